This is an optimization exercise on Yosys and OpenROAD, whose aim is small area, not a production implementation.
RTL that was checked went through simulation tests only; none was proved equivalent to the original.
Order is by start time. A run may have started before the one above it ended, and the first run may already hold edits.
Some runs may be left out. An edit can pass the tests and still lose a function that they never use.
The RTL of runs 5 to 8 was laid out without a check of its function.
The clock cells of runs 11 to 19 come from the design's own scripts or RTL, not from TritonCTS.
No driver is modelled on the clock port, so clock power and skew are understated where the tree is cut down; a real chip needs a root buffer or a tree.
Power figures rest on the tool's default switching activity, not on a simulated workload.

==> flow/design.v <==
`timescale 1ns/1ps
module baud_rate_generator #(
    parameter N = 9,     
    parameter M = 326    
)(
    input  wire        clk_50MHz,    
    input  wire        reset,        
    input  wire        phase_reset,  
    output wire        tick          
);
    reg [N-1:0] counter;
    always @(posedge clk_50MHz) begin
        if (reset || phase_reset) begin
            counter <= 0;
        end else if (counter == M-1) begin
            counter <= 0;
        end else begin
            counter <= counter + 1;
        end
    end
    assign tick = (counter == M-1);
endmodule
`timescale 1ns/1ps
module uart_receiver #(
    parameter DATA_BITS     = 8,
    parameter STOP_BIT_TICK = 16      
)(
    input  wire                 clk_50MHz,
    input  wire                 reset,         
    input  wire                 rx,            
    input  wire                 sample_tick,   
    output reg                  data_ready,    
    output wire [DATA_BITS-1:0] data_out,      
    output reg                  phase_reset    
);
  reg rx_sync0, rx_sync1, rx_prev;
  always @(posedge clk_50MHz) begin
    if (reset) begin
      rx_sync0 <= 1'b1;
      rx_sync1 <= 1'b1;
      rx_prev  <= 1'b1;
    end else begin
      rx_sync0 <= rx;
      rx_sync1 <= rx_sync0;
      rx_prev  <= rx_sync1;
    end
  end
  localparam [1:0]
    IDLE  = 2'b00,
    START = 2'b01,
    DATA  = 2'b10,
    STOP  = 2'b11;
  reg [1:0]                state, next_state;
  reg [3:0]                tick_cnt, next_tick;
  reg [3:0]                bit_cnt,  next_bit;
  reg [DATA_BITS-1:0]      data_reg, next_data;
  always @(posedge clk_50MHz) begin
    if (reset) begin
      state       <= IDLE;
      tick_cnt    <= 0;
      bit_cnt     <= 0;
      data_reg    <= {DATA_BITS{1'b0}};
      phase_reset <= 1'b0;
    end else begin
      phase_reset <= 1'b0;
      if (state == IDLE && rx_prev && !rx_sync1) begin
        state       <= START;
        tick_cnt    <= 0;
        phase_reset <= 1'b1;     
      end else begin
        state    <= next_state;
        tick_cnt <= next_tick;
      end
      bit_cnt  <= next_bit;
      data_reg <= next_data;
    end
  end
  always @* begin
    next_state = state;
    next_tick  = tick_cnt;
    next_bit   = bit_cnt;
    next_data  = data_reg;
    data_ready = 1'b0;
    case (state)
      IDLE: begin
      end
      START: begin
        if (sample_tick) begin
          if (tick_cnt == (STOP_BIT_TICK/2 - 1)) begin
            if (!rx_sync1) begin
              next_state = DATA;
              next_tick  = 0;
              next_bit   = 0;
              next_data  = {DATA_BITS{1'b0}};
            end else begin
              next_state = IDLE;  
            end
          end else begin
            next_tick = tick_cnt + 1;
          end
        end
      end
      DATA: begin
        if (sample_tick) begin
          if (tick_cnt == (STOP_BIT_TICK - 1)) begin
            next_data = { rx_sync1, data_reg[DATA_BITS-1:1] };
          end
          if (tick_cnt == STOP_BIT_TICK-1) begin
            next_tick = 0;
            if (bit_cnt == DATA_BITS-1)
              next_state = STOP;
            else
              next_bit = bit_cnt + 1;
          end else begin
            next_tick = tick_cnt + 1;
          end
        end
      end
      STOP: begin
        if (sample_tick) begin
          if (tick_cnt == STOP_BIT_TICK-1) begin
            data_ready = 1'b1;
            next_state = IDLE;
            next_tick  = 0;
          end else begin
            next_tick = tick_cnt + 1;
          end
        end
      end
    endcase
  end
  assign data_out = data_reg;
endmodule
module uart_transmitter
  #(
    parameter DATA_BITS     = 8,
    parameter STOP_BIT_TICK = 16     
  )
  (
    input  wire                   clk_50MHz,
    input  wire                   reset,        
    input  wire                   sample_tick,  
    input  wire                   tx_start,     
    input  wire [DATA_BITS-1:0]   data_in,      
    output wire                   tx,           
    output wire                   tx_busy,
    output wire                   tx_done_tick
  );
  localparam [1:0]
    S_IDLE  = 2'b00,
    S_START = 2'b01,
    S_DATA  = 2'b10,
    S_STOP  = 2'b11;
  reg [1:0]                state,       next_state;
  reg [3:0]                tick_cnt,    next_tick;
  reg [3:0]                bit_cnt,     next_bit;
  reg [DATA_BITS-1:0]      shreg,       next_shreg;
  reg                      tx_r,        next_tx;
  reg                      busy_r,      next_busy;
  reg                      done_r,      next_done;
  assign tx          = tx_r;
  assign tx_busy     = busy_r;
  assign tx_done_tick= done_r;
  always @(posedge clk_50MHz or posedge reset) begin
    if (reset) begin
      state    <= S_IDLE;
      tick_cnt <= 0;
      bit_cnt  <= 0;
      shreg    <= {DATA_BITS{1'b1}};   
      tx_r     <= 1'b1;
      busy_r   <= 1'b0;
      done_r   <= 1'b0;
    end else begin
      state    <= next_state;
      tick_cnt <= next_tick;
      bit_cnt  <= next_bit;
      shreg    <= next_shreg;
      tx_r     <= next_tx;
      busy_r   <= next_busy;
      done_r   <= next_done;
    end
  end
  always @* begin
    next_state = state;
    next_tick  = tick_cnt;
    next_bit   = bit_cnt;
    next_shreg = shreg;
    next_tx    = tx_r;
    next_busy  = busy_r;
    next_done  = 1'b0;               
    case (state)
      S_IDLE: begin
        next_tx   = 1'b1;
        next_busy = 1'b0;
        if (tx_start) begin
          next_state  = S_START;
          next_shreg  = data_in;      
          next_tick   = 0;
          next_busy   = 1'b1;
        end
      end
      S_START: begin
        next_tx   = 1'b0;             
        next_busy = 1'b1;
        if (sample_tick) begin
          if (tick_cnt == STOP_BIT_TICK-1) begin
            next_state = S_DATA;
            next_tick  = 0;
            next_bit   = 0;
          end else
            next_tick = tick_cnt + 1;
        end
      end
      S_DATA: begin
        next_tx   = shreg[0];         
        next_busy = 1'b1;
        if (sample_tick) begin
          if (tick_cnt == STOP_BIT_TICK-1) begin
            next_tick   = 0;
            next_shreg  = {1'b1, shreg[DATA_BITS-1:1]};  
            if (bit_cnt == DATA_BITS-1)
              next_state = S_STOP;
            else
              next_bit = bit_cnt + 1;
          end else
            next_tick = tick_cnt + 1;
        end
      end
      S_STOP: begin
        next_tx   = 1'b1;             
        next_busy = 1'b1;
        if (sample_tick) begin
          if (tick_cnt == STOP_BIT_TICK-1) begin
            next_state = S_IDLE;
            next_tick  = 0;
            next_done  = 1'b1;       
          end else
            next_tick = tick_cnt + 1;
        end
      end
    endcase
  end
endmodule
`timescale 1ns/1ps
module nmea_parser (
    input wire clk,
    input wire rst,
    input wire [7:0] rx_data,
    input wire rx_valid,
    output reg [7:0] lat_deg,
    output reg [12:0] lat_min,
    output reg [7:0] lon_deg,
    output reg [12:0] lon_min,
    output reg valid_fix
);
    localparam IDLE      = 5'b00000; 
    localparam DETECT_G  = 5'b00001; 
    localparam DETECT_P  = 5'b00010; 
    localparam DETECT_R  = 5'b00011; 
    localparam DETECT_M  = 5'b00100; 
    localparam DETECT_C  = 5'b00101; 
    localparam SKIP      = 5'b00110; 
    localparam SKIP1     = 5'b00111; 
    localparam SKIPA     = 5'b01000; 
    localparam READ_LAT  = 5'b01001; 
    localparam SKIP_NS   = 5'b01010; 
    localparam READ_LON  = 5'b01011; 
    localparam SKIP_EW   = 5'b01100; 
    localparam WAIT_CR   = 5'b01101; 
    localparam WAIT_LF   = 5'b01110; 
    localparam DONE      = 5'b01111; 
	 reg [4:0] next_state, state;
    reg [14:0] idx;
    reg [7:0] lat_idx;
    reg [7:0] lon_idx;
    reg [7:0] lat_str [0:15];
    reg [7:0] lon_str [0:15];
    always @(posedge clk)begin 
        if(rst == 0)begin
            state <= IDLE;
        end else begin
            state <= next_state;
        end
    end
    always @(*) begin  
        next_state = state;
        case(state)
            IDLE: next_state = (rx_data == 8'h24 && rx_valid)? DETECT_G : IDLE;
            DETECT_G:  next_state = (rx_data == 8'h47 && rx_valid) ? DETECT_P : DETECT_G;
            DETECT_P:  next_state = (rx_data == 8'h50 && rx_valid) ? DETECT_R : DETECT_P;
            DETECT_R: next_state = (rx_data == 8'h52 && rx_valid) ? DETECT_M : DETECT_R;
            DETECT_M: next_state = (rx_data == 8'h4D && rx_valid) ? DETECT_C : DETECT_M;
            DETECT_C:  next_state = (rx_data == 8'h43 && rx_valid) ? SKIP : DETECT_C;
            SKIP: next_state = (rx_data == 8'h2C && rx_valid)? SKIP1 : SKIP;
            SKIP1: next_state = (rx_data == 8'h2C && rx_valid)? SKIPA : SKIP1;
            SKIPA: next_state = (rx_data == 8'h2C && rx_valid)? READ_LAT : SKIPA;
            READ_LAT: next_state = (rx_data == 8'h2C && rx_valid)? SKIP_NS : READ_LAT;
            SKIP_NS: next_state = (rx_data == 8'h2C && rx_valid)? READ_LON : SKIP_NS;
            READ_LON: next_state = (rx_data == 8'h2C && rx_valid)? SKIP_EW : READ_LON;
            SKIP_EW: next_state = (rx_data == 8'h2C && rx_valid)? DONE : SKIP_EW;
            WAIT_CR: next_state = (rx_data == "\r" && rx_valid) ? DONE : WAIT_CR;   
            DONE: next_state = IDLE;
            default: next_state = IDLE;
        endcase
    end
    always @(posedge clk) begin
        if (!rst) begin
            idx <= 0;
            lat_idx <= 0;
            lon_idx <= 0;
            valid_fix <= 0;
            lat_deg <= 'd0;
            lat_min <= 'd0;
            lon_deg <= 'd0;
            lon_min <= 'd0;
        end else begin
            case (state)
                SKIP1: begin
                    lat_idx <= 0;
                end
                READ_LAT: begin
                    if (rx_data != "," && rx_valid) begin
                        if (lat_idx < 16)
                            lat_str[lat_idx[3:0]] <= rx_data;
                        lat_idx <= lat_idx + 1;
                    end
                end
                SKIP_NS: begin
                    lon_idx <= 0;
                end
                READ_LON: begin
                    if (rx_data != "," && rx_valid) begin
                        if (lon_idx < 16)
                            lon_str[lon_idx[3:0]] <= rx_data;
                        lon_idx <= lon_idx + 1;
                    end 
                end
                DONE: begin
                    lat_deg <= ((lat_str[0] - 8'h30) * 10 + (lat_str[1]- 8'h30));
                    lat_min <= (((lat_str[2]- 8'h30) * 10 + (lat_str[3]- 8'h30)) * 100 +
                                ((lat_str[5] - 8'h30) * 10 + (lat_str[6]- 8'h30)));
                    lon_deg <= (lon_str[0]- 8'h30) * 100 + (lon_str[1]- 8'h30) * 10 + (lon_str[2]- 8'h30);
                    lon_min <= (((lon_str[3] - 8'h30) * 10 + (lon_str[4] - 8'h30)) * 100 +
                                ((lon_str[6] - 8'h30) * 10 + (lon_str[7] - 8'h30)));
                    valid_fix <= 1;
                end
            endcase
        end
    end
endmodule
`timescale 1ns/1ps
module uart_top #(
    parameter DATA_BITS     = 8,
    parameter STOP_BIT_TICK = 16,    
    parameter BR_LIMIT      = 27,    
    parameter BR_BITS       = 5      
)(
    input  wire                  clk_50MHz,
    input  wire                  reset,     
    input  wire                  rx,        
    output wire                  tx,        
    output wire [7:0]            lat_deg,
    output wire [12:0]           lat_min,
    output wire [7:0]            lon_deg,
    output wire [12:0]           lon_min,
    output wire                  valid_fix
);
    wire                    tick;
    wire                    phase_reset;
    wire                    rx_done_tick;
    wire [DATA_BITS-1:0]    rx_data_out;
    wire                    tx_busy, tx_done_tick;
    reg  [DATA_BITS-1:0]    pending_buffer;
    reg                     pending_flag;
    reg  [DATA_BITS-1:0]    tx_buffer;
    reg                     tx_start_d;
    baud_rate_generator #(
        .N(BR_BITS),
        .M(BR_LIMIT)
    ) BAUD_GEN (
        .clk_50MHz   (clk_50MHz),
        .reset       (~reset),
        .phase_reset (phase_reset),
        .tick        (tick)
    );
    uart_receiver #(
        .DATA_BITS     (DATA_BITS),
        .STOP_BIT_TICK (STOP_BIT_TICK)
    ) UART_RX (
        .clk_50MHz    (clk_50MHz),
        .reset        (~reset),
        .rx           (rx),
        .sample_tick  (tick),
        .data_ready   (rx_done_tick),
        .data_out     (rx_data_out),
        .phase_reset  (phase_reset)
    );
    always @(posedge clk_50MHz or negedge reset) begin
        if (!reset) begin
            pending_flag  <= 1'b0;
            pending_buffer<= {DATA_BITS{1'b0}};
            tx_buffer     <= {DATA_BITS{1'b0}};
            tx_start_d    <= 1'b0;
        end else begin
            tx_start_d <= 1'b0;
            if (rx_done_tick) begin
                if (!tx_busy) begin
                    tx_buffer  <= rx_data_out;
                    tx_start_d <= 1'b1;
                end else begin
                    pending_buffer <= rx_data_out;
                    pending_flag   <= 1'b1;
                end
            end
            else if (tx_done_tick && pending_flag) begin
                tx_buffer    <= pending_buffer;
                tx_start_d   <= 1'b1;
                pending_flag <= 1'b0;
            end
        end
    end
    uart_transmitter #(
        .DATA_BITS     (DATA_BITS),
        .STOP_BIT_TICK (STOP_BIT_TICK)
    ) UART_TX (
        .clk_50MHz    (clk_50MHz),
        .reset        (~reset),
        .sample_tick  (tick),
        .tx_start     (tx_start_d),
        .data_in      (tx_buffer),
        .tx           (tx),
        .tx_busy      (tx_busy),
        .tx_done_tick (tx_done_tick)
    );
    nmea_parser PARSER (
        .clk       (clk_50MHz),
        .rst       (reset),
        .rx_data   (rx_data_out),
        .rx_valid  (rx_done_tick),
        .lat_deg   (lat_deg),
        .lat_min   (lat_min),
        .lon_deg   (lon_deg),
        .lon_min   (lon_min),
        .valid_fix (valid_fix)
    );
endmodule
==> flow/run.sh <==
#!/bin/bash
# synth_recipe.tcl (not shown) runs the flow's synth.tcl, then flattens the netlist and writes it again
# the make line also repeats each setting of config.mk as NAME=value (left out here)
make -C /OpenROAD-flow-scripts/flow DESIGN_CONFIG=/design/flow/config.mk WORK_HOME=/design/flow/orfs CLKGATE_MAP_FILE= SYNTH_SCRIPT=/design/flow/synth_recipe.tcl finish
==> flow/config.mk <==
export PLATFORM = sky130hd
export DESIGN_NAME = uart_top
export DESIGN_NICKNAME = uart_top
export VERILOG_FILES = /design/flow/design.v
export SDC_FILE = /design/flow/constraint.sdc
export NUM_CORES = 4
export LEC_CHECK = 0
export CAP_MARGIN = 20
export CORE_MARGIN = 2
export CORE_UTILIZATION = 40
export SLEW_MARGIN = 20
==> flow/constraint.sdc <==
create_clock -name core_clock -period 20.0 [get_ports {clk_50MHz}]
set_input_delay 4.0000 -clock core_clock [delete_from_list [all_inputs] [get_ports {clk_50MHz}]]
set_output_delay 4.0000 -clock core_clock [all_outputs]
set_load 0.01 [all_outputs]
==> results.py, run 1 <==
metrics = {
    "clock_network": {
        "htreeDepth": 1,
        "cts_setup_buffers": 0,
        "cts.sinks": 229,
        "clock_latency_ns": 0.56,
        "postCtsResizedCells": 0,
        "clkTransAtPathRegs_ns": 0.06,
        "clock_path_buffers": 3,
        "cts_inserted_buffers": 27,
        "cts_root_buf": "clkbuf_16",
        "postCtsHoldBufs": 0,
        "cts_tree": "done",
    },
    "logic_synthesis": {
        "synth_area_um2": 14900,
        "synth_flop_cell": "edfxtp_1",
        "ys_warn_count": 5,
        "seq_area_frac_synth_pct": 39.0,
        "synth_largest_area_cell": "edfxtp_1",
        "syn-num-nets": 1720,
        "syn-mean-instance-area_um2": 10.1,
        "synth_edf_count": 100,
        "ys_top_cells_by_area": "edfxtp_1 20%, ha_1 17%, dfxtp_1 12%",
        "synthArstFlopShare_pct": 17.0,
        "ys_types": 61,
        "yosys.area.top_type_share_pct": 20.2,
        "syn_inst": 1464,
        "ys_ff_latch": 229,
    },
    "worst_setup_path": {
        "crit_end": "PARSER.lat_min[12]$_SDFFE_PN0N_",
        "critical_path_required_ns": 20.42,
        "cp-start-kind": "register",
        "rr_worst_depth": 25,
        "reg2reg_to": "PARSER.lat_min[12]$_SDFFE_PN0N_",
        "crit_type": "reg2reg",
        "end_kind": "register",
        "timing.rr.start": "PARSER.lat_str[2][1]$_DFFE_PP_",
        "cp_max_fo": 4,
        "cp.arrival_ns": 6.69,
        "r2r_setup_slack_ns": 13.72,
        "worstSetupStartpoint": "PARSER.lat_str[2][1]$_DFFE_PP_",
    },
    "flow_run": {
        "cap_violations": 0,
    },
    "layout": {
        "regArea_um2": 5790,
        "fillCellCount": 3457,
        "mostFrequentLayoutCells": "206 x ha_1, 135 x nand2_1, 131 x inv_1, 131 x a21oi_1, 100 x edfxtp_1",
        "multi_input_area_um2": 8430,
        "largest_reg_flops": 53,
        "area_delta_synth_final_pct": 13.2,
        "n_antenna_cell": 0,
        "post_route_cells_drive_above_1_share_pct": 5.62,
        "final_common_cell": "ha_1",
        "nets": 1765,
    },
    "routing": {
        "drtIter0Drc": 673,
        "drt.antenna.violating_nets": 0,
        "route.detailed.drc": 0,
        "vias_per_cell": 5.15,
        "vias": 10300,
        "avgRoutedWirePerCell_um": 15.8,
        "drtPass1Iterations": 5,
        "drt-total-wl_um": 31600,
    },
    "global_routing": {
        "grt_pass1_wl_um": 53000,
        "grt_max_degree": 56,
        "grt_use_total_pct": 17.1,
        "antenna_found_initial": 0,
        "grt_overflow_total": 0,
        "grt_pass1_vias": 10300,
    },
    "min_path": {
        "hold_path_startpoint": "UART_RX.rx_sync0$_SDFF_PN1_",
        "hp-class": "reg2reg",
    },
    "floorplan": {
        "chipHeight_um": 197,
        "ioPinCount": 47,
        "coreArea_um2": 36600,
        "start_util_pct": 40.6,
        "fp.dieArea_um2": 38700,
        "num_rows": 70,
        "die_x_um": 197,
    },
    "sta": {
        "hold_viol": 0,
        "max_slew_margin_pct": 29.1,
        "rsz0062_at_grt": "no",
        "setup_tns_ns": 0,
        "clock_skew_ns": 0.0146,
        "worst_pin_slew_ns": 1.06,
        "max_freq_mhz": 159,
        "finalCritPeriodShare_pct": 31.4,
        "finalMaxSlewViolations": 0,
        "min_period_ns": 6.28,
        "setup_viol": 0,
    },
    "status": {
        "outcome": "complete, no violations",
    },
    "place": {
        "io_buffers": 46,
        "gp_congestion": 0.876,
        "hpwl_um": 23200,
    },
}
-- critical path, cell delays in order (launching register included) --
cell      delay (ns)
edfxtp_1        0.42
ha_1            0.31
ha_1            0.23
fa_1            0.45
ha_1            0.35
o21a_1          0.12
o31a_1          0.13
a21oi_1         0.27
ha_1            0.29
ha_1            0.27
inv_1           0.05
fa_1            0.53
inv_1           0.04
ha_1            0.33
a21oi_1         0.18
xor2_1          0.12
fa_1            0.41
xor2_1          0.16
xnor2_1         0.13
xnor2_1         0.16
xnor2_1         0.25
xnor2_2         0.14
xnor2_1         0.15
xnor3_1         0.35
xnor2_1         0.22
o31ai_2         0.07
-- cell usage after synthesis (4+ instances only) --
| cell | instances |
|---|---|
| fa_1 | 47 |
| dfxtp_1 | 90 |
| and3_1 | 7 |
| xor2_1 | 37 |
| nor2_1 | 96 |
| nor2b_1 | 5 |
| inv_1 | 131 |
| nand3_1 | 28 |
| or3_1 | 6 |
| ha_1 | 206 |
| o21bai_1 | 18 |
| mux2i_1 | 22 |
| xnor2_1 | 99 |
| a21oi_1 | 131 |
| dfstp_2 | 9 |
| and2_1 | 16 |
| nor4_1 | 9 |
| buf_1 | 4 |
| nand2b_1 | 15 |
| o21a_1 | 7 |
| nor3_1 | 19 |
| a21o_1 | 24 |
| a211oi_1 | 10 |
| clkbuf_1 | 33 |
| edfxtp_1 | 100 |
| a31oi_1 | 11 |
| nand2_1 | 135 |
| mux2_2 | 9 |
| nand4_1 | 12 |
| o21ai_0 | 47 |
| dfrtp_1 | 30 |
-- stage by stage --
| stage | utilization, % | cells | hold slack (ns) | worst slack, ns | instance area (um2) |
|---|---|---|---|---|---|
| 2_1_floorplan | - | 1464 | 0.386 | 14.11 | 14900 |
| 3_3_place_gp | 43.2 | 1948 | 0.393 | 13.49 | 15800 |
| 3_5_place_dp | 43.2 | 1948 | 0.401 | 13.45 | 15800 |
| 4_1_cts | 45.9 | 1998 | 0.416 | 13.70 | 16800 |
| 5_1_grt | 46.0 | 1998 | 0.425 | 13.40 | 16800 |
| 6_report | 46.0 | 1998 | 0.416 | 13.72 | 16800 |
-- routing by layer --
layer	up-vias	global-route usage [%]	part of all wire, %
li1	5149	-	-
met3	47	2.77	4.0
met1	4928	23.2	48
met4	0	3.82	1.9
met5	-	0	0
met2	162	28.7	47
-- cells by family (layout without fill, tap and decap cells) --
| group | count (synthesis) | in the layout | synth area share (%) |
|---|---|---|---|
| buffers and inverters | 171 | 237 | 4.33 |
| muxes | 31 | 31 | 2.16 |
| adders and majority gates | 253 | 253 | 23.7 |
| and+or+nand+nor | 368 | 368 | 11.5 |
| DFF | 229 | 229 | 39.0 |
| xor gates and xnor gates | 140 | 140 | 8.58 |
| AOI/OAI and AO/OA | 272 | 272 | 10.8 |
-- area by class of cell --
| class | count | area share [%] |
|---|---|---|
| multi-input cells | 1064 | 50.1 |
| well taps | 468 | 3.48 |
| repair buffers | 54 | 3.06 |
| clock inverters | 21 | 1.80 |
| clock buffers | 29 | 4.12 |
| inverters | 133 | 2.97 |
| flip-flops and latches | 229 | 34.4 |
-- how the worst min path moves through the flow --
stage | to | slack (ns) | depth (start not counted)
2_1_floorplan | UART_RX.rx_sync1$_SDFF_PN1_ | 0.39 | 1
3_3_place_gp | UART_RX.rx_sync1$_SDFF_PN1_ | 0.39 | 1
3_5_place_dp | UART_RX.rx_sync1$_SDFF_PN1_ | 0.40 | 1
4_1_cts | UART_RX.rx_sync1$_SDFF_PN1_ | 0.42 | 1
5_1_grt | UART_RX.rx_sync1$_SDFF_PN1_ | 0.42 | 1
6_report | UART_RX.rx_sync1$_SDFF_PN1_ | 0.42 | 1
Power of run 1 is not shown: the default activity estimate is doubtful for this run.
==> run 2: changes to the inputs <==
==> flow/design.v (replaced) <==
`timescale 1ns/1ps
module baud_rate_generator (
    input  wire clk_50MHz,
    input  wire reset_n,       
    input  wire phase_reset,
    output wire tick
);
    reg [4:0] counter;
    assign tick = counter[4] & counter[3] & counter[1];
    always @(posedge clk_50MHz) begin
        if (!reset_n || phase_reset || tick) counter <= 5'd0;
        else                                  counter <= counter + 5'd1;
    end
endmodule
`timescale 1ns/1ps
module uart_receiver (
    input  wire       clk_50MHz,
    input  wire       reset_n,
    input  wire       rx,
    input  wire       sample_tick,
    output wire       data_ready,
    output wire [7:0] data_out,
    output reg        phase_reset
);
    reg rx_sync0, rx_sync1, rx_prev;
    always @(posedge clk_50MHz) begin
        if (!reset_n) begin
            rx_sync0 <= 1'b1;
            rx_sync1 <= 1'b1;
            rx_prev  <= 1'b1;
        end else begin
            rx_sync0 <= rx;
            rx_sync1 <= rx_sync0;
            rx_prev  <= rx_sync1;
        end
    end
    reg [1:0] state;
    reg [3:0] tick_cnt;
    reg [8:0] sr;
    wire start_edge = (state == 2'd0) & rx_prev & ~rx_sync1;
    wire t7   = sample_tick & (tick_cnt == 4'd7);
    wire t15  = sample_tick & (tick_cnt == 4'd15);
    wire conf = state[0] & t7 & ~rx_sync1;
    assign data_ready = state[1] & sr[0] & t15;
    assign data_out   = sr[8:1];
    always @(posedge clk_50MHz) begin
        if (!reset_n) begin
            state       <= 2'd0;
            phase_reset <= 1'b0;
        end else begin
            phase_reset <= start_edge;
            if (start_edge)               state <= 2'd1;
            else if (state[0] & t7)       state <= rx_sync1 ? 2'd0 : 2'd2;
            else if (data_ready)          state <= 2'd0;
        end
    end
    always @(posedge clk_50MHz) begin
        if (state == 2'd0 || conf) tick_cnt <= 4'd0;
        else if (sample_tick)      tick_cnt <= tick_cnt + 4'd1;
    end
    always @(posedge clk_50MHz) begin
        if (conf)                         sr <= 9'h100;
        else if (state[1] & ~sr[0] & t15) sr <= {rx_sync1, sr[8:1]};
    end
endmodule
`timescale 1ns/1ps
module uart_transmitter (
    input  wire       clk_50MHz,
    input  wire       reset_n,
    input  wire       sample_tick,
    input  wire       tx_start,
    input  wire       load_a,
    input  wire [7:0] data_a,
    input  wire       load_b,
    input  wire [7:0] data_b,
    output reg        tx,
    output wire       tx_busy,
    output reg        tx_done_tick
);
    reg       active;
    reg [3:0] tick_cnt;
    reg [9:0] frame;
    wire bit_end = active & sample_tick & (tick_cnt == 4'd15);
    wire last    = (frame[9:1] == 9'd0);
    assign tx_busy = active | tx_done_tick;
    always @(posedge clk_50MHz or negedge reset_n) begin
        if (!reset_n) begin
            active       <= 1'b0;
            tx           <= 1'b1;
            tx_done_tick <= 1'b0;
        end else begin
            tx           <= ~active | frame[0];
            tx_done_tick <= bit_end & last;
            if (!active)             active <= tx_start;
            else if (bit_end & last) active <= 1'b0;
        end
    end
    always @(posedge clk_50MHz) begin
        if (!active)          tick_cnt <= 4'd0;
        else if (sample_tick) tick_cnt <= tick_cnt + 4'd1;
    end
    always @(posedge clk_50MHz) begin
        if (load_a)       frame <= {1'b1, data_a, 1'b0};
        else if (load_b)  frame <= {1'b1, data_b, 1'b0};
        else if (bit_end) frame <= {1'b0, frame[9:1]};
    end
endmodule
`timescale 1ns/1ps
module nmea_parser (
    input  wire        clk,
    input  wire        rst_n,
    input  wire [7:0]  rx_data,
    input  wire        rx_valid,
    output reg  [7:0]  lat_deg,
    output reg  [12:0] lat_min,
    output reg  [7:0]  lon_deg,
    output reg  [12:0] lon_min,
    output reg         valid_fix
);
    localparam [3:0] READ_LAT = 4'd9, READ_LON = 4'd11, SKIP_EW = 4'd12, DONE = 4'd13;
    reg [3:0] st;
    reg [7:0] expect_ch;
    always @* begin
        case (st)
            4'd0:    expect_ch = 8'h24;   
            4'd1:    expect_ch = 8'h47;   
            4'd2:    expect_ch = 8'h50;   
            4'd3:    expect_ch = 8'h52;   
            4'd4:    expect_ch = 8'h4D;   
            4'd5:    expect_ch = 8'h43;   
            default: expect_ch = 8'h2C;   
        endcase
    end
    wire is_comma = (rx_data == 8'h2C);
    always @(posedge clk) begin
        if (!rst_n || st >= DONE)                   st <= 4'd0;
        else if (rx_valid && rx_data == expect_ch)  st <= st + 4'd1;
    end
    wire       rd = (st == READ_LAT) | (st == READ_LON);
    reg  [7:0] idx;
    always @(posedge clk) begin
        if (!rd)                        idx <= 8'd0;
        else if (rx_valid && !is_comma) idx <= idx + 8'd1;
    end
    reg [3:0] slot_of;
    reg       used;
    always @* begin
        used = 1'b1;
        slot_of = 4'd0;
        if (st[1]) begin
            case (idx[2:0])
                3'd0: slot_of = 4'd6;
                3'd1: slot_of = 4'd7;
                3'd2: slot_of = 4'd8;
                3'd3: slot_of = 4'd9;
                3'd4: slot_of = 4'd10;
                3'd6: slot_of = 4'd11;
                3'd7: slot_of = 4'd12;
                default: used = 1'b0;
            endcase
        end else begin
            case (idx[2:0])
                3'd0: slot_of = 4'd0;
                3'd1: slot_of = 4'd1;
                3'd2: slot_of = 4'd2;
                3'd3: slot_of = 4'd3;
                3'd5: slot_of = 4'd4;
                3'd6: slot_of = 4'd5;
                default: used = 1'b0;
            endcase
        end
    end
    wire req = rd & rx_valid & ~is_comma & (idx[7:3] == 5'd0) & used;
    reg [2:0]   j;       
    reg [3:0]   sl;      
    reg [103:0] ring;
    reg         pend;
    reg [3:0]   wslot;
    always @(posedge clk) begin
        j <= j + 3'd1;
        if (j == 3'd7) sl <= (sl == 4'd12) ? 4'd0 : sl + 4'd1;
    end
    wire ins = pend & (sl == wslot) & (j == 3'd0);
    always @(posedge clk) begin
        if (req) begin
            pend  <= 1'b1;
            wslot <= slot_of;
        end else if (ins) begin
            pend  <= 1'b0;
        end
    end
    always @(posedge clk) begin
        ring <= {ring[0], ring[103:1]};
        if (ins) begin
            ring[103] <= rx_data[0];
            ring[6:0] <= rx_data[7:1];
        end
    end
    reg [3:0] k;         
    reg       act, h;    
    wire ew    = (st == SKIP_EW);
    wire [1:0] grp = (k <= 4'd1) ? 2'd0 : (k <= 4'd5) ? 2'd1 : (k <= 4'd8) ? 2'd2 : 2'd3;
    wire is8   = ~grp[0];
    wire first = (k == 4'd0) | (k == 4'd2) | (k == 4'd6) | (k == 4'd9);
    wire start = ew & ~act & (sl == k) & (j == 3'd0);
    wire run   = act | start;
    wire fin   = run & (is8 ? (j == 3'd7) : (h & j == 3'd4));
    always @(posedge clk) begin
        if (!ew) begin
            k   <= 4'd0;
            act <= 1'b0;
            h   <= 1'b0;
        end else begin
            act <= run & ~fin;
            h   <= run & ~is8 & ~fin & (h | j == 3'd7);
            if (fin) k <= k + 4'd1;
        end
    end
    reg [7:0]  t_ld, t_od;
    reg [12:0] t_lm, t_om;
    reg        d1, d2, d3, c1, c2;
    wire [3:0] p = {h, j};
    reg kx;
    always @* begin
        case (grp)
            2'd0: kx = (p == 4'd3) | (p == 4'd4);                                   
            2'd2: kx = (p == 4'd2) | (p == 4'd3) | (p == 4'd5);                     
            default: kx = (p == 4'd1) | (p == 4'd2) | (p == 4'd3) | (p == 4'd5) |
                          (p == 4'd7) | (p == 4'd8);                                
        endcase
    end
    wire p0 = (p == 4'd0);
    wire g1 = ~p0;
    wire g3 = (p >= 4'd3);
    wire xa = first ? kx : (d1 & g1);
    wire xb = ~first & d3 & g3;
    wire xc = ring[0] & ~h;
    wire s1  = xa ^ xb ^ xc;
    wire k1  = (xa & xb) | (xa & xc) | (xb & xc);
    wire y1  = c1 & g1;
    wire y2  = c2 & g1;
    wire nb  = s1 ^ y1 ^ y2;
    wire k2  = (s1 & y1) | (s1 & y2) | (y1 & y2);
    reg xo;
    always @* begin
        case (grp)
            2'd0: xo = t_ld[0];
            2'd1: xo = t_lm[0];
            2'd2: xo = t_od[0];
            default: xo = t_om[0];
        endcase
    end
    always @(posedge clk) begin
        d1 <= xo;
        d2 <= d1;
        d3 <= d2;
        c1 <= k1;
        c2 <= k2;
    end
    always @(posedge clk) begin
        if (run && grp == 2'd0) t_ld <= {nb, t_ld[7:1]};
        if (run && grp == 2'd1) t_lm <= {nb, t_lm[12:1]};
        if (run && grp == 2'd2) t_od <= {nb, t_od[7:1]};
        if (run && grp == 2'd3) t_om <= {nb, t_om[12:1]};
    end
    always @(posedge clk or negedge rst_n) begin
        if (!rst_n) begin
            lat_deg   <= 8'd0;
            lat_min   <= 13'd0;
            lon_deg   <= 8'd0;
            lon_min   <= 13'd0;
            valid_fix <= 1'b0;
        end else if (st == DONE) begin
            lat_deg   <= t_ld;
            lat_min   <= t_lm;
            lon_deg   <= t_od;
            lon_min   <= t_om;
            valid_fix <= 1'b1;
        end
    end
endmodule
`timescale 1ns/1ps
module uart_top (
    input  wire        clk_50MHz,
    input  wire        reset,     
    input  wire        rx,
    output wire        tx,
    output wire [7:0]  lat_deg,
    output wire [12:0] lat_min,
    output wire [7:0]  lon_deg,
    output wire [12:0] lon_min,
    output wire        valid_fix
);
    wire       tick, phase_reset, rx_done_tick;
    wire [7:0] rx_data_out;
    wire       tx_busy, tx_done_tick;
    reg  [7:0] pending_buffer;
    reg        pending_flag;
    reg        tx_start_d;
    baud_rate_generator BAUD_GEN (
        .clk_50MHz(clk_50MHz), .reset_n(reset), .phase_reset(phase_reset), .tick(tick));
    uart_receiver UART_RX (
        .clk_50MHz(clk_50MHz), .reset_n(reset), .rx(rx), .sample_tick(tick),
        .data_ready(rx_done_tick), .data_out(rx_data_out), .phase_reset(phase_reset));
    wire load_rx   = rx_done_tick & ~tx_busy & ~tx_start_d;
    wire load_pend = ~rx_done_tick & tx_done_tick & pending_flag;
    always @(posedge clk_50MHz or negedge reset) begin
        if (!reset) begin
            pending_flag <= 1'b0;
            tx_start_d   <= 1'b0;
        end else begin
            tx_start_d <= (rx_done_tick & ~tx_busy) | load_pend;
            if (rx_done_tick & tx_busy) pending_flag <= 1'b1;
            else if (load_pend)         pending_flag <= 1'b0;
        end
    end
    always @(posedge clk_50MHz)
        if (rx_done_tick & tx_busy) pending_buffer <= rx_data_out;
    uart_transmitter UART_TX (
        .clk_50MHz(clk_50MHz), .reset_n(reset), .sample_tick(tick), .tx_start(tx_start_d),
        .load_a(load_rx), .data_a(rx_data_out), .load_b(load_pend), .data_b(pending_buffer),
        .tx(tx), .tx_busy(tx_busy), .tx_done_tick(tx_done_tick));
    nmea_parser PARSER (
        .clk(clk_50MHz), .rst_n(reset), .rx_data(rx_data_out), .rx_valid(rx_done_tick),
        .lat_deg(lat_deg), .lat_min(lat_min), .lon_deg(lon_deg), .lon_min(lon_min),
        .valid_fix(valid_fix));
endmodule
==> run 2 against run 1 <==
Wire length shrank 49%. Sequential share of layout area grew 23 points. Sequential cell count grew 46. Global-route usage shrank 3.9 points. Critical path type is now reg2out. Largest cell class is now registers. Via count shrank 47%.
==> results.py, run 2 <==
metrics = {
    "status": {
        "outcome": "complete, no violations",
    },
    "logic_synthesis": {
        "synth-compound-area-share_pct": 5.61,
        "synth_adder_area_share_pct": 3.87,
        "synth_largest_area_cell": "dfxtp_1",
        "syn-num-nets": 745,
        "seq_area_frac_synth_pct": 67.9,
        "ys_warn_count": 5,
        "synthTopCellsByCount": "161 x dfxtp_1, 66 x edfxtp_1, 51 x mux2_2, 50 x nor2_1, 47 x dfrtp_1",
        "syn_inst": 714,
        "ys_types": 60,
        "ys_ff_latch": 275,
        "synthMuxAreaShare_pct": 7.89,
        "synth_top_family_by_area": "simple AND/OR/NAND/NOR gates",
        "yosys.area_share.simple_pct": 10.3,
        "ys_top_cells_by_area": "dfxtp_1 34%, edfxtp_1 21%, dfrtp_1 12%",
        "yosys.area.top_type_share_pct": 34.2,
        "synth_most_common_cell": "dfxtp_1",
        "syn-mean-instance-area_um2": 13.2,
        "synth_xor_area_share_pct": 2.41,
        "synthArstFlopShare_pct": 17.5,
        "synth_flop_cell": "dfxtp_1",
        "synth_edf_count": 66,
        "synth_area_um2": 9440,
    },
    "worst_setup_path": {
        "cp_max_fo": 1,
        "crit_family": "flip-flops",
        "cp.buffers_inverters": 1,
        "critical_path_required_ns": 16.00,
        "cp.arrival_ns": 1.58,
        "end_kind": "output pin",
        "slowest_stage": "dfstp_2",
        "critPathMaxStageDelay_ns": 0.52,
        "cp-start-kind": "register",
        "crit_type": "reg2out",
        "cp_cell_sequence": "clkdlybuf4s50_1",
    },
    "routing": {
        "drt.antenna.violating_nets": 0,
        "vias_per_cell": 4.88,
        "drtPass1Iterations": 5,
        "drtIter0Drc": 342,
        "drt-total-wl_um": 16100,
        "avgRoutedWirePerCell_um": 14.5,
        "route.detailed.drc": 0,
        "vias": 5418,
    },
    "clock_network": {
        "postCtsHoldBufs": 0,
        "cts.sinks": 275,
        "cts_setup_buffers": 0,
        "cts_tree": "done",
        "clkTransAtPathRegs_ns": 0.06,
        "clock_latency_ns": 0.54,
        "cts_root_buf": "clkbuf_16",
        "clock_path_buffers": 3,
        "htreeDepth": 1,
        "cts_inserted_buffers": 28,
        "postCtsResizedCells": 0,
    },
    "global_routing": {
        "grt_overflow_total": 0,
        "antenna_found_initial": 0,
        "grt_max_degree": 55,
        "grt_use_total_pct": 13.2,
        "grt_pass1_vias": 5397,
        "grt_pass1_wl_um": 26700,
    },
    "sta": {
        "finalCritPeriodShare_pct": 27.9,
        "clock_skew_ns": 0.0137,
        "finalMaxSlewViolations": 0,
        "max_slew_margin_pct": 30.5,
        "setup_viol": 0,
        "rsz0062_at_grt": "no",
        "min_period_ns": 5.58,
        "worst_pin_slew_ns": 1.04,
        "hold_viol": 0,
        "setup_tns_ns": 0,
        "max_freq_mhz": 179,
    },
    "layout": {
        "nets": 801,
        "n_antenna_cell": 0,
        "mostFrequentLayoutCells": "161 x dfxtp_1, 66 x edfxtp_1, 51 x mux2_2",
        "fillCellCount": 2040,
        "final_common_cell": "dfxtp_1",
        "largest_reg_flops": 104,
        "post_route_cells_drive_above_1_share_pct": 14.8,
        "area_delta_synth_final_pct": 19.1,
    },
    "place": {
        "hpwl_um": 10300,
        "io_buffers": 46,
        "gp_congestion": 0.759,
    },
    "floorplan": {
        "fp.dieArea_um2": 24800,
        "coreArea_um2": 23300,
        "start_util_pct": 40.4,
        "num_rows": 56,
        "chipHeight_um": 158,
        "die_x_um": 158,
        "ioPinCount": 47,
    },
    "min_path": {
        "hp-class": "reg2reg",
    },
    "flow_run": {
        "cap_violations": 0,
    },
}
==> run 2: worst paths after layout <==
kind / start / end / slack [ns] / cells past startpoint
max in group asynchronous: reset / pending_flag$_DFFE_PN0P_ / 15.92 / 2
hold reg to reg: PARSER.ring[64]$_DFF_P_ / PARSER.ring[63]$_DFF_P_ / 0.32 / 0
min in group asynchronous: reset / PARSER.lon_min[3]$_DFFE_PN0P_ / 3.58 / 2
setup / recovery: UART_TX.tx$_DFF_PN1_ / tx / 14.42 / 1
setup reg to reg: PARSER.k[0]$_SDFFE_PP0P_ / PARSER.t_lm[12]$_DFFE_PP_ / 16.50 / 8
hold / removal: PARSER.ring[64]$_DFF_P_ / PARSER.ring[63]$_DFF_P_ / 0.32 / 0
==> run 2: layout make-up <==
cell class                 count  area, um2  share of cell area, %
clock buffer                  39        835                   7.42
clock inverter                13        156                   1.39
inverter                      25       93.8                  0.835
multi-input combinational    390       2870                   25.5
sequential                   275       6410                   57.0
tap                          319        399                   3.55
timing repair buffer          50        485                   4.32
==> run 2: logic make-up (layout without fill, tap and decap cells) <==
logic type	after synthesis	after routing
flip-flops	275	275
AND/OR/NAND/NOR	186	186
XOR/XNOR	26	26
AO/OA/AOI/OAI	82	82
multiplexers	68	68
buffers and inverters	49	127
adder cells (fa/ha/maj)	28	28
==> run 2: routing by layer <==
metal	vias up	wire length, um	track usage (%)
met5	-	0	0
met4	0	354	4.63
met3	33	733	2.46
met2	124	7330	21.0
met1	2633	7640	18.1
li1	2628	-	-
==> run 2: metrics by stage <==
stage	std cells	setup slack [ns]	utilization (%)	area, um2	hold WS, ns
floorplan	714	15.38	-	9440	0.310
global placement	1059	14.56	43.9	10200	0.311
detailed placement	1059	14.48	43.9	10200	0.312
CTS	1111	14.39	48.1	11200	0.324
global route	1111	14.38	48.2	11200	0.327
finish	1111	14.42	48.2	11200	0.322
Power of run 2 is not shown: the default activity estimate is doubtful for this run.
==> run 3: changes to the inputs <==
--- a/flow/design.v
+++ b/flow/design.v
@@ -69,10 +69,7 @@
     input  wire       reset_n,
     input  wire       sample_tick,
     input  wire       tx_start,
-    input  wire       load_a,
-    input  wire [7:0] data_a,
-    input  wire       load_b,
-    input  wire [7:0] data_b,
+    input  wire [7:0] data_in,
     output reg        tx,
     output wire       tx_busy,
     output reg        tx_done_tick
@@ -100,9 +97,8 @@
         else if (sample_tick) tick_cnt <= tick_cnt + 4'd1;
     end
     always @(posedge clk_50MHz) begin
-        if (load_a)       frame <= {1'b1, data_a, 1'b0};
-        else if (load_b)  frame <= {1'b1, data_b, 1'b0};
-        else if (bit_end) frame <= {1'b0, frame[9:1]};
+        if (!active & tx_start) frame <= {1'b1, data_in, 1'b0};
+        else if (bit_end)       frame <= {1'b0, frame[9:1]};
     end
 endmodule
 `timescale 1ns/1ps
@@ -111,10 +107,10 @@
     input  wire        rst_n,
     input  wire [7:0]  rx_data,
     input  wire        rx_valid,
-    output reg  [7:0]  lat_deg,
-    output reg  [12:0] lat_min,
-    output reg  [7:0]  lon_deg,
-    output reg  [12:0] lon_min,
+    output wire [7:0]  lat_deg,
+    output wire [12:0] lat_min,
+    output wire [7:0]  lon_deg,
+    output wire [12:0] lon_min,
     output reg         valid_fix
 );
     localparam [3:0] READ_LAT = 4'd9, READ_LON = 4'd11, SKIP_EW = 4'd12, DONE = 4'd13;
@@ -136,57 +132,74 @@
         if (!rst_n || st >= DONE)                   st <= 4'd0;
         else if (rx_valid && rx_data == expect_ch)  st <= st + 4'd1;
     end
-    wire       rd = (st == READ_LAT) | (st == READ_LON);
-    reg  [7:0] idx;
-    always @(posedge clk) begin
-        if (!rd)                        idx <= 8'd0;
-        else if (rx_valid && !is_comma) idx <= idx + 8'd1;
-    end
-    reg [3:0] slot_of;
-    reg       used;
-    always @* begin
-        used = 1'b1;
-        slot_of = 4'd0;
-        if (st[1]) begin
-            case (idx[2:0])
-                3'd0: slot_of = 4'd6;
-                3'd1: slot_of = 4'd7;
-                3'd2: slot_of = 4'd8;
-                3'd3: slot_of = 4'd9;
-                3'd4: slot_of = 4'd10;
-                3'd6: slot_of = 4'd11;
-                3'd7: slot_of = 4'd12;
-                default: used = 1'b0;
-            endcase
-        end else begin
-            case (idx[2:0])
-                3'd0: slot_of = 4'd0;
-                3'd1: slot_of = 4'd1;
-                3'd2: slot_of = 4'd2;
-                3'd3: slot_of = 4'd3;
-                3'd5: slot_of = 4'd4;
-                3'd6: slot_of = 4'd5;
-                default: used = 1'b0;
-            endcase
-        end
-    end
-    wire req = rd & rx_valid & ~is_comma & (idx[7:3] == 5'd0) & used;
+    wire rd = (st == READ_LAT) | (st == READ_LON);
+    wire ew = (st == SKIP_EW);
     reg [2:0]   j;       
     reg [3:0]   sl;      
     reg [103:0] ring;
-    reg         pend;
-    reg [3:0]   wslot;
     always @(posedge clk) begin
         j <= j + 3'd1;
         if (j == 3'd7) sl <= (sl == 4'd12) ? 4'd0 : sl + 4'd1;
     end
-    wire ins = pend & (sl == wslot) & (j == 3'd0);
+    reg [7:0] cnt;
+    reg       pend, fld;
+    function [4:0] slot_of;   
+        input       f;
+        input [2:0] i;
+        begin
+            if (f) begin
+                case (i)
+                    3'd0: slot_of = {1'b1, 4'd6};
+                    3'd1: slot_of = {1'b1, 4'd7};
+                    3'd2: slot_of = {1'b1, 4'd8};
+                    3'd3: slot_of = {1'b1, 4'd9};
+                    3'd4: slot_of = {1'b1, 4'd10};
+                    3'd6: slot_of = {1'b1, 4'd11};
+                    3'd7: slot_of = {1'b1, 4'd12};
+                    default: slot_of = {1'b0, 4'd10};
+                endcase
+            end else begin
+                case (i)
+                    3'd0: slot_of = {1'b1, 4'd0};
+                    3'd1: slot_of = {1'b1, 4'd1};
+                    3'd2: slot_of = {1'b1, 4'd2};
+                    3'd3: slot_of = {1'b1, 4'd3};
+                    3'd5: slot_of = {1'b1, 4'd4};
+                    3'd6: slot_of = {1'b1, 4'd5};
+                    default: slot_of = {1'b0, 4'd3};
+                endcase
+            end
+        end
+    endfunction
+    wire [4:0] now_slot = slot_of(st[1], cnt[2:0]);
+    wire [4:0] pnd_slot = slot_of(fld, cnt[2:0]);
+    wire       chr      = rx_valid & ~is_comma;
+    wire       req      = rd & chr & (cnt[7:3] == 5'd0) & now_slot[4];
+    wire [3:0] tgt = ew ? cnt[3:0] : pnd_slot[3:0];
+    wire       hit = (sl == tgt) & (j == 3'd0);
+    wire       ins = pend & hit;
+    reg        act, h;    
+    wire [3:0] k     = cnt[3:0];
+    wire [1:0] grp   = (k <= 4'd1) ? 2'd0 : (k <= 4'd5) ? 2'd1 : (k <= 4'd8) ? 2'd2 : 2'd3;
+    wire       is8   = ~grp[0];
+    wire       first = (k == 4'd0) | (k == 4'd2) | (k == 4'd6) | (k == 4'd9);
+    wire       start = ew & ~act & hit;
+    wire       run   = act | start;
+    wire       fin   = run & (is8 ? (j == 3'd7) : (h & j == 3'd4));
+    always @(posedge clk) begin
+        if (req)      pend <= 1'b1;
+        else if (ins) pend <= 1'b0;
+        if (req)      fld  <= st[1];
+    end
     always @(posedge clk) begin
-        if (req) begin
-            pend  <= 1'b1;
-            wslot <= slot_of;
-        end else if (ins) begin
-            pend  <= 1'b0;
+        if (pend) begin
+            if (ins) cnt <= rd ? cnt + 8'd1 : 8'd0;
+        end else if (ew) begin
+            if (fin) cnt <= cnt + 8'd1;
+        end else if (!rd || (rx_valid && is_comma)) begin
+            cnt <= 8'd0;
+        end else if (chr && !req) begin
+            cnt <= cnt + 8'd1;
         end
     end
     always @(posedge clk) begin
@@ -196,30 +209,19 @@
             ring[6:0] <= rx_data[7:1];
         end
     end
-    reg [3:0] k;         
-    reg       act, h;    
-    wire ew    = (st == SKIP_EW);
-    wire [1:0] grp = (k <= 4'd1) ? 2'd0 : (k <= 4'd5) ? 2'd1 : (k <= 4'd8) ? 2'd2 : 2'd3;
-    wire is8   = ~grp[0];
-    wire first = (k == 4'd0) | (k == 4'd2) | (k == 4'd6) | (k == 4'd9);
-    wire start = ew & ~act & (sl == k) & (j == 3'd0);
-    wire run   = act | start;
-    wire fin   = run & (is8 ? (j == 3'd7) : (h & j == 3'd4));
     always @(posedge clk) begin
         if (!ew) begin
-            k   <= 4'd0;
             act <= 1'b0;
             h   <= 1'b0;
         end else begin
             act <= run & ~fin;
             h   <= run & ~is8 & ~fin & (h | j == 3'd7);
-            if (fin) k <= k + 4'd1;
         end
     end
     reg [7:0]  t_ld, t_od;
     reg [12:0] t_lm, t_om;
     reg        d1, d2, d3, c1, c2;
-    wire [3:0] p = {h, j};
+    wire [3:0] p = {h, j};    
     reg kx;
     always @* begin
         case (grp)
@@ -229,18 +231,17 @@
                           (p == 4'd7) | (p == 4'd8);                                
         endcase
     end
-    wire p0 = (p == 4'd0);
-    wire g1 = ~p0;
+    wire g1 = (p != 4'd0);
     wire g3 = (p >= 4'd3);
-    wire xa = first ? kx : (d1 & g1);
-    wire xb = ~first & d3 & g3;
+    wire xa = first ? kx : (~d1 & g1);
+    wire xb = ~first & ~d3 & g3;
     wire xc = ring[0] & ~h;
-    wire s1  = xa ^ xb ^ xc;
-    wire k1  = (xa & xb) | (xa & xc) | (xb & xc);
-    wire y1  = c1 & g1;
-    wire y2  = c2 & g1;
-    wire nb  = s1 ^ y1 ^ y2;
-    wire k2  = (s1 & y1) | (s1 & y2) | (y1 & y2);
+    wire s1 = xa ^ xb ^ xc;
+    wire k1 = (xa & xb) | (xa & xc) | (xb & xc);
+    wire y1 = c1 & g1;
+    wire y2 = c2 & g1;
+    wire nb = s1 ^ y1 ^ y2;
+    wire k2 = (s1 & y1) | (s1 & y2) | (y1 & y2);
     reg xo;
     always @* begin
         case (grp)
@@ -258,26 +259,29 @@
         c2 <= k2;
     end
     always @(posedge clk) begin
-        if (run && grp == 2'd0) t_ld <= {nb, t_ld[7:1]};
-        if (run && grp == 2'd1) t_lm <= {nb, t_lm[12:1]};
-        if (run && grp == 2'd2) t_od <= {nb, t_od[7:1]};
-        if (run && grp == 2'd3) t_om <= {nb, t_om[12:1]};
+        if (run && grp == 2'd0) t_ld <= {~nb, t_ld[7:1]};
+        if (run && grp == 2'd1) t_lm <= {~nb, t_lm[12:1]};
+        if (run && grp == 2'd2) t_od <= {~nb, t_od[7:1]};
+        if (run && grp == 2'd3) t_om <= {~nb, t_om[12:1]};
     end
-    always @(posedge clk or negedge rst_n) begin
-        if (!rst_n) begin
-            lat_deg   <= 8'd0;
-            lat_min   <= 13'd0;
-            lon_deg   <= 8'd0;
-            lon_min   <= 13'd0;
-            valid_fix <= 1'b0;
-        end else if (st == DONE) begin
-            lat_deg   <= t_ld;
-            lat_min   <= t_lm;
-            lon_deg   <= t_od;
-            lon_min   <= t_om;
-            valid_fix <= 1'b1;
+    reg [7:0]  o_ld, o_od;
+    reg [12:0] o_lm, o_om;
+    always @(posedge clk) begin
+        if (st == DONE) begin
+            o_ld <= t_ld;
+            o_lm <= t_lm;
+            o_od <= t_od;
+            o_om <= t_om;
         end
     end
+    always @(posedge clk or negedge rst_n) begin
+        if (!rst_n)           valid_fix <= 1'b0;
+        else if (st == DONE)  valid_fix <= 1'b1;
+    end
+    assign lat_deg = ~o_ld & {8{valid_fix}};
+    assign lat_min = ~o_lm & {13{valid_fix}};
+    assign lon_deg = ~o_od & {8{valid_fix}};
+    assign lon_min = ~o_om & {13{valid_fix}};
 endmodule
 `timescale 1ns/1ps
 module uart_top (
@@ -302,24 +306,21 @@
     uart_receiver UART_RX (
         .clk_50MHz(clk_50MHz), .reset_n(reset), .rx(rx), .sample_tick(tick),
         .data_ready(rx_done_tick), .data_out(rx_data_out), .phase_reset(phase_reset));
-    wire load_rx   = rx_done_tick & ~tx_busy & ~tx_start_d;
-    wire load_pend = ~rx_done_tick & tx_done_tick & pending_flag;
     always @(posedge clk_50MHz or negedge reset) begin
         if (!reset) begin
             pending_flag <= 1'b0;
             tx_start_d   <= 1'b0;
         end else begin
-            tx_start_d <= (rx_done_tick & ~tx_busy) | load_pend;
+            tx_start_d <= (rx_done_tick & ~tx_busy) | (tx_done_tick & pending_flag);
             if (rx_done_tick & tx_busy) pending_flag <= 1'b1;
-            else if (load_pend)         pending_flag <= 1'b0;
+            else if (tx_done_tick)      pending_flag <= 1'b0;
         end
     end
     always @(posedge clk_50MHz)
-        if (rx_done_tick & tx_busy) pending_buffer <= rx_data_out;
+        if (rx_done_tick) pending_buffer <= rx_data_out;
     uart_transmitter UART_TX (
         .clk_50MHz(clk_50MHz), .reset_n(reset), .sample_tick(tick), .tx_start(tx_start_d),
-        .load_a(load_rx), .data_a(rx_data_out), .load_b(load_pend), .data_b(pending_buffer),
-        .tx(tx), .tx_busy(tx_busy), .tx_done_tick(tx_done_tick));
+        .data_in(pending_buffer), .tx(tx), .tx_busy(tx_busy), .tx_done_tick(tx_done_tick));
     nmea_parser PARSER (
         .clk(clk_50MHz), .rst_n(reset), .rx_data(rx_data_out), .rx_valid(rx_done_tick),
         .lat_deg(lat_deg), .lat_min(lat_min), .lon_deg(lon_deg), .lon_min(lon_min),
==> run 3 against run 2 <==
Clock skew down 0.0067 ns. Non-clock buffer count down 2. Global-route usage down 0.82 points. Maximum frequency down 12%. Critical path depth up 1. Sequential cell count down 7. Worst setup slack worse by 0.73 ns. Synthesized cell count down 6.7%. Largest cell class unchanged. Highest routed layer unchanged.
==> results.py, run 3 <==
metrics = {
    "status": {
        "outcome": "complete, no violations",
    },
    "global_routing": {
        "grt_use_total_pct": 12.3,
        "grt_pass1_vias": 4967,
        "grt_overflow_total": 0,
        "grt_pass1_wl_um": 24600,
        "antenna_found_initial": 0,
        "grt_max_degree": 45,
    },
    "floorplan": {
        "start_util_pct": 40.5,
        "num_rows": 55,
        "die_x_um": 155,
        "ioPinCount": 47,
        "chipHeight_um": 155,
        "coreArea_um2": 22500,
        "fp.dieArea_um2": 24000,
    },
    "logic_synthesis": {
        "syn_inst": 666,
        "synth_most_common_cell": "dfxtp_1",
        "ys_ff_latch": 268,
        "synth_largest_area_cell": "edfxtp_1",
        "seq_area_frac_synth_pct": 71.6,
        "syn-num-nets": 690,
        "synth_area_um2": 9110,
        "yosys.area.top_type_share_pct": 37.2,
        "ys_top_cells_by_area": "edfxtp_1 37%, dfxtp_1 33%, nor2b_1 3.7%",
        "synthArstFlopShare_pct": 2.24,
        "synthTopCellsByCount": "149 x dfxtp_1, 113 x edfxtp_1, 54 x nor2b_1, 45 x nor2_1, 27 x nand2_1",
        "synth_edf_count": 113,
        "synth_flop_cell": "dfxtp_1",
        "syn-mean-instance-area_um2": 13.7,
        "ys_types": 63,
        "ys_warn_count": 5,
    },
    "sta": {
        "setup_tns_ns": 0,
        "clock_skew_ns": 0.00694,
        "worst_pin_slew_ns": 1.04,
        "max_slew_margin_pct": 30.4,
        "finalMaxSlewViolations": 0,
        "max_freq_mhz": 159,
        "min_period_ns": 6.31,
        "finalCritPeriodShare_pct": 31.5,
        "rsz0062_at_grt": "no",
        "hold_viol": 0,
        "setup_viol": 0,
    },
    "clock_network": {
        "clock_latency_ns": 0.52,
        "htreeDepth": 1,
        "cts.sinks": 268,
        "cts_inserted_buffers": 25,
        "cts_setup_buffers": 0,
        "cts_tree": "done",
        "clock_path_buffers": 3,
        "cts_root_buf": "clkbuf_16",
        "postCtsResizedCells": 0,
        "postCtsHoldBufs": 0,
        "clkTransAtPathRegs_ns": 0.06,
    },
    "worst_setup_path": {
        "cp.arrival_ns": 2.31,
        "timing.rr.start": "PARSER.cnt[0]$_DFFE_PP_",
        "rr_worst_depth": 8,
        "crit_type": "reg2out",
        "cp.depth": 2,
        "cp.buffers_inverters": 1,
        "end_kind": "output pin",
        "critical_path_required_ns": 16.00,
        "cp_max_fo": 44,
        "cp_cell_sequence": "nor2b_1, clkdlybuf4s50_1",
        "crit_end": "lat_deg[7]",
        "crit_family": "flip-flops",
        "reg2reg_to": "PARSER.t_lm[8]$_DFFE_PP_",
        "slowest_stage": "dfrtp_1",
        "r2r_setup_slack_ns": 16.22,
        "cp-start-kind": "register",
        "critPathMaxStageDelay_ns": 0.98,
        "worstSetupStartpoint": "PARSER.valid_fix$_DFFE_PN0P_",
    },
    "routing": {
        "vias": 5010,
        "drtPass1Iterations": 4,
        "route.detailed.drc": 0,
        "vias_per_cell": 4.89,
        "drt-total-wl_um": 14600,
        "drt.antenna.violating_nets": 0,
        "avgRoutedWirePerCell_um": 14.3,
        "drtIter0Drc": 242,
    },
    "layout": {
        "final_common_cell": "dfxtp_1",
        "n_antenna_cell": 0,
        "nets": 744,
        "fillCellCount": 1931,
        "post_route_cells_drive_above_1_share_pct": 9.07,
        "post-route-util_pct": 47.5,
        "largest_reg_flops": 104,
        "area_delta_synth_final_pct": 17.3,
        "mostFrequentLayoutCells": "149 x dfxtp_1, 113 x edfxtp_1, 54 x nor2b_1",
    },
    "place": {
        "gp_congestion": 0.774,
        "io_buffers": 46,
        "hpwl_um": 9370,
    },
    "flow_run": {
        "cap_violations": 0,
    },
    "min_path": {
        "hp-class": "reg2reg",
    },
}
-- run 3: cell count changes after synthesis, sizes merged, moves of 5 or more --
cell,previous run,this run
a21oi,22,17
a22oi,8,1
mux2,51,11
a22o,0,9
nor2,50,45
nand2,37,27
o21ai,18,12
edfxtp,66,113
nor2b,14,54
dfxtp,161,149
ha,26,19
dfrtp,47,5
xnor2,16,11
-- run 3: layout make-up --
class | count | area, um2 | area share (%)
repair buffers | 48 | 475 | 4.45
clock inverters | 10 | 82.6 | 0.772
clock buffers | 36 | 743 | 6.95
flip-flops and latches | 268 | 6530 | 61.1
inverters | 24 | 90.1 | 0.843
well taps | 285 | 357 | 3.34
multi-input cells | 353 | 2410 | 22.6
-- run 3: worst min path at each step --
stage / from / end / slack (ns) / cells past startpoint
2_1_floorplan: PARSER.d2$_DFF_P_ / PARSER.d3$_DFF_P_ / 0.31 / 0
3_3_place_gp: PARSER.ring[8]$_DFF_P_ / PARSER.ring[7]$_DFF_P_ / 0.31 / 0
3_5_place_dp: PARSER.ring[29]$_DFF_P_ / PARSER.ring[28]$_DFF_P_ / 0.31 / 0
4_1_cts: PARSER.ring[10]$_DFF_P_ / PARSER.ring[9]$_DFF_P_ / 0.32 / 0
5_1_grt: PARSER.ring[10]$_DFF_P_ / PARSER.ring[9]$_DFF_P_ / 0.33 / 0
6_report: PARSER.ring[10]$_DFF_P_ / PARSER.ring[9]$_DFF_P_ / 0.32 / 0
-- run 3: cell families after synthesis --
| kind of cell | Yosys count | share of synthesized area [%] |
|---|---|---|
| and+or+nand+nor | 209 | 12.3 |
| AOI/OAI and AO/OA | 74 | 5.79 |
| adders and majority gates | 21 | 3.05 |
| buffers and inverters | 45 | 1.99 |
| xor gates and xnor gates | 22 | 2.11 |
| muxes | 27 | 3.12 |
| DFF | 268 | 71.6 |
-- run 3: through the flow --
| stage | cell area [um2] | hold slack, ns | instances | setup slack (ns) |
|---|---|---|---|---|
| floorplan | 9110 | 0.310 | 666 | 15.11 |
| global placement | 9860 | 0.311 | 978 | 14.33 |
| detailed placement | 9860 | 0.312 | 978 | 14.18 |
| CTS | 10700 | 0.322 | 1024 | 13.62 |
| global route | 10700 | 0.327 | 1024 | 13.45 |
| finish | 10700 | 0.319 | 1024 | 13.69 |
-- run 3: per-layer routing --
layer	vias to the layer above	part of all wire [%]	track usage (%)	wire, um
li1	2467	-	-	-
met3	20	3.7	2.28	536
met5	-	0	0	0
met4	0	1.6	3.70	240
met1	2420	47	16.8	6940
met2	103	47	20.3	6900
-- run 3: worst reg2reg max path, cell delays in order (launching register included) --
cell	delay [ns]
edfxtp_1	0.61
inv_1	0.16
ha_1	0.29
or3_1	0.38
a311oi_2	0.32
a21oi_1	0.10
nand3b_1	0.24
o41a_1	0.51
nor3_2	0.79
Power of run 3 is not shown: the default activity estimate is doubtful for this run.
==> run 4: changes to the inputs <==
--- a/flow/config.mk
+++ b/flow/config.mk
@@ -5,7 +5,9 @@
 export SDC_FILE = /design/flow/constraint.sdc
 export NUM_CORES = 4
 export LEC_CHECK = 0
+export ABC_AREA = 1
 export CAP_MARGIN = 20
 export CORE_MARGIN = 2
-export CORE_UTILIZATION = 40
+export CORE_UTILIZATION = 70
+export CTS_BUF_LIST = sky130_fd_sc_hd__clkbuf_4
 export SLEW_MARGIN = 20
==> run 4 against run 3 <==
Die area decreased by 42%. Wire length grew 7.3%. First-iteration DRC count increased by 13%. Register-to-register slack improved by 0.49 ns. Synthesized area decreased by 0.77%. Sequential cell count stayed put. Maximum frequency rose by 1.5%. Cell count rose by 5.5%. Core utilization grew 36 points. Clock skew grew 0.019 ns.
==> results.py, run 4 <==
metrics = {
    "worst_setup_path": {
        "cp.buffers_inverters": 2,
        "critPathMaxStageDelay_ns": 0.53,
        "cp_cell_sequence": "inv_2, nor2_1, clkdlybuf4s50_1",
        "cp-start-kind": "register",
        "slowest_stage": "clkdlybuf4s50_1",
        "crit_type": "reg2out",
        "cp_max_fo": 43,
        "critical_path_required_ns": 16.00,
        "cp.arrival_ns": 2.21,
        "end_kind": "output pin",
        "crit_family": "buffers and inverters",
    },
    "logic_synthesis": {
        "syn-mean-instance-area_um2": 12.0,
        "seq_area_frac_synth_pct": 72.2,
        "synth_largest_area_cell": "edfxtp_1",
        "synth_edf_count": 113,
        "ys_warn_count": 5,
        "ys_top_cells_by_area": "edfxtp_1 38%, dfxtp_1 33%, nand2_1 4.4%",
        "ys_ff_latch": 268,
        "yosys.area.top_type_share_pct": 37.5,
        "syn_inst": 756,
        "synthTopCellsByCount": "149 x dfxtp_1, 113 x edfxtp_1, 106 x nand2_1, 87 x nor2_1, 80 x inv_1",
        "synth_flop_cell": "dfxtp_1",
        "synth_most_common_cell": "dfxtp_1",
        "synthArstFlopShare_pct": 2.24,
        "synth_area_um2": 9040,
        "ys_types": 47,
        "syn-num-nets": 780,
    },
    "clock_network": {
        "clock_latency_ns": 0.67,
        "cts.sinks": 268,
        "cts_inserted_buffers": 61,
        "clkTransAtPathRegs_ns": 0.07,
        "cts_root_buf": "clkbuf_4",
        "htreeDepth": 2,
        "clock_path_buffers": 3,
        "cts_setup_buffers": 0,
        "postCtsHoldBufs": 0,
        "postCtsResizedCells": 0,
        "cts_tree": "done",
    },
    "floorplan": {
        "num_rows": 41,
        "coreArea_um2": 12600,
        "start_util_pct": 71.7,
        "die_x_um": 118,
        "fp.dieArea_um2": 13800,
        "chipHeight_um": 118,
        "ioPinCount": 47,
    },
    "sta": {
        "setup_viol": 0,
        "max_slew_margin_pct": 47.3,
        "max_freq_mhz": 161,
        "worst_pin_slew_ns": 0.787,
        "min_period_ns": 6.21,
        "finalCritPeriodShare_pct": 31.1,
        "hold_viol": 0,
        "rsz0062_at_grt": "no",
        "finalMaxSlewViolations": 0,
        "clock_skew_ns": 0.0260,
        "setup_tns_ns": 0,
    },
    "global_routing": {
        "grt_pass1_vias": 5712,
        "antenna_found_initial": 0,
        "grt_overflow_total": 0,
        "grt_use_total_pct": 23.5,
        "grt_pass1_wl_um": 26300,
        "grt_max_degree": 44,
    },
    "min_path": {
        "hp-class": "reg2reg",
    },
    "layout": {
        "n_antenna_cell": 0,
        "mostFrequentLayoutCells": "149 x dfxtp_1, 113 x edfxtp_1, 106 x nand2_1",
        "area_delta_synth_final_pct": 16.6,
        "nets": 881,
        "post_route_cells_drive_above_1_share_pct": 16.2,
        "final_common_cell": "dfxtp_1",
        "largest_reg_flops": 104,
    },
    "routing": {
        "drt.antenna.violating_nets": 0,
        "drtPass1Iterations": 5,
        "vias": 5555,
        "wl_met2_um": 7930,
        "drt-met1-wl_um": 6670,
        "drt-total-wl_um": 15700,
        "met3WireLength_um": 783,
        "route.detailed.drc": 0,
        "highest_layer": "met4",
        "avgRoutedWirePerCell_um": 14.5,
        "vias_per_cell": 5.14,
        "drtIter0Drc": 273,
    },
    "place": {
        "gp_congestion": 0.820,
        "hpwl_um": 9980,
        "io_buffers": 46,
    },
    "status": {
        "outcome": "complete, no violations",
    },
    "flow_run": {
        "cap_violations": 0,
    },
}
## run 4: cell types whose count changed in the layout (fill, tap and decap cells not counted), sizes merged, moves of 9 or more
cell,previous run,this run
nor2,45,91
mux2i,16,0
clkinv,7,19
a21oi,17,30
nand3,16,30
xnor2,11,2
o21ai,12,44
mux2,11,0
nand2,27,113
and3,9,0
nor2b,54,0
nand2b,9,0
inv,26,87
clkbuf,36,93
## run 4: path summary, 6_finish.rpt
path                                               from                              to  slack [ns]  depth (start not counted)
hold reg to reg                 PARSER.ring[25]$_DFF_P_         PARSER.ring[24]$_DFF_P_        0.32                          0
max in group asynchronous                         reset            UART_TX.tx$_DFF_PN1_       16.00                          1
min in group asynchronous                         reset  UART_TX.tx_done_tick$_DFF_PN0_        3.66                          1
hold / removal                  PARSER.ring[25]$_DFF_P_         PARSER.ring[24]$_DFF_P_        0.32                          0
setup reg to reg                PARSER.cnt[1]$_DFFE_PP_        PARSER.t_od[7]$_DFFE_PP_       16.71                         13
setup / recovery           PARSER.valid_fix$_DFFE_PN0P_                      lat_min[7]       13.79                          3
## run 4: cell families (layout without fill, tap and decap cells)
group                      count (synthesis)  count (layout)  share of synthesized area [%]
and+or+nand+nor                          271             271                           13.6
DFF                                      268             268                           72.2
buffers and inverters                     97             249                           4.27
AOI/OAI and AO/OA                         88              88                           5.80
adders and majority gates                 21              21                           3.07
xor gates and xnor gates                  11              11                           1.07
## run 4: stage by stage
stage	instance area [um2]	hold slack [ns]	utilization (%)	instances	worst slack, ns
floorplan	9040	0.310	-	756	15.08
global placement	9680	0.311	76.7	965	14.07
detailed placement	9680	0.312	76.7	965	13.83
CTS	10500	0.321	83.3	1079	13.07
global route	10500	0.324	83.6	1080	13.64
finish	10500	0.317	83.6	1080	13.79
## run 4: layout make-up
class                   count  area (um2)
clock buffers              93         698
repair buffers             47         488
inverters                  88         337
fillers                   705        2070
well taps                 172         215
flip-flops and latches    268        6530
multi-input cells         391        2140
clock inverters            21         141
## run 4: per-layer routing
layer	track usage [%]	vias to the layer above
met5	0	-
met2	40.5	158
met4	10.2	0
met3	5.91	26
met1	28.3	2619
li1	-	2752
Power of run 4 is not shown: the default activity estimate is doubtful for this run.
==> run 5: changes to the inputs <==
--- a/flow/design.v
+++ b/flow/design.v
@@ -111,7 +111,7 @@
     output wire [12:0] lat_min,
     output wire [7:0]  lon_deg,
     output wire [12:0] lon_min,
-    output reg         valid_fix
+    output wire        valid_fix
 );
     localparam [3:0] READ_LAT = 4'd9, READ_LON = 4'd11, SKIP_EW = 4'd12, DONE = 4'd13;
     reg [3:0] st;
@@ -274,14 +274,16 @@
             o_om <= t_om;
         end
     end
+    reg no_fix;    
     always @(posedge clk or negedge rst_n) begin
-        if (!rst_n)           valid_fix <= 1'b0;
-        else if (st == DONE)  valid_fix <= 1'b1;
+        if (!rst_n)           no_fix <= 1'b1;
+        else if (st == DONE)  no_fix <= 1'b0;
     end
-    assign lat_deg = ~o_ld & {8{valid_fix}};
-    assign lat_min = ~o_lm & {13{valid_fix}};
-    assign lon_deg = ~o_od & {8{valid_fix}};
-    assign lon_min = ~o_om & {13{valid_fix}};
+    assign valid_fix = ~no_fix;
+    assign lat_deg = ~(o_ld | {8{no_fix}});
+    assign lat_min = ~(o_lm | {13{no_fix}});
+    assign lon_deg = ~(o_od | {8{no_fix}});
+    assign lon_min = ~(o_om | {13{no_fix}});
 endmodule
 `timescale 1ns/1ps
 module uart_top (
==> flow/flow/run.sh (new file) <==
#!/bin/bash
export BUFFER_PORTS_ARGS="-inputs -outputs -buffer_cell sky130_fd_sc_hd__buf_1"
export CTS_ARGS="-sink_clustering_enable -repair_clock_nets -dont_use_dummy_load -sink_clustering_size 18 -sink_clustering_max_diameter 150 -buf_list sky130_fd_sc_hd__clkbuf_16 -sink_buffer_max_cap_derate 1.0"
bash standard.sh > standard.log 2>&1
==> flow/standard.sh (new file) <==
#!/bin/bash
# synth_recipe.tcl (not shown) runs the flow's synth.tcl, then flattens the netlist and writes it again
# the make line also repeats each setting of config.mk as NAME=value (left out here)
make -C /OpenROAD-flow-scripts/flow DESIGN_CONFIG=/design/flow/config.mk WORK_HOME=/design/flow/orfs CLKGATE_MAP_FILE= SYNTH_SCRIPT=/design/flow/synth_recipe.tcl "${@:-finish}"
--- a/flow/config.mk
+++ b/flow/config.mk
@@ -8,6 +8,5 @@
 export ABC_AREA = 1
 export CAP_MARGIN = 20
 export CORE_MARGIN = 2
-export CORE_UTILIZATION = 70
-export CTS_BUF_LIST = sky130_fd_sc_hd__clkbuf_4
+export CORE_UTILIZATION = 80
 export SLEW_MARGIN = 20
removed: flow/run.sh
==> run 5 against run 4 <==
Cell area shrank 6.3%. Synthesized area grew 0.89%. Sequential share of layout area is 4.1 points higher. Count of clock-buffer cells in the layout decreased by 75. Maximum frequency rose by 4.6%. Cell count is 10% lower. First-iteration DRC count grew to 2.9 times the previous value. Critical path type unchanged. Global-route usage increased by 9.6 points.
==> results.py, run 5 <==
metrics = {
    "status": {
        "outcome": "complete, no violations",
    },
    "floorplan": {
        "fp.dieArea_um2": 12300,
        "chipHeight_um": 111,
        "coreArea_um2": 11300,
        "die_x_um": 111,
        "num_rows": 39,
        "ioPinCount": 47,
        "start_util_pct": 81.0,
    },
    "logic_synthesis": {
        "synth_area_um2": 9130,
        "synth_top_family_by_area": "simple AND/OR/NAND/NOR gates",
        "synth_xor_area_share_pct": 1.33,
        "synth-compound-area-share_pct": 5.47,
        "synth_flop_cell": "dfxtp_1",
        "synthMuxAreaShare_pct": 0,
        "syn-num-nets": 797,
        "synth_adder_area_share_pct": 3.18,
        "yosys.area_share.simple_pct": 13.9,
        "ys_types": 43,
        "synthTopCellsByCount": "149 x dfxtp_1, 113 x edfxtp_1, 101 x nand2_1, 98 x nor2_1, 84 x inv_1",
        "synthArstFlopShare_pct": 2.24,
        "syn-mean-instance-area_um2": 11.8,
        "ys_warn_count": 5,
        "synth_edf_count": 113,
        "synth_largest_area_cell": "edfxtp_1",
        "yosys.area.top_type_share_pct": 37.2,
        "ys_ff_latch": 268,
        "syn_inst": 772,
        "synth_most_common_cell": "dfxtp_1",
        "ys_top_cells_by_area": "edfxtp_1 37%, dfxtp_1 33%, nand2_1 4.2%",
        "seq_area_frac_synth_pct": 71.5,
    },
    "layout": {
        "n_antenna_cell": 0,
        "area_delta_synth_final_pct": 8.34,
        "largest_reg_flops": 104,
        "final_cell_area_um2": 9890,
        "post_route_cells_drive_above_1_share_pct": 8.00,
        "final_common_cell": "dfxtp_1",
        "nets": 852,
        "mostFrequentLayoutCells": "149 x dfxtp_1, 113 x edfxtp_1, 101 x nand2_1",
    },
    "clock_network": {
        "clock_latency_ns": 0.50,
        "htreeDepth": 1,
        "cts_root_buf": "clkbuf_16",
        "postCtsHoldBufs": 0,
        "cts.sinks": 268,
        "cts_inserted_buffers": 18,
        "postCtsResizedCells": 0,
        "clkTransAtPathRegs_ns": 0.08,
        "clock_path_buffers": 3,
        "cts_setup_buffers": 0,
        "cts_tree": "done",
    },
    "worst_setup_path": {
        "cp-start-kind": "register",
        "critPathMaxStageDelay_ns": 1.06,
        "crit_type": "reg2out",
        "cp_max_fo": 44,
        "rr_worst_depth": 11,
        "cp.arrival_ns": 1.94,
        "cp_cell_sequence": "nor2_1, buf_1",
        "critical_path_required_ns": 16.00,
        "end_kind": "output pin",
        "slowest_stage": "dfstp_2",
    },
    "min_path": {
        "hp-class": "reg2reg",
        "min_path_cells": 0,
    },
    "global_routing": {
        "antenna_found_initial": 0,
        "grt_pass1_vias": 5933,
        "grt_use_total_pct": 33.2,
        "grt_pass1_wl_um": 31800,
        "grt_max_degree": 45,
        "grt_overflow_total": 0,
    },
    "sta": {
        "hold_viol": 0,
        "max_slew_margin_pct": 24.9,
        "setup_viol": 0,
        "max_freq_mhz": 168,
        "setup_tns_ns": 0,
        "clock_skew_ns": 0.0398,
        "rsz0062_at_grt": "no",
        "worst_pin_slew_ns": 1.12,
        "finalMaxSlewViolations": 0,
        "finalCritPeriodShare_pct": 29.7,
        "min_period_ns": 5.94,
    },
    "routing": {
        "vias_per_cell": 6.29,
        "drtPass1Iterations": 5,
        "avgRoutedWirePerCell_um": 21.4,
        "vias": 6091,
        "route.detailed.drc": 0,
        "drt-total-wl_um": 20700,
        "drtIter0Drc": 802,
        "drt.antenna.violating_nets": 0,
    },
    "place": {
        "gp_congestion": 0.854,
        "hpwl_um": 11700,
        "io_buffers": 46,
        "post_dp_cell_area_um2": 9410,
    },
    "flow_run": {
        "cap_violations": 0,
    },
}
-- run 5: layout make-up --
| class | instances | area (um2) |
|---|---|---|
| Fill cell | 455 | 1390 |
| Clock buffer | 18 | 450 |
| Tap cell | 143 | 179 |
| Timing Repair Buffer | 47 | 200 |
| Multi-Input combinational cell | 401 | 2190 |
| Inverter | 91 | 342 |
| Sequential cell | 268 | 6530 |
-- run 5: path summary, 6_finish.rpt --
check | from | to | slack, ns
min reg2reg | PARSER.ring[38]$_DFF_P_ | PARSER.ring[37]$_DFF_P_ | 0.31
max in group asynchronous | reset | PARSER.no_fix$_DFFE_PN1P_ | 16.10
max reg2reg | PARSER.cnt[1]$_DFFE_PP_ | PARSER.t_om[12]$_DFFE_PP_ | 16.34
min in group asynchronous | reset | UART_TX.active$_DFF_PN0_ | 3.48
min | PARSER.ring[38]$_DFF_P_ | PARSER.ring[37]$_DFF_P_ | 0.31
max | PARSER.no_fix$_DFFE_PN1P_ | lat_min[2] | 14.06
-- run 5: stage by stage --
stage	worst slack [ns]	utilization (%)	instances	hold WS (ns)
floorplan	14.89	-	772	0.310
global placement	14.72	83.4	949	0.312
detailed placement	14.62	83.4	949	0.312
CTS	14.10	87.4	967	0.307
global route	14.00	87.7	968	0.321
finish	14.06	87.7	968	0.313
-- run 5: kinds of logic (layout without fill, tap and decap cells) --
logic type,count (synthesis),in the layout
adders and majority gates,22,22
DFF,268,268
AOI/OAI and AO/OA,84,84
xor gates and xnor gates,13,13
buffers and inverters,103,156
and+or+nand+nor,282,282
-- run 5: routing by layer --
layer / vias to the layer above / part of all wire, % / track usage (%)
li1: 2651 / - / -
met1: 2943 / 38 / 42.5
met2: 396 / 49 / 57.5
met3: 101 / 8.1 / 5.80
met4: 0 / 4.8 / 11.9
met5: - / 0 / 0
-- run 5: worst max-delay path, delay by kind of cell, from the launching register on --
| family | cells | cell delay [ns] |
|---|---|---|
| buffers and inverters | 1 | 0.19 |
| AND/OR/NAND/NOR | 1 | 0.20 |
| flip-flops | 1 | 1.06 |
Power of run 5 is not shown: the default activity estimate is doubtful for this run.
==> run 6: changes to the inputs <==
==> flow/flow/run.sh (replaced) <==
#!/bin/bash
export BUFFER_PORTS_ARGS="-inputs -outputs -buffer_cell sky130_fd_sc_hd__buf_1"
export CTS_ARGS="-sink_clustering_enable -repair_clock_nets -dont_use_dummy_load -sink_clustering_size 22 -sink_clustering_max_diameter 100 -buf_list sky130_fd_sc_hd__clkbuf_16 -sink_buffer_max_cap_derate 1.0"
bash standard.sh > standard.log 2>&1
==> run 6 against run 5 <==
Worst hold slack lost 0.032 ns. Synthesized cell count is the same. Count of clock-buffer cells in the layout shrank 2. Critical path depth is the same. Cell area shrank 0.51%. Critical path type unchanged. Global-route usage shrank 0.94 points.
==> results.py, run 6 <==
metrics = {
    "routing": {
        "vias_per_cell": 6.09,
        "drtPass1Iterations": 5,
        "avgRoutedWirePerCell_um": 21.4,
        "drt-total-wl_um": 20600,
        "wl_met2_um": 10600,
        "drt.antenna.violating_nets": 0,
        "vias": 5886,
        "met3WireLength_um": 1700,
        "route.detailed.drc": 0,
        "highest_layer": "met4",
        "drtIter0Drc": 958,
        "drt-met1-wl_um": 7550,
    },
    "clock_network": {
        "clock_path_buffers": 3,
        "cts_setup_buffers": 0,
        "cts_tree": "done",
        "postCtsHoldBufs": 0,
        "clock_latency_ns": 0.49,
        "cts_root_buf": "clkbuf_16",
        "htreeDepth": 1,
        "cts_inserted_buffers": 16,
        "postCtsResizedCells": 0,
        "cts.sinks": 268,
        "clkTransAtPathRegs_ns": 0.09,
    },
    "logic_synthesis": {
        "seq_area_frac_synth_pct": 71.5,
        "synthArstFlopShare_pct": 2.24,
        "synth_flop_cell": "dfxtp_1",
        "syn-mean-instance-area_um2": 11.8,
        "syn-num-nets": 797,
        "synth_largest_area_cell": "edfxtp_1",
        "synth_edf_count": 113,
        "ys_ff_latch": 268,
        "synth_most_common_cell": "dfxtp_1",
        "synth_area_um2": 9130,
        "ys_types": 43,
        "ys_top_cells_by_area": "edfxtp_1 37%, dfxtp_1 33%, nand2_1 4.2%",
        "syn_inst": 772,
        "synthTopCellsByCount": "149 x dfxtp_1, 113 x edfxtp_1, 101 x nand2_1, 98 x nor2_1, 84 x inv_1",
        "ys_warn_count": 5,
        "yosys.area.top_type_share_pct": 37.2,
    },
    "global_routing": {
        "antenna_found_initial": 0,
        "grt_pass1_vias": 5830,
        "grt_overflow_total": 0,
        "grt_use_total_pct": 32.2,
        "grt_pass1_wl_um": 31100,
        "grt_max_degree": 45,
    },
    "layout": {
        "final_common_cell": "dfxtp_1",
        "post_route_cells_drive_above_1_share_pct": 7.78,
        "mostFrequentLayoutCells": "149 x dfxtp_1, 113 x edfxtp_1, 101 x nand2_1",
        "area_delta_synth_final_pct": 7.79,
        "nets": 850,
        "n_antenna_cell": 0,
        "largest_reg_flops": 104,
    },
    "sta": {
        "worst_pin_slew_ns": 1.15,
        "finalCritPeriodShare_pct": 29.7,
        "min_period_ns": 5.95,
        "rsz0062_at_grt": "no",
        "finalMaxSlewViolations": 0,
        "hold_viol": 0,
        "max_slew_margin_pct": 22.8,
        "clock_skew_ns": 0.0514,
        "setup_viol": 0,
        "fin_ws_ns": 14.05,
        "setup_tns_ns": 0,
        "max_freq_mhz": 168,
    },
    "status": {
        "outcome": "complete, no violations",
    },
    "floorplan": {
        "ioPinCount": 47,
        "die_x_um": 111,
        "fp.dieArea_um2": 12300,
        "num_rows": 39,
        "chipHeight_um": 111,
        "start_util_pct": 81.0,
        "coreArea_um2": 11300,
    },
    "worst_setup_path": {
        "cp.buffers_inverters": 1,
        "cp_max_fo": 44,
        "crit_family": "flip-flops",
        "slowest_stage": "dfstp_2",
        "cp.arrival_ns": 1.95,
        "crit_type": "reg2out",
        "cp-start-kind": "register",
        "critical_path_required_ns": 16.00,
        "cp_cell_sequence": "nor2_1, buf_1",
        "critPathMaxStageDelay_ns": 1.07,
        "r2r_setup_slack_ns": 16.37,
        "end_kind": "output pin",
    },
    "flow_run": {
        "cap_violations": 0,
    },
    "place": {
        "hpwl_um": 11700,
        "gp_congestion": 0.854,
        "place_ws_ns": 14.62,
        "io_buffers": 46,
    },
    "min_path": {
        "hp-class": "reg2reg",
    },
}
==> run 6: cell families after synthesis <==
| family | after synthesis | share of synthesized area [%] |
|---|---|---|
| AO/OA/AOI/OAI | 84 | 5.47 |
| XOR/XNOR | 13 | 1.33 |
| adder cells (fa/ha/maj) | 22 | 3.18 |
| buffers and inverters | 103 | 4.61 |
| flip-flops | 268 | 71.5 |
| AND/OR/NAND/NOR | 282 | 13.9 |
==> run 6: path summary, 6_finish.rpt <==
check | startpoint | endpoint | depth (start not counted)
min reg2reg | PARSER.ring[70]$_DFF_P_ | PARSER.ring[69]$_DFF_P_ | 0
max reg2reg | PARSER.cnt[0]$_DFFE_PP_ | PARSER.t_od[7]$_DFFE_PP_ | 12
min | PARSER.ring[70]$_DFF_P_ | PARSER.ring[69]$_DFF_P_ | 0
max | PARSER.no_fix$_DFFE_PN1P_ | lat_min[3] | 2
max in group asynchronous | reset | UART_TX.active$_DFF_PN0_ | 1
min in group asynchronous | reset | tx_start_d$_DFF_PN0_ | 1
==> run 6: final cells by class <==
| cell class | instances | area (um2) |
|---|---|---|
| flip-flops and latches | 268 | 6530 |
| multi-input cells | 401 | 2190 |
| fillers | 454 | 1440 |
| clock buffers | 16 | 400 |
| inverters | 91 | 342 |
| repair buffers | 47 | 200 |
| well taps | 143 | 179 |
==> run 6: stage by stage <==
step                hold WS (ns)  area [um2]  instances  utilization [%]
floorplan                  0.310        9130        772                -
global placement           0.312        9410        949             83.4
detailed placement         0.312        9410        949             83.4
CTS                        0.290        9810        965             87.0
global route               0.285        9840        966             87.3
finish                     0.281        9840        966             87.3
==> run 6: per-layer routing <==
metal  up-vias  global-route usage (%)
met5         -                       0
met4         0                    11.5
met3        84                    3.94
met2       407                    56.5
met1      2756                    42.0
li1       2639                       -
Power of run 6 is not shown: the default activity estimate is doubtful for this run.
==> run 7: changes to the inputs <==
==> flow/flow/run.sh (replaced) <==
#!/bin/bash
export BUFFER_PORTS_ARGS="-inputs -outputs -buffer_cell sky130_fd_sc_hd__buf_1"
export CTS_ARGS="-sink_clustering_enable -repair_clock_nets -dont_use_dummy_load -sink_clustering_size 30 -sink_clustering_max_diameter 120 -buf_list sky130_fd_sc_hd__clkbuf_16 -sink_buffer_max_cap_derate 1.0"
bash standard.sh > standard.log 2>&1
--- a/flow/config.mk
+++ b/flow/config.mk
@@ -8,5 +8,5 @@
 export ABC_AREA = 1
 export CAP_MARGIN = 20
 export CORE_MARGIN = 2
-export CORE_UTILIZATION = 80
+export CORE_UTILIZATION = 85
 export SLEW_MARGIN = 20
==> run 7 against run 6 <==
The flow now stops in global routing. Synthesized cell count unchanged. Synthesized area did not move.
==> results.py, run 7 <==
metrics = {
    "logic_synthesis": {
        "yosys.area.top_type_share_pct": 37.2,
        "synth_edf_count": 113,
        "seq_area_frac_synth_pct": 71.5,
        "ys_types": 43,
        "ys_top_cells_by_area": "edfxtp_1 37%, dfxtp_1 33%, nand2_1 4.2%",
        "synthArstFlopShare_pct": 2.24,
        "synth_most_common_cell": "dfxtp_1",
        "syn-mean-instance-area_um2": 11.8,
        "synth_area_um2": 9130,
        "ys_ff_latch": 268,
        "synthTopCellsByCount": "149 x dfxtp_1, 113 x edfxtp_1, 101 x nand2_1, 98 x nor2_1, 84 x inv_1",
        "synth_flop_cell": "dfxtp_1",
        "ys_warn_count": 5,
        "synth_largest_area_cell": "edfxtp_1",
        "syn_inst": 772,
        "syn-num-nets": 797,
    },
    "clock_network": {
        "postCtsResizedCells": 0,
        "cts_root_buf": "clkbuf_16",
        "cts_inserted_buffers": 12,
        "postCtsHoldBufs": 0,
        "cts.sinks": 268,
        "htreeDepth": 1,
        "cts_setup_buffers": 0,
        "clock_path_buffers": 3,
    },
    "global_routing": {
        "antenna_found_initial": 1,
        "grt_max_degree": 45,
    },
    "status": {
        "lastStage": "global routing",
        "stop_error": "[ERROR DPL-0033] detailed placement checks failed during check placement.",
        "outcome": "aborted with a tool error",
    },
    "place": {
        "gp_congestion": 0.903,
        "post_dp_cell_area_um2": 9400,
        "hpwl_um": 15000,
        "dpl.cell_count": 942,
        "place_ws_ns": 14.58,
        "io_buffers": 46,
    },
    "floorplan": {
        "ioPinCount": 47,
        "num_rows": 37,
        "die_x_um": 108,
        "start_util_pct": 88.0,
        "chipHeight_um": 108,
    },
}
run 7: worst max path at each step:
stage,depth (start not counted),slack [ns],end
after floorplan,3,14.89,lat_deg[0]
after global placement,2,14.72,lat_min[2]
after detailed placement,3,14.58,PARSER.st[1]$_SDFFE_PP0P_
after CTS,2,14.00,lat_min[4]
run 7: power by group through the flow:
stage                     clock [mW]  combinational, mW  sequential, mW
after floorplan                    0            0.00172           0.579
after detailed placement           0            0.00297           0.579
after CTS                      0.268            0.00327           0.567
after global placement             0            0.00243           0.579
run 7: cell families after synthesis:
logic type	synth area share (%)
and+or+nand+nor	13.9
DFF	71.5
buffers and inverters	4.61
AOI/OAI and AO/OA	5.47
adders and majority gates	3.18
xor gates and xnor gates	1.33
==> run 8: changes to the inputs <==
==> flow/flow/run.sh (replaced) <==
#!/bin/bash
export BUFFER_PORTS_ARGS="-inputs -outputs -buffer_cell sky130_fd_sc_hd__buf_1"
export CTS_ARGS="-sink_clustering_enable -repair_clock_nets -dont_use_dummy_load -sink_clustering_size 26 -sink_clustering_max_diameter 100 -buf_list sky130_fd_sc_hd__clkbuf_16 -sink_buffer_max_cap_derate 1.0"
bash standard.sh > standard.log 2>&1
--- a/flow/config.mk
+++ b/flow/config.mk
@@ -8,5 +8,5 @@
 export ABC_AREA = 1
 export CAP_MARGIN = 20
 export CORE_MARGIN = 2
-export CORE_UTILIZATION = 85
+export CORE_UTILIZATION = 90
 export SLEW_MARGIN = 20
==> run 8 against run 7 <==
The run fails in detailed placement. Synthesized area unchanged. Synthesized cell count unchanged.
==> results.py, run 8 <==
metrics = {
    "logic_synthesis": {
        "synth_edf_count": 113,
        "synth_flop_cell": "dfxtp_1",
        "syn_inst": 772,
        "synthArstFlopShare_pct": 2.24,
        "synth_most_common_cell": "dfxtp_1",
        "synth_largest_area_cell": "edfxtp_1",
        "yosys.area.top_type_share_pct": 37.2,
        "ys_top_cells_by_area": "edfxtp_1 37%, dfxtp_1 33%, nand2_1 4.2%",
        "seq_area_frac_synth_pct": 71.5,
        "ys_types": 43,
        "synthTopCellsByCount": "149 x dfxtp_1, 113 x edfxtp_1, 101 x nand2_1, 98 x nor2_1, 84 x inv_1",
        "ys_warn_count": 5,
        "syn-mean-instance-area_um2": 11.8,
        "syn-num-nets": 797,
        "synth_area_um2": 9130,
        "ys_ff_latch": 268,
    },
    "place": {
        "gp_congestion": 0.883,
        "hpwl_um": 18100,
        "io_buffers": 46,
    },
    "floorplan": {
        "ioPinCount": 47,
        "die_x_um": 105,
        "chipHeight_um": 105,
        "start_util_pct": 92.9,
        "num_rows": 36,
    },
    "status": {
        "lastStage": "detailed placement",
        "outcome": "aborted with a tool error",
        "stop_error": "[ERROR DPL-0033] detailed placement checks failed during check placement.",
    },
}
[run 8: worst min path at each step]
stage | end | slack [ns] | cells after the start
3_3_place_gp | PARSER.ring[19]$_DFF_P_ | 0.31 | 0
2_1_floorplan | PARSER.d3$_DFF_P_ | 0.31 | 0
[run 8: cells by family after synthesis]
group	after synthesis	synth area share (%)
xor+xnor	13	1.33
flops	268	71.5
compound gates	84	5.47
buf+inv	103	4.61
simple gates	282	13.9
fa+ha+maj	22	3.18
[run 8: power by group through the flow]
stage             combinational (mW)  sequential [mW]  clock (mW)
global placement             0.00266            0.579           0
floorplan                    0.00172            0.579           0
[run 8: per-stage QoR]
step	std cells	cell area [um2]	power [mW]	setup WS (ns)
after global placement	940	9400	0.581	14.78
after floorplan	772	9130	0.580	14.89
==> run 9: changes to the inputs <==
--- a/flow/design.v
+++ b/flow/design.v
@@ -174,7 +174,7 @@
     wire [4:0] now_slot = slot_of(st[1], cnt[2:0]);
     wire [4:0] pnd_slot = slot_of(fld, cnt[2:0]);
     wire       chr      = rx_valid & ~is_comma;
-    wire       req      = rd & chr & (cnt[7:3] == 5'd0) & now_slot[4];
+    wire       req      = rst_n & rd & chr & (cnt[7:3] == 5'd0) & now_slot[4];
     wire [3:0] tgt = ew ? cnt[3:0] : pnd_slot[3:0];
     wire       hit = (sl == tgt) & (j == 3'd0);
     wire       ins = pend & hit;
==> flow/flow/run.sh (replaced) <==
#!/bin/bash
# Standard layout (bash standard.sh) with three changes, passed to ORFS as
# environment variables:
#  - ports are buffered with buf_1 instead of the default clkdlybuf4s50_1;
#  - CTS makes larger sink clusters (up to 22 sinks within 100 um) with
#    clkbuf_16 and adds no dummy loads.
# The full output of the flow is in standard.log.
export BUFFER_PORTS_ARGS="-inputs -outputs -buffer_cell sky130_fd_sc_hd__buf_1"
export CTS_ARGS="-sink_clustering_enable -repair_clock_nets -dont_use_dummy_load -sink_clustering_size 22 -sink_clustering_max_diameter 100 -buf_list sky130_fd_sc_hd__clkbuf_16 -sink_buffer_max_cap_derate 1.0"
bash standard.sh > standard.log 2>&1
--- a/flow/config.mk
+++ b/flow/config.mk
@@ -8,5 +8,5 @@
 export ABC_AREA = 1
 export CAP_MARGIN = 20
 export CORE_MARGIN = 2
-export CORE_UTILIZATION = 90
+export CORE_UTILIZATION = 80
 export SLEW_MARGIN = 20
==> run 9 against run 8 <==
The run now finishes clean. Synthesized cell count shrank 1.6%. Synthesized area shrank 0.49%.
==> results.py, run 9 <==
metrics = {
    "worst_setup_path": {
        "end_kind": "output pin",
        "crit_type": "reg2out",
        "r2r_setup_slack_ns": 16.17,
        "critical_path_required_ns": 16.00,
        "timing.rr.start": "PARSER.cnt[1]$_DFFE_PP_",
        "cp-start-kind": "register",
        "rr_worst_depth": 11,
        "worstSetupStartpoint": "PARSER.no_fix$_DFFE_PN1P_",
        "cp.arrival_ns": 1.84,
        "crit_end": "lon_min[5]",
        "reg2reg_to": "PARSER.t_lm[12]$_DFFE_PP_",
        "cp_max_fo": 44,
    },
    "layout": {
        "post-route-util_pct": 89.5,
        "fillCellCount": 423,
        "regArea_um2": 6530,
        "multi_input_area_um2": 2190,
        "post_route_cells_drive_above_1_share_pct": 7.80,
        "mostFrequentLayoutCells": "149 x dfxtp_1, 113 x edfxtp_1, 97 x nand2_1",
        "nets": 835,
        "final_common_cell": "dfxtp_1",
        "area_delta_synth_final_pct": 7.76,
        "n_antenna_cell": 0,
        "largest_reg_flops": 104,
    },
    "sta": {
        "max_freq_mhz": 171,
        "setup_tns_ns": 0,
        "clock_skew_ns": 0.0483,
        "setup_viol": 0,
        "worst_pin_slew_ns": 1.10,
        "fin_ws_ns": 14.16,
        "min_period_ns": 5.84,
        "finalMaxSlewViolations": 0,
        "hold_viol": 0,
        "finalCritPeriodShare_pct": 29.2,
        "max_slew_margin_pct": 26.2,
        "rsz0062_at_grt": "no",
    },
    "clock_network": {
        "cts_root_buf": "clkbuf_16",
        "cts.sinks": 268,
        "postCtsResizedCells": 0,
        "cts_setup_buffers": 0,
        "clock_path_buffers": 3,
        "clock_latency_ns": 0.48,
        "postCtsHoldBufs": 0,
        "htreeDepth": 1,
        "clkTransAtPathRegs_ns": 0.09,
        "cts_inserted_buffers": 16,
        "cts_tree": "done",
    },
    "logic_synthesis": {
        "ys_top_cells_by_area": "edfxtp_1 37%, dfxtp_1 33%, nand2_1 4.0%",
        "synth_edf_count": 113,
        "ys_warn_count": 5,
        "seq_area_frac_synth_pct": 71.9,
        "synth_largest_area_cell": "edfxtp_1",
        "synth_area_um2": 9080,
        "yosys.area.top_type_share_pct": 37.4,
        "syn_inst": 760,
        "ys_types": 44,
        "synth_flop_cell": "dfxtp_1",
        "ys_ff_latch": 268,
        "syn-mean-instance-area_um2": 11.9,
        "synthTopCellsByCount": "149 x dfxtp_1, 113 x edfxtp_1, 97 x nand2_1, 94 x nor2_1, 71 x inv_1",
        "synthArstFlopShare_pct": 2.24,
        "syn-num-nets": 785,
        "synth_most_common_cell": "dfxtp_1",
    },
    "global_routing": {
        "antenna_found_initial": 0,
        "grt_max_degree": 45,
        "grt_overflow_total": 0,
        "grt_pass1_vias": 5967,
        "grt_use_total_pct": 32.5,
        "grt_pass1_wl_um": 31800,
    },
    "routing": {
        "drt.antenna.violating_nets": 0,
        "vias_per_cell": 6.26,
        "avgRoutedWirePerCell_um": 20.7,
        "route.detailed.drc": 0,
        "drtPass1Iterations": 6,
        "vias": 5937,
        "drtIter0Drc": 963,
        "drt-total-wl_um": 19600,
    },
    "min_path": {
        "min_path_cells": 0,
        "hp-class": "reg2reg",
    },
    "floorplan": {
        "ioPinCount": 47,
        "num_rows": 38,
        "coreArea_um2": 10900,
        "start_util_pct": 83.0,
        "chipHeight_um": 111,
        "fp.dieArea_um2": 12200,
        "die_x_um": 111,
    },
    "status": {
        "outcome": "complete, no violations",
    },
    "place": {
        "place_ws_ns": 14.45,
        "io_buffers": 46,
        "hpwl_um": 11800,
        "gp_congestion": 0.863,
    },
    "flow_run": {
        "cap_violations": 0,
    },
}
==> run 9: routing by layer <==
| layer | up-vias | share of wire [%] | track usage [%] |
|---|---|---|---|
| li1 | 2614 | - | - |
| met1 | 2802 | 37 | 42.3 |
| met2 | 415 | 49 | 54.8 |
| met3 | 106 | 7.9 | 4.88 |
| met4 | 0 | 5.6 | 14.6 |
| met5 | - | 0 | 0 |
==> run 9: metrics by stage <==
stage	instances	instance area [um2]	hold WS, ns
global route	948	9780	0.275
finish	948	9780	0.279
detailed placement	931	9350	0.313
global placement	931	9350	0.311
floorplan	760	9080	0.310
CTS	947	9750	0.276
==> run 9: kinds of logic (layout without fill, tap and decap cells) <==
| kind of cell | after synthesis | in the layout | share of synthesized area (%) |
|---|---|---|---|
| adder cells (fa/ha/maj) | 22 | 22 | 3.20 |
| flip-flops | 268 | 268 | 71.9 |
| XOR/XNOR | 10 | 10 | 0.965 |
| buffers and inverters | 92 | 140 | 4.11 |
| AND/OR/NAND/NOR | 280 | 280 | 14.1 |
| AO/OA/AOI/OAI | 88 | 88 | 5.73 |
==> run 9: how the worst min path moves through the flow <==
stage / slack [ns] / startpoint / endpoint
5_1_grt: 0.28 / PARSER.ring[13]$_DFF_P_ / PARSER.ring[12]$_DFF_P_
3_5_place_dp: 0.31 / PARSER.ring[48]$_DFF_P_ / PARSER.ring[47]$_DFF_P_
3_3_place_gp: 0.31 / PARSER.ring[8]$_DFF_P_ / PARSER.ring[7]$_DFF_P_
6_report: 0.28 / PARSER.ring[11]$_DFF_P_ / PARSER.ring[10]$_DFF_P_
4_1_cts: 0.28 / PARSER.ring[11]$_DFF_P_ / PARSER.ring[10]$_DFF_P_
2_1_floorplan: 0.31 / PARSER.d2$_DFF_P_ / PARSER.d3$_DFF_P_
==> run 9: critical path, cell delays in order (launching register included) <==
cell and delay (ns):
dfstp_2 1.01, nor2_1 0.16, buf_1 0.18
==> run 9: layout make-up <==
type                    instances  area share [%]
clock buffers                  16            4.09
inverters                      77            2.98
multi-input cells             400            22.4
flip-flops and latches        268            66.7
well taps                     140            1.79
repair buffers                 47            2.05
Power of run 9 is not shown: the default activity estimate is doubtful for this run.
==> run 10: changes to the inputs <==
==> flow/flow/run.sh (replaced) <==
#!/bin/bash
# Standard layout (bash standard.sh) with three changes, passed to ORFS as
# environment variables:
#  - ports are buffered with buf_1 instead of the default clkdlybuf4s50_1;
#  - CTS makes larger sink clusters (up to 22 sinks within 100 um) with
#    clkbuf_16 and adds no dummy loads.
# The full output of the flow is in standard.log.
export BUFFER_PORTS_ARGS="-inputs -outputs -buffer_cell sky130_fd_sc_hd__buf_1"
export CTS_ARGS="-sink_clustering_enable -repair_clock_nets -dont_use_dummy_load -sink_clustering_size 28 -sink_clustering_max_diameter 70 -buf_list sky130_fd_sc_hd__clkbuf_16 -sink_buffer_max_cap_derate 1.0"
bash standard.sh > standard.log 2>&1
==> run 10 against run 9 <==
Still clean. Worst setup slack lost 0.031 ns. Core utilization shrank 0.69 points. Sequential share of layout area grew 0.52 points. Die area is the same. Via count grew 1.5%. Synthesized cell count is the same. Global-route usage grew 1.3 points. Cell count shrank 0.32%. Clock skew shrank 0.016 ns. Register-to-register slack gained 0.02 ns. Critical path depth is the same. Largest cell class unchanged. Highest routed layer unchanged.
==> results.py, run 10 <==
metrics = {
    "worst_setup_path": {
        "cp.buffers_inverters": 1,
        "r2r_setup_slack_ns": 16.19,
        "crit_family": "flip-flops",
        "critical_path_required_ns": 16.00,
        "reg2reg_to": "PARSER.t_lm[6]$_DFFE_PP_",
        "worstSetupStartpoint": "PARSER.no_fix$_DFFE_PN1P_",
        "crit_type": "reg2out",
        "cp_max_fo": 44,
        "end_kind": "output pin",
        "timing.rr.start": "PARSER.cnt[0]$_DFFE_PP_",
        "cp_cell_sequence": "nor2_1, buf_1",
        "rr_worst_depth": 13,
        "cp.depth": 2,
        "cp-start-kind": "register",
        "crit_end": "lon_min[6]",
        "critPathMaxStageDelay_ns": 1.03,
        "cp.arrival_ns": 1.87,
        "slowest_stage": "dfstp_2",
    },
    "flow_run": {
        "cap_violations": 0,
    },
    "sta": {
        "rsz0062_at_grt": "no",
        "finalCritPeriodShare_pct": 29.4,
        "clock_skew_ns": 0.0320,
        "fin_ws_ns": 14.13,
        "worst_pin_slew_ns": 1.14,
        "setup_tns_ns": 0,
        "finalMaxSlewViolations": 0,
        "min_period_ns": 5.87,
        "setup_viol": 0,
        "max_slew_margin_pct": 23.9,
        "hold_viol": 0,
        "max_freq_mhz": 170,
    },
    "logic_synthesis": {
        "synthMuxAreaShare_pct": 0,
        "synth_largest_area_cell": "edfxtp_1",
        "syn-mean-instance-area_um2": 11.9,
        "ys_top_cells_by_area": "edfxtp_1 37%, dfxtp_1 33%, nand2_1 4.0%",
        "synth_most_common_cell": "dfxtp_1",
        "seq_area_frac_synth_pct": 71.9,
        "synthArstFlopShare_pct": 2.24,
        "ys_warn_count": 5,
        "synth_area_um2": 9080,
        "syn_inst": 760,
        "synth_flop_cell": "dfxtp_1",
        "syn-num-nets": 785,
        "synth_xor_area_share_pct": 0.965,
        "ys_ff_latch": 268,
        "synth_edf_count": 113,
        "synthTopCellsByCount": "149 x dfxtp_1, 113 x edfxtp_1, 97 x nand2_1, 94 x nor2_1, 71 x inv_1",
        "yosys.area.top_type_share_pct": 37.4,
        "ys_types": 44,
        "synth-compound-area-share_pct": 5.73,
        "synth_adder_area_share_pct": 3.20,
        "yosys.area_share.simple_pct": 14.1,
        "synth_top_family_by_area": "simple AND/OR/NAND/NOR gates",
    },
    "routing": {
        "drtPass1Iterations": 7,
        "vias": 6025,
        "vias_per_cell": 6.38,
        "drt-total-wl_um": 20700,
        "drtIter0Drc": 928,
        "drt.antenna.violating_nets": 0,
        "route.detailed.drc": 0,
        "avgRoutedWirePerCell_um": 21.9,
    },
    "layout": {
        "post_route_cells_drive_above_1_share_pct": 7.45,
        "nets": 832,
        "final_common_cell": "dfxtp_1",
        "n_antenna_cell": 0,
        "area_delta_synth_final_pct": 6.93,
        "mostFrequentLayoutCells": "149 x dfxtp_1, 113 x edfxtp_1, 97 x nand2_1",
        "post-route-util_pct": 88.8,
        "largest_reg_flops": 104,
        "fillCellCount": 421,
        "final_cell_area_um2": 9710,
    },
    "global_routing": {
        "grt_use_total_pct": 33.8,
        "antenna_found_initial": 0,
        "grt_overflow_total": 0,
        "grt_max_degree": 45,
        "grt_pass1_vias": 6075,
        "grt_pass1_wl_um": 32500,
    },
    "clock_network": {
        "cts.sinks": 268,
        "cts_setup_buffers": 0,
        "postCtsHoldBufs": 0,
        "cts_root_buf": "clkbuf_16",
        "clock_path_buffers": 3,
        "cts_inserted_buffers": 13,
        "clkTransAtPathRegs_ns": 0.12,
        "postCtsResizedCells": 0,
        "clock_latency_ns": 0.49,
        "htreeDepth": 1,
        "cts_tree": "done",
    },
    "place": {
        "io_buffers": 46,
        "post_dp_cell_area_um2": 9350,
        "hpwl_um": 11800,
        "place_ws_ns": 14.45,
        "gp_congestion": 0.863,
    },
    "floorplan": {
        "fp.dieArea_um2": 12200,
        "coreArea_um2": 10900,
        "num_rows": 38,
        "chipHeight_um": 111,
        "ioPinCount": 47,
        "start_util_pct": 83.0,
        "die_x_um": 111,
    },
    "status": {
        "outcome": "complete, no violations",
    },
    "min_path": {
        "hp-class": "reg2reg",
    },
}
run 10: per-layer routing:
layer	routed length, um	GRT usage, %
met2	10100	57.4
met1	7490	42.1
met5	0	0
met3	1780	5.87
met4	1300	16.8
run 10: stage by stage:
| step | cells | hold slack (ns) |
|---|---|---|
| after global routing | 945 | 0.317 |
| after floorplan | 760 | 0.310 |
| after CTS | 944 | 0.316 |
| final | 945 | 0.305 |
| after global placement | 931 | 0.311 |
| after detailed placement | 931 | 0.313 |
run 10: worst min-delay path by stage:
stage | start | endpoint | slack [ns] | cells past startpoint
floorplan | PARSER.d2$_DFF_P_ | PARSER.d3$_DFF_P_ | 0.31 | 0
global placement | PARSER.ring[8]$_DFF_P_ | PARSER.ring[7]$_DFF_P_ | 0.31 | 0
detailed placement | PARSER.ring[48]$_DFF_P_ | PARSER.ring[47]$_DFF_P_ | 0.31 | 0
CTS | PARSER.ring[69]$_DFF_P_ | PARSER.ring[68]$_DFF_P_ | 0.32 | 0
global route | PARSER.ring[69]$_DFF_P_ | PARSER.ring[68]$_DFF_P_ | 0.32 | 0
finish | PARSER.ring[69]$_DFF_P_ | PARSER.ring[68]$_DFF_P_ | 0.30 | 0
run 10: cell families after synthesis:
family          count (synthesis)
xor+xnor                       10
fa+ha+maj                      22
flops                         268
compound gates                 88
buf+inv                        92
simple gates                  280
run 10: cell type report:
cell class | count | area, um2 | share of cell area [%]
inverters | 77 | 292 | 3.00
well taps | 140 | 175 | 1.80
clock buffers | 13 | 325 | 3.35
repair buffers | 47 | 200 | 2.06
multi-input cells | 400 | 2190 | 22.5
flip-flops and latches | 268 | 6530 | 67.2
run 10: worst register-to-register path: stages (launching register included):
cell	delay, ns
edfxtp_1	0.49
inv_1	0.15
ha_1	0.30
o21ai_0	0.25
nand2_1	0.11
a21oi_1	0.23
nand2_1	0.13
nand3_1	0.11
nand2_1	0.12
nor2_4	0.16
nand3_2	0.12
o21ai_1	0.21
inv_2	0.14
nor2_1	0.88
Power of run 10 is not shown: the default activity estimate is doubtful for this run.
==> run 11: changes to the inputs <==
==> flow/flow/run.sh (replaced) <==
#!/bin/bash
# Standard layout (bash standard.sh) with two changes, passed to ORFS as
# environment variables:
#  - ports are buffered with buf_1 instead of the default clkdlybuf4s50_1;
#  - the clock tree is built by flow/manual_cts.tcl (one root clkbuf_16
#    feeding one clkbuf_16 per k-means cluster of flip-flops) instead of
#    TritonCTS; the rest of the CTS step (legalisation, timing repair) is the
#    standard one.
# The full output of the flow is in standard.log.
export BUFFER_PORTS_ARGS="-inputs -outputs -buffer_cell sky130_fd_sc_hd__buf_1"
export PRE_CTS_TCL="$(pwd)/flow/manual_cts.tcl"
bash standard.sh > standard.log 2>&1
==> flow/flow/manual_cts.tcl (new file) <==
# Replaces TritonCTS with a two-level clock tree: the clock port drives one
# root buffer, which drives one leaf buffer per cluster of flip-flops
# (k-means on the placed flip-flop positions). Sourced as PRE_CTS_TCL: it
# redefines clock_tree_synthesis, which cts.tcl calls next.
proc clock_tree_synthesis { args } {
  set nclu   12
  set leafm  sky130_fd_sc_hd__clkbuf_16
  set rootm  sky130_fd_sc_hd__clkbuf_16
  set db     [ord::get_db]
  set block  [ord::get_db_block]
  set clknet [$block findNet clk_50MHz]
  set sinks  {}
  foreach it [$clknet getITerms] {
    set bb [[$it getInst] getBBox]
    lappend sinks [list $it [expr {([$bb xMin] + [$bb xMax]) / 2.0}] [expr {([$bb yMin] + [$bb yMax]) / 2.0}]]
  }
  set n [llength $sinks]
  puts "manual CTS: $n sinks, $nclu clusters, leaf $leafm, root $rootm"
  # k-means, seeded along a space-filling order of the sinks
  set sorted [lsort -real -index 1 $sinks]
  set cx {}; set cy {}
  for {set c 0} {$c < $nclu} {incr c} {
    set s [lindex $sorted [expr {int(($c + 0.5) * $n / $nclu)}]]
    lappend cx [lindex $s 1]; lappend cy [lindex $s 2]
  }
  for {set iter 0} {$iter < 30} {incr iter} {
    set sx [lrepeat $nclu 0.0]; set sy [lrepeat $nclu 0.0]; set cnt [lrepeat $nclu 0]
    set assign {}
    foreach s $sinks {
      set best 0; set bd 1e30
      for {set c 0} {$c < $nclu} {incr c} {
        set dx [expr {[lindex $s 1] - [lindex $cx $c]}]
        set dy [expr {[lindex $s 2] - [lindex $cy $c]}]
        set d [expr {abs($dx) + abs($dy)}]
        if {$d < $bd} { set bd $d; set best $c }
      }
      lappend assign $best
      lset sx $best [expr {[lindex $sx $best] + [lindex $s 1]}]
      lset sy $best [expr {[lindex $sy $best] + [lindex $s 2]}]
      lset cnt $best [expr {[lindex $cnt $best] + 1}]
    }
    for {set c 0} {$c < $nclu} {incr c} {
      if {[lindex $cnt $c] > 0} {
        lset cx $c [expr {[lindex $sx $c] / [lindex $cnt $c]}]
        lset cy $c [expr {[lindex $sy $c] / [lindex $cnt $c]}]
      }
    }
  }
  puts "manual CTS: cluster sizes $cnt"
  set leafmaster [$db findMaster $leafm]
  set rootmaster [$db findMaster $rootm]
  # root buffer at the centre of the clusters
  set rx 0.0; set ry 0.0; set used 0
  for {set c 0} {$c < $nclu} {incr c} {
    if {[lindex $cnt $c] > 0} { set rx [expr {$rx + [lindex $cx $c]}]; set ry [expr {$ry + [lindex $cy $c]}]; incr used }
  }
  set rx [expr {int($rx / $used)}]; set ry [expr {int($ry / $used)}]
  set root [odb::dbInst_create $block $rootmaster "mcts_root"]
  $root setLocation $rx $ry
  $root setPlacementStatus PLACED
  set rootnet [odb::dbNet_create $block "mcts_root_net"]
  $rootnet setSigType CLOCK
  [$root findITerm A] connect $clknet
  [$root findITerm X] connect $rootnet
  set leaves {}
  for {set c 0} {$c < $nclu} {incr c} {
    if {[lindex $cnt $c] == 0} { lappend leaves {}; continue }
    set leaf [odb::dbInst_create $block $leafmaster "mcts_leaf_$c"]
    $leaf setLocation [expr {int([lindex $cx $c])}] [expr {int([lindex $cy $c])}]
    $leaf setPlacementStatus PLACED
    set lnet [odb::dbNet_create $block "mcts_leaf_net_$c"]
    $lnet setSigType CLOCK
    [$leaf findITerm A] connect $rootnet
    [$leaf findITerm X] connect $lnet
    lappend leaves $lnet
  }
  set i 0
  foreach s $sinks {
    set it [lindex $s 0]
    set c [lindex $assign $i]
    $it disconnect
    $it connect [lindex $leaves $c]
    incr i
  }
  set_propagated_clock [all_clocks]
  puts "manual CTS: done"
}
==> run 11 against run 10 <==
Still clean. Die area unchanged. Sequential share of layout area down 0.052 points. Clock skew down 0.0026 ns. Worst setup slack better by 0.10 ns. Core utilization up 0.069 points. Critical path depth unchanged. Synthesized cell count unchanged. Cell count up 0.11%. First-iteration DRC count down 9.8%. Sequential cell count unchanged. Critical path type unchanged.
==> results.py, run 11 <==
metrics = {
    "logic_synthesis": {
        "synth_largest_area_cell": "edfxtp_1",
        "ys_types": 44,
        "syn_inst": 760,
        "yosys.area.top_type_share_pct": 37.4,
        "synth_area_um2": 9080,
        "ys_warn_count": 5,
        "synth_flop_cell": "dfxtp_1",
        "ys_ff_latch": 268,
        "synth_most_common_cell": "dfxtp_1",
        "synthArstFlopShare_pct": 2.24,
        "syn-num-nets": 785,
        "synthTopCellsByCount": "149 x dfxtp_1, 113 x edfxtp_1, 97 x nand2_1, 94 x nor2_1, 71 x inv_1",
        "syn-mean-instance-area_um2": 11.9,
        "ys_top_cells_by_area": "edfxtp_1 37%, dfxtp_1 33%, nand2_1 4.0%",
        "synth_edf_count": 113,
        "seq_area_frac_synth_pct": 71.9,
    },
    "status": {
        "outcome": "complete, no violations",
    },
    "floorplan": {
        "ioPinCount": 47,
        "fp.dieArea_um2": 12200,
        "num_rows": 38,
        "start_util_pct": 83.0,
        "die_x_um": 111,
        "coreArea_um2": 10900,
        "chipHeight_um": 111,
    },
    "worst_setup_path": {
        "crit_type": "reg2out",
        "cp_max_fo": 44,
        "reg2reg_to": "PARSER.t_od[7]$_DFFE_PP_",
        "timing.rr.start": "PARSER.cnt[1]$_DFFE_PP_",
        "r2r_setup_slack_ns": 16.04,
        "crit_end": "lon_min[2]",
        "rr_worst_depth": 11,
        "end_kind": "output pin",
        "worstSetupStartpoint": "PARSER.no_fix$_DFFE_PN1P_",
        "critical_path_required_ns": 16.00,
        "cp-start-kind": "register",
        "cp.arrival_ns": 1.77,
    },
    "routing": {
        "vias": 5888,
        "drt.antenna.violating_nets": 0,
        "drtIter0Drc": 837,
        "route.detailed.drc": 0,
        "drtPass1Iterations": 5,
        "avgRoutedWirePerCell_um": 20.6,
        "vias_per_cell": 6.22,
        "drt-total-wl_um": 19400,
    },
    "sta": {
        "setup_tns_ns": 0,
        "hold_viol": 0,
        "clock_skew_ns": 0.0294,
        "rsz0062_at_grt": "no",
        "max_freq_mhz": 173,
        "setup_viol": 0,
        "finalMaxSlewViolations": 0,
        "worst_pin_slew_ns": 1.02,
        "max_slew_margin_pct": 31.6,
        "min_period_ns": 5.77,
        "finalCritPeriodShare_pct": 28.9,
    },
    "flow_run": {
        "cap_violations": 0,
    },
    "clock_network": {
        "clkTransAtPathRegs_ns": 0.10,
        "postCtsResizedCells": 0,
        "cts_setup_buffers": 0,
        "clock_latency_ns": 0.44,
        "postCtsHoldBufs": 0,
    },
    "place": {
        "io_buffers": 46,
        "gp_congestion": 0.863,
        "hpwl_um": 11800,
    },
    "layout": {
        "largest_reg_flops": 104,
        "post_route_cells_drive_above_1_share_pct": 7.57,
        "n_antenna_cell": 0,
        "final_common_cell": "dfxtp_1",
        "nets": 833,
        "mostFrequentLayoutCells": "149 x dfxtp_1, 113 x edfxtp_1, 97 x nand2_1",
        "area_delta_synth_final_pct": 7.01,
    },
    "global_routing": {
        "grt_overflow_total": 0,
        "grt_pass1_wl_um": 30900,
        "grt_use_total_pct": 31.2,
        "grt_max_degree": 45,
        "grt_pass1_vias": 5992,
        "antenna_found_initial": 0,
    },
    "min_path": {
        "hp-class": "reg2reg",
    },
}
==> run 11: cell counts after synthesis <==
No cell type changed its count.
==> run 11: final cells by class <==
class / count / area [um2]
buffer: 13 / 325
fill: 425 / 1220
inverter: 77 / 292
multi-input combinational: 400 / 2190
sequential: 268 / 6530
tap: 140 / 175
timing repair buffer: 48 / 208
==> run 11: how the worst min path moves through the flow <==
stage,startpoint,to,slack [ns],cells past startpoint
after floorplan,PARSER.d2$_DFF_P_,PARSER.d3$_DFF_P_,0.31,0
after global placement,PARSER.ring[8]$_DFF_P_,PARSER.ring[7]$_DFF_P_,0.31,0
after detailed placement,PARSER.ring[48]$_DFF_P_,PARSER.ring[47]$_DFF_P_,0.31,0
after CTS,PARSER.ring[12]$_DFF_P_,PARSER.ring[11]$_DFF_P_,0.33,0
after global routing,PARSER.ring[12]$_DFF_P_,PARSER.ring[11]$_DFF_P_,0.33,0
final,PARSER.ring[12]$_DFF_P_,PARSER.ring[11]$_DFF_P_,0.33,0
==> run 11: worst max-delay path, cell delays in order, from the launching register on <==
cell	delay [ns]
dfstp_2	1.01
nor2_1	0.14
buf_1	0.17
==> run 11: routing by layer <==
metal	global-route usage [%]	vias to the layer above	wire, um
li1	-	2614	-
met1	40.5	2749	7160
met2	51.7	419	9460
met3	4.67	106	1710
met4	16.3	0	1120
met5	0	-	0
==> run 11: per-stage QoR <==
| stage | instance area [um2] | hold slack (ns) | util, % | setup WS [ns] | std cells |
|---|---|---|---|---|---|
| 2_1_floorplan | 9080 | 0.310 | - | 14.89 | 760 |
| 3_3_place_gp | 9350 | 0.311 | 85.5 | 14.49 | 931 |
| 3_5_place_dp | 9350 | 0.313 | 85.5 | 14.45 | 931 |
| 4_1_cts | 9680 | 0.332 | 88.5 | 14.22 | 944 |
| 5_1_grt | 9720 | 0.334 | 88.9 | 14.12 | 946 |
| 6_report | 9720 | 0.331 | 88.9 | 14.23 | 946 |
==> run 11: cells by family (layout without fill, tap and decap cells) <==
| family | count (synthesis) | count (layout) | synth area share, % |
|---|---|---|---|
| AND/OR/NAND/NOR | 280 | 280 | 14.1 |
| XOR/XNOR | 10 | 10 | 0.965 |
| AO/OA/AOI/OAI | 88 | 88 | 5.73 |
| adder cells (fa/ha/maj) | 22 | 22 | 3.20 |
| flip-flops | 268 | 268 | 71.9 |
| buffers and inverters | 92 | 138 | 4.11 |
Power of run 11 is not shown: the default activity estimate is doubtful for this run.
==> run 12: changes to the inputs <==
--- a/flow/flow/run.sh
+++ b/flow/flow/run.sh
@@ -9,4 +9,5 @@
 # The full output of the flow is in standard.log.
 export BUFFER_PORTS_ARGS="-inputs -outputs -buffer_cell sky130_fd_sc_hd__buf_1"
 export PRE_CTS_TCL="$(pwd)/flow/manual_cts.tcl"
+export POST_RESIZE_TCL="$(pwd)/flow/recover.tcl"
 bash standard.sh > standard.log 2>&1
==> flow/flow/recover.tcl (new file) <==
# Downsize cells where timing allows (the clock period leaves ample slack),
# then fix any slew or capacitance violation this causes.
estimate_parasitics -placement
repair_timing -recover_power 100
repair_design
==> run 12 against run 11 <==
Still clean. Worst setup slack gained 0.020 ns. Via count shrank 1.2%. Sequential cell count is the same. First-iteration DRC count shrank 2.4%. Critical path depth is the same. Synthesized cell count is the same. Critical endpoint is now lon_min[6]. Highest routed layer unchanged.
==> results.py, run 12 <==
metrics = {
    "sta": {
        "finalMaxSlewViolations": 0,
        "worst_pin_slew_ns": 1.04,
        "hold_viol": 0,
        "max_slew_margin_pct": 29.7,
        "rsz0062_at_grt": "no",
        "clock_skew_ns": 0.0237,
        "setup_viol": 0,
        "finalCritPeriodShare_pct": 28.8,
        "setup_tns_ns": 0,
        "max_freq_mhz": 174,
        "min_period_ns": 5.75,
    },
    "floorplan": {
        "num_rows": 38,
        "ioPinCount": 47,
        "die_x_um": 111,
        "start_util_pct": 83.0,
        "chipHeight_um": 111,
        "fp.dieArea_um2": 12200,
        "coreArea_um2": 10900,
    },
    "logic_synthesis": {
        "ys_ff_latch": 268,
        "synth_largest_area_cell": "edfxtp_1",
        "yosys.area.top_type_share_pct": 37.4,
        "seq_area_frac_synth_pct": 71.9,
        "synthArstFlopShare_pct": 2.24,
        "syn-mean-instance-area_um2": 11.9,
        "ys_types": 44,
        "ys_top_cells_by_area": "edfxtp_1 37%, dfxtp_1 33%, nand2_1 4.0%",
        "ys_warn_count": 5,
        "synth_flop_cell": "dfxtp_1",
        "synth_most_common_cell": "dfxtp_1",
        "syn-num-nets": 785,
        "synth_area_um2": 9080,
        "synth_edf_count": 113,
        "synthTopCellsByCount": "149 x dfxtp_1, 113 x edfxtp_1, 97 x nand2_1, 94 x nor2_1, 71 x inv_1",
        "syn_inst": 760,
    },
    "layout": {
        "post_route_cells_drive_above_1_share_pct": 6.45,
        "area_delta_synth_final_pct": 6.48,
        "final_common_cell": "dfxtp_1",
        "n_antenna_cell": 0,
        "mostFrequentLayoutCells": "149 x dfxtp_1, 113 x edfxtp_1, 97 x nand2_1",
        "fillCellCount": 415,
        "nets": 833,
        "largest_reg_flops": 104,
    },
    "min_path": {
        "min_path_cells": 0,
        "hold_end": "PARSER.ring[25]$_DFF_P_",
        "hold_path_startpoint": "PARSER.ring[26]$_DFF_P_",
        "hp-class": "reg2reg",
    },
    "clock_network": {
        "postCtsHoldBufs": 0,
        "clock_latency_ns": 0.42,
        "postCtsResizedCells": 0,
        "clkTransAtPathRegs_ns": 0.10,
        "cts_setup_buffers": 0,
    },
    "routing": {
        "drtIter0Drc": 817,
        "avgRoutedWirePerCell_um": 19.6,
        "drt-total-wl_um": 18600,
        "drtPass1Iterations": 6,
        "route.detailed.drc": 0,
        "vias_per_cell": 6.15,
        "vias": 5818,
        "drt.antenna.violating_nets": 0,
    },
    "place": {
        "io_buffers": 46,
        "hpwl_um": 11600,
        "gp_congestion": 0.863,
    },
    "worst_setup_path": {
        "cp.arrival_ns": 1.75,
        "critical_path_required_ns": 16.00,
        "r2r_setup_slack_ns": 16.15,
        "reg2reg_to": "PARSER.cnt[6]$_DFFE_PP_",
        "critPathMaxStageDelay_ns": 1.02,
        "crit_family": "flip-flops",
        "crit_type": "reg2out",
        "slowest_stage": "dfstp_2",
        "rr_worst_depth": 11,
        "end_kind": "output pin",
        "cp_max_fo": 44,
        "cp-start-kind": "register",
        "timing.rr.start": "PARSER.cnt[0]$_DFFE_PP_",
        "cp.buffers_inverters": 1,
        "cp_cell_sequence": "nor2_1, buf_1",
    },
    "global_routing": {
        "grt_max_degree": 45,
        "grt_use_total_pct": 30.5,
        "grt_pass1_wl_um": 30200,
        "grt_pass1_vias": 5815,
        "antenna_found_initial": 0,
        "grt_overflow_total": 0,
    },
    "status": {
        "outcome": "complete, no violations",
    },
    "flow_run": {
        "cap_violations": 0,
    },
}
## run 12: cell count changes in the layout (fill, tap and decap cells not counted), sizes merged
| cell | change |
|---|---|
| buf | -1 |
| clkbuf | +1 |
## run 12: worst reg2reg max path, stage by stage, from the launching register on
cell and delay, ns:
edfxtp_1 0.45, inv_1 0.16, ha_1 0.30, o21ai_0 0.28, nand2_1 0.12, nor2_1 0.19
o21bai_1 0.10, nand2_1 0.10, nand3_1 0.09, nand2_2 0.09, nand4_1 0.63, a21oi_1 0.97
## run 12: how the worst max path moves through the flow
stage                         startpoint                 endpoint  slack (ns)  cells past startpoint
6_report       PARSER.no_fix$_DFFE_PN1P_               lon_min[6]       14.25                      2
3_5_place_dp                       reset  PARSER.cnt[4]$_DFFE_PP_       14.26                      6
2_1_floorplan  PARSER.no_fix$_DFFE_PN1P_               lat_deg[0]       14.89                      3
3_3_place_gp                       reset  PARSER.cnt[0]$_DFFE_PP_       14.49                      6
5_1_grt        PARSER.no_fix$_DFFE_PN1P_               lon_min[6]       14.12                      2
4_1_cts        PARSER.no_fix$_DFFE_PN1P_              lon_min[10]       13.79                      2
## run 12: cell families (layout without fill, tap and decap cells)
logic type	after synthesis	count (layout)	share of synthesized area, %
buffers and inverters	92	138	4.11
adders and majority gates	22	22	3.20
DFF	268	268	71.9
AOI/OAI and AO/OA	88	88	5.73
xor gates and xnor gates	10	10	0.965
and+or+nand+nor	280	280	14.1
## run 12: metal layers
metal,vias to the layer above,part of all wire (%),track usage (%)
met5,-,0,0
met2,374,50,53.9
met3,88,7.5,3.02
li1,2621,-,-
met1,2735,38,40.3
met4,0,4.7,9.50
## run 12: cell type report
type                       instances  area [um2]  area share, %
buffer                            13         325           3.36
inverter                          77         292           3.02
multi-input combinational        400        2150           22.2
sequential                       268        6530           67.5
tap                              140         175           1.81
timing repair buffer              48         200           2.07
## run 12: per-stage QoR
stage	utilization (%)	hold slack [ns]	std cells	area, um2	setup WS (ns)
4_1_cts	88.3	0.326	945	9660	13.79
5_1_grt	88.4	0.337	946	9670	14.12
2_1_floorplan	-	0.310	760	9080	14.89
3_5_place_dp	85.3	0.312	932	9330	14.26
6_report	88.4	0.324	946	9670	14.25
3_3_place_gp	85.5	0.311	931	9350	14.49
Power of run 12 is not shown: the default activity estimate is doubtful for this run.
==> run 13: changes to the inputs <==
--- a/flow/flow/manual_cts.tcl
+++ b/flow/flow/manual_cts.tcl
@@ -3,7 +3,7 @@
 # (k-means on the placed flip-flop positions). Sourced as PRE_CTS_TCL: it
 # redefines clock_tree_synthesis, which cts.tcl calls next.
 proc clock_tree_synthesis { args } {
-  set nclu   12
+  set nclu   11
   set leafm  sky130_fd_sc_hd__clkbuf_16
   set rootm  sky130_fd_sc_hd__clkbuf_16
   set db     [ord::get_db]
==> run 13 against run 12 <==
Cell area is 0.31% lower. Synthesized area unchanged. Sequential share of layout area up 0.21 points. Register-to-register slack better by 0.14 ns. Still clean on timing, DRC and antenna. Global-route usage shrank 0.60 points. Synthesized cell count unchanged. Worst hold slack lost 0.0019 ns.
==> results.py, run 13 <==
metrics = {
    "sta": {
        "min_period_ns": 5.82,
        "max_slew_margin_pct": 30.6,
        "finalMaxSlewViolations": 0,
        "setup_viol": 0,
        "setup_tns_ns": 0,
        "worst_pin_slew_ns": 1.03,
        "rsz0062_at_grt": "no",
        "hold_viol": 0,
        "fin_ws_ns": 14.18,
        "max_freq_mhz": 172,
        "clock_skew_ns": 0.0442,
        "finalCritPeriodShare_pct": 29.1,
    },
    "routing": {
        "avgRoutedWirePerCell_um": 19.3,
        "drtIter0Drc": 804,
        "route.detailed.drc": 0,
        "vias_per_cell": 6.12,
        "vias": 5780,
        "drt-total-wl_um": 18200,
        "drt.antenna.violating_nets": 0,
        "drtPass1Iterations": 6,
    },
    "worst_setup_path": {
        "cp_cell_sequence": "nor2_1, buf_1",
        "slowest_stage": "dfstp_2",
        "end_kind": "output pin",
        "crit_type": "reg2out",
        "cp-start-kind": "register",
        "timing.rr.start": "PARSER.cnt[0]$_DFFE_PP_",
        "critical_path_required_ns": 16.00,
        "cp_max_fo": 44,
        "critPathMaxStageDelay_ns": 1.02,
        "cp.arrival_ns": 1.82,
        "reg2reg_to": "PARSER.t_od[7]$_DFFE_PP_",
        "rr_worst_depth": 12,
        "r2r_setup_slack_ns": 16.29,
    },
    "logic_synthesis": {
        "yosys.area.top_type_share_pct": 37.4,
        "synth_largest_area_cell": "edfxtp_1",
        "synthArstFlopShare_pct": 2.24,
        "synth_adder_area_share_pct": 3.20,
        "synth_xor_area_share_pct": 0.965,
        "ys_top_cells_by_area": "edfxtp_1 37%, dfxtp_1 33%, nand2_1 4.0%",
        "ys_types": 44,
        "syn_inst": 760,
        "synth_edf_count": 113,
        "synth_most_common_cell": "dfxtp_1",
        "synthMuxAreaShare_pct": 0,
        "ys_warn_count": 5,
        "syn-num-nets": 785,
        "synth_area_um2": 9080,
        "yosys.area_share.simple_pct": 14.1,
        "syn-mean-instance-area_um2": 11.9,
        "synth_top_family_by_area": "simple AND/OR/NAND/NOR gates",
        "seq_area_frac_synth_pct": 71.9,
        "ys_ff_latch": 268,
        "synthTopCellsByCount": "149 x dfxtp_1, 113 x edfxtp_1, 97 x nand2_1, 94 x nor2_1, 71 x inv_1",
        "synth_flop_cell": "dfxtp_1",
        "synth-compound-area-share_pct": 5.73,
    },
    "clock_network": {
        "clock_latency_ns": 0.45,
        "postCtsHoldBufs": 0,
        "clkTransAtPathRegs_ns": 0.10,
        "postCtsResizedCells": 0,
        "cts_setup_buffers": 0,
    },
    "layout": {
        "area_delta_synth_final_pct": 6.15,
        "fillCellCount": 432,
        "post-route-util_pct": 88.1,
        "regArea_um2": 6530,
        "multi_input_area_um2": 2150,
        "final_cell_area_um2": 9640,
        "post_route_cells_drive_above_1_share_pct": 6.34,
        "mostFrequentLayoutCells": "149 x dfxtp_1, 113 x edfxtp_1, 97 x nand2_1",
        "largest_reg_flops": 104,
        "n_antenna_cell": 0,
        "final_common_cell": "dfxtp_1",
        "nets": 831,
    },
    "place": {
        "io_buffers": 46,
        "gp_congestion": 0.863,
        "post_dp_cell_area_um2": 9330,
        "place_ws_ns": 14.26,
        "hpwl_um": 11600,
    },
    "global_routing": {
        "antenna_found_initial": 0,
        "grt_pass1_wl_um": 29600,
        "grt_use_total_pct": 29.9,
        "grt_pass1_vias": 5672,
        "grt_max_degree": 45,
        "grt_overflow_total": 0,
    },
    "floorplan": {
        "chipHeight_um": 111,
        "start_util_pct": 83.0,
        "die_x_um": 111,
        "fp.dieArea_um2": 12200,
        "num_rows": 38,
        "ioPinCount": 47,
        "coreArea_um2": 10900,
    },
    "status": {
        "outcome": "complete, no violations",
    },
    "min_path": {
        "hold_path_startpoint": "PARSER.ring[26]$_DFF_P_",
        "hp-class": "reg2reg",
        "min_path_cells": 0,
        "hold_end": "PARSER.ring[25]$_DFF_P_",
    },
    "flow_run": {
        "cap_violations": 0,
    },
}
run 13: cell counts after synthesis:
Identical to the previous run, type by type.
run 13: logic make-up (layout without fill, tap and decap cells):
logic type,count (synthesis),after routing
AND/OR/NAND/NOR,280,280
flip-flops,268,268
buffers and inverters,92,136
AO/OA/AOI/OAI,88,88
adder cells (fa/ha/maj),22,22
XOR/XNOR,10,10
run 13: final cells by class:
class | count | area share (%)
plain buffers | 12 | 3.12
well taps | 140 | 1.82
flip-flops and latches | 268 | 67.7
repair buffers | 47 | 2.00
multi-input cells | 400 | 22.3
inverters | 77 | 3.02
run 13: critical path, delay by kind of cell, from the launching register on:
kind | cells | cell delay [ns]
flip-flops | 1 | 1.02
AND/OR/NAND/NOR | 1 | 0.17
buffers and inverters | 1 | 0.19
run 13: how the worst max path moves through the flow:
stage,start,to,slack (ns),cells after the start
floorplan,PARSER.no_fix$_DFFE_PN1P_,lat_deg[0],14.89,3
global placement,reset,PARSER.cnt[0]$_DFFE_PP_,14.49,6
detailed placement,reset,PARSER.cnt[4]$_DFFE_PP_,14.26,6
CTS,PARSER.no_fix$_DFFE_PN1P_,lon_min[3],13.73,2
global route,PARSER.no_fix$_DFFE_PN1P_,lon_min[3],14.12,2
finish,PARSER.no_fix$_DFFE_PN1P_,lon_min[3],14.18,2
run 13: metal layers:
| layer | vias up | track usage, % | wire, um |
|---|---|---|---|
| met1 | 2695 | 40.4 | 6980 |
| met4 | 0 | 10.3 | 867 |
| met2 | 370 | 50.9 | 8920 |
| li1 | 2609 | - | - |
| met5 | - | 0 | 0 |
| met3 | 106 | 3.68 | 1470 |
run 13: metrics by stage:
| stage | std cells | hold WS, ns |
|---|---|---|
| floorplan | 760 | 0.310 |
| global placement | 931 | 0.311 |
| detailed placement | 932 | 0.312 |
| CTS | 944 | 0.324 |
| global route | 944 | 0.321 |
| finish | 944 | 0.322 |
Power of run 13 is not shown: the default activity estimate is doubtful for this run.
==> run 14: changes to the inputs <==
--- a/flow/flow/manual_cts.tcl
+++ b/flow/flow/manual_cts.tcl
@@ -3,9 +3,9 @@
 # (k-means on the placed flip-flop positions). Sourced as PRE_CTS_TCL: it
 # redefines clock_tree_synthesis, which cts.tcl calls next.
 proc clock_tree_synthesis { args } {
-  set nclu   11
+  set nclu   12
   set leafm  sky130_fd_sc_hd__clkbuf_16
-  set rootm  sky130_fd_sc_hd__clkbuf_16
+  set rootm  sky130_fd_sc_hd__clkbuf_8
   set db     [ord::get_db]
   set block  [ord::get_db_block]
   set clknet [$block findNet clk_50MHz]
==> run 14 against run 13 <==
Still clean. Maximum frequency is 0.25% lower. Critical path depth unchanged. Worst setup slack worse by 0.015 ns. Register-to-register slack worse by 0.08 ns. Sequential share of layout area is 0.097 points lower. Via count shrank 1.2%. Sequential cell count is the same.
==> results.py, run 14 <==
metrics = {
    "status": {
        "outcome": "complete, no violations",
    },
    "logic_synthesis": {
        "syn-mean-instance-area_um2": 11.9,
        "ys_types": 44,
        "synthArstFlopShare_pct": 2.24,
        "syn-num-nets": 785,
        "ys_ff_latch": 268,
        "seq_area_frac_synth_pct": 71.9,
        "synth_most_common_cell": "dfxtp_1",
        "synth_edf_count": 113,
        "synth_flop_cell": "dfxtp_1",
        "ys_top_cells_by_area": "edfxtp_1 37%, dfxtp_1 33%, nand2_1 4.0%",
        "syn_inst": 760,
        "yosys.area.top_type_share_pct": 37.4,
        "synth_largest_area_cell": "edfxtp_1",
        "synth_area_um2": 9080,
        "ys_warn_count": 5,
        "synthTopCellsByCount": "149 x dfxtp_1, 113 x edfxtp_1, 97 x nand2_1, 94 x nor2_1, 71 x inv_1",
    },
    "worst_setup_path": {
        "cp-start-kind": "register",
        "timing.rr.start": "PARSER.cnt[1]$_DFFE_PP_",
        "reg2reg_to": "PARSER.cnt[5]$_DFFE_PP_",
        "r2r_setup_slack_ns": 16.21,
        "cp.arrival_ns": 1.83,
        "end_kind": "output pin",
        "rr_worst_depth": 11,
        "crit_type": "reg2out",
        "critical_path_required_ns": 16.00,
        "cp_max_fo": 44,
    },
    "routing": {
        "drtIter0Drc": 722,
        "route.detailed.drc": 0,
        "drt-total-wl_um": 18000,
        "vias_per_cell": 6.05,
        "vias": 5713,
        "drt.antenna.violating_nets": 0,
        "avgRoutedWirePerCell_um": 19.1,
        "drtPass1Iterations": 6,
    },
    "place": {
        "hpwl_um": 11600,
        "gp_congestion": 0.863,
        "io_buffers": 46,
        "dpl.cell_count": 932,
    },
    "min_path": {
        "hold_end": "PARSER.ring[25]$_DFF_P_",
        "hp-class": "reg2reg",
        "min_path_cells": 0,
        "hold_path_startpoint": "PARSER.ring[26]$_DFF_P_",
    },
    "sta": {
        "finalMaxSlewViolations": 0,
        "setup_tns_ns": 0,
        "setup_viol": 0,
        "holdWs_ns": 0.319,
        "rsz0062_at_grt": "no",
        "max_slew_margin_pct": 27.4,
        "max_freq_mhz": 171,
        "worst_pin_slew_ns": 1.08,
        "min_period_ns": 5.83,
        "finalCritPeriodShare_pct": 29.2,
        "hold_viol": 0,
        "clock_skew_ns": 0.0251,
    },
    "floorplan": {
        "num_rows": 38,
        "start_util_pct": 83.0,
        "fp.dieArea_um2": 12200,
        "die_x_um": 111,
        "coreArea_um2": 10900,
        "chipHeight_um": 111,
        "ioPinCount": 47,
    },
    "global_routing": {
        "grt_pass1_vias": 5726,
        "grt_overflow_total": 0,
        "grt_use_total_pct": 29.6,
        "antenna_found_initial": 0,
        "grt_max_degree": 45,
        "grt_pass1_wl_um": 29400,
    },
    "layout": {
        "post_route_cells_drive_above_1_share_pct": 6.46,
        "largest_reg_flops": 104,
        "area_delta_synth_final_pct": 6.30,
        "n_antenna_cell": 0,
        "finalNonFillerCells": 945,
        "mostFrequentLayoutCells": "149 x dfxtp_1, 113 x edfxtp_1, 97 x nand2_1",
        "nets": 832,
        "final_common_cell": "dfxtp_1",
    },
    "clock_network": {
        "postCtsHoldBufs": 0,
        "postCtsResizedCells": 0,
        "cts_setup_buffers": 0,
        "clock_latency_ns": 0.52,
        "clkTransAtPathRegs_ns": 0.10,
    },
    "flow_run": {
        "cap_violations": 0,
    },
}
[run 14: metal layers]
| metal | up-vias | GRT usage [%] | wire, um |
|---|---|---|---|
| li1 | 2609 | - | - |
| met1 | 2694 | 39.6 | 6970 |
| met2 | 346 | 51.5 | 8900 |
| met3 | 64 | 3.68 | 1450 |
| met4 | 0 | 8.92 | 692 |
| met5 | - | 0 | 0 |
[run 14: logic make-up (layout without fill, tap and decap cells)]
group	after synthesis	after routing	share of synthesized area, %
xor gates and xnor gates	10	10	0.965
DFF	268	268	71.9
and+or+nand+nor	280	280	14.1
adders and majority gates	22	22	3.20
AOI/OAI and AO/OA	88	88	5.73
buffers and inverters	92	137	4.11
[run 14: critical path: stages, from the launching register on]
cell and delay, ns:
dfstp_2 1.01, nor2_1 0.12, buf_1 0.18
[run 14: how the worst max path moves through the flow]
stage / from / to / slack [ns] / cells past startpoint
6_report: PARSER.no_fix$_DFFE_PN1P_ / lat_deg[3] / 14.17 / 2
2_1_floorplan: PARSER.no_fix$_DFFE_PN1P_ / lat_deg[0] / 14.89 / 3
4_1_cts: PARSER.no_fix$_DFFE_PN1P_ / lon_min[10] / 13.71 / 2
3_5_place_dp: reset / PARSER.cnt[4]$_DFFE_PP_ / 14.26 / 6
3_3_place_gp: reset / PARSER.cnt[0]$_DFFE_PP_ / 14.49 / 6
5_1_grt: PARSER.no_fix$_DFFE_PN1P_ / lon_min[6] / 14.04 / 2
[run 14: through the flow]
| stage | utilization [%] | instance area [um2] | setup slack [ns] |
|---|---|---|---|
| 2_1_floorplan | - | 9080 | 14.89 |
| 3_3_place_gp | 85.5 | 9350 | 14.49 |
| 3_5_place_dp | 85.3 | 9330 | 14.26 |
| 4_1_cts | 88.2 | 9650 | 13.71 |
| 5_1_grt | 88.3 | 9650 | 14.04 |
| 6_report | 88.3 | 9650 | 14.17 |
[run 14: cell type report]
cell class	instances	area (um2)
well taps	140	175
fillers	429	1280
inverters	77	292
repair buffers	47	193
multi-input cells	400	2150
plain buffers	13	314
flip-flops and latches	268	6530
Power of run 14 is not shown: the default activity estimate is doubtful for this run.
==> run 15: changes to the inputs <==
--- a/flow/design.v
+++ b/flow/design.v
@@ -142,44 +142,17 @@
         if (j == 3'd7) sl <= (sl == 4'd12) ? 4'd0 : sl + 4'd1;
     end
     reg [7:0] cnt;
-    reg       pend, fld;
-    function [4:0] slot_of;   
-        input       f;
-        input [2:0] i;
-        begin
-            if (f) begin
-                case (i)
-                    3'd0: slot_of = {1'b1, 4'd6};
-                    3'd1: slot_of = {1'b1, 4'd7};
-                    3'd2: slot_of = {1'b1, 4'd8};
-                    3'd3: slot_of = {1'b1, 4'd9};
-                    3'd4: slot_of = {1'b1, 4'd10};
-                    3'd6: slot_of = {1'b1, 4'd11};
-                    3'd7: slot_of = {1'b1, 4'd12};
-                    default: slot_of = {1'b0, 4'd10};
-                endcase
-            end else begin
-                case (i)
-                    3'd0: slot_of = {1'b1, 4'd0};
-                    3'd1: slot_of = {1'b1, 4'd1};
-                    3'd2: slot_of = {1'b1, 4'd2};
-                    3'd3: slot_of = {1'b1, 4'd3};
-                    3'd5: slot_of = {1'b1, 4'd4};
-                    3'd6: slot_of = {1'b1, 4'd5};
-                    default: slot_of = {1'b0, 4'd3};
-                endcase
-            end
-        end
-    endfunction
-    wire [4:0] now_slot = slot_of(st[1], cnt[2:0]);
-    wire [4:0] pnd_slot = slot_of(fld, cnt[2:0]);
-    wire       chr      = rx_valid & ~is_comma;
-    wire       req      = rst_n & rd & chr & (cnt[7:3] == 5'd0) & now_slot[4];
-    wire [3:0] tgt = ew ? cnt[3:0] : pnd_slot[3:0];
+    reg       pend;
+    wire [3:0] slot_of = cnt[3:0] - {2'b00, cnt[3], cnt[2] & (~cnt[3] | cnt[1])};
+    wire       used    = cnt[3] ? ~(cnt[2] & ~cnt[1] & cnt[0]) : ~(cnt[2] & ~(cnt[1] ^ cnt[0]));
+    wire chr = rx_valid & ~is_comma;
+    wire req = rst_n & rd & chr & (cnt[7:4] == 4'd0) & (cnt[3] == st[1]) & used;
+    wire [3:0] k   = cnt[3:0];
+    wire [3:0] tgt = ew ? k : slot_of;
     wire       hit = (sl == tgt) & (j == 3'd0);
     wire       ins = pend & hit;
-    reg        act, h;    
-    wire [3:0] k     = cnt[3:0];
+    wire       act   = cnt[4];
+    wire       h     = cnt[5];
     wire [1:0] grp   = (k <= 4'd1) ? 2'd0 : (k <= 4'd5) ? 2'd1 : (k <= 4'd8) ? 2'd2 : 2'd3;
     wire       is8   = ~grp[0];
     wire       first = (k == 4'd0) | (k == 4'd2) | (k == 4'd6) | (k == 4'd9);
@@ -189,15 +162,16 @@
     always @(posedge clk) begin
         if (req)      pend <= 1'b1;
         else if (ins) pend <= 1'b0;
-        if (req)      fld  <= st[1];
     end
     always @(posedge clk) begin
         if (pend) begin
             if (ins) cnt <= rd ? cnt + 8'd1 : 8'd0;
         end else if (ew) begin
-            if (fin) cnt <= cnt + 8'd1;
+            cnt[3:0] <= fin ? k + 4'd1 : k;
+            cnt[4]   <= run & ~fin;
+            cnt[5]   <= run & ~is8 & ~fin & (h | j == 3'd7);
         end else if (!rd || (rx_valid && is_comma)) begin
-            cnt <= 8'd0;
+            cnt <= (st == 4'd10) ? 8'd8 : 8'd0;
         end else if (chr && !req) begin
             cnt <= cnt + 8'd1;
         end
@@ -209,15 +183,6 @@
             ring[6:0] <= rx_data[7:1];
         end
     end
-    always @(posedge clk) begin
-        if (!ew) begin
-            act <= 1'b0;
-            h   <= 1'b0;
-        end else begin
-            act <= run & ~fin;
-            h   <= run & ~is8 & ~fin & (h | j == 3'd7);
-        end
-    end
     reg [7:0]  t_ld, t_od;
     reg [12:0] t_lm, t_om;
     reg        d1, d2, d3, c1, c2;
==> flow/flow/run.sh (replaced) <==
#!/bin/bash
# Standard layout (bash standard.sh) with two changes, passed to ORFS as
# environment variables:
#  - ports are buffered with buf_1 instead of the default clkdlybuf4s50_1;
#  - the clock tree is built by flow/manual_cts.tcl (one root clkbuf_8
#    feeding one clkbuf_16 per k-means cluster of flip-flops) instead of
#    TritonCTS; the rest of the CTS step (legalisation, timing repair) is the
#    standard one.
#  - after the placement resizing step, flow/recover.tcl downsizes cells
#    where timing allows (repair_timing -recover_power) and re-runs
#    repair_design.
# The full output of the flow is in standard.log.
export BUFFER_PORTS_ARGS="-inputs -outputs -buffer_cell sky130_fd_sc_hd__buf_1"
export PRE_CTS_TCL="$(pwd)/flow/manual_cts.tcl"
export POST_RESIZE_TCL="$(pwd)/flow/recover.tcl"
bash standard.sh > standard.log 2>&1
==> run 15 against run 14 <==
First-iteration DRC count up 71%. Core utilization fell by 0.22 points. Synthesized cell count is 0.92% lower. Cell count shrank 0.21%.
==> results.py, run 15 <==
metrics = {
    "status": {
        "outcome": "complete, no violations",
    },
    "routing": {
        "drtIter0Drc": 1236,
        "drt-total-wl_um": 23100,
        "route.detailed.drc": 0,
        "avgRoutedWirePerCell_um": 24.5,
        "vias_per_cell": 6.69,
        "vias": 6308,
        "drtPass1Iterations": 8,
        "drt.antenna.violating_nets": 0,
    },
    "logic_synthesis": {
        "synth_xor_area_share_pct": 1.26,
        "syn_inst": 753,
        "ys_top_cells_by_area": "edfxtp_1 37%, dfxtp_1 33%, nand2_1 4.1%",
        "ys_types": 45,
        "syn-num-nets": 782,
        "yosys.area.top_type_share_pct": 37.3,
        "seq_area_frac_synth_pct": 71.7,
        "synthArstFlopShare_pct": 2.26,
        "ys_ff_latch": 265,
        "synth_adder_area_share_pct": 3.86,
        "synth_most_common_cell": "dfxtp_1",
        "synth-compound-area-share_pct": 5.57,
        "synth_largest_area_cell": "edfxtp_1",
        "syn-mean-instance-area_um2": 12.0,
        "yosys.area_share.simple_pct": 13.3,
        "synth_top_family_by_area": "simple AND/OR/NAND/NOR gates",
        "ys_warn_count": 5,
        "synth_edf_count": 112,
        "synth_flop_cell": "dfxtp_1",
        "synthMuxAreaShare_pct": 0,
        "synth_area_um2": 9000,
        "synthTopCellsByCount": "147 x dfxtp_1, 112 x edfxtp_1, 98 x nand2_1, 89 x nor2_1, 79 x inv_1",
    },
    "layout": {
        "largest_reg_flops": 104,
        "mostFrequentLayoutCells": "147 x dfxtp_1, 112 x edfxtp_1, 98 x nand2_1",
        "fillCellCount": 384,
        "final_cell_area_um2": 9590,
        "final_common_cell": "dfxtp_1",
        "n_antenna_cell": 0,
        "nets": 834,
        "area_delta_synth_final_pct": 6.45,
        "finalNonFillerCells": 943,
        "post_route_cells_drive_above_1_share_pct": 4.48,
    },
    "sta": {
        "hold_viol": 0,
        "setup_viol": 0,
        "min_period_ns": 5.99,
        "clock_skew_ns": 0.0324,
        "finalCritPeriodShare_pct": 30.0,
        "finalMaxSlewViolations": 0,
        "worst_pin_slew_ns": 1.11,
        "fin_ws_ns": 14.01,
        "setup_tns_ns": 0,
        "rsz0062_at_grt": "no",
        "max_slew_margin_pct": 25.5,
        "max_freq_mhz": 167,
    },
    "clock_network": {
        "clock_latency_ns": 0.55,
        "clkTransAtPathRegs_ns": 0.11,
        "postCtsHoldBufs": 0,
        "cts_setup_buffers": 0,
        "postCtsResizedCells": 0,
    },
    "worst_setup_path": {
        "cp-start-kind": "register",
        "crit_family": "flip-flops",
        "cp.arrival_ns": 1.99,
        "end_kind": "output pin",
        "cp_max_fo": 44,
        "cp.buffers_inverters": 1,
        "crit_type": "reg2out",
        "slowest_stage": "dfstp_2",
        "cp_cell_sequence": "nor2_1, buf_1",
        "critical_path_required_ns": 16.00,
        "critPathMaxStageDelay_ns": 1.07,
    },
    "place": {
        "io_buffers": 46,
        "dpl.cell_count": 930,
        "post_dp_cell_area_um2": 9270,
        "gp_congestion": 0.885,
        "place_ws_ns": 14.10,
        "hpwl_um": 12900,
    },
    "global_routing": {
        "grt_max_degree": 45,
        "grt_pass1_vias": 6086,
        "antenna_found_initial": 0,
        "grt_use_total_pct": 39.1,
        "grt_overflow_total": 0,
        "grt_pass1_wl_um": 34600,
    },
    "min_path": {
        "hp-class": "reg2reg",
    },
    "floorplan": {
        "chipHeight_um": 110,
        "coreArea_um2": 10900,
        "die_x_um": 110,
        "ioPinCount": 47,
        "start_util_pct": 82.7,
        "num_rows": 38,
        "fp.dieArea_um2": 12100,
    },
    "flow_run": {
        "cap_violations": 0,
    },
}
==> run 15: changes by cell type after synthesis, moves of 3 or more <==
cell     delta
ha_1        +3
nand3_1     -5
and2_1      +3
nor3_1      +4
nor2_1      -5
nand2_2     -5
inv_1       +8
==> run 15: cells by family (layout without fill, tap and decap cells) <==
kind of cell,count (synthesis),after routing
XOR/XNOR,13,13
flip-flops,265,265
buffers and inverters,95,145
AO/OA/AOI/OAI,87,87
AND/OR/NAND/NOR,267,267
adder cells (fa/ha/maj),26,26
==> run 15: through the flow <==
| step | hold WS (ns) | util, % |
|---|---|---|
| floorplan | 0.310 | - |
| global placement | 0.314 | 85.4 |
| detailed placement | 0.312 | 85.1 |
| CTS | 0.331 | 88.0 |
| global route | 0.333 | 88.0 |
| finish | 0.328 | 88.0 |
==> run 15: final cells by class <==
class	instances	area [um2]	share of cell area [%]
flip-flops and latches	265	6460	67.4
inverters	84	318	3.32
repair buffers	48	205	2.14
well taps	140	175	1.83
multi-input cells	393	2110	22.1
plain buffers	13	314	3.28
==> run 15: final timing paths <==
kind / from / end / slack (ns) / depth (start not counted)
min reg2reg: PARSER.ring[36]$_DFF_P_ / PARSER.ring[35]$_DFF_P_ / 0.33 / 0
min: PARSER.ring[36]$_DFF_P_ / PARSER.ring[35]$_DFF_P_ / 0.33 / 0
max reg2reg: PARSER.cnt[3]$_DFFE_PP_ / PARSER.t_om[11]$_DFFE_PP_ / 15.87 / 12
max: PARSER.no_fix$_DFFE_PN1P_ / lat_deg[5] / 14.01 / 2
min in group asynchronous: reset / UART_TX.tx_done_tick$_DFF_PN0_ / 3.49 / 1
max in group asynchronous: reset / pending_flag$_DFFE_PN0P_ / 16.07 / 1
==> run 15: per-layer routing <==
layer	track usage, %	up-vias	part of all wire, %
met5	0	-	0
met4	20.4	0	8.1
met3	10.1	208	14
met2	62.0	705	45
met1	50.1	2805	33
li1	-	2590	-
Power of run 15 is not shown: the default activity estimate is doubtful for this run.
==> run 16: changes to the inputs <==
--- a/flow/design.v
+++ b/flow/design.v
@@ -137,9 +137,18 @@
     reg [2:0]   j;       
     reg [3:0]   sl;      
     reg [103:0] ring;
-    always @(posedge clk) begin
-        j <= j + 3'd1;
-        if (j == 3'd7) sl <= (sl == 4'd12) ? 4'd0 : sl + 4'd1;
+    reg ring_init;
+    always @(posedge clk) begin
+        if (!rst_n) ring_init <= 1'b1;
+    end
+    always @(posedge clk) begin
+        if (!rst_n && !(ring_init === 1'b1)) begin
+            j  <= 3'd0;
+            sl <= 4'd0;
+        end else begin
+            j <= j + 3'd1;
+            if (j == 3'd7) sl <= (sl == 4'd12) ? 4'd0 : sl + 4'd1;
+        end
     end
     reg [7:0] cnt;
     reg       pend;
--- a/flow/flow/run.sh
+++ b/flow/flow/run.sh
@@ -1,11 +1,11 @@
 #!/bin/bash
-# Standard layout (bash standard.sh) with two changes, passed to ORFS as
+# Standard layout (bash standard.sh) with three changes, passed to ORFS as
 # environment variables:
 #  - ports are buffered with buf_1 instead of the default clkdlybuf4s50_1;
 #  - the clock tree is built by flow/manual_cts.tcl (one root clkbuf_8
 #    feeding one clkbuf_16 per k-means cluster of flip-flops) instead of
 #    TritonCTS; the rest of the CTS step (legalisation, timing repair) is the
-#    standard one.
+#    standard one;
 #  - after the placement resizing step, flow/recover.tcl downsizes cells
 #    where timing allows (repair_timing -recover_power) and re-runs
 #    repair_design.
==> run 16 against run 15 <==
Core utilization fell by 0.11 points. Maximum frequency decreased by 0.86%. Synthesized area grew 0.11%. Die area grew 0.11%. Worst hold slack lost 0.039 ns. Clock skew grew 0.017 ns. Synthesized cell count is 1.5% higher. Sequential cell count did not move. Wire length shrank 18%. Critical path type unchanged.
==> results.py, run 16 <==
metrics = {
    "clock_network": {
        "clock_latency_ns": 0.55,
        "postCtsHoldBufs": 0,
        "clkTransAtPathRegs_ns": 0.11,
        "cts_setup_buffers": 0,
        "postCtsResizedCells": 0,
    },
    "logic_synthesis": {
        "ys_warn_count": 5,
        "ys_ff_latch": 265,
        "yosys.area_share.simple_pct": 13.5,
        "ys_types": 40,
        "synth_adder_area_share_pct": 3.86,
        "synth_flop_cell": "dfxtp_1",
        "synth_edf_count": 112,
        "synth_xor_area_share_pct": 0.972,
        "synth-compound-area-share_pct": 5.84,
        "seq_area_frac_synth_pct": 71.6,
        "synthTopCellsByCount": "147 x dfxtp_1, 112 x edfxtp_1, 103 x nand2_1, 95 x nor2_1, 86 x inv_1",
        "synth_largest_area_cell": "edfxtp_1",
        "synth_most_common_cell": "dfxtp_1",
        "syn-num-nets": 793,
        "synthMuxAreaShare_pct": 0,
        "syn_inst": 764,
        "synth_area_um2": 9010,
        "yosys.area.top_type_share_pct": 37.3,
        "synthArstFlopShare_pct": 2.26,
        "synth_top_family_by_area": "simple AND/OR/NAND/NOR gates",
        "ys_top_cells_by_area": "edfxtp_1 37%, dfxtp_1 33%, nand2_1 4.3%",
        "syn-mean-instance-area_um2": 11.8,
    },
    "worst_setup_path": {
        "crit_type": "reg2out",
        "end_kind": "output pin",
        "crit_family": "flip-flops",
        "cp_max_fo": 44,
        "slowest_stage": "dfstp_2",
        "critPathMaxStageDelay_ns": 1.07,
        "cp.buffers_inverters": 1,
        "critical_path_required_ns": 16.00,
        "cp.arrival_ns": 2.04,
        "cp_cell_sequence": "nor2_1, buf_1",
        "cp-start-kind": "register",
    },
    "layout": {
        "regArea_um2": 6460,
        "area_delta_synth_final_pct": 6.66,
        "largest_reg_flops": 104,
        "multi_input_area_um2": 2130,
        "post-route-util_pct": 87.9,
        "fillCellCount": 457,
        "post_route_cells_drive_above_1_share_pct": 4.91,
        "nets": 846,
        "final_common_cell": "dfxtp_1",
        "n_antenna_cell": 0,
        "mostFrequentLayoutCells": "147 x dfxtp_1, 112 x edfxtp_1, 103 x nand2_1",
    },
    "routing": {
        "drt-met1-wl_um": 7160,
        "avgRoutedWirePerCell_um": 19.9,
        "route.detailed.drc": 0,
        "drtIter0Drc": 867,
        "wl_met2_um": 9650,
        "vias_per_cell": 6.09,
        "highest_layer": "met4",
        "met3WireLength_um": 1310,
        "drt-total-wl_um": 19000,
        "drtPass1Iterations": 8,
        "vias": 5818,
        "drt.antenna.violating_nets": 0,
    },
    "floorplan": {
        "die_x_um": 110,
        "ioPinCount": 47,
        "num_rows": 38,
        "coreArea_um2": 10900,
        "chipHeight_um": 110,
        "fp.dieArea_um2": 12100,
        "start_util_pct": 82.4,
    },
    "global_routing": {
        "grt_pass1_wl_um": 29900,
        "grt_max_degree": 45,
        "grt_pass1_vias": 5590,
        "grt_overflow_total": 0,
        "grt_use_total_pct": 32.5,
        "antenna_found_initial": 0,
    },
    "sta": {
        "setup_viol": 0,
        "max_freq_mhz": 165,
        "setup_tns_ns": 0,
        "clock_skew_ns": 0.0492,
        "finalMaxSlewViolations": 0,
        "max_slew_margin_pct": 38.6,
        "hold_viol": 0,
        "worst_pin_slew_ns": 0.918,
        "rsz0062_at_grt": "no",
        "finalCritPeriodShare_pct": 30.2,
        "min_period_ns": 6.04,
    },
    "status": {
        "outcome": "complete, no violations",
    },
    "place": {
        "io_buffers": 46,
        "hpwl_um": 12300,
        "gp_congestion": 0.855,
    },
    "flow_run": {
        "cap_violations": 0,
    },
    "min_path": {
        "hp-class": "reg2reg",
    },
}
run 16: cell count changes after synthesis, sizes merged, moves of 3 or more:
cell,before,now
and2,3,0
inv,84,88
nand2,100,107
nor2,94,100
o21ai,46,50
xor2,10,7
run 16: final timing paths:
kind / startpoint / end / slack (ns) / cells past startpoint
setup / recovery: PARSER.no_fix$_DFFE_PN1P_ / lon_min[8] / 13.96 / 2
hold / removal: PARSER.ring[8]$_DFF_P_ / PARSER.ring[7]$_DFF_P_ / 0.29 / 0
setup reg to reg: PARSER.cnt[1]$_DFFE_PP_ / PARSER.t_om[0]$_DFFE_PP_ / 16.08 / 12
hold reg to reg: PARSER.ring[8]$_DFF_P_ / PARSER.ring[7]$_DFF_P_ / 0.29 / 0
max in group asynchronous: reset / UART_TX.tx$_DFF_PN1_ / 16.24 / 1
min in group asynchronous: reset / UART_TX.active$_DFF_PN0_ / 3.41 / 1
run 16: logic make-up after synthesis:
family                   after synthesis
flip-flops                           265
XOR/XNOR                              10
adder cells (fa/ha/maj)               26
AO/OA/AOI/OAI                         91
AND/OR/NAND/NOR                      274
buffers and inverters                 98
run 16: final cells by class:
type	count	share of cell area [%]
repair buffers	48	2.16
well taps	140	1.82
multi-input cells	401	22.1
plain buffers	13	3.27
inverters	88	3.44
flip-flops and latches	265	67.2
run 16: metal layers:
metal | vias to the layer above | global-route usage (%)
met5 | - | 0
met3 | 92 | 4.17
met4 | 0 | 12.5
met1 | 2743 | 41.5
li1 | 2613 | -
met2 | 370 | 57.0
run 16: stage by stage:
stage | hold slack, ns | setup slack (ns) | area [um2] | instances
final | 0.289 | 13.96 | 9620 | 955
after global routing | 0.301 | 13.88 | 9620 | 955
after CTS | 0.297 | 13.36 | 9600 | 954
after detailed placement | 0.312 | 14.11 | 9290 | 941
after global placement | 0.310 | 14.56 | 9320 | 940
after floorplan | 0.310 | 14.89 | 9010 | 764
Power of run 16 is not shown: the default activity estimate is doubtful for this run.
==> run 17: changes to the inputs <==
==> flow/flow/run.sh (replaced) <==
#!/bin/bash
# Standard layout (bash standard.sh) with four changes:
#  - synthesis maps with ABC's area mapper: ORFS's scripts are copied to
#    orfs_scripts/ with flow/abc_area.script (strash; dch -f; amap) in place
#    of ORFS's abc_area.script (which maps for delay and then buffers and
#    resizes); everything else in synthesis is the standard one, so the
#    registers are the same;
#  - ports are buffered with buf_1 instead of the default clkdlybuf4s50_1;
#  - the clock tree is built by flow/manual_cts.tcl (one root clkbuf_8
#    feeding one clkbuf_16 per k-means cluster of flip-flops) instead of
#    TritonCTS; the rest of the CTS step (legalisation, timing repair) is the
#    standard one;
#  - after the placement resizing step, flow/recover.tcl downsizes cells
#    where timing allows (repair_timing -recover_power) and re-runs
#    repair_design.
# The full output of the flow is in standard.log.
set -e
rm -rf orfs_scripts
cp -r "$FLOW_HOME/scripts" orfs_scripts
cp flow/abc_area.script orfs_scripts/abc_area.script
export BUFFER_PORTS_ARGS="-inputs -outputs -buffer_cell sky130_fd_sc_hd__buf_1"
export PRE_CTS_TCL="$(pwd)/flow/manual_cts.tcl"
export POST_RESIZE_TCL="$(pwd)/flow/recover.tcl"
bash standard.sh SCRIPTS_DIR="$(pwd)/orfs_scripts" finish > standard.log 2>&1
==> flow/flow/abc_area.script (new file) <==
strash
dch -f
amap
topo
stime -c
==> run 17 against run 16 <==
Still clean on timing, DRC and antenna. Cell count down 11%. Critical path depth up 7. Core utilization up 1.7 points.
==> results.py, run 17 <==
metrics = {
    "status": {
        "outcome": "complete, no violations",
    },
    "layout": {
        "nets": 741,
        "fillCellCount": 347,
        "mostFrequentLayoutCells": "147 x dfxtp_1, 113 x nor2_1, 112 x edfxtp_1",
        "largest_reg_flops": 104,
        "final_cell_area_um2": 9300,
        "multi_input_area_um2": 1920,
        "final_common_cell": "dfxtp_1",
        "post_route_cells_drive_above_1_share_pct": 2.96,
        "area_delta_synth_final_pct": 8.32,
        "n_antenna_cell": 0,
        "regArea_um2": 6460,
    },
    "logic_synthesis": {
        "synth_area_um2": 8580,
        "ys_warn_count": 5,
        "ys_ff_latch": 265,
        "ys_types": 38,
        "yosys.area.top_type_share_pct": 39.2,
        "ys_top_cells_by_area": "edfxtp_1 39%, dfxtp_1 34%, nor2_1 5.0%",
        "synth_most_common_cell": "dfxtp_1",
        "syn_inst": 648,
        "syn-mean-instance-area_um2": 13.2,
        "synth_largest_area_cell": "edfxtp_1",
        "seq_area_frac_synth_pct": 75.3,
        "synthTopCellsByCount": "147 x dfxtp_1, 115 x nor2_1, 112 x edfxtp_1, 60 x clkinv_1, 27 x nand2_1",
        "syn-num-nets": 677,
        "synthArstFlopShare_pct": 2.26,
        "synth_edf_count": 112,
        "synth_flop_cell": "dfxtp_1",
    },
    "worst_setup_path": {
        "cp_max_fo": 10,
        "critical_path_required_ns": 20.21,
        "crit_family": "simple AND/OR/NAND/NOR gates",
        "rr_worst_depth": 13,
        "cp_cell_sequence": "clkbuf_1, clkinv_1, or3_1, nor4_1, o21ai_0, nor2_1, nor2_1, o21ai_0, a21oi_1",
        "cp.arrival_ns": 6.47,
        "slowest_stage": "clkbuf_1",
        "timing.rr.start": "PARSER.cnt[2]$_DFFE_PP_",
        "critPathMaxStageDelay_ns": 0.48,
        "cp.buffers_inverters": 2,
        "crit_type": "in2reg",
        "worstSetupStartpoint": "reset",
        "cp-start-kind": "input pin",
        "end_kind": "register",
        "r2r_setup_slack_ns": 14.17,
        "reg2reg_to": "PARSER.cnt[2]$_DFFE_PP_",
    },
    "routing": {
        "avgRoutedWirePerCell_um": 26.4,
        "drt-total-wl_um": 22400,
        "vias": 5933,
        "vias_per_cell": 7.01,
        "drtIter0Drc": 1144,
        "route.detailed.drc": 0,
        "drt.antenna.violating_nets": 0,
        "drtPass1Iterations": 8,
    },
    "floorplan": {
        "chipHeight_um": 108,
        "start_util_pct": 82.8,
        "coreArea_um2": 10400,
        "num_rows": 37,
        "ioPinCount": 47,
        "fp.dieArea_um2": 11600,
        "die_x_um": 108,
    },
    "clock_network": {
        "postCtsResizedCells": 0,
        "cts_setup_buffers": 0,
        "clock_latency_ns": 0.54,
        "postCtsHoldBufs": 0,
        "clkTransAtPathRegs_ns": 0.09,
    },
    "sta": {
        "max_freq_mhz": 160,
        "hold_viol": 0,
        "finalMaxSlewViolations": 0,
        "max_slew_margin_pct": 28.1,
        "finalCritPeriodShare_pct": 31.3,
        "worst_pin_slew_ns": 1.07,
        "setup_tns_ns": 0,
        "clock_skew_ns": 0.0292,
        "rsz0062_at_grt": "no",
        "min_period_ns": 6.26,
        "setup_viol": 0,
    },
    "global_routing": {
        "grt_pass1_wl_um": 33800,
        "grt_max_degree": 44,
        "grt_pass1_vias": 5952,
        "grt_overflow_total": 0,
        "grt_use_total_pct": 39.2,
        "antenna_found_initial": 0,
    },
    "min_path": {
        "min_path_cells": 0,
        "hp-class": "reg2reg",
        "hold_path_startpoint": "PARSER.ring[93]$_DFF_P_",
        "hold_end": "PARSER.ring[92]$_DFF_P_",
    },
    "place": {
        "hpwl_um": 11800,
        "io_buffers": 46,
        "gp_congestion": 0.867,
        "post_dp_cell_area_um2": 8970,
    },
    "flow_run": {
        "cap_violations": 0,
    },
}
-- run 17: layout make-up --
class                           count  share of cell area, %
Multi-Input combinational cell    323                   20.6
Buffer                             13                   3.38
Tap cell                          136                   1.83
Sequential cell                   265                   69.5
Inverter                           60                   2.42
Timing Repair Buffer               49                   2.26
-- run 17: logic make-up after synthesis --
kind of cell	count (synthesis)	share of synthesized area (%)
AND/OR/NAND/NOR	190	9.52
AO/OA/AOI/OAI	107	8.54
adder cells (fa/ha/maj)	26	4.05
buffers and inverters	60	2.62
flip-flops	265	75.3
-- run 17: through the flow --
step	hold slack [ns]	setup slack (ns)	instances	utilization, %
after floorplan	0.310	14.58	648	-
after global placement	0.312	13.80	831	86.3
after detailed placement	0.312	13.64	833	86.5
after CTS	0.328	13.49	846	89.6
after global routing	0.330	13.70	846	89.6
final	0.327	13.74	846	89.6
-- run 17: layer usage --
metal	wire, um	GRT usage [%]	vias up
met2	10800	65.2	591
met3	2380	7.63	195
met1	7450	48.0	2754
li1	-	-	2393
met5	0	0	-
met4	1710	23.2	0
-- run 17: worst max-delay path by stage --
stage                         endpoint  cells past startpoint
3_3_place_gp   PARSER.cnt[0]$_DFFE_PP_                      9
6_report       PARSER.cnt[2]$_DFFE_PP_                      9
3_5_place_dp   PARSER.cnt[0]$_DFFE_PP_                      9
2_1_floorplan  PARSER.cnt[0]$_DFFE_PP_                      8
5_1_grt        PARSER.cnt[0]$_DFFE_PP_                      9
4_1_cts                      valid_fix                      2
-- run 17: worst register-to-register path, cell delays in order (launching register included) --
cell and delay, ns:
edfxtp_1 0.61, clkinv_1 0.40, nor2_1 0.24, ha_1 0.22, clkinv_1 0.10, a2111oi_0 0.77
o21ai_0 0.31, a221oi_1 0.49, o211ai_1 0.20, nor2_1 0.87, nor2_1 0.25, nor2_1 0.38
o21ai_0 0.20, a21oi_1 0.44
Power of run 17 is not shown: the default activity estimate is doubtful for this run.
==> run 18: changes to the inputs <==
==> flow/flow/run.sh (replaced) <==
#!/bin/bash
# Standard layout (bash standard.sh) with four changes:
#  - synthesis maps all logic with ABC's area mapper: ORFS's scripts are
#    copied to orfs_scripts/ with flow/abc_area.script (strash; dch; amap,
#    twice) in place of ORFS's abc_area.script (which maps for delay and then
#    buffers and resizes), and ADDER_MAP_FILE is left empty so that adders
#    are not mapped to half/full-adder cells before ABC; everything else in
#    synthesis is the standard one, so the registers are the same;
#  - ports are buffered with buf_1 instead of the default clkdlybuf4s50_1;
#  - the clock tree is built by flow/manual_cts.tcl (one root clkbuf_8
#    feeding one clkbuf_16 per k-means cluster of flip-flops) instead of
#    TritonCTS; the rest of the CTS step (legalisation, timing repair) is the
#    standard one;
#  - after the placement resizing step, flow/recover.tcl downsizes cells
#    where timing allows (repair_timing -recover_power) and re-runs
#    repair_design.
# The full output of the flow is in standard.log.
set -e
rm -rf orfs_scripts
cp -r "$FLOW_HOME/scripts" orfs_scripts
cp flow/abc_area.script orfs_scripts/abc_area.script
export BUFFER_PORTS_ARGS="-inputs -outputs -buffer_cell sky130_fd_sc_hd__buf_1"
export PRE_CTS_TCL="$(pwd)/flow/manual_cts.tcl"
export POST_RESIZE_TCL="$(pwd)/flow/recover.tcl"
bash standard.sh SCRIPTS_DIR="$(pwd)/orfs_scripts" ADDER_MAP_FILE= finish > standard.log 2>&1
==> flow/flow/abc_area.script (replaced) <==
strash
dch
amap
strash
dch
amap
topo
stime -c
==> run 18 against run 17 <==
Maximum frequency increased by 3.5%. Wire length decreased by 17%. First-iteration DRC count decreased by 35%. Cell area decreased by 3.9%. Sequential cell count unchanged. Largest cell class unchanged. Clock skew increased by 0.0013 ns. Global-route usage decreased by 5.0 points. Worst hold slack got worse by 0.0040 ns. Synthesized area decreased by 4.0%.
==> results.py, run 18 <==
metrics = {
    "logic_synthesis": {
        "syn_inst": 628,
        "synthTopCellsByCount": "147 x dfxtp_1, 116 x nor2_1, 112 x edfxtp_1, 56 x clkinv_1, 32 x nand2_1",
        "syn-num-nets": 631,
        "ys_ff_latch": 265,
        "ys_types": 37,
        "synth_largest_area_cell": "edfxtp_1",
        "syn-mean-instance-area_um2": 13.1,
        "synth_most_common_cell": "dfxtp_1",
        "synth_edf_count": 112,
        "seq_area_frac_synth_pct": 78.4,
        "ys_top_cells_by_area": "edfxtp_1 41%, dfxtp_1 36%, nor2_1 5.3%",
        "synthArstFlopShare_pct": 2.26,
        "synth_flop_cell": "dfxtp_1",
        "synth_area_um2": 8240,
        "ys_warn_count": 5,
        "yosys.area.top_type_share_pct": 40.8,
    },
    "routing": {
        "drt-total-wl_um": 18500,
        "vias": 5361,
        "drt.antenna.violating_nets": 0,
        "vias_per_cell": 6.49,
        "route.detailed.drc": 0,
        "drtPass1Iterations": 7,
        "drtIter0Drc": 741,
        "avgRoutedWirePerCell_um": 22.4,
    },
    "place": {
        "gp_congestion": 0.921,
        "hpwl_um": 11100,
        "io_buffers": 46,
        "dpl.cell_count": 813,
    },
    "sta": {
        "holdWs_ns": 0.323,
        "hold_viol": 0,
        "setup_viol": 0,
        "setup_tns_ns": 0,
        "finalCritPeriodShare_pct": 30.2,
        "worst_pin_slew_ns": 0.904,
        "max_freq_mhz": 165,
        "max_slew_margin_pct": 38.2,
        "min_period_ns": 6.04,
        "finalMaxSlewViolations": 0,
        "clock_skew_ns": 0.0305,
        "rsz0062_at_grt": "no",
    },
    "layout": {
        "area_delta_synth_final_pct": 8.42,
        "mostFrequentLayoutCells": "147 x dfxtp_1, 115 x nor2_1, 112 x edfxtp_1",
        "largest_reg_flops": 104,
        "n_antenna_cell": 0,
        "finalNonFillerCells": 826,
        "post_route_cells_drive_above_1_share_pct": 2.75,
        "nets": 695,
        "final_common_cell": "dfxtp_1",
    },
    "floorplan": {
        "fp.dieArea_um2": 11100,
        "coreArea_um2": 10100,
        "num_rows": 37,
        "chipHeight_um": 105,
        "start_util_pct": 81.2,
        "die_x_um": 105,
        "ioPinCount": 47,
    },
    "global_routing": {
        "grt_pass1_vias": 5502,
        "grt_pass1_wl_um": 29500,
        "grt_max_degree": 44,
        "antenna_found_initial": 0,
        "grt_use_total_pct": 34.3,
        "grt_overflow_total": 0,
    },
    "worst_setup_path": {
        "crit_family": "compound AO/OA/AOI/OAI gates",
        "slowest_stage": "a2111oi_0",
        "critPathMaxStageDelay_ns": 0.75,
        "cp_max_fo": 11,
        "cp_cell_sequence": "clkbuf_1, o2111ai_1, a2111oi_0, nor2_1, o31ai_1, a211oi_1",
        "cp.arrival_ns": 6.27,
        "critical_path_required_ns": 20.22,
        "crit_type": "in2reg",
        "cp.buffers_inverters": 1,
        "cp-start-kind": "input pin",
        "end_kind": "register",
    },
    "min_path": {
        "hp-class": "reg2reg",
    },
    "clock_network": {
        "cts_setup_buffers": 0,
        "postCtsHoldBufs": 0,
        "clock_latency_ns": 0.53,
        "postCtsResizedCells": 0,
        "clkTransAtPathRegs_ns": 0.09,
    },
    "flow_run": {
        "cap_violations": 0,
    },
    "status": {
        "outcome": "complete, no violations",
    },
}
## run 18: cell count changes in the layout (fill, tap and decap cells not counted), sizes merged, moves of 5 or more
cell	before	now
o21ai	19	30
a211oi	12	5
nor3	13	23
a21oi	24	13
ha	23	0
nand2	27	32
## run 18: worst reg2reg max path: cells and delay by family (launching register included)
| family | cells | cell delay, ns |
|---|---|---|
| simple gates | 4 | 1.00 |
| compound gates | 7 | 2.34 |
| flops | 1 | 0.42 |
| buf+inv | 2 | 0.82 |
## run 18: layout make-up
class / count / area (um2)
multi-input combinational: 307 / 1580
fill: 379 / 1210
sequential: 265 / 6460
tap: 136 / 170
buffer: 13 / 314
timing repair buffer: 49 / 201
inverter: 56 / 210
## run 18: final timing paths
check | start | to | slack, ns | depth (start not counted)
max reg2reg | PARSER.st[3]$_SDFFE_PP0P_ | PARSER.cnt[2]$_DFFE_PP_ | 15.07 | 13
max in group asynchronous | reset | UART_TX.active$_DFF_PN0_ | 16.13 | 1
min reg2reg | PARSER.ring[98]$_DFF_P_ | PARSER.ring[97]$_DFF_P_ | 0.32 | 0
max | reset | PARSER.cnt[2]$_DFFE_PP_ | 13.96 | 6
min | PARSER.ring[98]$_DFF_P_ | PARSER.ring[97]$_DFF_P_ | 0.32 | 0
min in group asynchronous | reset | UART_TX.tx_done_tick$_DFF_PN0_ | 3.45 | 1
## run 18: metrics by stage
| step | setup slack, ns | area, um2 | utilization, % |
|---|---|---|---|
| after floorplan | 14.63 | 8240 | - |
| after global placement | 13.91 | 8610 | 84.9 |
| after detailed placement | 13.65 | 8610 | 85.0 |
| after CTS | 13.46 | 8930 | 88.1 |
| after global routing | 13.87 | 8930 | 88.1 |
| final | 13.96 | 8930 | 88.1 |
## run 18: layer usage
metal,wire length [um],global-route usage [%]
met5,0,0
met4,880,11.1
met3,1560,4.08
met2,9490,61.6
met1,6550,43.7
## run 18: kinds of logic (layout without fill, tap and decap cells)
| kind of cell | Yosys count | count (layout) | synth area share [%] |
|---|---|---|---|
| DFF | 265 | 265 | 78.4 |
| AOI/OAI and AO/OA | 101 | 101 | 8.29 |
| buffers and inverters | 56 | 118 | 2.55 |
| and+or+nand+nor | 206 | 206 | 10.7 |
Power of run 18 is not shown: the default activity estimate is doubtful for this run.
==> run 19: changes to the inputs <==
--- a/flow/flow/run.sh
+++ b/flow/flow/run.sh
@@ -1,8 +1,8 @@
 #!/bin/bash
 # Standard layout (bash standard.sh) with four changes:
 #  - synthesis maps all logic with ABC's area mapper: ORFS's scripts are
-#    copied to orfs_scripts/ with flow/abc_area.script (strash; dch; amap,
-#    twice) in place of ORFS's abc_area.script (which maps for delay and then
+#    copied to orfs_scripts/ with flow/abc_area.script (&deepsyn for 40 s,
+#    then dch; amap) in place of ORFS's abc_area.script (which maps for delay and then
 #    buffers and resizes), and ADDER_MAP_FILE is left empty so that adders
 #    are not mapped to half/full-adder cells before ABC; everything else in
 #    synthesis is the standard one, so the registers are the same;
==> flow/flow/abc_area.script (replaced) <==
strash
&get -n
&deepsyn -T 40 -S 1
&put
dch
amap
topo
stime -c
==> run 19 against run 18 <==
Register-to-register slack improved by 0.33 ns. Synthesized area fell by 1.3%. Sequential share of layout area rose by 0.95 points. Clock skew barely moved. Synthesized cell count fell by 1.3%. Worst setup slack improved by 0.0091 ns. Global-route usage rose by 3.6 points. Critical endpoint is now valid_fix. Critical path depth fell by 4. Core utilization rose by 1.7 points. Via count rose by 3.6%.
==> results.py, run 19 <==
metrics = {
    "logic_synthesis": {
        "synth_largest_area_cell": "edfxtp_1",
        "ys_warn_count": 5,
        "synthArstFlopShare_pct": 2.26,
        "syn_inst": 620,
        "ys_ff_latch": 265,
        "syn-num-nets": 623,
        "ys_top_cells_by_area": "edfxtp_1 41%, dfxtp_1 36%, nor2_1 5.7%",
        "synth_flop_cell": "dfxtp_1",
        "synth_area_um2": 8130,
        "seq_area_frac_synth_pct": 79.4,
        "ys_types": 36,
        "yosys.area.top_type_share_pct": 41.4,
        "syn-mean-instance-area_um2": 13.1,
        "synthTopCellsByCount": "147 x dfxtp_1, 123 x nor2_1, 112 x edfxtp_1, 54 x clkinv_1, 32 x nand2_1",
        "synth_most_common_cell": "dfxtp_1",
        "synth_edf_count": 112,
    },
    "floorplan": {
        "num_rows": 36,
        "coreArea_um2": 9820,
        "fp.dieArea_um2": 11000,
        "die_x_um": 105,
        "start_util_pct": 82.8,
        "ioPinCount": 47,
        "chipHeight_um": 105,
    },
    "layout": {
        "final_common_cell": "dfxtp_1",
        "post_route_cells_drive_above_1_share_pct": 3.08,
        "largest_reg_flops": 104,
        "post-route-util_pct": 89.8,
        "n_antenna_cell": 0,
        "area_delta_synth_final_pct": 8.37,
        "nets": 686,
        "mostFrequentLayoutCells": "147 x dfxtp_1, 121 x nor2_1, 112 x edfxtp_1",
    },
    "place": {
        "gp_congestion": 0.855,
        "hpwl_um": 10400,
        "io_buffers": 46,
    },
    "sta": {
        "worst_pin_slew_ns": 1.12,
        "clock_skew_ns": 0.0308,
        "finalMaxSlewViolations": 0,
        "min_period_ns": 6.03,
        "max_slew_margin_pct": 24.8,
        "setup_viol": 0,
        "max_freq_mhz": 166,
        "setup_tns_ns": 0,
        "hold_viol": 0,
        "finalCritPeriodShare_pct": 30.2,
        "rsz0062_at_grt": "no",
    },
    "global_routing": {
        "top_usage_layer": "met2",
        "met1_usage_pct": 46.6,
        "antenna_found_initial": 0,
        "grt_pass1_wl_um": 31500,
        "grt_max_degree": 44,
        "grtUsageMet3_pct": 6.92,
        "grt_use_total_pct": 37.9,
        "grt_overflow_total": 0,
        "grt_pass1_vias": 5532,
        "use_met2_pct": 65.3,
    },
    "routing": {
        "drtIter0Drc": 944,
        "vias_per_cell": 6.82,
        "drt.antenna.violating_nets": 0,
        "avgRoutedWirePerCell_um": 25.7,
        "drt-total-wl_um": 20900,
        "vias": 5552,
        "route.detailed.drc": 0,
        "drtPass1Iterations": 8,
    },
    "status": {
        "outcome": "complete, no violations",
    },
    "worst_setup_path": {
        "crit_type": "reg2out",
        "cp.arrival_ns": 2.03,
        "cp-start-kind": "register",
        "end_kind": "output pin",
        "critical_path_required_ns": 16.00,
        "cp_max_fo": 43,
    },
    "clock_network": {
        "cts_setup_buffers": 0,
        "clkTransAtPathRegs_ns": 0.10,
        "postCtsHoldBufs": 0,
        "clock_latency_ns": 0.53,
        "postCtsResizedCells": 0,
    },
    "min_path": {
        "hp-class": "reg2reg",
    },
    "flow_run": {
        "cap_violations": 0,
    },
}
[run 19: path summary, 6_finish.rpt]
| path | to | slack [ns] | depth (start not counted) | startpoint |
|---|---|---|---|---|
| setup / recovery | valid_fix | 13.97 | 2 | PARSER.no_fix$_DFFE_PN1P_ |
| hold / removal | PARSER.ring[36]$_DFF_P_ | 0.30 | 0 | PARSER.ring[37]$_DFF_P_ |
| setup reg to reg | PARSER.cnt[0]$_DFFE_PP_ | 15.40 | 12 | PARSER.st[1]$_SDFFE_PP0P_ |
| hold reg to reg | PARSER.ring[36]$_DFF_P_ | 0.30 | 0 | PARSER.ring[37]$_DFF_P_ |
| max in group asynchronous | UART_TX.active$_DFF_PN0_ | 16.15 | 1 | reset |
| min in group asynchronous | tx_start_d$_DFF_PN0_ | 3.45 | 1 | reset |
[run 19: metal layers]
layer	wire length, um	share of wire (%)
met4	1570	7.5
met1	6780	32
met2	10200	49
met5	0	0
met3	2420	12
[run 19: layout make-up]
type                       count  area [um2]
buffer                        13         314
fill                         350        1010
inverter                      54         203
multi-input combinational    301        1490
sequential                   265        6460
tap                          133         166
timing repair buffer          48         185
[run 19: cell families (layout without fill, tap and decap cells)]
family / after synthesis / count (layout) / share of synthesized area, %
AND/OR/NAND/NOR: 212 / 212 / 11.1
AO/OA/AOI/OAI: 89 / 89 / 7.02
flip-flops: 265 / 265 / 79.4
buffers and inverters: 54 / 115 / 2.49
[run 19: metrics by stage]
step | area, um2 | setup WS, ns | instances | hold slack [ns]
3_5_place_dp | 8490 | 13.69 | 801 | 0.312
6_report | 8810 | 13.97 | 814 | 0.300
2_1_floorplan | 8130 | 14.63 | 620 | 0.310
4_1_cts | 8810 | 13.96 | 814 | 0.303
3_3_place_gp | 8490 | 13.91 | 800 | 0.311
5_1_grt | 8810 | 13.75 | 814 | 0.311
[run 19: worst max-delay path: stages (launching register included)]
cell,delay [ns]
dfstp_2,1.12
clkinv_1,0.21
buf_1,0.18
Power of run 19 is not shown: the default activity estimate is doubtful for this run.

## static timing again, ports no longer ideal
No port has a modelled driver above. Below, the same layouts with a new extraction and two added sets of constraints. Step 1: set_driving_cell puts a clkbuf_16 on clk_50MHz and a buf_2 on each other input, an assumption about the parent block. Step 2 moves the port delays by t, midway between the first and last clock arrival at a register: inputs arrive t later, outputs are due t later. That takes back most of the time a late clock gives input paths. a / b / c = ideal / step 1 / step 2; a / b = the first two.
run	t (ns)	slack for setup (ns)	worst setup path after step 2	worst slew at a driven data input, ns
run 1	0.602	13.725 / 13.725 / 13.538	input to register	0.03
run 2	0.578	14.422 / 14.378 / 14.515	input to register	0.03
run 3	0.558	13.694 / 13.649 / 14.207	register to output	0.03
run 4	0.692	13.786 / 13.751 / 14.312	input to register	0.03
run 5	0.524	14.060 / 14.018 / 14.542	register to output	0.03
run 6	0.510	14.052 / 14.010 / 14.517	input to register	0.03
run 9	0.494	14.159 / 14.116 / 14.214	input to register	0.03
run 10	0.515	14.128 / 14.086 / 14.147	input to register	0.03
run 11	0.461	14.228 / 14.189 / 14.300	input to register	0.03
run 12	0.451	14.248 / 14.204 / 14.158	input to register	0.03
run 13	0.464	14.180 / 14.141 / 14.217	input to register	0.03
run 14	0.544	14.165 / 14.131 / 14.200	input to register	0.03
run 15	0.574	14.010 / 13.974 / 14.314	input to register	0.03
run 16	0.561	13.958 / 13.918 / 14.202	input to register	0.03
run 17	0.561	13.745 / 13.753 / 13.191	input to register	0.05
run 18	0.553	13.957 / 13.972 / 13.419	input to register	0.04
run 19	0.556	13.966 / 13.929 / 13.444	input to register	0.03
After both steps setup and hold are still met in every run listed. For run 17, which loses most, drivers alone change the setup slack by +0.008 ns; drivers and shift together by -0.554 ns.
